Source: an optimization exercise on an open RTL-to-GDS flow (aim: small area and a short achievable clock period). Production flows keep margins and buffers that such runs may drop. In this exercise RTL edits were held to simulation tests only and were not proved equivalent to the original. Order is by start time. A run may have started before the one above it ended, and the first run may already hold edits. Some runs may be left out. An edit can pass the tests and still lose a function that they never use. Power figures rest on the tool's default switching activity, not on a simulated workload.

--- run.sh ---
#!/bin/bash
# synth_recipe.tcl (not shown) runs the flow's synth.tcl, then flattens the netlist and writes it again
# the make line also repeats each setting of config.mk as NAME=value (left out here)
make -C /OpenROAD-flow-scripts/flow DESIGN_CONFIG=/design/flow/config.mk WORK_HOME=/design/flow/orfs CLKGATE_MAP_FILE= SYNTH_SCRIPT=/design/flow/synth_recipe.tcl finish
--- constraint.sdc ---
create_clock -name core_clock -period 13.0 [get_ports {iClk}]
set_input_delay 2.6000 -clock core_clock [delete_from_list [all_inputs] [get_ports {iClk}]]
set_output_delay 2.6000 -clock core_clock [all_outputs]
set_load 0.01 [all_outputs]
--- config.mk ---
export PLATFORM = sky130hd
export DESIGN_NAME = ALU_Micros1
export DESIGN_NICKNAME = ALU_Micros1
export VERILOG_FILES = /design/flow/design.v
export SDC_FILE = /design/flow/constraint.sdc
export NUM_CORES = 4
export LEC_CHECK = 0
export CAP_MARGIN = 20
export CORE_MARGIN = 2
export CORE_UTILIZATION = 40
export SLEW_MARGIN = 20
--- design.v ---
module ALU_Micros1(
input [7:0] iA,
input [7:0] iB,   
input [4:0] ALU_Sel, 
input iClk,
output [7:0] oRESALU,
output [4:0] oBanderas 
 ); 
   reg [8:0] ALU_Resultadomedio;
	reg [7:0] ALU_D;
	reg [7:0] ALU_Q;
	reg [4:0] Banderas_D;
	reg [4:0] Banderas_Q;
	reg ALU_Carry;
	wire par;
	assign oRESALU = ALU_Q [7:0];
	assign oBanderas = Banderas_Q [4:0];
	assign par = ~^ALU_Q;
 always @(posedge iClk) 
 begin 
     ALU_Q <= ALU_D;
	  Banderas_Q <= Banderas_D;
 end 
    always @(*)
    begin
        ALU_Resultadomedio = 9'b000000000;
        ALU_Carry = 1'b0;
        case(ALU_Sel)
		  5'b00000: begin  
           ALU_Resultadomedio [8:0] = iA * iB;
			  ALU_D [7:0] = ALU_Resultadomedio [7:0];
			  ALU_Carry = ALU_Resultadomedio [8:7];
			        end 
		  5'b00001: begin  
           ALU_Resultadomedio [8:0] = (iB == 8'b00000000) ? 9'b011111111 : iA / iB;
			  ALU_D [7:0] = ALU_Resultadomedio [7:0];
			  ALU_Carry = ALU_Resultadomedio [8:7];
			        end
        5'b00010: begin  
           ALU_Resultadomedio [8:0] = iA + 1'b1;
			  ALU_D [7:0] = ALU_Resultadomedio [7:0];
			  ALU_Carry = ALU_Resultadomedio [8:7];
			        end
        5'b00011: begin  
           ALU_Resultadomedio [8:0] = iA - 1'b1;
			  ALU_D [7:0] = ALU_Resultadomedio [7:0];
			  ALU_Carry = ALU_Resultadomedio [8:7];
			        end
        5'b00100: begin  
           ALU_Resultadomedio [8:0] = iA & iB;
			  ALU_D [7:0] = ALU_Resultadomedio [7:0];
			  ALU_Carry = ALU_Resultadomedio [8:7];
			        end
        5'b00101: begin  
           ALU_Resultadomedio [8:0] = iA | iB;
			  ALU_D [7:0] = ALU_Resultadomedio [7:0];
			  ALU_Carry = ALU_Resultadomedio [8:7];
			        end
        5'b00110: begin  
           ALU_D [7:0]  = ~iA;
			        end
        5'b00111: begin  
           ALU_Resultadomedio [8:0] = iA^iB;
			  ALU_D [7:0] = ALU_Resultadomedio [7:0];
			  ALU_Carry = ALU_Resultadomedio [8:7];
			        end
        5'b01000: begin  
           ALU_D [7:0]  = ~iA;
			         end
        5'b01001: begin  
           ALU_D [6:0] = iA [6:0] <<<iB [6:0];
			  ALU_D [7] = iA[7];
			        end
        5'b01010: begin  
           ALU_D [6:0] = iA [6:0] >>>iB [6:0];
			  ALU_D [7] = iA[7];
			         end
        5'b01011: begin  
           ALU_Resultadomedio [8:0] = iA<<iB;
			  ALU_D [7:0] = ALU_Resultadomedio [7:0];
			  ALU_Carry = ALU_Resultadomedio [8:7];
			         end
        5'b01100: begin  
           ALU_Resultadomedio [8:0] = iA>>iB;
			  ALU_D [7:0] = ALU_Resultadomedio [7:0];
			  ALU_Carry = ALU_Resultadomedio [8:7];
			         end
        5'b01101: begin  
           ALU_Resultadomedio [8:0] = {iA[7:0],iA[7]};
			  ALU_D [7:0] = ALU_Resultadomedio [7:0];
			  ALU_Carry = ALU_Resultadomedio [8:7];
			        end
        5'b01110: begin  
           ALU_Resultadomedio [8:0] = {iA[0],iA[7:1]};
			  ALU_D [7:0] = ALU_Resultadomedio [7:0];
			  ALU_Carry = ALU_Resultadomedio [8:7];
			        end
        5'b01111: begin  
           ALU_Resultadomedio [8:0] = iA+iB;
			  ALU_D [7:0] = ALU_Resultadomedio [7:0];
			  ALU_Carry = ALU_Resultadomedio [8:7];
			        end
        5'b10000: begin  
           ALU_Resultadomedio [8:0] = iA - iB;
			  ALU_D [7:0] = ALU_Resultadomedio [7:0];
			  ALU_Carry = ALU_Resultadomedio [8:7];
			        end
					  default: ALU_D = ALU_Q;
		  endcase
       if(ALU_Q==8'b00000000)  
         begin
			Banderas_D [0] =1'b1;
         end
		  else
			begin
	      Banderas_D [0] =1'b0;	
			end
		 if(ALU_Q [7]==1'b1 && ALU_Q > 8'b01111111 )  
         begin
			Banderas_D [1] =1'b1;
         end
		  else
			begin
	      Banderas_D [1] =1'b0;	
			end
		 if(ALU_Carry==1'b1)  
         begin
			Banderas_D [2] =1'b1;
         end
		  else
			begin
	      Banderas_D [2] =1'b0;	
			end
	    if(ALU_Resultadomedio > 9'b011111111)  
         begin
			Banderas_D [3] =1'b1;
         end
		  else
			begin
	       Banderas_D [3] =1'b0;	
			end
	    if(par==1'b1)  
         begin
			Banderas_D [4] =1'b1;
         end
		  else
			begin
	      Banderas_D [4] =1'b0;	
			end
end
endmodule
==> impl_metrics.ini, run 1 <==
[outcome]
result_of_the_run = complete, no violations

[grt]
grt_pass1_vias = 7042
grt_start_max_net_pins = 28
grt_remaining_overflow = 0
grt_antenna_before_repair = 1
globalRouteTotalUtil_pct = 28.6
wire_length_of_the_first_global_routing_pass_mm = 37.6

[timing]
worst_clock_skew_ns = 0.0110
setup-tns-final_ns = 0
worst-slew-pin-transition_ns = 1.12
final_worst_path_period_share_pct = 96.8
finalMaxSlewViolations = 0
report.final.setup_viol = 0
final_period_minus_worst_setup_slack_ns = 12.58
slew_headroom_pct = 23.4
achievable-frequency_ghz = 0.0795
hold_violations = 0

[power_and_ir_drop]
vdd_drop_max_uv = 51.8
power.switching_w = 0.000267
pwr-share-comb_pct = 79.2
seqPwrFrac_pct = 10.4
power.internal_w = 0.000313
power_density_mw_per_mm2 = 71.8
swShare_pct = 46.0
cellLeakagePower_nw = 3.43
pwr-share-clk_pct = 10.4

[synthesis]
synth_seq_cells = 13
share_of_synthesized_flip_flops_with_an_asynchronous_set_or_reset_pct = 0
synth_ff_type = sky130_fd_sc_hd__edfxtp_1
seq_area_frac_synth_pct = 5.43
synthesis.yosys.warnings = 1
synth-edff-count = 8
area_of_the_mapped_netlist_sq_mm = 0.00627
synth_cells = 846
mappedNetlistNets = 985
postSynthAreaPerCell_sq_um = 7.41
synthDistinctLibCells = 90

[layout]
fillers = 1481
sequential_area_sq_um = 340
multi_input_comb_area_sq_mm = 0.00593
antenna_cells_inserted = 0
drive_above_1_share_pct = 21.6
area_growth_pct = 28.9
final_net_count = 1098
layout.core_utilization_pct = 53.0

[cts]
tritoncts = built
clk_latency_ns = 0.25
ctsHtreeMaxLevel = 1
tritoncts.num_buffers = 3
clk_root_buffer_cell = sky130_fd_sc_hd__clkbuf_16
clockBufferDepth = 2
path_clk_slew_ns = 0.05
clock_sinks = 13
holdBufCountCts = 0

[floorplanning]
area_of_the_core_region_sq_mm = 0.0153
floorplan.initialDensity_pct = 41.1
number_of_top_level_design_ports = 35
fp.dieArea_sq_mm = 0.0167
die_height_um = 129
floorplan.die.width_um = 129
row_count = 45

[worst_setup_path]
required_ns = 12.99
critPathTopFamily = compound AO/OA/AOI/OAI gates
critical-path-slowest-cell = sky130_fd_sc_hd__or4_4
max_stage_delay_ns = 0.55
cp-end-kind = flip-flop
crit_type = input pin to flip-flop
crit_top_cell = sky130_fd_sc_hd__ha_4
arrival_ns = 12.57
worstPathMaxFanout = 6
sort_of_element_at_the_start_of_the_critical_path = input pin
timing.critical_path.buf_inv = 6

[routing]
routed_wirelength_mm = 24.1
dr.first_iter.drc_count = 791
detail_route.drc_violations = 0
ant_nets = 0
vias = 7210
via_per_inst = 6.17
avgRoutedWirePerCell_um = 20.7
drt_pre_antenna_iters = 7

[placement]
gp_congestion = 1.01
place.port_buffers = 34
dp_hpwl_mm = 17.9

[worst_hold_path]
timing.hold.worst.class = flip-flop to flip-flop

[flow_run]
number_of_violations_of_the_max_capacitance_limit = 0
==> through the flow <==
| step | hold WS, ns | total power (W) | cells | setup WS (ns) | cell area, sq um |
|---|---|---|---|---|---|
| 6_report | 0.599 | 0.000580 | 1169 | 0.422 | 8080 |
| 4_1_cts | 0.613 | 0.000549 | 1165 | 0.000179 | 7770 |
| 3_3_place_gp | 0.614 | 0.000471 | 1150 | -0.453 | 7500 |
| 2_1_floorplan | 0.620 | 0.000324 | 846 | 0.0374 | 6320 |
| 5_1_grt | 0.669 | 0.000627 | 1169 | -0.0786 | 8080 |
| 3_5_place_dp | 0.605 | 0.000474 | 1150 | -0.759 | 7500 |
==> worst reg2reg max path: cells and delay by family (launching register included) <==
family     cells  cell delay [ns]
flops          1             0.47
fa+ha+maj      1             0.30
xor+xnor       2             0.27
buf+inv        1             0.07
==> power groups by stage <==
stage / Combinational, W / Clock (W) / Sequential (W)
after floorplan: 0.000258 / 0 / 0.0000652
after detailed placement: 0.000412 / 0 / 0.0000614
after global routing: 0.000504 / 0.0000614 / 0.0000618
after CTS: 0.000428 / 0.0000603 / 0.0000607
final: 0.000459 / 0.0000603 / 0.0000606
after global placement: 0.000409 / 0 / 0.0000613
==> cell type report <==
cell class                 instances  share of cell area (%)
multi-input combinational        726                    73.3
timing repair buffer             152                    15.3
sequential                        13                    4.21
tap                              211                    3.27
inverter                          63                    2.94
clock buffer                       4                   0.975
==> placed cells by master (no fill, tap or decap), types with 12 or more instances in the layout <==
cell and n:
sky130_fd_sc_hd__xnor2_1 23, sky130_fd_sc_hd__clkdlybuf4s50_1 26, sky130_fd_sc_hd__ha_4 13, sky130_fd_sc_hd__nand3_1 22, sky130_fd_sc_hd__nor2_1 91, sky130_fd_sc_hd__a21oi_1 46
sky130_fd_sc_hd__mux2i_1 14, sky130_fd_sc_hd__inv_1 56, sky130_fd_sc_hd__nor3_1 28, sky130_fd_sc_hd__fa_1 20, sky130_fd_sc_hd__a21o_1 13, sky130_fd_sc_hd__buf_4 116
sky130_fd_sc_hd__nand2_1 66, sky130_fd_sc_hd__nand2b_1 12, sky130_fd_sc_hd__o21ai_0 29, sky130_fd_sc_hd__ha_1 82
==> per-layer routing <==
layer,vias to the layer above,GRT usage [%],share of wire (%)
met5,-,0,0
met4,0,12.7,5.3
met3,102,5.28,8.6
met2,353,47.4,46
met1,3385,36.2,41
li1,3370,-,-
==> cells by family (layout without fill, tap and decap cells) <==
logic type                 after synthesis  count (layout)  synth area share (%)
and+or+nand+nor                        307             307                  24.4
other                                    1               1                0.0598
xor gates and xnor gates                35              35                  4.89
buffers and inverters                  107             219                  6.88
adders and majority gates              117             117                  25.7
muxes                                   30              30                  5.53
DFF                                     13              13                  5.43
AOI/OAI and AO/OA                      236             236                  27.1
==> what timing repair did <==
item / 4_1_cts / 5_1_grt
gates resized for setup: 21 / 55
pin swaps: 25 / 36
setup endpoints to repair: 1 / 1
buffers inserted: 11 / 4
==> final timing paths <==
kind	from	to	slack, ns	cells past startpoint
worst max-delay path	iB[7]	ALU_Q[0]	0.42	47
worst min-delay path	ALU_Q[7]	Banderas_Q[1]	0.60	2
worst max register to register	ALU_Q[0]	Banderas_Q[4]	11.77	4
worst min register to register	ALU_Q[7]	Banderas_Q[1]	0.60	2
==> registers in the layout (all words and copies together), names as in the netlist <==
name / count
ALU_Q: 8
Banderas_Q: 5
==> cell usage after synthesis (8+ instances only) <==
cell	instances	area (sq um)
sky130_fd_sc_hd__a211oi_1	14	105
sky130_fd_sc_hd__a21o_1	13	97.6
sky130_fd_sc_hd__a21oi_1	48	240
sky130_fd_sc_hd__clkbuf_1	34	128
sky130_fd_sc_hd__edfxtp_1	8	240
sky130_fd_sc_hd__fa_1	20	400
sky130_fd_sc_hd__ha_1	97	1210
sky130_fd_sc_hd__inv_1	56	210
sky130_fd_sc_hd__mux2_2	13	146
sky130_fd_sc_hd__mux2i_1	14	140
sky130_fd_sc_hd__nand2_1	68	255
sky130_fd_sc_hd__nand2b_1	12	75.1
sky130_fd_sc_hd__nand3_1	22	110
sky130_fd_sc_hd__nand4_1	11	68.8
sky130_fd_sc_hd__nor2_1	92	345
sky130_fd_sc_hd__nor3_1	30	150
sky130_fd_sc_hd__o21a_1	10	75.1
sky130_fd_sc_hd__o21ai_0	34	170
sky130_fd_sc_hd__or3_1	14	87.6
sky130_fd_sc_hd__xnor2_1	24	210
sky130_fd_sc_hd__xor2_1	11	96.3
==> inputs of run 2 (changes only) <==
==> design.v (replaced) <==
module ALU_Micros1(
  input  [7:0] iA,
  input  [7:0] iB,
  input  [4:0] ALU_Sel,
  input        iClk,
  output [7:0] oRESALU,
  output [4:0] oBanderas
);
  reg [7:0] ALU_Q;
  reg [4:0] Banderas_Q;
  assign oRESALU   = ALU_Q;
  assign oBanderas = Banderas_Q;
  wire [4:0] s = ALU_Sel;
  wire o_mul = (s == 5'd0);
  wire o_div = (s == 5'd1);
  wire o_inc = (s == 5'd2);
  wire o_dec = (s == 5'd3);
  wire o_and = (s == 5'd4);
  wire o_or  = (s == 5'd5);
  wire o_not = (s == 5'd6) | (s == 5'd8);
  wire o_xor = (s == 5'd7);
  wire o_asl = (s == 5'd9);
  wire o_asr = (s == 5'd10);
  wire o_lsl = (s == 5'd11);
  wire o_lsr = (s == 5'd12);
  wire o_rol = (s == 5'd13);
  wire o_ror = (s == 5'd14);
  wire o_add = (s == 5'd15);
  wire o_sub = (s == 5'd16);
  wire hold  = (s > 5'd16);
  wire o_ar  = o_inc | o_dec | o_add | o_sub;
  wire pp0_0 = ~(iA[0] & iB[0]);   
  wire pp0_1 = ~(iA[0] & iB[1]);   
  wire pp0_2 = ~(iA[0] & iB[2]);   
  wire pp0_3 = ~(iA[0] & iB[3]);   
  wire pp0_4 = ~(iA[0] & iB[4]);   
  wire pp0_5 = ~(iA[0] & iB[5]);   
  wire pp0_6 = ~(iA[0] & iB[6]);   
  wire pp0_7 = ~(iA[0] & iB[7]);   
  wire pp1_0 = ~(iA[1] & iB[0]);   
  wire pp1_1 = ~(iA[1] & iB[1]);   
  wire pp1_2 = ~(iA[1] & iB[2]);   
  wire pp1_3 = ~(iA[1] & iB[3]);   
  wire pp1_4 = ~(iA[1] & iB[4]);   
  wire pp1_5 = ~(iA[1] & iB[5]);   
  wire pp1_6 = ~(iA[1] & iB[6]);   
  wire pp1_7 = ~(iA[1] & iB[7]);   
  wire pp2_0 = ~(iA[2] & iB[0]);   
  wire pp2_1 = ~(iA[2] & iB[1]);   
  wire pp2_2 = ~(iA[2] & iB[2]);   
  wire pp2_3 = ~(iA[2] & iB[3]);   
  wire pp2_4 = ~(iA[2] & iB[4]);   
  wire pp2_5 = ~(iA[2] & iB[5]);   
  wire pp2_6 = ~(iA[2] & iB[6]);   
  wire pp3_0 = ~(iA[3] & iB[0]);   
  wire pp3_1 = ~(iA[3] & iB[1]);   
  wire pp3_2 = ~(iA[3] & iB[2]);   
  wire pp3_3 = ~(iA[3] & iB[3]);   
  wire pp3_4 = ~(iA[3] & iB[4]);   
  wire pp3_5 = ~(iA[3] & iB[5]);   
  wire pp4_0 = ~(iA[4] & iB[0]);   
  wire pp4_1 = ~(iA[4] & iB[1]);   
  wire pp4_2 = ~(iA[4] & iB[2]);   
  wire pp4_3 = ~(iA[4] & iB[3]);   
  wire pp4_4 = ~(iA[4] & iB[4]);   
  wire pp5_0 = ~(iA[5] & iB[0]);   
  wire pp5_1 = ~(iA[5] & iB[1]);   
  wire pp5_2 = ~(iA[5] & iB[2]);   
  wire pp5_3 = ~(iA[5] & iB[3]);   
  wire pp6_0 = ~(iA[6] & iB[0]);   
  wire pp6_1 = ~(iA[6] & iB[1]);   
  wire pp6_2 = ~(iA[6] & iB[2]);   
  wire pp7_0 = ~(iA[7] & iB[0]);   
  wire pp7_1 = ~(iA[7] & iB[1]);   
  wire m1_s, m1_c;
  xnor2m u_m1x (.a(pp0_6), .b(pp1_5), .y(m1_s));
  or2m u_m1o (.a(pp0_6), .b(pp1_5), .y(m1_c));
  wire m2_s, m2_c;
  fa u_m2 (.a(pp0_7), .b(pp1_6), .c(pp2_5), .s(m2_s), .co(m2_c));
  wire m3_s, m3_c;
  xnor2m u_m3x (.a(pp3_4), .b(pp4_3), .y(m3_s));
  or2m u_m3o (.a(pp3_4), .b(pp4_3), .y(m3_c));
  wire mx4 = pp1_7 ^ pp2_6 ^ pp3_5;
  wire mx5 = ~(pp4_4 ^ pp5_3);
  wire m6_s, m6_c;
  xnor2m u_m6x (.a(pp0_4), .b(pp1_3), .y(m6_s));
  or2m u_m6o (.a(pp0_4), .b(pp1_3), .y(m6_c));
  wire m7_s, m7_c;
  fa u_m7 (.a(pp0_5), .b(pp1_4), .c(pp2_3), .s(m7_s), .co(m7_c));
  wire m8_s, m8_c;
  xnor2m u_m8x (.a(pp3_2), .b(pp4_1), .y(m8_s));
  or2m u_m8o (.a(pp3_2), .b(pp4_1), .y(m8_c));
  wire m9_s, m9_c;
  fa u_m9 (.a(m1_s), .b(pp2_4), .c(pp3_3), .s(m9_s), .co(m9_c));
  wire m10_s, m10_c;
  fa u_m10 (.a(pp4_2), .b(pp5_1), .c(pp6_0), .s(m10_s), .co(m10_c));
  wire m11_s, m11_c;
  fa u_m11 (.a(m2_s), .b(m3_s), .c(pp5_2), .s(m11_s), .co(m11_c));
  wire m12_s, m12_c;
  fa u_m12 (.a(pp6_1), .b(pp7_0), .c(m1_c), .s(m12_s), .co(m12_c));
  wire mx13 = mx4 ^ mx5 ^ pp6_2;
  wire mx14 = pp7_1 ^ m2_c ^ m3_c;
  wire m15_s, m15_c;
  xnor2m u_m15x (.a(pp0_3), .b(pp1_2), .y(m15_s));
  or2m u_m15o (.a(pp0_3), .b(pp1_2), .y(m15_c));
  wire m16_s, m16_c;
  fa u_m16 (.a(m6_s), .b(pp2_2), .c(pp3_1), .s(m16_s), .co(m16_c));
  wire m17_s, m17_c;
  fa u_m17 (.a(m7_s), .b(m8_s), .c(pp5_0), .s(m17_s), .co(m17_c));
  wire m18_s, m18_c;
  fa u_m18 (.a(m9_s), .b(m10_s), .c(m7_c), .s(m18_s), .co(m18_c));
  wire m19_s, m19_c;
  fa u_m19 (.a(m11_s), .b(m12_s), .c(m9_c), .s(m19_s), .co(m19_c));
  wire mx20 = mx13 ^ mx14 ^ m11_c;
  wire m21_s, m21_c;
  xnor2m u_m21x (.a(pp0_2), .b(pp1_1), .y(m21_s));
  or2m u_m21o (.a(pp0_2), .b(pp1_1), .y(m21_c));
  wire m22_s, m22_c;
  fa u_m22 (.a(m15_s), .b(pp2_1), .c(pp3_0), .s(m22_s), .co(m22_c));
  wire m23_s, m23_c;
  fa u_m23 (.a(m16_s), .b(pp4_0), .c(m15_c), .s(m23_s), .co(m23_c));
  wire m24_s, m24_c;
  fa u_m24 (.a(m17_s), .b(m6_c), .c(m16_c), .s(m24_s), .co(m24_c));
  wire m25_s, m25_c;
  fa u_m25 (.a(m18_s), .b(m8_c), .c(m17_c), .s(m25_s), .co(m25_c));
  wire m26_s, m26_c;
  fa u_m26 (.a(m19_s), .b(m10_c), .c(m18_c), .s(m26_s), .co(m26_c));
  wire mx27 = mx20 ^ m12_c ^ m19_c;
  wire [8:0] mul;
  assign mul[0] = ~pp0_0;
  wire m28_s, m28_c;
  xnor2m u_m28x (.a(pp0_1), .b(pp1_0), .y(m28_s));
  or2m u_m28o (.a(pp0_1), .b(pp1_0), .y(m28_c));
  assign mul[1] = ~m28_s;
  wire m29_s, m29_c;
  fa u_m29 (.a(m21_s), .b(pp2_0), .c(m28_c), .s(m29_s), .co(m29_c));
  assign mul[2] = ~m29_s;
  wire m30_s, m30_c;
  fa u_m30 (.a(m22_s), .b(m21_c), .c(m29_c), .s(m30_s), .co(m30_c));
  assign mul[3] = ~m30_s;
  wire m31_s, m31_c;
  fa u_m31 (.a(m23_s), .b(m22_c), .c(m30_c), .s(m31_s), .co(m31_c));
  assign mul[4] = ~m31_s;
  wire m32_s, m32_c;
  fa u_m32 (.a(m24_s), .b(m23_c), .c(m31_c), .s(m32_s), .co(m32_c));
  assign mul[5] = ~m32_s;
  wire m33_s, m33_c;
  fa u_m33 (.a(m25_s), .b(m24_c), .c(m32_c), .s(m33_s), .co(m33_c));
  assign mul[6] = ~m33_s;
  wire m34_s, m34_c;
  fa u_m34 (.a(m26_s), .b(m25_c), .c(m33_c), .s(m34_s), .co(m34_c));
  assign mul[7] = ~m34_s;
  assign mul[8] = ~mx27 ^ ~m26_c ^ ~m34_c;
  wire [7:0] q;
  wire [7:0] nb = ~iB;
  wire hz1 = ~|iB[7:1];
  wire hz2 = ~|iB[7:2];
  wire hz3 = ~|iB[7:3];
  wire hz4 = ~|iB[7:4];
  wire hz5 = ~|iB[7:5];
  wire hz6 = ~|iB[7:6];
  wire hz7 = ~|iB[7:7];
  wire dh7_35_s = iA[7] ^ nb[0];
  wire dh7_35_c = iA[7] & nb[0];
  assign q[7] = hz1 & (iA[7] | nb[0]);
  wire [0:0] r7;
  assign r7[0] = q[7] ? ~dh7_35_s : iA[7];
  wire dh6_36_s = iA[6] ^ nb[0];
  wire dh6_36_c = iA[6] & nb[0];
  wire dh6_37_s = r7[0] ^ nb[1];
  wire dh6_37_c = r7[0] & nb[1];
  wire pg6_38_g = dh6_37_c | (dh6_37_s & (iA[6] | nb[0]));
  assign q[6] = hz2 & pg6_38_g;
  wire [1:0] r6;
  assign r6[0] = q[6] ? ~dh6_36_s : iA[6];
  assign r6[1] = q[6] ? (dh6_37_s ^ (iA[6] | nb[0])) : r7[0];
  wire dh5_39_s = iA[5] ^ nb[0];
  wire dh5_39_c = iA[5] & nb[0];
  wire dh5_40_s = r6[0] ^ nb[1];
  wire dh5_40_c = r6[0] & nb[1];
  wire dh5_41_s = r6[1] ^ nb[2];
  wire dh5_41_c = r6[1] & nb[2];
  wire pg5_42_g = dh5_40_c | (dh5_40_s & (iA[5] | nb[0]));
  wire pg5_43_g = dh5_41_c | (dh5_41_s & pg5_42_g);
  wire pg5_43_p = dh5_41_s & dh5_40_s;
  assign q[5] = hz3 & pg5_43_g;
  wire [2:0] r5;
  assign r5[0] = q[5] ? ~dh5_39_s : iA[5];
  assign r5[1] = q[5] ? (dh5_40_s ^ (iA[5] | nb[0])) : r6[0];
  assign r5[2] = q[5] ? (dh5_41_s ^ pg5_42_g) : r6[1];
  wire dh4_44_s = iA[4] ^ nb[0];
  wire dh4_44_c = iA[4] & nb[0];
  wire dh4_45_s = r5[0] ^ nb[1];
  wire dh4_45_c = r5[0] & nb[1];
  wire dh4_46_s = r5[1] ^ nb[2];
  wire dh4_46_c = r5[1] & nb[2];
  wire dh4_47_s = r5[2] ^ nb[3];
  wire dh4_47_c = r5[2] & nb[3];
  wire pg4_48_g = dh4_45_c | (dh4_45_s & (iA[4] | nb[0]));
  wire pg4_49_g = dh4_47_c | (dh4_47_s & dh4_46_c);
  wire pg4_49_p = dh4_47_s & dh4_46_s;
  wire pg4_50_g = dh4_46_c | (dh4_46_s & pg4_48_g);
  wire pg4_50_p = dh4_46_s & dh4_45_s;
  wire pg4_51_g = pg4_49_g | (pg4_49_p & pg4_48_g);
  wire pg4_51_p = pg4_49_p & dh4_45_s;
  assign q[4] = hz4 & pg4_51_g;
  wire [3:0] r4;
  assign r4[0] = q[4] ? ~dh4_44_s : iA[4];
  assign r4[1] = q[4] ? (dh4_45_s ^ (iA[4] | nb[0])) : r5[0];
  assign r4[2] = q[4] ? (dh4_46_s ^ pg4_48_g) : r5[1];
  assign r4[3] = q[4] ? (dh4_47_s ^ pg4_50_g) : r5[2];
  wire dh3_52_s = iA[3] ^ nb[0];
  wire dh3_52_c = iA[3] & nb[0];
  wire dh3_53_s = r4[0] ^ nb[1];
  wire dh3_53_c = r4[0] & nb[1];
  wire dh3_54_s = r4[1] ^ nb[2];
  wire dh3_54_c = r4[1] & nb[2];
  wire dh3_55_s = r4[2] ^ nb[3];
  wire dh3_55_c = r4[2] & nb[3];
  wire dh3_56_s = r4[3] ^ nb[4];
  wire dh3_56_c = r4[3] & nb[4];
  wire pg3_57_g = dh3_53_c | (dh3_53_s & (iA[3] | nb[0]));
  wire pg3_58_g = dh3_55_c | (dh3_55_s & dh3_54_c);
  wire pg3_58_p = dh3_55_s & dh3_54_s;
  wire pg3_59_g = dh3_54_c | (dh3_54_s & pg3_57_g);
  wire pg3_59_p = dh3_54_s & dh3_53_s;
  wire pg3_60_g = pg3_58_g | (pg3_58_p & pg3_57_g);
  wire pg3_60_p = pg3_58_p & dh3_53_s;
  wire pg3_61_g = dh3_56_c | (dh3_56_s & pg3_60_g);
  wire pg3_61_p = dh3_56_s & pg3_60_p;
  assign q[3] = hz5 & pg3_61_g;
  wire [4:0] r3;
  assign r3[0] = q[3] ? ~dh3_52_s : iA[3];
  assign r3[1] = q[3] ? (dh3_53_s ^ (iA[3] | nb[0])) : r4[0];
  assign r3[2] = q[3] ? (dh3_54_s ^ pg3_57_g) : r4[1];
  assign r3[3] = q[3] ? (dh3_55_s ^ pg3_59_g) : r4[2];
  assign r3[4] = q[3] ? (dh3_56_s ^ pg3_60_g) : r4[3];
  wire dh2_62_s = iA[2] ^ nb[0];
  wire dh2_62_c = iA[2] & nb[0];
  wire dh2_63_s = r3[0] ^ nb[1];
  wire dh2_63_c = r3[0] & nb[1];
  wire dh2_64_s = r3[1] ^ nb[2];
  wire dh2_64_c = r3[1] & nb[2];
  wire dh2_65_s = r3[2] ^ nb[3];
  wire dh2_65_c = r3[2] & nb[3];
  wire dh2_66_s = r3[3] ^ nb[4];
  wire dh2_66_c = r3[3] & nb[4];
  wire dh2_67_s = r3[4] ^ nb[5];
  wire dh2_67_c = r3[4] & nb[5];
  wire pg2_68_g = dh2_63_c | (dh2_63_s & (iA[2] | nb[0]));
  wire pg2_69_g = dh2_65_c | (dh2_65_s & dh2_64_c);
  wire pg2_69_p = dh2_65_s & dh2_64_s;
  wire pg2_70_g = dh2_67_c | (dh2_67_s & dh2_66_c);
  wire pg2_70_p = dh2_67_s & dh2_66_s;
  wire pg2_71_g = dh2_64_c | (dh2_64_s & pg2_68_g);
  wire pg2_71_p = dh2_64_s & dh2_63_s;
  wire pg2_72_g = pg2_69_g | (pg2_69_p & pg2_68_g);
  wire pg2_72_p = pg2_69_p & dh2_63_s;
  wire pg2_73_g = dh2_66_c | (dh2_66_s & pg2_72_g);
  wire pg2_73_p = dh2_66_s & pg2_72_p;
  wire pg2_74_g = pg2_70_g | (pg2_70_p & pg2_72_g);
  wire pg2_74_p = pg2_70_p & pg2_72_p;
  assign q[2] = hz6 & pg2_74_g;
  wire [5:0] r2;
  assign r2[0] = q[2] ? ~dh2_62_s : iA[2];
  assign r2[1] = q[2] ? (dh2_63_s ^ (iA[2] | nb[0])) : r3[0];
  assign r2[2] = q[2] ? (dh2_64_s ^ pg2_68_g) : r3[1];
  assign r2[3] = q[2] ? (dh2_65_s ^ pg2_71_g) : r3[2];
  assign r2[4] = q[2] ? (dh2_66_s ^ pg2_72_g) : r3[3];
  assign r2[5] = q[2] ? (dh2_67_s ^ pg2_73_g) : r3[4];
  wire dh1_75_s = iA[1] ^ nb[0];
  wire dh1_75_c = iA[1] & nb[0];
  wire dh1_76_s = r2[0] ^ nb[1];
  wire dh1_76_c = r2[0] & nb[1];
  wire dh1_77_s = r2[1] ^ nb[2];
  wire dh1_77_c = r2[1] & nb[2];
  wire dh1_78_s = r2[2] ^ nb[3];
  wire dh1_78_c = r2[2] & nb[3];
  wire dh1_79_s = r2[3] ^ nb[4];
  wire dh1_79_c = r2[3] & nb[4];
  wire dh1_80_s = r2[4] ^ nb[5];
  wire dh1_80_c = r2[4] & nb[5];
  wire dh1_81_s = r2[5] ^ nb[6];
  wire dh1_81_c = r2[5] & nb[6];
  wire pg1_82_g = dh1_76_c | (dh1_76_s & (iA[1] | nb[0]));
  wire pg1_83_g = dh1_78_c | (dh1_78_s & dh1_77_c);
  wire pg1_83_p = dh1_78_s & dh1_77_s;
  wire pg1_84_g = dh1_80_c | (dh1_80_s & dh1_79_c);
  wire pg1_84_p = dh1_80_s & dh1_79_s;
  wire pg1_85_g = dh1_77_c | (dh1_77_s & pg1_82_g);
  wire pg1_85_p = dh1_77_s & dh1_76_s;
  wire pg1_86_g = pg1_83_g | (pg1_83_p & pg1_82_g);
  wire pg1_86_p = pg1_83_p & dh1_76_s;
  wire pg1_87_g = dh1_81_c | (dh1_81_s & pg1_84_g);
  wire pg1_87_p = dh1_81_s & pg1_84_p;
  wire pg1_88_g = dh1_79_c | (dh1_79_s & pg1_86_g);
  wire pg1_88_p = dh1_79_s & pg1_86_p;
  wire pg1_89_g = pg1_84_g | (pg1_84_p & pg1_86_g);
  wire pg1_89_p = pg1_84_p & pg1_86_p;
  wire pg1_90_g = pg1_87_g | (pg1_87_p & pg1_86_g);
  wire pg1_90_p = pg1_87_p & pg1_86_p;
  assign q[1] = hz7 & pg1_90_g;
  wire [6:0] r1;
  assign r1[0] = q[1] ? ~dh1_75_s : iA[1];
  assign r1[1] = q[1] ? (dh1_76_s ^ (iA[1] | nb[0])) : r2[0];
  assign r1[2] = q[1] ? (dh1_77_s ^ pg1_82_g) : r2[1];
  assign r1[3] = q[1] ? (dh1_78_s ^ pg1_85_g) : r2[2];
  assign r1[4] = q[1] ? (dh1_79_s ^ pg1_86_g) : r2[3];
  assign r1[5] = q[1] ? (dh1_80_s ^ pg1_88_g) : r2[4];
  assign r1[6] = q[1] ? (dh1_81_s ^ pg1_89_g) : r2[5];
  wire dh0_91_s = iA[0] ^ nb[0];
  wire dh0_91_c = iA[0] & nb[0];
  wire dh0_92_s = r1[0] ^ nb[1];
  wire dh0_92_c = r1[0] & nb[1];
  wire dh0_93_s = r1[1] ^ nb[2];
  wire dh0_93_c = r1[1] & nb[2];
  wire dh0_94_s = r1[2] ^ nb[3];
  wire dh0_94_c = r1[2] & nb[3];
  wire dh0_95_s = r1[3] ^ nb[4];
  wire dh0_95_c = r1[3] & nb[4];
  wire dh0_96_s = r1[4] ^ nb[5];
  wire dh0_96_c = r1[4] & nb[5];
  wire dh0_97_s = r1[5] ^ nb[6];
  wire dh0_97_c = r1[5] & nb[6];
  wire dh0_98_s = r1[6] ^ nb[7];
  wire dh0_98_c = r1[6] & nb[7];
  wire pg0_99_g = dh0_92_c | (dh0_92_s & (iA[0] | nb[0]));
  wire pg0_100_g = dh0_94_c | (dh0_94_s & dh0_93_c);
  wire pg0_100_p = dh0_94_s & dh0_93_s;
  wire pg0_101_g = dh0_96_c | (dh0_96_s & dh0_95_c);
  wire pg0_101_p = dh0_96_s & dh0_95_s;
  wire pg0_102_g = dh0_98_c | (dh0_98_s & dh0_97_c);
  wire pg0_102_p = dh0_98_s & dh0_97_s;
  wire pg0_103_g = dh0_93_c | (dh0_93_s & pg0_99_g);
  wire pg0_103_p = dh0_93_s & dh0_92_s;
  wire pg0_104_g = pg0_100_g | (pg0_100_p & pg0_99_g);
  wire pg0_104_p = pg0_100_p & dh0_92_s;
  wire pg0_105_g = dh0_97_c | (dh0_97_s & pg0_101_g);
  wire pg0_105_p = dh0_97_s & pg0_101_p;
  wire pg0_106_g = pg0_102_g | (pg0_102_p & pg0_101_g);
  wire pg0_106_p = pg0_102_p & pg0_101_p;
  wire pg0_107_g = dh0_95_c | (dh0_95_s & pg0_104_g);
  wire pg0_107_p = dh0_95_s & pg0_104_p;
  wire pg0_108_g = pg0_101_g | (pg0_101_p & pg0_104_g);
  wire pg0_108_p = pg0_101_p & pg0_104_p;
  wire pg0_109_g = pg0_105_g | (pg0_105_p & pg0_104_g);
  wire pg0_109_p = pg0_105_p & pg0_104_p;
  wire pg0_110_g = pg0_106_g | (pg0_106_p & pg0_104_g);
  wire pg0_110_p = pg0_106_p & pg0_104_p;
  assign q[0] = pg0_110_g;
  wire [7:0] ab  = ({8{o_add}} & iB) | ({8{o_sub}} & ~iB) | {8{o_dec}};
  wire       ab8 = o_sub | o_dec;
  wire       cin = o_sub | o_inc;
  wire ad111_s, ad111_c;
  fa u_ad111 (.a(iA[0]), .b(ab[0]), .c(cin), .s(ad111_s), .co(ad111_c));
  wire ad112_s, ad112_c;
  fa u_ad112 (.a(iA[1]), .b(ab[1]), .c(ad111_c), .s(ad112_s), .co(ad112_c));
  wire ad113_s, ad113_c;
  fa u_ad113 (.a(iA[2]), .b(ab[2]), .c(ad112_c), .s(ad113_s), .co(ad113_c));
  wire ad114_s, ad114_c;
  fa u_ad114 (.a(iA[3]), .b(ab[3]), .c(ad113_c), .s(ad114_s), .co(ad114_c));
  wire ad115_s, ad115_c;
  fa u_ad115 (.a(iA[4]), .b(ab[4]), .c(ad114_c), .s(ad115_s), .co(ad115_c));
  wire ad116_s, ad116_c;
  fa u_ad116 (.a(iA[5]), .b(ab[5]), .c(ad115_c), .s(ad116_s), .co(ad116_c));
  wire ad117_s, ad117_c;
  fa u_ad117 (.a(iA[6]), .b(ab[6]), .c(ad116_c), .s(ad117_s), .co(ad117_c));
  wire ad118_s, ad118_c;
  fa u_ad118 (.a(iA[7]), .b(ab[7]), .c(ad117_c), .s(ad118_s), .co(ad118_c));
  wire [8:0] sum = {ab8 ^ ad118_c, ad118_s, ad117_s, ad116_s, ad115_s, ad114_s, ad113_s, ad112_s, ad111_s};
  wire [8:0] shl0 = {1'b0, iA} << iB[3:0];
  wire lbig = o_asl ? (|iB[6:4]) : (|iB[7:4]);
  wire [8:0] shl  = lbig ? 9'h000 : shl0;
  wire [7:0] srin = {iA[7] & ~o_asr, iA[6:0]};
  wire [7:0] shr0 = srin >> iB[2:0];
  wire rbig = o_asr ? (|iB[6:3]) : (|iB[7:3]);
  wire [7:0] shr  = rbig ? 8'h00 : shr0;
  wire [3:0] lt = ({4{o_and}} & 4'b1000) | ({4{o_or}} & 4'b1110) |
                  ({4{o_xor}} & 4'b0110) | ({4{o_not}} & 4'b0011);
  wire [7:0] lu;
  genvar gi;
  generate for (gi = 0; gi < 8; gi = gi + 1) begin : lug
    assign lu[gi] = lt[{iA[gi], iB[gi]}];
  end endgenerate
  wire o_shl = o_asl | o_lsl;
  wire o_shr = o_asr | o_lsr;
  wire [7:0] D = lu
      | ({8{o_mul}} & mul[7:0])
      | ({8{o_div}} & q)
      | ({8{o_ar}}  & sum[7:0])
      | ({o_lsl, {7{o_shl}}} & shl[7:0])
      | ({o_lsr, {7{o_shr}}} & shr)
      | ({8{o_rol}} & {iA[6:0], iA[7]})
      | ({8{o_ror}} & {iA[0], iA[7:1]})
      | {(o_asl | o_asr) & iA[7], 7'd0};
  wire f_v = (o_mul & mul[8]) | (o_ar & sum[8]) | (o_lsl & shl[8]) | (o_rol & iA[7]);
  wire f_c = D[7] & ~(o_not | o_asl | o_asr | hold);
  always @(posedge iClk) begin
    if (!hold) ALU_Q <= D;
    Banderas_Q <= {~^ALU_Q, f_v, f_c, ALU_Q[7], ~|ALU_Q};
  end
endmodule
module fa(input a, input b, input c, output s, output co);
  assign s  = a ^ b ^ c;
  assign co = (a & b) | (a & c) | (b & c);
endmodule
module xnor2m(input a, input b, output y);
  assign y = ~(a ^ b);
endmodule
module or2m(input a, input b, output y);
  assign y = a | b;
endmodule
--- a/config.mk
+++ b/config.mk
@@ -6,6 +6,10 @@
 export NUM_CORES = 4
 export LEC_CHECK = 0
+export ABC_AREA = 1
 export CAP_MARGIN = 20
 export CORE_MARGIN = 2
 export CORE_UTILIZATION = 40
+export SETUP_SLACK_MARGIN = 1.5
 export SLEW_MARGIN = 20
+export SYNTH_HIERARCHICAL = 1
+export SYNTH_MINIMUM_KEEP_SIZE = 0
==> impl_metrics.ini, run 2 <==
[worst_setup_path]
timing.critical_path.buf_inv = 6
arrival_ns = 11.08
reg2reg_depth = 4
worstSetupPathDepth = 55
crit_top_cell = sky130_fd_sc_hd__nand2_2
max_stage_delay_ns = 0.51
cp-end-kind = flip-flop
critical_path.startpoint = iB[4]
rr_endpoint = Banderas_Q[4]
required_ns = 12.98
crit_type = input pin to flip-flop
worstPathMaxFanout = 7
setup.reg_to_reg.worst_slack_ns = 11.89
r2r-start = ALU_Q[7]
crit_path_end = ALU_Q[0]
critical-path-slowest-cell = sky130_fd_sc_hd__fa_1
critPathTopFamily = adder cells
sort_of_element_at_the_start_of_the_critical_path = input pin

[timing]
worst-slew-pin-transition_ns = 0.864
final_worst_path_period_share_pct = 85.4
worst_clock_skew_ns = 0.00243
finalWorstSetupSlack_ns = 1.90
finalMaxSlewViolations = 0
slew_headroom_pct = 42.2
grt_setup_unrepaired = no
achievable-frequency_ghz = 0.0901
report.final.setup_viol = 0
hold_violations = 0
final_period_minus_worst_setup_slack_ns = 11.10
setup-tns-final_ns = 0

[placement]
gp_congestion = 0.998
pre_cts_slack_ns = 0.460
dp_hpwl_mm = 11.1
place.port_buffers = 34

[synthesis]
post_synth_main_area_contributors = sky130_fd_sc_hd__fa_1 (19%), sky130_fd_sc_hd__nand2_1 (14%), sky130_fd_sc_hd__ha_1 (11%)
synth_cells = 654
synth-edff-count = 8
mappedNetlistNets = 757
synthesis.yosys.warnings = 7
share_of_synthesized_flip_flops_with_an_asynchronous_set_or_reset_pct = 0
area_of_the_mapped_netlist_sq_mm = 0.00447
ys_top_cells_by_count = sky130_fd_sc_hd__nand2_1 (171), sky130_fd_sc_hd__inv_1 (85), sky130_fd_sc_hd__o21ai_0 (49), sky130_fd_sc_hd__fa_1 (43), sky130_fd_sc_hd__a21oi_1 (40)
seq_area_frac_synth_pct = 7.62
synth_ff_type = sky130_fd_sc_hd__edfxtp_1
top_cell_type_by_total_area_after_synthesis = sky130_fd_sc_hd__fa_1
synth_top_cell_area_share_pct = 19.3
synth_seq_cells = 13
synthDistinctLibCells = 53
most_frequently_used_cell_type_in_the_post_synthesis_netlist = sky130_fd_sc_hd__nand2_1
postSynthAreaPerCell_sq_um = 6.83

[layout]
final_net_count = 811
commonest_cells_after_routing_fill_and_taps_aside = sky130_fd_sc_hd__nand2_1 (163), sky130_fd_sc_hd__inv_1 (82), sky130_fd_sc_hd__o21ai_0 (43)
reg_top3 = ALU_Q (8), Banderas_Q (5)
drive_above_1_share_pct = 18.4
top_register = ALU_Q
fillers = 1097
final_common_cell = sky130_fd_sc_hd__nand2_1
area_growth_pct = 19.3
largest_register_ffs = 8
antenna_cells_inserted = 0

[routing]
dr.first_iter.drc_count = 408
routed_wirelength_mm = 14.5
drt_pre_antenna_iters = 5
via_per_inst = 5.48
ant_nets = 0
vias = 4643
avgRoutedWirePerCell_um = 17.1
detail_route.drc_violations = 0

[power_and_ir_drop]
power_density_mw_per_mm2 = 63.1
post-layout-total-power_w = 0.000336
cellLeakagePower_nw = 2.59
vdd_drop_max_uv = 56.4

[cts]
tritoncts.num_buffers = 3
tritoncts = built
path_clk_slew_ns = 0.05
clk_root_buffer_cell = sky130_fd_sc_hd__clkbuf_8
clockBufferDepth = 2
ctsHtreeMaxLevel = 1
holdBufCountCts = 0
clk_latency_ns = 0.23
clock_sinks = 13

[grt]
grt_pass1_vias = 4532
globalRouteTotalUtil_pct = 24.8
grt_remaining_overflow = 0
wire_length_of_the_first_global_routing_pass_mm = 23.0
grt_antenna_before_repair = 0
grt_start_max_net_pins = 30

[flow_run]
number_of_violations_of_the_max_capacitance_limit = 0

[floorplanning]
floorplan.initialDensity_pct = 41.0
row_count = 38
fp.dieArea_sq_mm = 0.0120
area_of_the_core_region_sq_mm = 0.0109
number_of_top_level_design_ports = 35
die_height_um = 110
floorplan.die.width_um = 110

[outcome]
result_of_the_run = complete, no violations

[worst_hold_path]
timing.hold.worst.class = flip-flop to flip-flop
## run 2: cell types whose count changed in the layout (fill, tap and decap cells not counted), sizes merged, moves of 23 or more
cell and delta:
buf -84, inv +44, nor2 -53, nor3 -25, ha -59, fa +23, nand2 +117
## run 2: where the power goes
| part | internal [W] | leakage [nW] | switching (W) |
|---|---|---|---|
| registers | 0.0000507 | 0.119 | 0.00000208 |
| logic | 0.000107 | 2.44 | 0.000141 |
| clock network | 0.0000215 | 0.0228 | 0.0000128 |
## run 2: cells by family (layout without fill, tap and decap cells)
group | Yosys count | count (layout) | synth area share, %
fa+ha+maj | 81 | 81 | 29.9
buf+inv | 122 | 174 | 10.8
flops | 13 | 13 | 7.62
simple gates | 285 | 286 | 29.4
xor+xnor | 21 | 21 | 4.71
compound gates | 132 | 132 | 17.5
## run 2: layout make-up
| cell class | count | area (sq um) | area share, % |
|---|---|---|---|
| Timing Repair Buffer | 68 | 593 | 11.1 |
| Sequential cell | 13 | 340 | 6.39 |
| Inverter | 102 | 388 | 7.28 |
| Tap cell | 140 | 175 | 3.29 |
| Multi-Input combinational cell | 520 | 3790 | 71.1 |
| Clock buffer | 4 | 45.0 | 0.845 |
## run 2: through the flow
stage	hold slack (ns)	cells	cell area, sq um	util (%)
after CTS	0.390	840	5190	47.7
final	0.386	847	5330	48.9
after global routing	0.395	847	5330	48.9
after detailed placement	0.378	822	4990	45.8
after floorplan	0.435	654	4470	-
after global placement	0.381	822	4990	45.8
## run 2: timing repair
item / CTS / global route
gates resized for setup: 24 / 33
endpoints found under the setup margin: 1 / 1
pin swaps: 9 / 22
cloned: 1 / 0
setup buffers: 13 / 7
## run 2: worst min-delay path by stage
stage                   from            end  slack [ns]  cells past startpoint
floorplan           ALU_Q[7]  Banderas_Q[1]        0.44                      0
global placement    ALU_Q[7]  Banderas_Q[1]        0.38                      0
detailed placement  ALU_Q[7]  Banderas_Q[1]        0.38                      0
CTS                 ALU_Q[7]  Banderas_Q[1]        0.39                      0
global route        ALU_Q[7]  Banderas_Q[1]        0.39                      0
finish              ALU_Q[7]  Banderas_Q[1]        0.39                      0
## run 2: per-module statistics from Yosys (local to each module, per instance)
module	cells inside	flops+latches	copies in the design	area, sq um
ALU_Micros1	569	13	1	3670
fa	1	0	29	20.0
xnor2m	5	0	7	18.8
or2m	3	0	7	11.3
## run 2: metal layers
layer	vias to the layer above	share of wire (%)	global-route usage [%]
li1	2229	-	-
met1	2180	43	32.4
met2	204	48	43.2
met3	30	6.5	2.19
met4	0	3.2	8.05
met5	-	0	0
==> inputs of run 3 (changes only) <==
==> design.v (replaced) <==
module ALU_Micros1(
  input  [7:0] iA,
  input  [7:0] iB,
  input  [4:0] ALU_Sel,
  input        iClk,
  output [7:0] oRESALU,
  output [4:0] oBanderas
);
  reg [7:0] ALU_Q;
  reg [4:0] Banderas_Q;
  assign oRESALU   = ALU_Q;
  assign oBanderas = Banderas_Q;
  wire [4:0] s = ALU_Sel;
  wire o_mul = (s == 5'd0);
  wire o_div = (s == 5'd1);
  wire o_inc = (s == 5'd2);
  wire o_dec = (s == 5'd3);
  wire o_and = (s == 5'd4);
  wire o_or  = (s == 5'd5);
  wire o_not = (s == 5'd6) | (s == 5'd8);
  wire o_xor = (s == 5'd7);
  wire o_asl = (s == 5'd9);
  wire o_asr = (s == 5'd10);
  wire o_lsl = (s == 5'd11);
  wire o_lsr = (s == 5'd12);
  wire o_rol = (s == 5'd13);
  wire o_ror = (s == 5'd14);
  wire o_add = (s == 5'd15);
  wire o_sub = (s == 5'd16);
  wire hold  = (s > 5'd16);
  wire o_ar  = o_inc | o_dec | o_add | o_sub;
  wire pp0_0 = ~(iA[0] & iB[0]);   
  wire pp0_1 = ~(iA[0] & iB[1]);   
  wire pp0_2 = ~(iA[0] & iB[2]);   
  wire pp0_3 = ~(iA[0] & iB[3]);   
  wire pp0_4 = ~(iA[0] & iB[4]);   
  wire pp0_5 = ~(iA[0] & iB[5]);   
  wire pp0_6 = ~(iA[0] & iB[6]);   
  wire pp0_7 = ~(iA[0] & iB[7]);   
  wire pp1_0 = ~(iA[1] & iB[0]);   
  wire pp1_1 = ~(iA[1] & iB[1]);   
  wire pp1_2 = ~(iA[1] & iB[2]);   
  wire pp1_3 = ~(iA[1] & iB[3]);   
  wire pp1_4 = ~(iA[1] & iB[4]);   
  wire pp1_5 = ~(iA[1] & iB[5]);   
  wire pp1_6 = ~(iA[1] & iB[6]);   
  wire pp1_7 = ~(iA[1] & iB[7]);   
  wire pp2_0 = ~(iA[2] & iB[0]);   
  wire pp2_1 = ~(iA[2] & iB[1]);   
  wire pp2_2 = ~(iA[2] & iB[2]);   
  wire pp2_3 = ~(iA[2] & iB[3]);   
  wire pp2_4 = ~(iA[2] & iB[4]);   
  wire pp2_5 = ~(iA[2] & iB[5]);   
  wire pp2_6 = ~(iA[2] & iB[6]);   
  wire pp3_0 = ~(iA[3] & iB[0]);   
  wire pp3_1 = ~(iA[3] & iB[1]);   
  wire pp3_2 = ~(iA[3] & iB[2]);   
  wire pp3_3 = ~(iA[3] & iB[3]);   
  wire pp3_4 = ~(iA[3] & iB[4]);   
  wire pp3_5 = ~(iA[3] & iB[5]);   
  wire pp4_0 = ~(iA[4] & iB[0]);   
  wire pp4_1 = ~(iA[4] & iB[1]);   
  wire pp4_2 = ~(iA[4] & iB[2]);   
  wire pp4_3 = ~(iA[4] & iB[3]);   
  wire pp4_4 = ~(iA[4] & iB[4]);   
  wire pp5_0 = ~(iA[5] & iB[0]);   
  wire pp5_1 = ~(iA[5] & iB[1]);   
  wire pp5_2 = ~(iA[5] & iB[2]);   
  wire pp5_3 = ~(iA[5] & iB[3]);   
  wire pp6_0 = ~(iA[6] & iB[0]);   
  wire pp6_1 = ~(iA[6] & iB[1]);   
  wire pp6_2 = ~(iA[6] & iB[2]);   
  wire pp7_0 = ~(iA[7] & iB[0]);   
  wire pp7_1 = ~(iA[7] & iB[1]);   
  wire m1_s, m1_c;
  xnor2m u_m1x (.a(pp0_6), .b(pp1_5), .y(m1_s));
  or2m u_m1o (.a(pp0_6), .b(pp1_5), .y(m1_c));
  wire m2_s, m2_c;
  fa u_m2 (.a(pp0_7), .b(pp1_6), .c(pp2_5), .s(m2_s), .co(m2_c));
  wire m3_s, m3_c;
  xnor2m u_m3x (.a(pp3_4), .b(pp4_3), .y(m3_s));
  or2m u_m3o (.a(pp3_4), .b(pp4_3), .y(m3_c));
  wire mx4 = pp1_7 ^ pp2_6 ^ pp3_5;
  wire mx5 = ~(pp4_4 ^ pp5_3);
  wire m6_s, m6_c;
  xnor2m u_m6x (.a(pp0_4), .b(pp1_3), .y(m6_s));
  or2m u_m6o (.a(pp0_4), .b(pp1_3), .y(m6_c));
  wire m7_s, m7_c;
  fa u_m7 (.a(pp0_5), .b(pp1_4), .c(pp2_3), .s(m7_s), .co(m7_c));
  wire m8_s, m8_c;
  xnor2m u_m8x (.a(pp3_2), .b(pp4_1), .y(m8_s));
  or2m u_m8o (.a(pp3_2), .b(pp4_1), .y(m8_c));
  wire m9_s, m9_c;
  fa u_m9 (.a(m1_s), .b(pp2_4), .c(pp3_3), .s(m9_s), .co(m9_c));
  wire m10_s, m10_c;
  fa u_m10 (.a(pp4_2), .b(pp5_1), .c(pp6_0), .s(m10_s), .co(m10_c));
  wire m11_s, m11_c;
  fa u_m11 (.a(m2_s), .b(m3_s), .c(pp5_2), .s(m11_s), .co(m11_c));
  wire m12_s, m12_c;
  fa u_m12 (.a(pp6_1), .b(pp7_0), .c(m1_c), .s(m12_s), .co(m12_c));
  wire mx13 = mx4 ^ mx5 ^ pp6_2;
  wire mx14 = pp7_1 ^ m2_c ^ m3_c;
  wire m15_s, m15_c;
  xnor2m u_m15x (.a(pp0_3), .b(pp1_2), .y(m15_s));
  or2m u_m15o (.a(pp0_3), .b(pp1_2), .y(m15_c));
  wire m16_s, m16_c;
  fa u_m16 (.a(m6_s), .b(pp2_2), .c(pp3_1), .s(m16_s), .co(m16_c));
  wire m17_s, m17_c;
  fa u_m17 (.a(m7_s), .b(m8_s), .c(pp5_0), .s(m17_s), .co(m17_c));
  wire m18_s, m18_c;
  fa u_m18 (.a(m9_s), .b(m10_s), .c(m7_c), .s(m18_s), .co(m18_c));
  wire m19_s, m19_c;
  fa u_m19 (.a(m11_s), .b(m12_s), .c(m9_c), .s(m19_s), .co(m19_c));
  wire mx20 = mx13 ^ mx14 ^ m11_c;
  wire m21_s, m21_c;
  xnor2m u_m21x (.a(pp0_2), .b(pp1_1), .y(m21_s));
  or2m u_m21o (.a(pp0_2), .b(pp1_1), .y(m21_c));
  wire m22_s, m22_c;
  fa u_m22 (.a(m15_s), .b(pp2_1), .c(pp3_0), .s(m22_s), .co(m22_c));
  wire m23_s, m23_c;
  fa u_m23 (.a(m16_s), .b(pp4_0), .c(m15_c), .s(m23_s), .co(m23_c));
  wire m24_s, m24_c;
  fa u_m24 (.a(m17_s), .b(m6_c), .c(m16_c), .s(m24_s), .co(m24_c));
  wire m25_s, m25_c;
  fa u_m25 (.a(m18_s), .b(m8_c), .c(m17_c), .s(m25_s), .co(m25_c));
  wire m26_s, m26_c;
  fa u_m26 (.a(m19_s), .b(m10_c), .c(m18_c), .s(m26_s), .co(m26_c));
  wire mx27 = mx20 ^ m12_c ^ m19_c;
  wire [8:0] mul;
  assign mul[0] = ~pp0_0;
  wire m28_s, m28_c;
  xnor2m u_m28x (.a(pp0_1), .b(pp1_0), .y(m28_s));
  or2m u_m28o (.a(pp0_1), .b(pp1_0), .y(m28_c));
  assign mul[1] = ~m28_s;
  wire m29_s, m29_c;
  fa u_m29 (.a(m21_s), .b(pp2_0), .c(m28_c), .s(m29_s), .co(m29_c));
  assign mul[2] = ~m29_s;
  wire m30_s, m30_c;
  fa u_m30 (.a(m22_s), .b(m21_c), .c(m29_c), .s(m30_s), .co(m30_c));
  assign mul[3] = ~m30_s;
  wire m31_s, m31_c;
  fa u_m31 (.a(m23_s), .b(m22_c), .c(m30_c), .s(m31_s), .co(m31_c));
  assign mul[4] = ~m31_s;
  wire m32_s, m32_c;
  fa u_m32 (.a(m24_s), .b(m23_c), .c(m31_c), .s(m32_s), .co(m32_c));
  assign mul[5] = ~m32_s;
  wire m33_s, m33_c;
  fa u_m33 (.a(m25_s), .b(m24_c), .c(m32_c), .s(m33_s), .co(m33_c));
  assign mul[6] = ~m33_s;
  wire m34_s, m34_c;
  fa u_m34 (.a(m26_s), .b(m25_c), .c(m33_c), .s(m34_s), .co(m34_c));
  assign mul[7] = ~m34_s;
  assign mul[8] = ~mx27 ^ ~m26_c ^ ~m34_c;
  wire [7:0] q;
  wire [9:0] m1 = {2'b00, iB};
  wire [9:0] m2 = {1'b0, iB, 1'b0};
  wire [9:0] m3 = m1 + m2;
  wire [9:0] n1 = ~m1;
  wire [9:0] n3 = ~m3;
  wire s6m1p35_p = iA[6] ^ n1[0];
  wire s6m1p35_g = iA[6] & n1[0];
  wire s6m1p36_p = iA[7] ^ n1[1];
  wire s6m1p36_g = iA[7] & n1[1];
  wire s6m1c37_g = s6m1p36_g | (s6m1p36_p & (iA[6] | n1[0]));
  wire s6m1c37_p = s6m1p36_p & s6m1p35_p;
  wire ge6_1 = (~|m1[9:2]) & s6m1c37_g;
  wire s6m2p38_p = iA[7] ^ n1[0];
  wire s6m2p38_g = iA[7] & n1[0];
  wire ge6_2 = (~|m1[9:1]) & (iA[7] | n1[0]);
  wire s6m3p39_p = iA[6] ^ n3[0];
  wire s6m3p39_g = iA[6] & n3[0];
  wire s6m3p40_p = iA[7] ^ n3[1];
  wire s6m3p40_g = iA[7] & n3[1];
  wire s6m3c41_g = s6m3p40_g | (s6m3p40_p & (iA[6] | n3[0]));
  wire s6m3c41_p = s6m3p40_p & s6m3p39_p;
  wire ge6_3 = (~|m3[9:2]) & s6m3c41_g;
  assign q[7] = ge6_2;
  assign q[6] = ge6_3 | (ge6_1 & ~ge6_2);
  wire [1:0] r6;
  assign r6[0] = ge6_3 ? ~s6m3p39_p : ge6_2 ? iA[6] : ge6_1 ? ~s6m1p35_p : iA[6];
  assign r6[1] = ge6_3 ? (s6m3p40_p ^ (iA[6] | n3[0])) : ge6_2 ? ~s6m2p38_p : ge6_1 ? (s6m1p36_p ^ (iA[6] | n1[0])) : iA[7];
  wire s4m1p42_p = iA[4] ^ n1[0];
  wire s4m1p42_g = iA[4] & n1[0];
  wire s4m1p43_p = iA[5] ^ n1[1];
  wire s4m1p43_g = iA[5] & n1[1];
  wire s4m1p44_p = r6[0] ^ n1[2];
  wire s4m1p44_g = r6[0] & n1[2];
  wire s4m1p45_p = r6[1] ^ n1[3];
  wire s4m1p45_g = r6[1] & n1[3];
  wire s4m1c46_g = s4m1p43_g | (s4m1p43_p & (iA[4] | n1[0]));
  wire s4m1c46_p = s4m1p43_p & s4m1p42_p;
  wire s4m1c47_g = s4m1p45_g | (s4m1p45_p & s4m1p44_g);
  wire s4m1c47_p = s4m1p45_p & s4m1p44_p;
  wire s4m1c48_g = s4m1p44_g | (s4m1p44_p & s4m1c46_g);
  wire s4m1c48_p = s4m1p44_p & s4m1c46_p;
  wire s4m1c49_g = s4m1c47_g | (s4m1c47_p & s4m1c46_g);
  wire s4m1c49_p = s4m1c47_p & s4m1c46_p;
  wire ge4_1 = (~|m1[9:4]) & s4m1c49_g;
  wire s4m2p50_p = iA[5] ^ n1[0];
  wire s4m2p50_g = iA[5] & n1[0];
  wire s4m2p51_p = r6[0] ^ n1[1];
  wire s4m2p51_g = r6[0] & n1[1];
  wire s4m2p52_p = r6[1] ^ n1[2];
  wire s4m2p52_g = r6[1] & n1[2];
  wire s4m2c53_g = s4m2p51_g | (s4m2p51_p & (iA[5] | n1[0]));
  wire s4m2c53_p = s4m2p51_p & s4m2p50_p;
  wire s4m2c54_g = s4m2p52_g | (s4m2p52_p & s4m2c53_g);
  wire s4m2c54_p = s4m2p52_p & s4m2c53_p;
  wire ge4_2 = (~|m1[9:3]) & s4m2c54_g;
  wire s4m3p55_p = iA[4] ^ n3[0];
  wire s4m3p55_g = iA[4] & n3[0];
  wire s4m3p56_p = iA[5] ^ n3[1];
  wire s4m3p56_g = iA[5] & n3[1];
  wire s4m3p57_p = r6[0] ^ n3[2];
  wire s4m3p57_g = r6[0] & n3[2];
  wire s4m3p58_p = r6[1] ^ n3[3];
  wire s4m3p58_g = r6[1] & n3[3];
  wire s4m3c59_g = s4m3p56_g | (s4m3p56_p & (iA[4] | n3[0]));
  wire s4m3c59_p = s4m3p56_p & s4m3p55_p;
  wire s4m3c60_g = s4m3p58_g | (s4m3p58_p & s4m3p57_g);
  wire s4m3c60_p = s4m3p58_p & s4m3p57_p;
  wire s4m3c61_g = s4m3p57_g | (s4m3p57_p & s4m3c59_g);
  wire s4m3c61_p = s4m3p57_p & s4m3c59_p;
  wire s4m3c62_g = s4m3c60_g | (s4m3c60_p & s4m3c59_g);
  wire s4m3c62_p = s4m3c60_p & s4m3c59_p;
  wire ge4_3 = (~|m3[9:4]) & s4m3c62_g;
  assign q[5] = ge4_2;
  assign q[4] = ge4_3 | (ge4_1 & ~ge4_2);
  wire [3:0] r4;
  assign r4[0] = ge4_3 ? ~s4m3p55_p : ge4_2 ? iA[4] : ge4_1 ? ~s4m1p42_p : iA[4];
  assign r4[1] = ge4_3 ? (s4m3p56_p ^ (iA[4] | n3[0])) : ge4_2 ? ~s4m2p50_p : ge4_1 ? (s4m1p43_p ^ (iA[4] | n1[0])) : iA[5];
  assign r4[2] = ge4_3 ? (s4m3p57_p ^ s4m3c59_g) : ge4_2 ? (s4m2p51_p ^ (iA[5] | n1[0])) : ge4_1 ? (s4m1p44_p ^ s4m1c46_g) : r6[0];
  assign r4[3] = ge4_3 ? (s4m3p58_p ^ s4m3c61_g) : ge4_2 ? (s4m2p52_p ^ s4m2c53_g) : ge4_1 ? (s4m1p45_p ^ s4m1c48_g) : r6[1];
  wire s2m1p63_p = iA[2] ^ n1[0];
  wire s2m1p63_g = iA[2] & n1[0];
  wire s2m1p64_p = iA[3] ^ n1[1];
  wire s2m1p64_g = iA[3] & n1[1];
  wire s2m1p65_p = r4[0] ^ n1[2];
  wire s2m1p65_g = r4[0] & n1[2];
  wire s2m1p66_p = r4[1] ^ n1[3];
  wire s2m1p66_g = r4[1] & n1[3];
  wire s2m1p67_p = r4[2] ^ n1[4];
  wire s2m1p67_g = r4[2] & n1[4];
  wire s2m1p68_p = r4[3] ^ n1[5];
  wire s2m1p68_g = r4[3] & n1[5];
  wire s2m1c69_g = s2m1p64_g | (s2m1p64_p & (iA[2] | n1[0]));
  wire s2m1c69_p = s2m1p64_p & s2m1p63_p;
  wire s2m1c70_g = s2m1p66_g | (s2m1p66_p & s2m1p65_g);
  wire s2m1c70_p = s2m1p66_p & s2m1p65_p;
  wire s2m1c71_g = s2m1p68_g | (s2m1p68_p & s2m1p67_g);
  wire s2m1c71_p = s2m1p68_p & s2m1p67_p;
  wire s2m1c72_g = s2m1p65_g | (s2m1p65_p & s2m1c69_g);
  wire s2m1c72_p = s2m1p65_p & s2m1c69_p;
  wire s2m1c73_g = s2m1c70_g | (s2m1c70_p & s2m1c69_g);
  wire s2m1c73_p = s2m1c70_p & s2m1c69_p;
  wire s2m1c74_g = s2m1p67_g | (s2m1p67_p & s2m1c73_g);
  wire s2m1c74_p = s2m1p67_p & s2m1c73_p;
  wire s2m1c75_g = s2m1c71_g | (s2m1c71_p & s2m1c73_g);
  wire s2m1c75_p = s2m1c71_p & s2m1c73_p;
  wire ge2_1 = (~|m1[9:6]) & s2m1c75_g;
  wire s2m2p76_p = iA[3] ^ n1[0];
  wire s2m2p76_g = iA[3] & n1[0];
  wire s2m2p77_p = r4[0] ^ n1[1];
  wire s2m2p77_g = r4[0] & n1[1];
  wire s2m2p78_p = r4[1] ^ n1[2];
  wire s2m2p78_g = r4[1] & n1[2];
  wire s2m2p79_p = r4[2] ^ n1[3];
  wire s2m2p79_g = r4[2] & n1[3];
  wire s2m2p80_p = r4[3] ^ n1[4];
  wire s2m2p80_g = r4[3] & n1[4];
  wire s2m2c81_g = s2m2p77_g | (s2m2p77_p & (iA[3] | n1[0]));
  wire s2m2c81_p = s2m2p77_p & s2m2p76_p;
  wire s2m2c82_g = s2m2p79_g | (s2m2p79_p & s2m2p78_g);
  wire s2m2c82_p = s2m2p79_p & s2m2p78_p;
  wire s2m2c83_g = s2m2p78_g | (s2m2p78_p & s2m2c81_g);
  wire s2m2c83_p = s2m2p78_p & s2m2c81_p;
  wire s2m2c84_g = s2m2c82_g | (s2m2c82_p & s2m2c81_g);
  wire s2m2c84_p = s2m2c82_p & s2m2c81_p;
  wire s2m2c85_g = s2m2p80_g | (s2m2p80_p & s2m2c84_g);
  wire s2m2c85_p = s2m2p80_p & s2m2c84_p;
  wire ge2_2 = (~|m1[9:5]) & s2m2c85_g;
  wire s2m3p86_p = iA[2] ^ n3[0];
  wire s2m3p86_g = iA[2] & n3[0];
  wire s2m3p87_p = iA[3] ^ n3[1];
  wire s2m3p87_g = iA[3] & n3[1];
  wire s2m3p88_p = r4[0] ^ n3[2];
  wire s2m3p88_g = r4[0] & n3[2];
  wire s2m3p89_p = r4[1] ^ n3[3];
  wire s2m3p89_g = r4[1] & n3[3];
  wire s2m3p90_p = r4[2] ^ n3[4];
  wire s2m3p90_g = r4[2] & n3[4];
  wire s2m3p91_p = r4[3] ^ n3[5];
  wire s2m3p91_g = r4[3] & n3[5];
  wire s2m3c92_g = s2m3p87_g | (s2m3p87_p & (iA[2] | n3[0]));
  wire s2m3c92_p = s2m3p87_p & s2m3p86_p;
  wire s2m3c93_g = s2m3p89_g | (s2m3p89_p & s2m3p88_g);
  wire s2m3c93_p = s2m3p89_p & s2m3p88_p;
  wire s2m3c94_g = s2m3p91_g | (s2m3p91_p & s2m3p90_g);
  wire s2m3c94_p = s2m3p91_p & s2m3p90_p;
  wire s2m3c95_g = s2m3p88_g | (s2m3p88_p & s2m3c92_g);
  wire s2m3c95_p = s2m3p88_p & s2m3c92_p;
  wire s2m3c96_g = s2m3c93_g | (s2m3c93_p & s2m3c92_g);
  wire s2m3c96_p = s2m3c93_p & s2m3c92_p;
  wire s2m3c97_g = s2m3p90_g | (s2m3p90_p & s2m3c96_g);
  wire s2m3c97_p = s2m3p90_p & s2m3c96_p;
  wire s2m3c98_g = s2m3c94_g | (s2m3c94_p & s2m3c96_g);
  wire s2m3c98_p = s2m3c94_p & s2m3c96_p;
  wire ge2_3 = (~|m3[9:6]) & s2m3c98_g;
  assign q[3] = ge2_2;
  assign q[2] = ge2_3 | (ge2_1 & ~ge2_2);
  wire [5:0] r2;
  assign r2[0] = ge2_3 ? ~s2m3p86_p : ge2_2 ? iA[2] : ge2_1 ? ~s2m1p63_p : iA[2];
  assign r2[1] = ge2_3 ? (s2m3p87_p ^ (iA[2] | n3[0])) : ge2_2 ? ~s2m2p76_p : ge2_1 ? (s2m1p64_p ^ (iA[2] | n1[0])) : iA[3];
  assign r2[2] = ge2_3 ? (s2m3p88_p ^ s2m3c92_g) : ge2_2 ? (s2m2p77_p ^ (iA[3] | n1[0])) : ge2_1 ? (s2m1p65_p ^ s2m1c69_g) : r4[0];
  assign r2[3] = ge2_3 ? (s2m3p89_p ^ s2m3c95_g) : ge2_2 ? (s2m2p78_p ^ s2m2c81_g) : ge2_1 ? (s2m1p66_p ^ s2m1c72_g) : r4[1];
  assign r2[4] = ge2_3 ? (s2m3p90_p ^ s2m3c96_g) : ge2_2 ? (s2m2p79_p ^ s2m2c83_g) : ge2_1 ? (s2m1p67_p ^ s2m1c73_g) : r4[2];
  assign r2[5] = ge2_3 ? (s2m3p91_p ^ s2m3c97_g) : ge2_2 ? (s2m2p80_p ^ s2m2c84_g) : ge2_1 ? (s2m1p68_p ^ s2m1c74_g) : r4[3];
  wire s0m1p99_p = iA[0] ^ n1[0];
  wire s0m1p99_g = iA[0] & n1[0];
  wire s0m1p100_p = iA[1] ^ n1[1];
  wire s0m1p100_g = iA[1] & n1[1];
  wire s0m1p101_p = r2[0] ^ n1[2];
  wire s0m1p101_g = r2[0] & n1[2];
  wire s0m1p102_p = r2[1] ^ n1[3];
  wire s0m1p102_g = r2[1] & n1[3];
  wire s0m1p103_p = r2[2] ^ n1[4];
  wire s0m1p103_g = r2[2] & n1[4];
  wire s0m1p104_p = r2[3] ^ n1[5];
  wire s0m1p104_g = r2[3] & n1[5];
  wire s0m1p105_p = r2[4] ^ n1[6];
  wire s0m1p105_g = r2[4] & n1[6];
  wire s0m1p106_p = r2[5] ^ n1[7];
  wire s0m1p106_g = r2[5] & n1[7];
  wire s0m1c107_g = s0m1p100_g | (s0m1p100_p & (iA[0] | n1[0]));
  wire s0m1c107_p = s0m1p100_p & s0m1p99_p;
  wire s0m1c108_g = s0m1p102_g | (s0m1p102_p & s0m1p101_g);
  wire s0m1c108_p = s0m1p102_p & s0m1p101_p;
  wire s0m1c109_g = s0m1p104_g | (s0m1p104_p & s0m1p103_g);
  wire s0m1c109_p = s0m1p104_p & s0m1p103_p;
  wire s0m1c110_g = s0m1p106_g | (s0m1p106_p & s0m1p105_g);
  wire s0m1c110_p = s0m1p106_p & s0m1p105_p;
  wire s0m1c111_g = s0m1p101_g | (s0m1p101_p & s0m1c107_g);
  wire s0m1c111_p = s0m1p101_p & s0m1c107_p;
  wire s0m1c112_g = s0m1c108_g | (s0m1c108_p & s0m1c107_g);
  wire s0m1c112_p = s0m1c108_p & s0m1c107_p;
  wire s0m1c113_g = s0m1p105_g | (s0m1p105_p & s0m1c109_g);
  wire s0m1c113_p = s0m1p105_p & s0m1c109_p;
  wire s0m1c114_g = s0m1c110_g | (s0m1c110_p & s0m1c109_g);
  wire s0m1c114_p = s0m1c110_p & s0m1c109_p;
  wire s0m1c115_g = s0m1p103_g | (s0m1p103_p & s0m1c112_g);
  wire s0m1c115_p = s0m1p103_p & s0m1c112_p;
  wire s0m1c116_g = s0m1c109_g | (s0m1c109_p & s0m1c112_g);
  wire s0m1c116_p = s0m1c109_p & s0m1c112_p;
  wire s0m1c117_g = s0m1c113_g | (s0m1c113_p & s0m1c112_g);
  wire s0m1c117_p = s0m1c113_p & s0m1c112_p;
  wire s0m1c118_g = s0m1c114_g | (s0m1c114_p & s0m1c112_g);
  wire s0m1c118_p = s0m1c114_p & s0m1c112_p;
  wire ge0_1 = (~|m1[9:8]) & s0m1c118_g;
  wire s0m2p119_p = iA[1] ^ n1[0];
  wire s0m2p119_g = iA[1] & n1[0];
  wire s0m2p120_p = r2[0] ^ n1[1];
  wire s0m2p120_g = r2[0] & n1[1];
  wire s0m2p121_p = r2[1] ^ n1[2];
  wire s0m2p121_g = r2[1] & n1[2];
  wire s0m2p122_p = r2[2] ^ n1[3];
  wire s0m2p122_g = r2[2] & n1[3];
  wire s0m2p123_p = r2[3] ^ n1[4];
  wire s0m2p123_g = r2[3] & n1[4];
  wire s0m2p124_p = r2[4] ^ n1[5];
  wire s0m2p124_g = r2[4] & n1[5];
  wire s0m2p125_p = r2[5] ^ n1[6];
  wire s0m2p125_g = r2[5] & n1[6];
  wire s0m2c126_g = s0m2p120_g | (s0m2p120_p & (iA[1] | n1[0]));
  wire s0m2c126_p = s0m2p120_p & s0m2p119_p;
  wire s0m2c127_g = s0m2p122_g | (s0m2p122_p & s0m2p121_g);
  wire s0m2c127_p = s0m2p122_p & s0m2p121_p;
  wire s0m2c128_g = s0m2p124_g | (s0m2p124_p & s0m2p123_g);
  wire s0m2c128_p = s0m2p124_p & s0m2p123_p;
  wire s0m2c129_g = s0m2p121_g | (s0m2p121_p & s0m2c126_g);
  wire s0m2c129_p = s0m2p121_p & s0m2c126_p;
  wire s0m2c130_g = s0m2c127_g | (s0m2c127_p & s0m2c126_g);
  wire s0m2c130_p = s0m2c127_p & s0m2c126_p;
  wire s0m2c131_g = s0m2p125_g | (s0m2p125_p & s0m2c128_g);
  wire s0m2c131_p = s0m2p125_p & s0m2c128_p;
  wire s0m2c132_g = s0m2p123_g | (s0m2p123_p & s0m2c130_g);
  wire s0m2c132_p = s0m2p123_p & s0m2c130_p;
  wire s0m2c133_g = s0m2c128_g | (s0m2c128_p & s0m2c130_g);
  wire s0m2c133_p = s0m2c128_p & s0m2c130_p;
  wire s0m2c134_g = s0m2c131_g | (s0m2c131_p & s0m2c130_g);
  wire s0m2c134_p = s0m2c131_p & s0m2c130_p;
  wire ge0_2 = (~|m1[9:7]) & s0m2c134_g;
  wire s0m3p135_p = iA[0] ^ n3[0];
  wire s0m3p135_g = iA[0] & n3[0];
  wire s0m3p136_p = iA[1] ^ n3[1];
  wire s0m3p136_g = iA[1] & n3[1];
  wire s0m3p137_p = r2[0] ^ n3[2];
  wire s0m3p137_g = r2[0] & n3[2];
  wire s0m3p138_p = r2[1] ^ n3[3];
  wire s0m3p138_g = r2[1] & n3[3];
  wire s0m3p139_p = r2[2] ^ n3[4];
  wire s0m3p139_g = r2[2] & n3[4];
  wire s0m3p140_p = r2[3] ^ n3[5];
  wire s0m3p140_g = r2[3] & n3[5];
  wire s0m3p141_p = r2[4] ^ n3[6];
  wire s0m3p141_g = r2[4] & n3[6];
  wire s0m3p142_p = r2[5] ^ n3[7];
  wire s0m3p142_g = r2[5] & n3[7];
  wire s0m3c143_g = s0m3p136_g | (s0m3p136_p & (iA[0] | n3[0]));
  wire s0m3c143_p = s0m3p136_p & s0m3p135_p;
  wire s0m3c144_g = s0m3p138_g | (s0m3p138_p & s0m3p137_g);
  wire s0m3c144_p = s0m3p138_p & s0m3p137_p;
  wire s0m3c145_g = s0m3p140_g | (s0m3p140_p & s0m3p139_g);
  wire s0m3c145_p = s0m3p140_p & s0m3p139_p;
  wire s0m3c146_g = s0m3p142_g | (s0m3p142_p & s0m3p141_g);
  wire s0m3c146_p = s0m3p142_p & s0m3p141_p;
  wire s0m3c147_g = s0m3p137_g | (s0m3p137_p & s0m3c143_g);
  wire s0m3c147_p = s0m3p137_p & s0m3c143_p;
  wire s0m3c148_g = s0m3c144_g | (s0m3c144_p & s0m3c143_g);
  wire s0m3c148_p = s0m3c144_p & s0m3c143_p;
  wire s0m3c149_g = s0m3p141_g | (s0m3p141_p & s0m3c145_g);
  wire s0m3c149_p = s0m3p141_p & s0m3c145_p;
  wire s0m3c150_g = s0m3c146_g | (s0m3c146_p & s0m3c145_g);
  wire s0m3c150_p = s0m3c146_p & s0m3c145_p;
  wire s0m3c151_g = s0m3p139_g | (s0m3p139_p & s0m3c148_g);
  wire s0m3c151_p = s0m3p139_p & s0m3c148_p;
  wire s0m3c152_g = s0m3c145_g | (s0m3c145_p & s0m3c148_g);
  wire s0m3c152_p = s0m3c145_p & s0m3c148_p;
  wire s0m3c153_g = s0m3c149_g | (s0m3c149_p & s0m3c148_g);
  wire s0m3c153_p = s0m3c149_p & s0m3c148_p;
  wire s0m3c154_g = s0m3c150_g | (s0m3c150_p & s0m3c148_g);
  wire s0m3c154_p = s0m3c150_p & s0m3c148_p;
  wire ge0_3 = (~|m3[9:8]) & s0m3c154_g;
  assign q[1] = ge0_2;
  assign q[0] = ge0_3 | (ge0_1 & ~ge0_2);
  wire [7:0] ab  = ({8{o_add}} & iB) | ({8{o_sub}} & ~iB) | {8{o_dec}};
  wire       ab8 = o_sub | o_dec;
  wire       cin = o_sub | o_inc;
  wire ad155_s, ad155_c;
  fa u_ad155 (.a(iA[0]), .b(ab[0]), .c(cin), .s(ad155_s), .co(ad155_c));
  wire ad156_s, ad156_c;
  fa u_ad156 (.a(iA[1]), .b(ab[1]), .c(ad155_c), .s(ad156_s), .co(ad156_c));
  wire ad157_s, ad157_c;
  fa u_ad157 (.a(iA[2]), .b(ab[2]), .c(ad156_c), .s(ad157_s), .co(ad157_c));
  wire ad158_s, ad158_c;
  fa u_ad158 (.a(iA[3]), .b(ab[3]), .c(ad157_c), .s(ad158_s), .co(ad158_c));
  wire ad159_s, ad159_c;
  fa u_ad159 (.a(iA[4]), .b(ab[4]), .c(ad158_c), .s(ad159_s), .co(ad159_c));
  wire ad160_s, ad160_c;
  fa u_ad160 (.a(iA[5]), .b(ab[5]), .c(ad159_c), .s(ad160_s), .co(ad160_c));
  wire ad161_s, ad161_c;
  fa u_ad161 (.a(iA[6]), .b(ab[6]), .c(ad160_c), .s(ad161_s), .co(ad161_c));
  wire ad162_s, ad162_c;
  fa u_ad162 (.a(iA[7]), .b(ab[7]), .c(ad161_c), .s(ad162_s), .co(ad162_c));
  wire [8:0] sum = {ab8 ^ ad162_c, ad162_s, ad161_s, ad160_s, ad159_s, ad158_s, ad157_s, ad156_s, ad155_s};
  wire [8:0] shl0 = {1'b0, iA} << iB[3:0];
  wire lbig = o_asl ? (|iB[6:4]) : (|iB[7:4]);
  wire [8:0] shl  = lbig ? 9'h000 : shl0;
  wire [7:0] srin = {iA[7] & ~o_asr, iA[6:0]};
  wire [7:0] shr0 = srin >> iB[2:0];
  wire rbig = o_asr ? (|iB[6:3]) : (|iB[7:3]);
  wire [7:0] shr  = rbig ? 8'h00 : shr0;
  wire [3:0] lt = ({4{o_and}} & 4'b1000) | ({4{o_or}} & 4'b1110) |
                  ({4{o_xor}} & 4'b0110) | ({4{o_not}} & 4'b0011);
  wire [7:0] lu;
  genvar gi;
  generate for (gi = 0; gi < 8; gi = gi + 1) begin : lug
    assign lu[gi] = lt[{iA[gi], iB[gi]}];
  end endgenerate
  wire o_shl = o_asl | o_lsl;
  wire o_shr = o_asr | o_lsr;
  wire [7:0] D = lu
      | ({8{o_mul}} & mul[7:0])
      | ({8{o_div}} & q)
      | ({8{o_ar}}  & sum[7:0])
      | ({o_lsl, {7{o_shl}}} & shl[7:0])
      | ({o_lsr, {7{o_shr}}} & shr)
      | ({8{o_rol}} & {iA[6:0], iA[7]})
      | ({8{o_ror}} & {iA[0], iA[7:1]})
      | {(o_asl | o_asr) & iA[7], 7'd0};
  wire f_v = (o_mul & mul[8]) | (o_ar & sum[8]) | (o_lsl & shl[8]) | (o_rol & iA[7]);
  wire f_c = D[7] & ~(o_not | o_asl | o_asr | hold);
  always @(posedge iClk) begin
    if (!hold) ALU_Q <= D;
    Banderas_Q <= {~^ALU_Q, f_v, f_c, ALU_Q[7], ~|ALU_Q};
  end
endmodule
module fa(input a, input b, input c, output s, output co);
  assign s  = a ^ b ^ c;
  assign co = (a & b) | (a & c) | (b & c);
endmodule
module xnor2m(input a, input b, output y);
  assign y = ~(a ^ b);
endmodule
module or2m(input a, input b, output y);
  assign y = a | b;
endmodule
--- a/config.mk
+++ b/config.mk
@@ -10,5 +10,5 @@
 export CORE_MARGIN = 2
 export CORE_UTILIZATION = 40
-export SETUP_SLACK_MARGIN = 1.5
+export SETUP_SLACK_MARGIN = 4
 export SLEW_MARGIN = 20
 export SYNTH_HIERARCHICAL = 1
==> impl_metrics.ini, run 3 <==
[outcome]
result_of_the_run = complete, no violations

[layout]
drive_above_1_share_pct = 18.0
final_common_cell = sky130_fd_sc_hd__nand2_1
area_growth_pct = 27.8
reg_top3 = ALU_Q (8), Banderas_Q (5)
fin_cells = 1013
top_register = ALU_Q
commonest_cells_after_routing_fill_and_taps_aside = sky130_fd_sc_hd__nand2_1 (185), sky130_fd_sc_hd__inv_1 (114), sky130_fd_sc_hd__ha_1 (59)
final_net_count = 980
antenna_cells_inserted = 0
largest_register_ffs = 8
layout.core_utilization_pct = 52.1

[synthesis]
post_synth_main_area_contributors = sky130_fd_sc_hd__fa_1 (18%), sky130_fd_sc_hd__ha_1 (17%), sky130_fd_sc_hd__nand2_1 (15%)
ys_top_cells_by_count = sky130_fd_sc_hd__nand2_1 (199), sky130_fd_sc_hd__inv_1 (124), sky130_fd_sc_hd__ha_1 (69), sky130_fd_sc_hd__o21ai_0 (55), sky130_fd_sc_hd__nor2_1 (49)
synthDistinctLibCells = 50
synth_cells = 760
most_frequently_used_cell_type_in_the_post_synthesis_netlist = sky130_fd_sc_hd__nand2_1
synth_fa_ha_area_share_pct = 35.2
share_of_synthesized_flip_flops_with_an_asynchronous_set_or_reset_pct = 0
area_of_the_mapped_netlist_sq_mm = 0.00513
seq_area_frac_synth_pct = 6.64
post_synth_xor_area_fraction_pct = 4.59
synth_top_cell_area_share_pct = 18.4
area_fraction_in_and_or_nand_and_nor_cells_after_synthesis_pct = 25.8
synth_seq_cells = 13
synth_ff_type = sky130_fd_sc_hd__edfxtp_1
multiplexer_share_of_the_synthesized_area_pct = 0.195
mappedNetlistNets = 898
postSynthAreaPerCell_sq_um = 6.74
synth-edff-count = 8
synth_top_family_by_area = adder cells
synthesis.yosys.warnings = 7
post_synthesis_compound_gate_area_fraction_pct = 16.9
top_cell_type_by_total_area_after_synthesis = sky130_fd_sc_hd__fa_1

[worst_setup_path]
critical-path-slowest-cell = sky130_fd_sc_hd__fa_2
crit_top_cell = sky130_fd_sc_hd__nand2_2
arrival_ns = 8.81
worstPathMaxFanout = 5
sort_of_element_at_the_start_of_the_critical_path = input pin
required_ns = 12.99
crit_type = input pin to flip-flop
cp-end-kind = flip-flop
max_stage_delay_ns = 0.42

[timing]
achievable-frequency_ghz = 0.113
slew_headroom_pct = 49.4
setup-tns-final_ns = 0
grt_setup_unrepaired = yes
finalMaxSlewViolations = 0
worst_clock_skew_ns = 0.00615
final_period_minus_worst_setup_slack_ns = 8.82
worst-slew-pin-transition_ns = 0.757
report.final.setup_viol = 0
final_worst_path_period_share_pct = 67.9
hold_violations = 0

[placement]
dp_hpwl_mm = 13.7
place.detailed.instances = 959
place.port_buffers = 34
gp_congestion = 1.00

[cts]
clockBufferDepth = 2
clock_sinks = 13
holdBufCountCts = 0
path_clk_slew_ns = 0.05
tritoncts.num_buffers = 3
clk_latency_ns = 0.24
ctsHtreeMaxLevel = 1
tritoncts = built
clk_root_buffer_cell = sky130_fd_sc_hd__clkbuf_16

[floorplanning]
area_of_the_core_region_sq_mm = 0.0126
row_count = 41
floorplan.initialDensity_pct = 40.8
die_height_um = 117
floorplan.die.width_um = 117
number_of_top_level_design_ports = 35
fp.dieArea_sq_mm = 0.0137

[routing]
via_per_inst = 5.43
vias = 5497
dr.first_iter.drc_count = 482
routed_wirelength_mm = 18.0
drt_pre_antenna_iters = 6
ant_nets = 0
detail_route.drc_violations = 0
avgRoutedWirePerCell_um = 17.8

[grt]
grt_start_max_net_pins = 30
grt_pass1_vias = 5062
globalRouteTotalUtil_pct = 25.8
grt_antenna_before_repair = 0
grt_remaining_overflow = 0
wire_length_of_the_first_global_routing_pass_mm = 27.0

[power_and_ir_drop]
cellLeakagePower_nw = 3.19
power_density_mw_per_mm2 = 67.0
vdd_drop_max_uv = 39.1

[worst_hold_path]
timing.hold.worst.class = flip-flop to flip-flop

[flow_run]
number_of_violations_of_the_max_capacitance_limit = 0
run 3: cell count changes after synthesis, moves of 6 or more:
cell                      change
sky130_fd_sc_hd__inv_1       +39
sky130_fd_sc_hd__o21ai_0      +6
sky130_fd_sc_hd__nor2_1      +18
sky130_fd_sc_hd__nand2_1     +28
sky130_fd_sc_hd__xnor2_1      +6
sky130_fd_sc_hd__ha_1        +31
sky130_fd_sc_hd__inv_2       -11
run 3: worst paths after layout:
check | from | to | slack, ns | depth (start not counted)
setup / recovery | iB[2] | ALU_Q[0] | 4.18 | 41
hold / removal | ALU_Q[7] | Banderas_Q[1] | 0.42 | 0
setup reg to reg | ALU_Q[0] | Banderas_Q[4] | 11.84 | 4
hold reg to reg | ALU_Q[7] | Banderas_Q[1] | 0.42 | 0
run 3: power breakdown:
group | internal [W] | total, W | switching (W)
clock network | 0.0000414 | 0.0000587 | 0.0000173
registers | 0.0000512 | 0.0000539 | 0.00000276
logic | 0.000142 | 0.000327 | 0.000185
run 3: metrics by stage:
step	setup WS [ns]	power, W	hold WS (ns)	cell area (sq um)
2_1_floorplan	4.01	0.000246	0.435	5130
3_3_place_gp	2.34	0.000332	0.420	5680
3_5_place_dp	2.12	0.000337	0.432	5680
4_1_cts	4.00	0.000409	0.443	6020
5_1_grt	3.90	0.000478	0.442	6550
6_report	4.18	0.000439	0.423	6550
run 3: critical path, delay by kind of cell:
family	cells	cell delay (ns)
adders and majority gates	6	2.15
and+or+nand+nor	20	2.10
AOI/OAI and AO/OA	8	1.00
buffers and inverters	6	0.73
xor gates and xnor gates	1	0.18
run 3: layout make-up:
| type | count | area [sq um] |
|---|---|---|
| clock buffer | 4 | 78.8 |
| fill | 1192 | 6010 |
| timing repair buffer | 93 | 867 |
| sequential | 13 | 340 |
| inverter | 128 | 509 |
| multi-input combinational | 603 | 4540 |
| tap | 172 | 215 |
run 3: kinds of logic (layout without fill, tap and decap cells):
family,count (synthesis),in the layout
adder cells (fa/ha/maj),116,116
AO/OA/AOI/OAI,146,146
XOR/XNOR,26,26
multiplexers,1,1
buffers and inverters,144,225
AND/OR/NAND/NOR,314,314
flip-flops,13,13
run 3: timing repair:
action	4_1_cts	5_1_grt
resized for setup	47	99
setup buffers	9	39
cloned	2	0
endpoints found under the hold margin	0	0
pin swaps	4	38
endpoints found under the setup margin	4	2
run 3: layer usage:
metal / vias to the layer above / global-route usage, % / share of wire, %
li1: 2647 / - / -
met1: 2558 / 36.1 / 42
met2: 238 / 42.6 / 46
met3: 54 / 1.44 / 7.6
met4: 0 / 8.55 / 4.1
met5: - / 0 / 0
run 3: Yosys stat by module, one instance, submodules excluded:
module | flip-flops and latches | times used
ALU_Micros1 | 13 | 1
fa | 0 | 29
xnor2m | 0 | 7
or2m | 0 | 7
==> inputs of run 4 (changes only) <==
==> flow/run.sh (new file) <==
#!/bin/bash
set -euo pipefail
W=$PWD
rm -rf "$W/scripts_fa"
cp -r "$FLOW_HOME/scripts" "$W/scripts_fa"
sed -i 's/^  extract_fa {\*}\[dont_use_extract_fa_args\]$/  extract_fa {*}[dont_use_extract_fa_args] fa/' "$W/scripts_fa/synth.tcl"
grep -q 'extract_fa {\*}\[dont_use_extract_fa_args\] fa$' "$W/scripts_fa/synth.tcl"
export BUFFER_PORTS_ARGS="-buffer_cell sky130_fd_sc_hd__buf_2"
bash standard.sh SCRIPTS_DIR="$W/scripts_fa" SETUP_SLACK_MARGIN=6.5 finish > "$W/flow.log" 2>&1
==> standard.sh (new file) <==
#!/bin/bash
# synth_recipe.tcl (not shown) runs the flow's synth.tcl, then flattens the netlist and writes it again
# the make line also repeats each setting of config.mk as NAME=value (left out here)
make -C /OpenROAD-flow-scripts/flow DESIGN_CONFIG=/design/flow/config.mk WORK_HOME=/design/flow/orfs CLKGATE_MAP_FILE= SYNTH_SCRIPT=/design/flow/synth_recipe.tcl "${@:-finish}"
--- a/config.mk
+++ b/config.mk
@@ -9,6 +9,5 @@
 export CAP_MARGIN = 20
 export CORE_MARGIN = 2
-export CORE_UTILIZATION = 40
-export SETUP_SLACK_MARGIN = 4
+export CORE_UTILIZATION = 65
 export SLEW_MARGIN = 20
 export SYNTH_HIERARCHICAL = 1
removed: run.sh
==> impl_metrics.ini, run 4 <==
[timing]
report.final.setup_viol = 0
setup-tns-final_ns = 0
final_period_minus_worst_setup_slack_ns = 6.44
slew_headroom_pct = 30.6
grt_setup_unrepaired = yes
achievable-frequency_ghz = 0.155
worst_clock_skew_ns = 0.00803
final_worst_path_period_share_pct = 49.6
worst-slew-pin-transition_ns = 1.01
finalMaxSlewViolations = 0
hold_violations = 0

[floorplanning]
floorplan.initialDensity_pct = 67.5
fp.dieArea_sq_mm = 0.00828
number_of_top_level_design_ports = 35
die_height_um = 91.0
floorplan.die.width_um = 91.0
row_count = 31
area_of_the_core_region_sq_mm = 0.00729

[synthesis]
synthesis.yosys.warnings = 7
synth_seq_cells = 13
top_cell_type_by_total_area_after_synthesis = sky130_fd_sc_hd__nand2_1
mappedNetlistNets = 901
postSynthAreaPerCell_sq_um = 5.79
share_of_synthesized_flip_flops_with_an_asynchronous_set_or_reset_pct = 0
synth_ff_type = sky130_fd_sc_hd__edfxtp_1
post_synth_main_area_contributors = sky130_fd_sc_hd__nand2_1 (21%), sky130_fd_sc_hd__fa_1 (12%), sky130_fd_sc_hd__inv_1 (7.9%)
synth_cells = 850
synth-edff-count = 8
most_frequently_used_cell_type_in_the_post_synthesis_netlist = sky130_fd_sc_hd__nand2_1
seq_area_frac_synth_pct = 6.92
synthDistinctLibCells = 57
synth_top_cell_area_share_pct = 21.4
area_of_the_mapped_netlist_sq_mm = 0.00492
ys_top_cells_by_count = sky130_fd_sc_hd__nand2_1 (280), sky130_fd_sc_hd__inv_1 (104), sky130_fd_sc_hd__nor2_1 (77), sky130_fd_sc_hd__nand3_1 (61), sky130_fd_sc_hd__o21ai_0 (37)

[routing]
avgRoutedWirePerCell_um = 19.1
drt_pre_antenna_iters = 8
dr.first_iter.drc_count = 1104
ant_nets = 0
via_per_inst = 6.45
vias = 6335
routed_wirelength_mm = 18.7
detail_route.drc_violations = 0

[placement]
place.port_buffers = 34
dp_hpwl_mm = 14.0
gp_congestion = 1.09

[worst_setup_path]
required_ns = 13.01
critical_path.startpoint = iB[2]
critical-path-slowest-cell = sky130_fd_sc_hd__o22ai_1
critPathTopFamily = simple AND/OR/NAND/NOR gates
arrival_ns = 6.45
crit_top_cell = sky130_fd_sc_hd__nand2_1
crit_type = input pin to flip-flop
cp-end-kind = flip-flop
timing.critical_path.buf_inv = 4
worstPathMaxFanout = 30
r2r-start = ALU_Q[5]
sort_of_element_at_the_start_of_the_critical_path = input pin
max_stage_delay_ns = 0.31

[cts]
clk_root_buffer_cell = sky130_fd_sc_hd__clkbuf_8
path_clk_slew_ns = 0.06
clk_latency_ns = 0.25
ctsHtreeMaxLevel = 1
clockBufferDepth = 2
clock_sinks = 13
tritoncts = built
tritoncts.num_buffers = 3

[power_and_ir_drop]
cellLeakagePower_nw = 2.88
vdd_drop_max_uv = 44.8
power_density_mw_per_mm2 = 64.9

[layout]
antenna_cells_inserted = 0
commonest_cells_after_routing_fill_and_taps_aside = sky130_fd_sc_hd__nand2_1 (267), sky130_fd_sc_hd__inv_1 (97), sky130_fd_sc_hd__nor2_1 (67)
largest_register_ffs = 8
area_growth_pct = 15.5
layout.core_utilization_pct = 77.9
reg_top3 = ALU_Q (8), Banderas_Q (5)
final_net_count = 935
final_common_cell = sky130_fd_sc_hd__nand2_1
top_register = ALU_Q
drive_above_1_share_pct = 21.2

[worst_hold_path]
hold_path_startpoint = ALU_Q[7]
timing.hold.worst.class = flip-flop to flip-flop

[outcome]
result_of_the_run = complete, no violations

[grt]
grt_antenna_before_repair = 0
wire_length_of_the_first_global_routing_pass_mm = 29.0
grt_remaining_overflow = 0
grt_start_max_net_pins = 31
grt_pass1_vias = 5898
globalRouteTotalUtil_pct = 43.3

[flow_run]
number_of_violations_of_the_max_capacitance_limit = 0
## run 4: cell count changes after synthesis, moves of 8 or more
cell,previous run,this run
sky130_fd_sc_hd__nand2_1,199,280
sky130_fd_sc_hd__ha_1,69,0
sky130_fd_sc_hd__nor2_1,49,77
sky130_fd_sc_hd__nand3_1,34,61
sky130_fd_sc_hd__nand2_2,5,28
sky130_fd_sc_hd__inv_1,124,104
sky130_fd_sc_hd__a21oi_1,42,24
sky130_fd_sc_hd__fa_1,47,29
sky130_fd_sc_hd__o21ai_0,55,37
sky130_fd_sc_hd__nand3_2,2,15
sky130_fd_sc_hd__inv_2,2,11
sky130_fd_sc_hd__o22ai_1,5,13
## run 4: modules after synthesis (local to each module, per instance)
module / copies in the design / cells / flip-flops and latches
fa: 29 / 1 / 0
ALU_Micros1: 1 / 765 / 13
xnor2m: 7 / 5 / 0
or2m: 7 / 3 / 0
## run 4: cell type report
type | count | area (sq um)
sequential | 13 | 340
tap | 99 | 124
clock buffer | 4 | 45.0
inverter | 120 | 500
multi-input combinational | 690 | 4170
fill | 543 | 1610
timing repair buffer | 56 | 503
## run 4: routing by layer
layer  routed length [um]  up-vias  track usage [%]
met1                 6560     2778             53.5
li1                     -     2818                -
met4                 1170        0             21.0
met3                 2780      151             10.2
met2                 8210      588             70.8
met5                    0        -                0
## run 4: what timing repair did
action,4_1_cts,5_1_grt
buffers inserted,3,18
setup endpoints to repair,6,6
hold buffers,0,0
cloned,0,1
pin swaps,2,16
resized for setup,16,95
## run 4: worst register-to-register path: cells and delay by family, from the launching register on
kind | cells | cell delay [ns]
and+or+nand+nor | 2 | 0.41
DFF | 1 | 0.40
xor gates and xnor gates | 2 | 0.22
## run 4: power by group
part | internal [W] | switching [W]
clock | 0.0000217 | 0.0000163
sequential | 0.0000511 | 0.00000339
combinational | 0.0000991 | 0.000177
## run 4: worst paths after layout
| check | end | slack (ns) | cells past startpoint |
|---|---|---|---|
| setup / recovery | ALU_Q[0] | 6.56 | 32 |
| hold / removal | Banderas_Q[1] | 0.48 | 0 |
| setup reg to reg | Banderas_Q[4] | 11.86 | 4 |
| hold reg to reg | Banderas_Q[1] | 0.48 | 0 |
## run 4: through the flow
step                      hold WS (ns)  setup slack (ns)  instance area [sq um]  total power (W)  std cells
after floorplan                  0.456              6.42                   4970         0.000239        850
after global placement           0.469              5.65                   5110         0.000295        956
after detailed placement         0.480              5.67                   5110         0.000301        956
after CTS                        0.492              6.50                   5230         0.000341        963
after global routing             0.487              6.30                   5680         0.000394        982
final                            0.478              6.56                   5680         0.000369        982
## run 4: kinds of logic (layout without fill, tap and decap cells)
kind of cell	Yosys count	in the layout	synth area share, %
AOI/OAI and AO/OA	136	136	17.8
xor gates and xnor gates	29	29	5.47
adders and majority gates	29	29	11.8
buffers and inverters	147	180	12.2
DFF	13	13	6.92
and+or+nand+nor	496	496	45.9
==> inputs of run 5 (changes only) <==
==> design.v (replaced) <==
module ALU_Micros1(
  input  [7:0] iA,
  input  [7:0] iB,
  input  [4:0] ALU_Sel,
  input        iClk,
  output [7:0] oRESALU,
  output [4:0] oBanderas
);
  reg [7:0] ALU_Q;
  reg [4:0] Banderas_Q;
  assign oRESALU   = ALU_Q;
  assign oBanderas = Banderas_Q;
  wire [4:0] s = ALU_Sel;
  wire o_mul = (s == 5'd0);
  wire o_div = (s == 5'd1);
  wire o_inc = (s == 5'd2);
  wire o_dec = (s == 5'd3);
  wire o_and = (s == 5'd4);
  wire o_or  = (s == 5'd5);
  wire o_not = (s == 5'd6) | (s == 5'd8);
  wire o_xor = (s == 5'd7);
  wire o_asl = (s == 5'd9);
  wire o_asr = (s == 5'd10);
  wire o_lsl = (s == 5'd11);
  wire o_lsr = (s == 5'd12);
  wire o_rol = (s == 5'd13);
  wire o_ror = (s == 5'd14);
  wire o_add = (s == 5'd15);
  wire o_sub = (s == 5'd16);
  wire hold  = (s > 5'd16);
  wire o_ar  = o_inc | o_dec | o_add | o_sub;
  wire o_au  = o_ar | o_and | o_or | o_xor | o_not;
  wire o_left  = o_asl | o_lsl | o_rol;
  wire o_right = o_asr | o_lsr | o_ror;
  wire o_sh    = o_left | o_right;
  wire [7:0] am = {iA[7] & ~o_asr, iA[6:0]};
  wire [7:0] ma = o_right ? {am[0], am[1], am[2], am[3], am[4], am[5], am[6], am[7]} : iA;
  wire       rot  = o_rol | o_ror;
  wire       asx  = o_asl | o_asr;
  wire       inr  = asx ? ~|iB[6:3] : ~|iB[7:3];    
  wire [7:0] oneh = 8'd1 << iB[2:0];
  wire [8:0] shb  = rot ? 9'd2 : {o_lsl & (iB == 8'd8), {8{inr}} & oneh};
  wire [8:0] mb   = o_sh ? shb : {1'b0, iB};
  wire pp0_0 = ~(ma[0] & mb[0]);
  wire pp0_1 = ~(ma[0] & mb[1]);
  wire pp0_2 = ~(ma[0] & mb[2]);
  wire pp0_3 = ~(ma[0] & mb[3]);
  wire pp0_4 = ~(ma[0] & mb[4]);
  wire pp0_5 = ~(ma[0] & mb[5]);
  wire pp0_6 = ~(ma[0] & mb[6]);
  wire pp0_7 = ~(ma[0] & mb[7]);
  wire pp0_8 = ~(ma[0] & mb[8]);
  wire pp1_0 = ~(ma[1] & mb[0]);
  wire pp1_1 = ~(ma[1] & mb[1]);
  wire pp1_2 = ~(ma[1] & mb[2]);
  wire pp1_3 = ~(ma[1] & mb[3]);
  wire pp1_4 = ~(ma[1] & mb[4]);
  wire pp1_5 = ~(ma[1] & mb[5]);
  wire pp1_6 = ~(ma[1] & mb[6]);
  wire pp1_7 = ~(ma[1] & mb[7]);
  wire pp2_0 = ~(ma[2] & mb[0]);
  wire pp2_1 = ~(ma[2] & mb[1]);
  wire pp2_2 = ~(ma[2] & mb[2]);
  wire pp2_3 = ~(ma[2] & mb[3]);
  wire pp2_4 = ~(ma[2] & mb[4]);
  wire pp2_5 = ~(ma[2] & mb[5]);
  wire pp2_6 = ~(ma[2] & mb[6]);
  wire pp3_0 = ~(ma[3] & mb[0]);
  wire pp3_1 = ~(ma[3] & mb[1]);
  wire pp3_2 = ~(ma[3] & mb[2]);
  wire pp3_3 = ~(ma[3] & mb[3]);
  wire pp3_4 = ~(ma[3] & mb[4]);
  wire pp3_5 = ~(ma[3] & mb[5]);
  wire pp4_0 = ~(ma[4] & mb[0]);
  wire pp4_1 = ~(ma[4] & mb[1]);
  wire pp4_2 = ~(ma[4] & mb[2]);
  wire pp4_3 = ~(ma[4] & mb[3]);
  wire pp4_4 = ~(ma[4] & mb[4]);
  wire pp5_0 = ~(ma[5] & mb[0]);
  wire pp5_1 = ~(ma[5] & mb[1]);
  wire pp5_2 = ~(ma[5] & mb[2]);
  wire pp5_3 = ~(ma[5] & mb[3]);
  wire pp6_0 = ~(ma[6] & mb[0]);
  wire pp6_1 = ~(ma[6] & mb[1]);
  wire pp6_2 = ~(ma[6] & mb[2]);
  wire pp7_0 = ~(ma[7] & mb[0]);
  wire pp7_1 = ~(ma[7] & mb[1]);
  wire m1_s = ~(pp0_6 ^ pp1_5);
  wire m1_c = pp0_6 | pp1_5;
  wire m2_s, m2_c;
  fa u_m2 (.a(pp0_7), .b(pp1_6), .c(pp2_5), .s(m2_s), .co(m2_c));
  wire m3_s = ~(pp3_4 ^ pp4_3);
  wire m3_c = pp3_4 | pp4_3;
  wire mx4 = pp0_8 ^ pp1_7 ^ pp2_6;
  wire mx5 = pp3_5 ^ pp4_4 ^ pp5_3;
  wire m6_s = ~(pp0_4 ^ pp1_3);
  wire m6_c = pp0_4 | pp1_3;
  wire m7_s, m7_c;
  fa u_m7 (.a(pp0_5), .b(pp1_4), .c(pp2_3), .s(m7_s), .co(m7_c));
  wire m8_s = ~(pp3_2 ^ pp4_1);
  wire m8_c = pp3_2 | pp4_1;
  wire m9_s, m9_c;
  fa u_m9 (.a(m1_s), .b(pp2_4), .c(pp3_3), .s(m9_s), .co(m9_c));
  wire m10_s, m10_c;
  fa u_m10 (.a(pp4_2), .b(pp5_1), .c(pp6_0), .s(m10_s), .co(m10_c));
  wire m11_s, m11_c;
  fa u_m11 (.a(m2_s), .b(m3_s), .c(pp5_2), .s(m11_s), .co(m11_c));
  wire m12_s, m12_c;
  fa u_m12 (.a(pp6_1), .b(pp7_0), .c(m1_c), .s(m12_s), .co(m12_c));
  wire mx13 = mx4 ^ mx5 ^ pp6_2;
  wire mx14 = pp7_1 ^ m2_c ^ m3_c;
  wire m15_s = ~(pp0_3 ^ pp1_2);
  wire m15_c = pp0_3 | pp1_2;
  wire m16_s, m16_c;
  fa u_m16 (.a(m6_s), .b(pp2_2), .c(pp3_1), .s(m16_s), .co(m16_c));
  wire m17_s, m17_c;
  fa u_m17 (.a(m7_s), .b(m8_s), .c(pp5_0), .s(m17_s), .co(m17_c));
  wire m18_s, m18_c;
  fa u_m18 (.a(m9_s), .b(m10_s), .c(m7_c), .s(m18_s), .co(m18_c));
  wire m19_s, m19_c;
  fa u_m19 (.a(m11_s), .b(m12_s), .c(m9_c), .s(m19_s), .co(m19_c));
  wire mx20 = mx13 ^ mx14 ^ m11_c;
  wire m21_s = ~(pp0_2 ^ pp1_1);
  wire m21_c = pp0_2 | pp1_1;
  wire m22_s, m22_c;
  fa u_m22 (.a(m15_s), .b(pp2_1), .c(pp3_0), .s(m22_s), .co(m22_c));
  wire m23_s, m23_c;
  fa u_m23 (.a(m16_s), .b(pp4_0), .c(m15_c), .s(m23_s), .co(m23_c));
  wire m24_s, m24_c;
  fa u_m24 (.a(m17_s), .b(m6_c), .c(m16_c), .s(m24_s), .co(m24_c));
  wire m25_s, m25_c;
  fa u_m25 (.a(m18_s), .b(m8_c), .c(m17_c), .s(m25_s), .co(m25_c));
  wire m26_s, m26_c;
  fa u_m26 (.a(m19_s), .b(m10_c), .c(m18_c), .s(m26_s), .co(m26_c));
  wire mx27 = mx20 ^ m12_c ^ m19_c;
  wire [8:0] P;
  wire [8:0] mfx = {~mx27, ~m26_s, ~m25_s, ~m24_s, ~m23_s, ~m22_s, ~m21_s, ~pp0_1, ~pp0_0};
  wire [8:0] mfy = {~m26_c, ~m25_c, ~m24_c, ~m23_c, ~m22_c, ~m21_c, ~pp2_0, ~pp1_0, 1'b0};
  wire [8:0] mfp = mfx ^ mfy;
  wire [8:0] mfg = mfx & mfy;
  wire mfc28_g = mfg[1] | (mfp[1] & mfg[0]);
  wire mfc28_p = mfp[1] & mfp[0];
  wire mfc29_g = mfg[3] | (mfp[3] & mfg[2]);
  wire mfc29_p = mfp[3] & mfp[2];
  wire mfc30_g = mfg[5] | (mfp[5] & mfg[4]);
  wire mfc30_p = mfp[5] & mfp[4];
  wire mfc31_g = mfg[7] | (mfp[7] & mfg[6]);
  wire mfc31_p = mfp[7] & mfp[6];
  wire mfc32_g = mfc29_g | (mfc29_p & mfc28_g);
  wire mfc32_p = mfc29_p & mfc28_p;
  wire mfc33_g = mfc31_g | (mfc31_p & mfc30_g);
  wire mfc33_p = mfc31_p & mfc30_p;
  wire mfc34_g = mfc33_g | (mfc33_p & mfc32_g);
  wire mfc34_p = mfc33_p & mfc32_p;
  wire mfc35_g = mfc30_g | (mfc30_p & mfc32_g);
  wire mfc35_p = mfc30_p & mfc32_p;
  wire mfc36_g = mfg[2] | (mfp[2] & mfc28_g);
  wire mfc36_p = mfp[2] & mfc28_p;
  wire mfc37_g = mfg[4] | (mfp[4] & mfc32_g);
  wire mfc37_p = mfp[4] & mfc32_p;
  wire mfc38_g = mfg[6] | (mfp[6] & mfc35_g);
  wire mfc38_p = mfp[6] & mfc35_p;
  wire mfc39_g = mfg[8] | (mfp[8] & mfc34_g);
  wire mfc39_p = mfp[8] & mfc34_p;
  assign P = mfp ^ {mfc34_g, mfc38_g, mfc35_g, mfc37_g, mfc32_g, mfc36_g, mfc28_g, mfg[0], 1'b0};
  wire [7:0] q;
  wire [9:0] m1 = {2'b00, iB};
  wire [9:0] m3 = {2'b00, iB} + {1'b0, iB, 1'b0};
  wire [9:0] n1 = ~m1;
  wire [9:0] n3 = ~m3;
  wire s6m1p40_p = iA[6] ^ n1[0];
  wire s6m1p40_g = iA[6] & n1[0];
  wire s6m1p41_p = iA[7] ^ n1[1];
  wire s6m1p41_g = iA[7] & n1[1];
  wire s6m1c42_g = s6m1p41_g | (s6m1p41_p & (s6m1p40_g | (s6m1p40_p & 1'b1)));
  wire s6m1c42_p = s6m1p41_p & s6m1p40_p;
  wire ge6_1 = (~|m1[9:2]) & s6m1c42_g;
  wire s6m2p43_p = iA[7] ^ n1[0];
  wire s6m2p43_g = iA[7] & n1[0];
  wire ge6_2 = (~|m1[9:1]) & (s6m2p43_g | (s6m2p43_p & 1'b1));
  wire s6m3p44_p = iA[6] ^ n3[0];
  wire s6m3p44_g = iA[6] & n3[0];
  wire s6m3p45_p = iA[7] ^ n3[1];
  wire s6m3p45_g = iA[7] & n3[1];
  wire s6m3c46_g = s6m3p45_g | (s6m3p45_p & (s6m3p44_g | (s6m3p44_p & 1'b1)));
  wire s6m3c46_p = s6m3p45_p & s6m3p44_p;
  wire ge6_3 = (~|m3[9:2]) & s6m3c46_g;
  assign q[7] = ge6_2;
  assign q[6] = ge6_3 | (ge6_1 & ~ge6_2);
  wire [1:0] r6;
  assign r6[0] = ge6_3 ? ~s6m3p44_p : ge6_2 ? iA[6] : ge6_1 ? ~s6m1p40_p : iA[6];
  assign r6[1] = ge6_3 ? (s6m3p45_p ^ (s6m3p44_g | (s6m3p44_p & 1'b1))) : ge6_2 ? ~s6m2p43_p : ge6_1 ? (s6m1p41_p ^ (s6m1p40_g | (s6m1p40_p & 1'b1))) : iA[7];
  wire s4m1p47_p = iA[4] ^ n1[0];
  wire s4m1p47_g = iA[4] & n1[0];
  wire s4m1p48_p = iA[5] ^ n1[1];
  wire s4m1p48_g = iA[5] & n1[1];
  wire s4m1p49_p = r6[0] ^ n1[2];
  wire s4m1p49_g = r6[0] & n1[2];
  wire s4m1p50_p = r6[1] ^ n1[3];
  wire s4m1p50_g = r6[1] & n1[3];
  wire s4m1c51_g = s4m1p48_g | (s4m1p48_p & (s4m1p47_g | (s4m1p47_p & 1'b1)));
  wire s4m1c51_p = s4m1p48_p & s4m1p47_p;
  wire s4m1c52_g = s4m1p50_g | (s4m1p50_p & s4m1p49_g);
  wire s4m1c52_p = s4m1p50_p & s4m1p49_p;
  wire s4m1c53_g = s4m1p49_g | (s4m1p49_p & s4m1c51_g);
  wire s4m1c53_p = s4m1p49_p & s4m1c51_p;
  wire s4m1c54_g = s4m1c52_g | (s4m1c52_p & s4m1c51_g);
  wire s4m1c54_p = s4m1c52_p & s4m1c51_p;
  wire ge4_1 = (~|m1[9:4]) & s4m1c54_g;
  wire s4m2p55_p = iA[5] ^ n1[0];
  wire s4m2p55_g = iA[5] & n1[0];
  wire s4m2p56_p = r6[0] ^ n1[1];
  wire s4m2p56_g = r6[0] & n1[1];
  wire s4m2p57_p = r6[1] ^ n1[2];
  wire s4m2p57_g = r6[1] & n1[2];
  wire s4m2c58_g = s4m2p56_g | (s4m2p56_p & (s4m2p55_g | (s4m2p55_p & 1'b1)));
  wire s4m2c58_p = s4m2p56_p & s4m2p55_p;
  wire s4m2c59_g = s4m2p57_g | (s4m2p57_p & s4m2c58_g);
  wire s4m2c59_p = s4m2p57_p & s4m2c58_p;
  wire ge4_2 = (~|m1[9:3]) & s4m2c59_g;
  wire s4m3p60_p = iA[4] ^ n3[0];
  wire s4m3p60_g = iA[4] & n3[0];
  wire s4m3p61_p = iA[5] ^ n3[1];
  wire s4m3p61_g = iA[5] & n3[1];
  wire s4m3p62_p = r6[0] ^ n3[2];
  wire s4m3p62_g = r6[0] & n3[2];
  wire s4m3p63_p = r6[1] ^ n3[3];
  wire s4m3p63_g = r6[1] & n3[3];
  wire s4m3c64_g = s4m3p61_g | (s4m3p61_p & (s4m3p60_g | (s4m3p60_p & 1'b1)));
  wire s4m3c64_p = s4m3p61_p & s4m3p60_p;
  wire s4m3c65_g = s4m3p63_g | (s4m3p63_p & s4m3p62_g);
  wire s4m3c65_p = s4m3p63_p & s4m3p62_p;
  wire s4m3c66_g = s4m3p62_g | (s4m3p62_p & s4m3c64_g);
  wire s4m3c66_p = s4m3p62_p & s4m3c64_p;
  wire s4m3c67_g = s4m3c65_g | (s4m3c65_p & s4m3c64_g);
  wire s4m3c67_p = s4m3c65_p & s4m3c64_p;
  wire ge4_3 = (~|m3[9:4]) & s4m3c67_g;
  assign q[5] = ge4_2;
  assign q[4] = ge4_3 | (ge4_1 & ~ge4_2);
  wire [3:0] r4;
  assign r4[0] = ge4_3 ? ~s4m3p60_p : ge4_2 ? iA[4] : ge4_1 ? ~s4m1p47_p : iA[4];
  assign r4[1] = ge4_3 ? (s4m3p61_p ^ (s4m3p60_g | (s4m3p60_p & 1'b1))) : ge4_2 ? ~s4m2p55_p : ge4_1 ? (s4m1p48_p ^ (s4m1p47_g | (s4m1p47_p & 1'b1))) : iA[5];
  assign r4[2] = ge4_3 ? (s4m3p62_p ^ s4m3c64_g) : ge4_2 ? (s4m2p56_p ^ (s4m2p55_g | (s4m2p55_p & 1'b1))) : ge4_1 ? (s4m1p49_p ^ s4m1c51_g) : r6[0];
  assign r4[3] = ge4_3 ? (s4m3p63_p ^ s4m3c66_g) : ge4_2 ? (s4m2p57_p ^ s4m2c58_g) : ge4_1 ? (s4m1p50_p ^ s4m1c53_g) : r6[1];
  wire s2m1p68_p = iA[2] ^ n1[0];
  wire s2m1p68_g = iA[2] & n1[0];
  wire s2m1p69_p = iA[3] ^ n1[1];
  wire s2m1p69_g = iA[3] & n1[1];
  wire s2m1p70_p = r4[0] ^ n1[2];
  wire s2m1p70_g = r4[0] & n1[2];
  wire s2m1p71_p = r4[1] ^ n1[3];
  wire s2m1p71_g = r4[1] & n1[3];
  wire s2m1p72_p = r4[2] ^ n1[4];
  wire s2m1p72_g = r4[2] & n1[4];
  wire s2m1p73_p = r4[3] ^ n1[5];
  wire s2m1p73_g = r4[3] & n1[5];
  wire s2m1c74_g = s2m1p69_g | (s2m1p69_p & (s2m1p68_g | (s2m1p68_p & 1'b1)));
  wire s2m1c74_p = s2m1p69_p & s2m1p68_p;
  wire s2m1c75_g = s2m1p71_g | (s2m1p71_p & s2m1p70_g);
  wire s2m1c75_p = s2m1p71_p & s2m1p70_p;
  wire s2m1c76_g = s2m1p73_g | (s2m1p73_p & s2m1p72_g);
  wire s2m1c76_p = s2m1p73_p & s2m1p72_p;
  wire s2m1c77_g = s2m1p70_g | (s2m1p70_p & s2m1c74_g);
  wire s2m1c77_p = s2m1p70_p & s2m1c74_p;
  wire s2m1c78_g = s2m1c75_g | (s2m1c75_p & s2m1c74_g);
  wire s2m1c78_p = s2m1c75_p & s2m1c74_p;
  wire s2m1c79_g = s2m1p72_g | (s2m1p72_p & s2m1c78_g);
  wire s2m1c79_p = s2m1p72_p & s2m1c78_p;
  wire s2m1c80_g = s2m1c76_g | (s2m1c76_p & s2m1c78_g);
  wire s2m1c80_p = s2m1c76_p & s2m1c78_p;
  wire ge2_1 = (~|m1[9:6]) & s2m1c80_g;
  wire s2m2p81_p = iA[3] ^ n1[0];
  wire s2m2p81_g = iA[3] & n1[0];
  wire s2m2p82_p = r4[0] ^ n1[1];
  wire s2m2p82_g = r4[0] & n1[1];
  wire s2m2p83_p = r4[1] ^ n1[2];
  wire s2m2p83_g = r4[1] & n1[2];
  wire s2m2p84_p = r4[2] ^ n1[3];
  wire s2m2p84_g = r4[2] & n1[3];
  wire s2m2p85_p = r4[3] ^ n1[4];
  wire s2m2p85_g = r4[3] & n1[4];
  wire s2m2c86_g = s2m2p82_g | (s2m2p82_p & (s2m2p81_g | (s2m2p81_p & 1'b1)));
  wire s2m2c86_p = s2m2p82_p & s2m2p81_p;
  wire s2m2c87_g = s2m2p84_g | (s2m2p84_p & s2m2p83_g);
  wire s2m2c87_p = s2m2p84_p & s2m2p83_p;
  wire s2m2c88_g = s2m2p83_g | (s2m2p83_p & s2m2c86_g);
  wire s2m2c88_p = s2m2p83_p & s2m2c86_p;
  wire s2m2c89_g = s2m2c87_g | (s2m2c87_p & s2m2c86_g);
  wire s2m2c89_p = s2m2c87_p & s2m2c86_p;
  wire s2m2c90_g = s2m2p85_g | (s2m2p85_p & s2m2c89_g);
  wire s2m2c90_p = s2m2p85_p & s2m2c89_p;
  wire ge2_2 = (~|m1[9:5]) & s2m2c90_g;
  wire s2m3p91_p = iA[2] ^ n3[0];
  wire s2m3p91_g = iA[2] & n3[0];
  wire s2m3p92_p = iA[3] ^ n3[1];
  wire s2m3p92_g = iA[3] & n3[1];
  wire s2m3p93_p = r4[0] ^ n3[2];
  wire s2m3p93_g = r4[0] & n3[2];
  wire s2m3p94_p = r4[1] ^ n3[3];
  wire s2m3p94_g = r4[1] & n3[3];
  wire s2m3p95_p = r4[2] ^ n3[4];
  wire s2m3p95_g = r4[2] & n3[4];
  wire s2m3p96_p = r4[3] ^ n3[5];
  wire s2m3p96_g = r4[3] & n3[5];
  wire s2m3c97_g = s2m3p92_g | (s2m3p92_p & (s2m3p91_g | (s2m3p91_p & 1'b1)));
  wire s2m3c97_p = s2m3p92_p & s2m3p91_p;
  wire s2m3c98_g = s2m3p94_g | (s2m3p94_p & s2m3p93_g);
  wire s2m3c98_p = s2m3p94_p & s2m3p93_p;
  wire s2m3c99_g = s2m3p96_g | (s2m3p96_p & s2m3p95_g);
  wire s2m3c99_p = s2m3p96_p & s2m3p95_p;
  wire s2m3c100_g = s2m3p93_g | (s2m3p93_p & s2m3c97_g);
  wire s2m3c100_p = s2m3p93_p & s2m3c97_p;
  wire s2m3c101_g = s2m3c98_g | (s2m3c98_p & s2m3c97_g);
  wire s2m3c101_p = s2m3c98_p & s2m3c97_p;
  wire s2m3c102_g = s2m3p95_g | (s2m3p95_p & s2m3c101_g);
  wire s2m3c102_p = s2m3p95_p & s2m3c101_p;
  wire s2m3c103_g = s2m3c99_g | (s2m3c99_p & s2m3c101_g);
  wire s2m3c103_p = s2m3c99_p & s2m3c101_p;
  wire ge2_3 = (~|m3[9:6]) & s2m3c103_g;
  assign q[3] = ge2_2;
  assign q[2] = ge2_3 | (ge2_1 & ~ge2_2);
  wire [5:0] r2;
  assign r2[0] = ge2_3 ? ~s2m3p91_p : ge2_2 ? iA[2] : ge2_1 ? ~s2m1p68_p : iA[2];
  assign r2[1] = ge2_3 ? (s2m3p92_p ^ (s2m3p91_g | (s2m3p91_p & 1'b1))) : ge2_2 ? ~s2m2p81_p : ge2_1 ? (s2m1p69_p ^ (s2m1p68_g | (s2m1p68_p & 1'b1))) : iA[3];
  assign r2[2] = ge2_3 ? (s2m3p93_p ^ s2m3c97_g) : ge2_2 ? (s2m2p82_p ^ (s2m2p81_g | (s2m2p81_p & 1'b1))) : ge2_1 ? (s2m1p70_p ^ s2m1c74_g) : r4[0];
  assign r2[3] = ge2_3 ? (s2m3p94_p ^ s2m3c100_g) : ge2_2 ? (s2m2p83_p ^ s2m2c86_g) : ge2_1 ? (s2m1p71_p ^ s2m1c77_g) : r4[1];
  assign r2[4] = ge2_3 ? (s2m3p95_p ^ s2m3c101_g) : ge2_2 ? (s2m2p84_p ^ s2m2c88_g) : ge2_1 ? (s2m1p72_p ^ s2m1c78_g) : r4[2];
  assign r2[5] = ge2_3 ? (s2m3p96_p ^ s2m3c102_g) : ge2_2 ? (s2m2p85_p ^ s2m2c89_g) : ge2_1 ? (s2m1p73_p ^ s2m1c79_g) : r4[3];
  wire s0m1p104_p = iA[0] ^ n1[0];
  wire s0m1p104_g = iA[0] & n1[0];
  wire s0m1p105_p = iA[1] ^ n1[1];
  wire s0m1p105_g = iA[1] & n1[1];
  wire s0m1p106_p = r2[0] ^ n1[2];
  wire s0m1p106_g = r2[0] & n1[2];
  wire s0m1p107_p = r2[1] ^ n1[3];
  wire s0m1p107_g = r2[1] & n1[3];
  wire s0m1p108_p = r2[2] ^ n1[4];
  wire s0m1p108_g = r2[2] & n1[4];
  wire s0m1p109_p = r2[3] ^ n1[5];
  wire s0m1p109_g = r2[3] & n1[5];
  wire s0m1p110_p = r2[4] ^ n1[6];
  wire s0m1p110_g = r2[4] & n1[6];
  wire s0m1p111_p = r2[5] ^ n1[7];
  wire s0m1p111_g = r2[5] & n1[7];
  wire s0m1c112_g = s0m1p105_g | (s0m1p105_p & (s0m1p104_g | (s0m1p104_p & 1'b1)));
  wire s0m1c112_p = s0m1p105_p & s0m1p104_p;
  wire s0m1c113_g = s0m1p107_g | (s0m1p107_p & s0m1p106_g);
  wire s0m1c113_p = s0m1p107_p & s0m1p106_p;
  wire s0m1c114_g = s0m1p109_g | (s0m1p109_p & s0m1p108_g);
  wire s0m1c114_p = s0m1p109_p & s0m1p108_p;
  wire s0m1c115_g = s0m1p111_g | (s0m1p111_p & s0m1p110_g);
  wire s0m1c115_p = s0m1p111_p & s0m1p110_p;
  wire s0m1c116_g = s0m1p106_g | (s0m1p106_p & s0m1c112_g);
  wire s0m1c116_p = s0m1p106_p & s0m1c112_p;
  wire s0m1c117_g = s0m1c113_g | (s0m1c113_p & s0m1c112_g);
  wire s0m1c117_p = s0m1c113_p & s0m1c112_p;
  wire s0m1c118_g = s0m1p110_g | (s0m1p110_p & s0m1c114_g);
  wire s0m1c118_p = s0m1p110_p & s0m1c114_p;
  wire s0m1c119_g = s0m1c115_g | (s0m1c115_p & s0m1c114_g);
  wire s0m1c119_p = s0m1c115_p & s0m1c114_p;
  wire s0m1c120_g = s0m1p108_g | (s0m1p108_p & s0m1c117_g);
  wire s0m1c120_p = s0m1p108_p & s0m1c117_p;
  wire s0m1c121_g = s0m1c114_g | (s0m1c114_p & s0m1c117_g);
  wire s0m1c121_p = s0m1c114_p & s0m1c117_p;
  wire s0m1c122_g = s0m1c118_g | (s0m1c118_p & s0m1c117_g);
  wire s0m1c122_p = s0m1c118_p & s0m1c117_p;
  wire s0m1c123_g = s0m1c119_g | (s0m1c119_p & s0m1c117_g);
  wire s0m1c123_p = s0m1c119_p & s0m1c117_p;
  wire ge0_1 = (~|m1[9:8]) & s0m1c123_g;
  wire s0m2p124_p = iA[1] ^ n1[0];
  wire s0m2p124_g = iA[1] & n1[0];
  wire s0m2p125_p = r2[0] ^ n1[1];
  wire s0m2p125_g = r2[0] & n1[1];
  wire s0m2p126_p = r2[1] ^ n1[2];
  wire s0m2p126_g = r2[1] & n1[2];
  wire s0m2p127_p = r2[2] ^ n1[3];
  wire s0m2p127_g = r2[2] & n1[3];
  wire s0m2p128_p = r2[3] ^ n1[4];
  wire s0m2p128_g = r2[3] & n1[4];
  wire s0m2p129_p = r2[4] ^ n1[5];
  wire s0m2p129_g = r2[4] & n1[5];
  wire s0m2p130_p = r2[5] ^ n1[6];
  wire s0m2p130_g = r2[5] & n1[6];
  wire s0m2c131_g = s0m2p125_g | (s0m2p125_p & (s0m2p124_g | (s0m2p124_p & 1'b1)));
  wire s0m2c131_p = s0m2p125_p & s0m2p124_p;
  wire s0m2c132_g = s0m2p127_g | (s0m2p127_p & s0m2p126_g);
  wire s0m2c132_p = s0m2p127_p & s0m2p126_p;
  wire s0m2c133_g = s0m2p129_g | (s0m2p129_p & s0m2p128_g);
  wire s0m2c133_p = s0m2p129_p & s0m2p128_p;
  wire s0m2c134_g = s0m2p126_g | (s0m2p126_p & s0m2c131_g);
  wire s0m2c134_p = s0m2p126_p & s0m2c131_p;
  wire s0m2c135_g = s0m2c132_g | (s0m2c132_p & s0m2c131_g);
  wire s0m2c135_p = s0m2c132_p & s0m2c131_p;
  wire s0m2c136_g = s0m2p130_g | (s0m2p130_p & s0m2c133_g);
  wire s0m2c136_p = s0m2p130_p & s0m2c133_p;
  wire s0m2c137_g = s0m2p128_g | (s0m2p128_p & s0m2c135_g);
  wire s0m2c137_p = s0m2p128_p & s0m2c135_p;
  wire s0m2c138_g = s0m2c133_g | (s0m2c133_p & s0m2c135_g);
  wire s0m2c138_p = s0m2c133_p & s0m2c135_p;
  wire s0m2c139_g = s0m2c136_g | (s0m2c136_p & s0m2c135_g);
  wire s0m2c139_p = s0m2c136_p & s0m2c135_p;
  wire ge0_2 = (~|m1[9:7]) & s0m2c139_g;
  wire s0m3p140_p = iA[0] ^ n3[0];
  wire s0m3p140_g = iA[0] & n3[0];
  wire s0m3p141_p = iA[1] ^ n3[1];
  wire s0m3p141_g = iA[1] & n3[1];
  wire s0m3p142_p = r2[0] ^ n3[2];
  wire s0m3p142_g = r2[0] & n3[2];
  wire s0m3p143_p = r2[1] ^ n3[3];
  wire s0m3p143_g = r2[1] & n3[3];
  wire s0m3p144_p = r2[2] ^ n3[4];
  wire s0m3p144_g = r2[2] & n3[4];
  wire s0m3p145_p = r2[3] ^ n3[5];
  wire s0m3p145_g = r2[3] & n3[5];
  wire s0m3p146_p = r2[4] ^ n3[6];
  wire s0m3p146_g = r2[4] & n3[6];
  wire s0m3p147_p = r2[5] ^ n3[7];
  wire s0m3p147_g = r2[5] & n3[7];
  wire s0m3c148_g = s0m3p141_g | (s0m3p141_p & (s0m3p140_g | (s0m3p140_p & 1'b1)));
  wire s0m3c148_p = s0m3p141_p & s0m3p140_p;
  wire s0m3c149_g = s0m3p143_g | (s0m3p143_p & s0m3p142_g);
  wire s0m3c149_p = s0m3p143_p & s0m3p142_p;
  wire s0m3c150_g = s0m3p145_g | (s0m3p145_p & s0m3p144_g);
  wire s0m3c150_p = s0m3p145_p & s0m3p144_p;
  wire s0m3c151_g = s0m3p147_g | (s0m3p147_p & s0m3p146_g);
  wire s0m3c151_p = s0m3p147_p & s0m3p146_p;
  wire s0m3c152_g = s0m3p142_g | (s0m3p142_p & s0m3c148_g);
  wire s0m3c152_p = s0m3p142_p & s0m3c148_p;
  wire s0m3c153_g = s0m3c149_g | (s0m3c149_p & s0m3c148_g);
  wire s0m3c153_p = s0m3c149_p & s0m3c148_p;
  wire s0m3c154_g = s0m3p146_g | (s0m3p146_p & s0m3c150_g);
  wire s0m3c154_p = s0m3p146_p & s0m3c150_p;
  wire s0m3c155_g = s0m3c151_g | (s0m3c151_p & s0m3c150_g);
  wire s0m3c155_p = s0m3c151_p & s0m3c150_p;
  wire s0m3c156_g = s0m3p144_g | (s0m3p144_p & s0m3c153_g);
  wire s0m3c156_p = s0m3p144_p & s0m3c153_p;
  wire s0m3c157_g = s0m3c150_g | (s0m3c150_p & s0m3c153_g);
  wire s0m3c157_p = s0m3c150_p & s0m3c153_p;
  wire s0m3c158_g = s0m3c154_g | (s0m3c154_p & s0m3c153_g);
  wire s0m3c158_p = s0m3c154_p & s0m3c153_p;
  wire s0m3c159_g = s0m3c155_g | (s0m3c155_p & s0m3c153_g);
  wire s0m3c159_p = s0m3c155_p & s0m3c153_p;
  wire ge0_3 = (~|m3[9:8]) & s0m3c159_g;
  assign q[1] = ge0_2;
  assign q[0] = ge0_3 | (ge0_1 & ~ge0_2);
  wire [7:0] ab  = ({8{o_add | o_and | o_or | o_xor}} & iB) | ({8{o_sub}} & ~iB) | {8{o_dec | o_not}};
  wire       ab8 = o_sub | o_dec;
  wire       cin = o_sub | o_inc;
  wire [7:0] ap  = iA ^ ab;
  wire [7:0] ag  = iA & ab;
  wire adc160_g = ag[1] | (ap[1] & (ag[0] | (ap[0] & cin)));
  wire adc160_p = ap[1] & ap[0];
  wire adc161_g = ag[3] | (ap[3] & ag[2]);
  wire adc161_p = ap[3] & ap[2];
  wire adc162_g = ag[5] | (ap[5] & ag[4]);
  wire adc162_p = ap[5] & ap[4];
  wire adc163_g = ag[7] | (ap[7] & ag[6]);
  wire adc163_p = ap[7] & ap[6];
  wire adc164_g = adc161_g | (adc161_p & adc160_g);
  wire adc164_p = adc161_p & adc160_p;
  wire adc165_g = adc163_g | (adc163_p & adc162_g);
  wire adc165_p = adc163_p & adc162_p;
  wire adc166_g = adc165_g | (adc165_p & adc164_g);
  wire adc166_p = adc165_p & adc164_p;
  wire adc167_g = adc162_g | (adc162_p & adc164_g);
  wire adc167_p = adc162_p & adc164_p;
  wire adc168_g = ag[2] | (ap[2] & adc160_g);
  wire adc168_p = ap[2] & adc160_p;
  wire adc169_g = ag[4] | (ap[4] & adc164_g);
  wire adc169_p = ap[4] & adc164_p;
  wire adc170_g = ag[6] | (ap[6] & adc167_g);
  wire adc170_p = ap[6] & adc167_p;
  wire [8:0] ac = {adc166_g, adc170_g, adc167_g, adc169_g, adc164_g, adc168_g, adc160_g, (ag[0] | (ap[0] & cin)), cin};
  wire pe = ~o_and;
  wire ge = o_and | o_or;
  wire [7:0] au = (({8{pe}} & ap) | ({8{ge}} & ag)) ^ ({8{o_ar}} & ac[7:0]);
  wire sum8 = ab8 ^ ac[8];
  wire [7:0] Prev = {P[0], P[1], P[2], P[3], P[4], P[5], P[6], P[7]};
  wire o_pl = o_mul | o_lsl | o_rol;
  wire [7:0] D = ({8{o_au}} & au)
      | ({o_pl, {7{o_pl | o_asl}}} & P[7:0])
      | ({o_lsr | o_ror, {7{o_right}}} & Prev)
      | ({8{o_div}} & q)
      | {(asx & iA[7]) | (o_ror & iA[0]), 6'd0, o_rol & iA[7]};
  wire f_v = (o_pl & P[8]) | (o_ar & sum8);
  wire f_c = D[7] & ~(o_not | asx | hold);
  always @(posedge iClk) begin
    if (!hold) ALU_Q <= D;
    Banderas_Q <= {~^ALU_Q, f_v, f_c, ALU_Q[7], ~|ALU_Q};
  end
endmodule
module fa(input a, input b, input c, output s, output co);
  assign s  = a ^ b ^ c;
  assign co = (a & b) | (a & c) | (b & c);
endmodule
--- a/flow/run.sh
+++ b/flow/run.sh
@@ -1,3 +1,8 @@
 #!/bin/bash
+# The standard layout (standard.sh) with these changes:
+#  - synthesis maps full adders (Yosys extract_fa) only inside the design's `fa` module,
+#    instead of wherever a 3-input XOR/majority pair appears (in the divider that put slow
+#    adder cells on the critical path); everything else is left to ABC as usual;
+#  - the port buffers that placement inserts are sky130_fd_sc_hd__buf_2;
 set -euo pipefail
 W=$PWD
@@ -7,3 +12,3 @@
 grep -q 'extract_fa {\*}\[dont_use_extract_fa_args\] fa$' "$W/scripts_fa/synth.tcl"
 export BUFFER_PORTS_ARGS="-buffer_cell sky130_fd_sc_hd__buf_2"
-bash standard.sh SCRIPTS_DIR="$W/scripts_fa" SETUP_SLACK_MARGIN=6.5 finish > "$W/flow.log" 2>&1
+bash standard.sh SCRIPTS_DIR="$W/scripts_fa" SETUP_SLACK_MARGIN=6 finish > "$W/flow.log" 2>&1
==> impl_metrics.ini, run 5 <==
[outcome]
result_of_the_run = complete, no violations

[layout]
sequential_area_sq_um = 340
commonest_cells_after_routing_fill_and_taps_aside = sky130_fd_sc_hd__nand2_1 (287), sky130_fd_sc_hd__nor2_1 (97), sky130_fd_sc_hd__inv_1 (96)
antenna_cells_inserted = 0
multi_input_comb_area_sq_mm = 0.00387
fillers = 641
top_register = ALU_Q
final_net_count = 913
reg_top3 = ALU_Q (8), Banderas_Q (5)
post-route-cell-area_sq_mm = 0.00509
final_common_cell = sky130_fd_sc_hd__nand2_1
area_growth_pct = 8.75
drive_above_1_share_pct = 17.4
largest_register_ffs = 8

[power_and_ir_drop]
cellLeakagePower_nw = 2.56
vdd_drop_max_uv = 83.9
power_density_mw_per_mm2 = 86.2

[routing]
drt_pre_antenna_iters = 7
detail_route.drc_violations = 0
via_per_inst = 5.98
vias = 5802
routed_wirelength_mm = 15.0
avgRoutedWirePerCell_um = 15.4
ant_nets = 0
dr.first_iter.drc_count = 776

[worst_setup_path]
cp-end-kind = flip-flop
crit_type = input pin to flip-flop
required_ns = 13.00
sort_of_element_at_the_start_of_the_critical_path = input pin
setup.reg_to_reg.worst_slack_ns = 11.86
worstPathMaxFanout = 14
arrival_ns = 6.90

[synthesis]
postSynthAreaPerCell_sq_um = 5.57
synth_seq_cells = 13
synth_top_cell_area_share_pct = 23.2
seq_area_frac_synth_pct = 7.28
synth-edff-count = 8
synth_cells = 840
most_frequently_used_cell_type_in_the_post_synthesis_netlist = sky130_fd_sc_hd__nand2_1
synth_ff_type = sky130_fd_sc_hd__edfxtp_1
mappedNetlistNets = 877
area_of_the_mapped_netlist_sq_mm = 0.00468
post_synth_main_area_contributors = sky130_fd_sc_hd__nand2_1 (23%), sky130_fd_sc_hd__nor2_1 (7.9%), sky130_fd_sc_hd__inv_1 (7.7%)
share_of_synthesized_flip_flops_with_an_asynchronous_set_or_reset_pct = 0
ys_top_cells_by_count = sky130_fd_sc_hd__nand2_1 (289), sky130_fd_sc_hd__nor2_1 (99), sky130_fd_sc_hd__inv_1 (96), sky130_fd_sc_hd__nand3_1 (60), sky130_fd_sc_hd__o21ai_0 (36)
top_cell_type_by_total_area_after_synthesis = sky130_fd_sc_hd__nand2_1
synthDistinctLibCells = 52
synthesis.yosys.warnings = 7

[floorplanning]
fp.dieArea_sq_mm = 0.00789
number_of_top_level_design_ports = 35
row_count = 30
area_of_the_core_region_sq_mm = 0.00687
floorplan.die.width_um = 88.8
die_height_um = 88.8
floorplan.initialDensity_pct = 68.1

[cts]
clock_sinks = 13
tritoncts = built
clockBufferDepth = 2
clk_latency_ns = 0.24
path_clk_slew_ns = 0.06
tritoncts.num_buffers = 3
clk_root_buffer_cell = sky130_fd_sc_hd__clkbuf_8
ctsHtreeMaxLevel = 1
holdBufCountCts = 0

[timing]
final_period_minus_worst_setup_slack_ns = 6.90
hold_violations = 0
final_worst_path_period_share_pct = 53.1
worst-slew-pin-transition_ns = 0.782
grt_setup_unrepaired = no
report.final.setup_viol = 0
slew_headroom_pct = 47.5
worst_clock_skew_ns = 0.00289
achievable-frequency_ghz = 0.145
setup-tns-final_ns = 0
finalMaxSlewViolations = 0

[grt]
grt_start_max_net_pins = 19
wire_length_of_the_first_global_routing_pass_mm = 23.3
grt_antenna_before_repair = 0
globalRouteTotalUtil_pct = 37.5
grt_remaining_overflow = 0
grt_pass1_vias = 4910

[placement]
gp_congestion = 1.00
place.port_buffers = 34
detailed_place.area_sq_mm = 0.00489
dp_hpwl_mm = 11.9

[worst_hold_path]
timing.hold.worst.class = flip-flop to flip-flop

[flow_run]
number_of_violations_of_the_max_capacitance_limit = 0
run 5: power by group:
group | total [W] | switching, W | internal (W)
clock network | 0.0000362 | 0.0000145 | 0.0000216
registers | 0.0000593 | 0.00000443 | 0.0000549
logic | 0.000343 | 0.000217 | 0.000126
run 5: cell families after synthesis:
family / count (synthesis) / synth area share, %
adders and majority gates: 16 / 6.63
and+or+nand+nor: 534 / 52.4
AOI/OAI and AO/OA: 106 / 14.2
DFF: 13 / 7.28
xor gates and xnor gates: 41 / 8.16
buffers and inverters: 130 / 11.3
run 5: final timing paths:
| check | start | endpoint | cells after the start |
|---|---|---|---|
| hold reg to reg | ALU_Q[7] | Banderas_Q[1] | 0 |
| setup reg to reg | ALU_Q[5] | Banderas_Q[4] | 4 |
| hold / removal | ALU_Q[7] | Banderas_Q[1] | 0 |
| setup / recovery | ALU_Sel[1] | ALU_Q[0] | 25 |
run 5: critical path: stages:
cell and delay (ns):
sky130_fd_sc_hd__buf_2 0.14, sky130_fd_sc_hd__inv_2 0.08, sky130_fd_sc_hd__nor2_2 0.06, sky130_fd_sc_hd__nand2_2 0.10, sky130_fd_sc_hd__nor2_4 0.05, sky130_fd_sc_hd__nor2_4 0.22
sky130_fd_sc_hd__inv_6 0.11, sky130_fd_sc_hd__nor3_4 0.27, sky130_fd_sc_hd__clkinv_2 0.18, sky130_fd_sc_hd__o21ai_1 0.36, sky130_fd_sc_hd__inv_1 0.16, sky130_fd_sc_hd__nand2_1 0.12
sky130_fd_sc_hd__fa_1 0.46, sky130_fd_sc_hd__fa_1 0.54, sky130_fd_sc_hd__fa_1 0.52, sky130_fd_sc_hd__nor2_1 0.10, sky130_fd_sc_hd__inv_1 0.07, sky130_fd_sc_hd__a21boi_2 0.17
sky130_fd_sc_hd__nand2_1 0.11, sky130_fd_sc_hd__a21oi_2 0.16, sky130_fd_sc_hd__nor2_1 0.09, sky130_fd_sc_hd__nand2_1 0.06, sky130_fd_sc_hd__nand4_1 0.07, sky130_fd_sc_hd__inv_1 0.06
sky130_fd_sc_hd__nand2_1 0.05
run 5: area by class of cell:
| cell class | count | area share (%) |
|---|---|---|
| sequential | 13 | 6.69 |
| tap | 96 | 2.36 |
| timing repair buffer | 43 | 4.92 |
| inverter | 117 | 9.03 |
| timing repair inverter | 1 | 0.0984 |
| clock buffer | 4 | 0.886 |
| multi-input combinational | 697 | 76.0 |
run 5: stage by stage:
step,util (%),cells,setup slack [ns],hold slack [ns],power [W]
4_1_cts,72.0,963,6.02,0.433,0.000415
5_1_grt,74.0,971,5.94,0.454,0.000476
3_3_place_gp,71.2,958,5.81,0.407,0.000365
2_1_floorplan,-,840,6.16,0.456,0.000307
6_report,74.0,971,6.10,0.434,0.000438
3_5_place_dp,71.2,958,5.56,0.421,0.000378
run 5: modules after synthesis, one instance, submodules excluded:
module	times used	cells inside	area, sq um	flip-flops and latches
ALU_Micros1	1	825	4380	13
fa	15	1	20.0	0
run 5: timing repair:
item | in CTS | in global routing
endpoints found under the setup margin | 4 | 6
pin swaps | 1 | 8
resized for setup | 5 | 23
buffers inserted | 1 | 7
gates cloned | 0 | 1
run 5: routing by layer:
| layer | global-route usage [%] | wire length (um) | vias to the layer above |
|---|---|---|---|
| li1 | - | - | 2764 |
| met1 | 54.1 | 6040 | 2553 |
| met2 | 57.3 | 6380 | 408 |
| met3 | 6.90 | 1960 | 77 |
| met4 | 10.2 | 571 | 0 |
| met5 | 0 | 0 | - |
==> inputs of run 6 (changes only) <==
--- a/design.v
+++ b/design.v
@@ -12,34 +12,45 @@
   assign oBanderas = Banderas_Q;
   wire [4:0] s = ALU_Sel;
-  wire o_mul = (s == 5'd0);
-  wire o_div = (s == 5'd1);
-  wire o_inc = (s == 5'd2);
-  wire o_dec = (s == 5'd3);
-  wire o_and = (s == 5'd4);
-  wire o_or  = (s == 5'd5);
-  wire o_not = (s == 5'd6) | (s == 5'd8);
-  wire o_xor = (s == 5'd7);
-  wire o_asl = (s == 5'd9);
-  wire o_asr = (s == 5'd10);
-  wire o_lsl = (s == 5'd11);
-  wire o_lsr = (s == 5'd12);
-  wire o_rol = (s == 5'd13);
-  wire o_ror = (s == 5'd14);
-  wire o_add = (s == 5'd15);
-  wire o_sub = (s == 5'd16);
-  wire hold  = (s > 5'd16);
+  wire [3:0] c = ALU_Sel[3:0];
+  wire hold  = s[4] & (c != 4'd0);
+  wire o_mul = ~s[4] & (c == 4'd0);
+  wire o_div = (c == 4'd1);
+  wire o_inc = (c == 4'd2);
+  wire o_dec = (c == 4'd3);
+  wire o_and = (c == 4'd4);
+  wire o_or  = (c == 4'd5);
+  wire o_not = (c == 4'd6) | (c == 4'd8);
+  wire o_xor = (c == 4'd7);
+  wire o_asl = (c == 4'd9);
+  wire o_asr = (c == 4'd10);
+  wire o_lsl = (c == 4'd11);
+  wire o_lsr = (c == 4'd12);
+  wire o_rol = (c == 4'd13);
+  wire o_ror = (c == 4'd14);
+  wire o_add = (c == 4'd15);
+  wire o_sub = s[4];
   wire o_ar  = o_inc | o_dec | o_add | o_sub;
   wire o_au  = o_ar | o_and | o_or | o_xor | o_not;
   wire o_left  = o_asl | o_lsl | o_rol;
   wire o_right = o_asr | o_lsr | o_ror;
-  wire o_sh    = o_left | o_right;
-  wire [7:0] am = {iA[7] & ~o_asr, iA[6:0]};
-  wire [7:0] ma = o_right ? {am[0], am[1], am[2], am[3], am[4], am[5], am[6], am[7]} : iA;
-  wire       rot  = o_rol | o_ror;
-  wire       asx  = o_asl | o_asr;
-  wire       inr  = asx ? ~|iB[6:3] : ~|iB[7:3];    
+  wire asx = o_asl | o_asr;
+  wire m_sh  = c[3];                         
+  wire m_rev = c[3] & ~c[0];                 
+  wire m_rot = c[2] & (c[1] ^ c[0]);         
+  wire m_asx = ~c[2] & (c[1] ^ c[0]);        
+  wire m_l8  = ~c[2] & c[1] & c[0];          
+  wire a_b   = c[2] & (c[0] | ~c[1]);        
+  wire a_nb  = s[4];                         
+  wire a_one = (c[3] & ~c[0]) | (~c[2] & c[1] & c[0]) | (c[2] & c[1] & ~c[0]);   
+  wire a_cin = s[4] | ~(c[0] | c[3]);        
+  wire a_ce  = s[4] | ~(c[3] | c[2]) | (c[3] & c[1] & c[0]);   
+  wire a_pe  = ~(c[2] & ~c[1] & ~c[0]);      
+  wire a_ge  = c[2] & ~c[1];                 
+  wire [7:0] am = {iA[7] & ~(m_asx & m_rev), iA[6:0]};
+  wire [7:0] ma = m_rev ? {am[0], am[1], am[2], am[3], am[4], am[5], am[6], am[7]} : iA;
+  wire       inr  = m_asx ? ~|iB[6:3] : ~|iB[7:3];    
   wire [7:0] oneh = 8'd1 << iB[2:0];
-  wire [8:0] shb  = rot ? 9'd2 : {o_lsl & (iB == 8'd8), {8{inr}} & oneh};
-  wire [8:0] mb   = o_sh ? shb : {1'b0, iB};
+  wire [8:0] shb  = m_rot ? 9'd2 : {m_l8 & (iB == 8'd8), {8{inr}} & oneh};
+  wire [8:0] mb   = m_sh ? shb : {1'b0, iB};
   wire pp0_0 = ~(ma[0] & mb[0]);
   wire pp0_1 = ~(ma[0] & mb[1]);
@@ -175,8 +186,8 @@
   wire s6m1c42_g = s6m1p41_g | (s6m1p41_p & (s6m1p40_g | (s6m1p40_p & 1'b1)));
   wire s6m1c42_p = s6m1p41_p & s6m1p40_p;
-  wire ge6_1 = (~|m1[9:2]) & s6m1c42_g;
+  wire ge6_1 = (~|iB[7:2]) & s6m1c42_g;
   wire s6m2p43_p = iA[7] ^ n1[0];
   wire s6m2p43_g = iA[7] & n1[0];
-  wire ge6_2 = (~|m1[9:1]) & (s6m2p43_g | (s6m2p43_p & 1'b1));
+  wire ge6_2 = (~|iB[7:1]) & (s6m2p43_g | (s6m2p43_p & 1'b1));
   wire s6m3p44_p = iA[6] ^ n3[0];
   wire s6m3p44_g = iA[6] & n3[0];
@@ -185,5 +196,5 @@
   wire s6m3c46_g = s6m3p45_g | (s6m3p45_p & (s6m3p44_g | (s6m3p44_p & 1'b1)));
   wire s6m3c46_p = s6m3p45_p & s6m3p44_p;
-  wire ge6_3 = (~|m3[9:2]) & s6m3c46_g;
+  wire ge6_3 = ((iB <= 8'd1)) & s6m3c46_g;
   assign q[7] = ge6_2;
   assign q[6] = ge6_3 | (ge6_1 & ~ge6_2);
@@ -207,5 +218,5 @@
   wire s4m1c54_g = s4m1c52_g | (s4m1c52_p & s4m1c51_g);
   wire s4m1c54_p = s4m1c52_p & s4m1c51_p;
-  wire ge4_1 = (~|m1[9:4]) & s4m1c54_g;
+  wire ge4_1 = (~|iB[7:4]) & s4m1c54_g;
   wire s4m2p55_p = iA[5] ^ n1[0];
   wire s4m2p55_g = iA[5] & n1[0];
@@ -218,5 +229,5 @@
   wire s4m2c59_g = s4m2p57_g | (s4m2p57_p & s4m2c58_g);
   wire s4m2c59_p = s4m2p57_p & s4m2c58_p;
-  wire ge4_2 = (~|m1[9:3]) & s4m2c59_g;
+  wire ge4_2 = (~|iB[7:3]) & s4m2c59_g;
   wire s4m3p60_p = iA[4] ^ n3[0];
   wire s4m3p60_g = iA[4] & n3[0];
@@ -235,5 +246,5 @@
   wire s4m3c67_g = s4m3c65_g | (s4m3c65_p & s4m3c64_g);
   wire s4m3c67_p = s4m3c65_p & s4m3c64_p;
-  wire ge4_3 = (~|m3[9:4]) & s4m3c67_g;
+  wire ge4_3 = ((iB <= 8'd5)) & s4m3c67_g;
   assign q[5] = ge4_2;
   assign q[4] = ge4_3 | (ge4_1 & ~ge4_2);
@@ -269,5 +280,5 @@
   wire s2m1c80_g = s2m1c76_g | (s2m1c76_p & s2m1c78_g);
   wire s2m1c80_p = s2m1c76_p & s2m1c78_p;
-  wire ge2_1 = (~|m1[9:6]) & s2m1c80_g;
+  wire ge2_1 = (~|iB[7:6]) & s2m1c80_g;
   wire s2m2p81_p = iA[3] ^ n1[0];
   wire s2m2p81_g = iA[3] & n1[0];
@@ -290,5 +301,5 @@
   wire s2m2c90_g = s2m2p85_g | (s2m2p85_p & s2m2c89_g);
   wire s2m2c90_p = s2m2p85_p & s2m2c89_p;
-  wire ge2_2 = (~|m1[9:5]) & s2m2c90_g;
+  wire ge2_2 = (~|iB[7:5]) & s2m2c90_g;
   wire s2m3p91_p = iA[2] ^ n3[0];
   wire s2m3p91_g = iA[2] & n3[0];
@@ -317,5 +328,5 @@
   wire s2m3c103_g = s2m3c99_g | (s2m3c99_p & s2m3c101_g);
   wire s2m3c103_p = s2m3c99_p & s2m3c101_p;
-  wire ge2_3 = (~|m3[9:6]) & s2m3c103_g;
+  wire ge2_3 = ((iB <= 8'd21)) & s2m3c103_g;
   assign q[3] = ge2_2;
   assign q[2] = ge2_3 | (ge2_1 & ~ge2_2);
@@ -367,5 +378,5 @@
   wire s0m1c123_g = s0m1c119_g | (s0m1c119_p & s0m1c117_g);
   wire s0m1c123_p = s0m1c119_p & s0m1c117_p;
-  wire ge0_1 = (~|m1[9:8]) & s0m1c123_g;
+  wire ge0_1 = (1'b1) & s0m1c123_g;
   wire s0m2p124_p = iA[1] ^ n1[0];
   wire s0m2p124_g = iA[1] & n1[0];
@@ -400,5 +411,5 @@
   wire s0m2c139_g = s0m2c136_g | (s0m2c136_p & s0m2c135_g);
   wire s0m2c139_p = s0m2c136_p & s0m2c135_p;
-  wire ge0_2 = (~|m1[9:7]) & s0m2c139_g;
+  wire ge0_2 = (~|iB[7:7]) & s0m2c139_g;
   wire s0m3p140_p = iA[0] ^ n3[0];
   wire s0m3p140_g = iA[0] & n3[0];
@@ -441,10 +452,10 @@
   wire s0m3c159_g = s0m3c155_g | (s0m3c155_p & s0m3c153_g);
   wire s0m3c159_p = s0m3c155_p & s0m3c153_p;
-  wire ge0_3 = (~|m3[9:8]) & s0m3c159_g;
+  wire ge0_3 = ((iB <= 8'd85)) & s0m3c159_g;
   assign q[1] = ge0_2;
   assign q[0] = ge0_3 | (ge0_1 & ~ge0_2);
-  wire [7:0] ab  = ({8{o_add | o_and | o_or | o_xor}} & iB) | ({8{o_sub}} & ~iB) | {8{o_dec | o_not}};
+  wire [7:0] ab  = ({8{a_b}} & iB) | ({8{a_nb}} & ~iB) | {8{a_one}};
   wire       ab8 = o_sub | o_dec;
-  wire       cin = o_sub | o_inc;
+  wire       cin = a_cin;
   wire [7:0] ap  = iA ^ ab;
   wire [7:0] ag  = iA & ab;
@@ -472,7 +483,5 @@
   wire adc170_p = ap[6] & adc167_p;
   wire [8:0] ac = {adc166_g, adc170_g, adc167_g, adc169_g, adc164_g, adc168_g, adc160_g, (ag[0] | (ap[0] & cin)), cin};
-  wire pe = ~o_and;
-  wire ge = o_and | o_or;
-  wire [7:0] au = (({8{pe}} & ap) | ({8{ge}} & ag)) ^ ({8{o_ar}} & ac[7:0]);
+  wire [7:0] au = (({8{a_pe}} & ap) | ({8{a_ge}} & ag)) ^ ({8{a_ce}} & ac[7:0]);
   wire sum8 = ab8 ^ ac[8];
   wire [7:0] Prev = {P[0], P[1], P[2], P[3], P[4], P[5], P[6], P[7]};
@@ -483,5 +492,5 @@
       | ({8{o_div}} & q)
       | {(asx & iA[7]) | (o_ror & iA[0]), 6'd0, o_rol & iA[7]};
-  wire f_v = (o_pl & P[8]) | (o_ar & sum8);
+  wire f_v = ((o_pl & P[8]) | (o_ar & sum8)) & ~hold;
   wire f_c = D[7] & ~(o_not | asx | hold);
   always @(posedge iClk) begin
==> impl_metrics.ini, run 6 <==
[grt]
globalRouteTotalUtil_pct = 37.0
wire_length_of_the_first_global_routing_pass_mm = 22.8
grt_start_max_net_pins = 19
grt_antenna_before_repair = 0
grt_pass1_vias = 4888
grt_remaining_overflow = 0

[timing]
final_period_minus_worst_setup_slack_ns = 6.79
finalMaxSlewViolations = 0
setup-tns-final_ns = 0
hold_violations = 0
worst_clock_skew_ns = 0.000748
slew_headroom_pct = 32.6
grt_setup_unrepaired = no
finalWorstSetupSlack_ns = 6.21
final_worst_path_period_share_pct = 52.2
achievable-frequency_ghz = 0.147
worst-slew-pin-transition_ns = 1.00
worst_hold_slack_ns = 0.472
report.final.setup_viol = 0

[cts]
ctsHtreeMaxLevel = 1
clk_root_buffer_cell = sky130_fd_sc_hd__clkbuf_8
clk_latency_ns = 0.24
tritoncts.num_buffers = 3
cts_post_setup_buffers_inserted = 0
clockBufferDepth = 2
holdBufCountCts = 0
clock_sinks = 13
tritoncts = built
path_clk_slew_ns = 0.05

[routing]
detail_route.drc_violations = 0
via_per_inst = 6.07
vias = 5625
drt_pre_antenna_iters = 10
dr.first_iter.drc_count = 585
routed_wirelength_mm = 14.0
avgRoutedWirePerCell_um = 15.2
ant_nets = 0

[layout]
commonest_cells_after_routing_fill_and_taps_aside = sky130_fd_sc_hd__nand2_1 (253), sky130_fd_sc_hd__nor2_1 (104), sky130_fd_sc_hd__inv_1 (96)
final_common_cell = sky130_fd_sc_hd__nand2_1
reg_top3 = ALU_Q (8), Banderas_Q (5)
drive_above_1_share_pct = 12.9
fillers = 650
top_register = ALU_Q
largest_register_ffs = 8
final_net_count = 884
antenna_cells_inserted = 0
area_growth_pct = 6.27

[power_and_ir_drop]
power_density_mw_per_mm2 = 74.2
cellLeakagePower_nw = 2.35
vdd_drop_max_uv = 49.3

[placement]
gp_congestion = 0.984
place.port_buffers = 34
pre_cts_slack_ns = 5.68
dp_hpwl_mm = 11.3

[synthesis]
most_frequently_used_cell_type_in_the_post_synthesis_netlist = sky130_fd_sc_hd__nand2_1
seq_area_frac_synth_pct = 7.51
synthDistinctLibCells = 53
synth-edff-count = 8
mappedNetlistNets = 863
post_synth_main_area_contributors = sky130_fd_sc_hd__nand2_1 (21%), sky130_fd_sc_hd__nor2_1 (8.9%), sky130_fd_sc_hd__inv_1 (7.9%)
top_cell_type_by_total_area_after_synthesis = sky130_fd_sc_hd__nand2_1
synthesis.yosys.warnings = 7
share_of_synthesized_flip_flops_with_an_asynchronous_set_or_reset_pct = 0
synth_cells = 826
area_of_the_mapped_netlist_sq_mm = 0.00453
synth_seq_cells = 13
ys_top_cells_by_count = sky130_fd_sc_hd__nand2_1 (253), sky130_fd_sc_hd__nor2_1 (107), sky130_fd_sc_hd__inv_1 (96), sky130_fd_sc_hd__nand3_1 (66), sky130_fd_sc_hd__o21ai_0 (34)
synth_top_cell_area_share_pct = 20.9
synth_ff_type = sky130_fd_sc_hd__edfxtp_1
postSynthAreaPerCell_sq_um = 5.49

[floorplanning]
row_count = 30
floorplan.initialDensity_pct = 67.1
number_of_top_level_design_ports = 35
floorplan.die.width_um = 87.5
die_height_um = 87.5
area_of_the_core_region_sq_mm = 0.00676
fp.dieArea_sq_mm = 0.00766

[worst_setup_path]
timing.critical_path.buf_inv = 3
critPathTopFamily = adder cells
cp_cell_sequence = buf_2 -> clkinv_4 -> nand2_2 -> nor2_1 -> o21ai_1 -> inv_1 -> nand3_1 -> o21ai_2 -> nand2_1 -> fa_1 -> fa_1 -> fa_1 -> fa_1 -> xnor2_2 -> xnor2_1 -> xor2_1 -> a21oi_1 -> o21ai_0 -> a21boi_1
cp-end-kind = flip-flop
required_ns = 13.15
crit_type = input pin to flip-flop
max_stage_delay_ns = 0.53
arrival_ns = 6.94
crit_top_cell = sky130_fd_sc_hd__fa_1
critical-path-slowest-cell = sky130_fd_sc_hd__fa_1
sort_of_element_at_the_start_of_the_critical_path = input pin
worstPathMaxFanout = 18

[outcome]
result_of_the_run = complete, no violations

[flow_run]
number_of_violations_of_the_max_capacitance_limit = 0

[worst_hold_path]
timing.hold.worst.class = flip-flop to flip-flop
run 6: changes by cell type in the layout (fill, tap and decap cells not counted), moves of 7 or more:
cell,previous run,this run
sky130_fd_sc_hd__nand2_1,287,253
sky130_fd_sc_hd__a21oi_1,18,32
sky130_fd_sc_hd__nand3_2,16,5
sky130_fd_sc_hd__o22ai_1,13,4
sky130_fd_sc_hd__a211oi_1,0,8
sky130_fd_sc_hd__buf_4,8,0
sky130_fd_sc_hd__nand3_1,59,66
sky130_fd_sc_hd__nor2_1,97,104
sky130_fd_sc_hd__nor3_1,4,11
run 6: worst register-to-register path: stages, from the launching register on:
cell,delay (ns)
sky130_fd_sc_hd__edfxtp_1,0.40
sky130_fd_sc_hd__or2_2,0.32
sky130_fd_sc_hd__nand2_1,0.08
sky130_fd_sc_hd__xnor2_1,0.15
sky130_fd_sc_hd__xnor2_1,0.15
run 6: worst paths after layout:
kind | from | endpoint | slack [ns] | cells after the start
hold reg to reg | ALU_Q[7] | Banderas_Q[1] | 0.47 | 0
setup reg to reg | ALU_Q[3] | Banderas_Q[4] | 11.82 | 4
hold / removal | ALU_Q[7] | Banderas_Q[1] | 0.47 | 0
setup / recovery | iB[3] | Banderas_Q[3] | 6.21 | 19
run 6: Yosys stat by module (local to each module, per instance):
module	cells	flops+latches	cell area (sq um)
ALU_Micros1	811	13	4230
fa	1	0	20.0
run 6: cells by family (layout without fill, tap and decap cells):
family / count (synthesis) / in the layout / share of synthesized area (%)
AND/OR/NAND/NOR: 493 / 493 / 47.7
XOR/XNOR: 41 / 41 / 7.92
adder cells (fa/ha/maj): 16 / 16 / 6.85
AO/OA/AOI/OAI: 131 / 131 / 18.3
flip-flops: 13 / 13 / 7.51
buffers and inverters: 132 / 152 / 11.7
run 6: report_power, final:
part | total (W) | switching [W] | leakage (nW) | internal, W
clock network | 0.0000358 | 0.0000142 | 0.0228 | 0.0000216
logic | 0.000262 | 0.000170 | 2.20 | 0.0000923
registers | 0.0000599 | 0.00000473 | 0.120 | 0.0000551
run 6: per-stage QoR:
step,cells,total power (W),utilization (%),cell area (sq um)
2_1_floorplan,826,0.000257,-,4530
3_3_place_gp,922,0.000305,69.7,4710
3_5_place_dp,922,0.000314,69.7,4710
4_1_cts,926,0.000351,70.4,4750
5_1_grt,926,0.000392,71.3,4820
6_report,926,0.000358,71.3,4820
run 6: area by class of cell:
type	count	area (sq um)	area share (%)
Clock buffer	4	45.0	0.935
Inverter	114	438	9.09
Multi-Input combinational cell	681	3720	77.3
Sequential cell	13	340	7.06
Tap cell	80	100	2.08
Timing Repair Buffer	34	170	3.53
run 6: what timing repair did:
item	4_1_cts	5_1_grt
gates resized for setup	1	17
endpoints found under the setup margin	2	6
cloned	0	0
pin swaps	0	3
run 6: routing by layer:
metal / GRT usage [%] / wire, um / vias to the layer above
li1: - / - / 2717
met1: 51.2 / 5830 / 2516
met2: 55.4 / 5860 / 341
met3: 11.2 / 1860 / 51
met4: 11.5 / 481 / 0
met5: 0 / 0 / -
==> inputs of run 7 (changes only) <==
--- a/design.v
+++ b/design.v
@@ -39,5 +39,4 @@
   wire m_rot = c[2] & (c[1] ^ c[0]);         
   wire m_asx = ~c[2] & (c[1] ^ c[0]);        
-  wire m_l8  = ~c[2] & c[1] & c[0];          
   wire a_b   = c[2] & (c[0] | ~c[1]);        
   wire a_nb  = s[4];                         
@@ -49,8 +48,8 @@
   wire [7:0] am = {iA[7] & ~(m_asx & m_rev), iA[6:0]};
   wire [7:0] ma = m_rev ? {am[0], am[1], am[2], am[3], am[4], am[5], am[6], am[7]} : iA;
-  wire       inr  = m_asx ? ~|iB[6:3] : ~|iB[7:3];    
   wire [7:0] oneh = 8'd1 << iB[2:0];
-  wire [8:0] shb  = m_rot ? 9'd2 : {m_l8 & (iB == 8'd8), {8{inr}} & oneh};
-  wire [8:0] mb   = m_sh ? shb : {1'b0, iB};
+  wire [7:0] shb  = m_rot ? 8'd2 : oneh;
+  wire [8:0] mb   = m_sh ? {1'b0, shb} : {1'b0, iB};
+  wire       sbig = asx ? |iB[6:3] : |iB[7:3];
   wire pp0_0 = ~(ma[0] & mb[0]);
   wire pp0_1 = ~(ma[0] & mb[1]);
@@ -486,11 +485,13 @@
   wire sum8 = ab8 ^ ac[8];
   wire [7:0] Prev = {P[0], P[1], P[2], P[3], P[4], P[5], P[6], P[7]};
-  wire o_pl = o_mul | o_lsl | o_rol;
+  wire o_pl = o_mul | ((o_lsl & ~sbig) | o_rol);
+  wire o_pa = o_pl | (o_asl & ~sbig);
+  wire o_pr = (o_lsr | o_asr) & ~sbig | o_ror;
   wire [7:0] D = ({8{o_au}} & au)
-      | ({o_pl, {7{o_pl | o_asl}}} & P[7:0])
-      | ({o_lsr | o_ror, {7{o_right}}} & Prev)
+      | ({o_pl, {7{o_pa}}} & P[7:0])
+      | ({(o_lsr & ~sbig) | o_ror, {7{o_pr}}} & Prev)
       | ({8{o_div}} & q)
       | {(asx & iA[7]) | (o_ror & iA[0]), 6'd0, o_rol & iA[7]};
-  wire f_v = ((o_pl & P[8]) | (o_ar & sum8)) & ~hold;
+  wire f_v = ((o_pl & P[8]) | (o_ar & sum8) | (o_lsl & (iB == 8'd8) & iA[0])) & ~hold;
   wire f_c = D[7] & ~(o_not | asx | hold);
   always @(posedge iClk) begin
==> impl_metrics.ini, run 7 <==
[outcome]
result_of_the_run = complete, no violations

[worst_setup_path]
worstPathMaxFanout = 15
crit_top_cell = sky130_fd_sc_hd__fa_1
r2r-start = ALU_Q[5]
required_ns = 13.12
crit_type = input pin to flip-flop
arrival_ns = 6.85
critical-path-slowest-cell = sky130_fd_sc_hd__fa_1
reg2reg_depth = 4
cp-end-kind = flip-flop
cp_cell_sequence = buf_4 -> clkinvlp_4 -> nor2_4 -> inv_1 -> o21ai_4 -> nand2_1 -> fa_1 -> fa_1 -> fa_1 -> fa_1 -> xnor2_1 -> xnor2_1 -> xor2_1 -> xor2_1 -> a21oi_1 -> o21ai_1 -> a31oi_1
sort_of_element_at_the_start_of_the_critical_path = input pin
max_stage_delay_ns = 0.54
setup.reg_to_reg.worst_slack_ns = 11.81
rr_endpoint = Banderas_Q[4]

[power_and_ir_drop]
power_density_mw_per_mm2 = 75.1
vdd_drop_max_uv = 59.9
seqPwrFrac_pct = 15.9
power.internal_w = 0.000173
power.switching_w = 0.000194
pwr-share-comb_pct = 74.4
cellLeakagePower_nw = 2.43
pwr-share-clk_pct = 9.7
swShare_pct = 52.8

[placement]
detailed_place.area_sq_mm = 0.00477
dp_hpwl_mm = 11.7
place.port_buffers = 34
gp_congestion = 0.992
pre_cts_slack_ns = 5.47

[synthesis]
synth_seq_cells = 13
synth_top_cell_area_share_pct = 21.9
synth-edff-count = 8
most_frequently_used_cell_type_in_the_post_synthesis_netlist = sky130_fd_sc_hd__nand2_1
seq_area_frac_synth_pct = 7.46
post_synth_main_area_contributors = sky130_fd_sc_hd__nand2_1 (22%), sky130_fd_sc_hd__nand3_1 (8.2%), sky130_fd_sc_hd__inv_1 (8.1%)
top_cell_type_by_total_area_after_synthesis = sky130_fd_sc_hd__nand2_1
synthesis.yosys.warnings = 7
synth_ff_type = sky130_fd_sc_hd__edfxtp_1
synthDistinctLibCells = 54
area_of_the_mapped_netlist_sq_mm = 0.00456
synth_cells = 828
share_of_synthesized_flip_flops_with_an_asynchronous_set_or_reset_pct = 0
postSynthAreaPerCell_sq_um = 5.51
mappedNetlistNets = 865
ys_top_cells_by_count = sky130_fd_sc_hd__nand2_1 (266), sky130_fd_sc_hd__inv_1 (99), sky130_fd_sc_hd__nor2_1 (96), sky130_fd_sc_hd__nand3_1 (75), sky130_fd_sc_hd__o21ai_0 (33)

[worst_hold_path]
hold-path-endpoint = Banderas_Q[1]
timing.hold.worst.class = flip-flop to flip-flop
min_path_cells = 0
hold_path_startpoint = ALU_Q[7]

[layout]
sequential_area_sq_um = 340
final_common_cell = sky130_fd_sc_hd__nand2_1
largest_register_ffs = 8
fillers = 657
reg_top3 = ALU_Q (8), Banderas_Q (5)
post-route-cell-area_sq_mm = 0.00490
drive_above_1_share_pct = 13.9
multi_input_comb_area_sq_mm = 0.00372
final_net_count = 892
layout.core_utilization_pct = 72.1
commonest_cells_after_routing_fill_and_taps_aside = sky130_fd_sc_hd__nand2_1 (266), sky130_fd_sc_hd__inv_1 (97), sky130_fd_sc_hd__nor2_1 (93)
antenna_cells_inserted = 0
top_register = ALU_Q
area_growth_pct = 7.26

[grt]
grt_start_max_net_pins = 20
grt_pass1_vias = 4932
grt_antenna_before_repair = 0
wire_length_of_the_first_global_routing_pass_mm = 22.5
globalRouteTotalUtil_pct = 36.6
grt_remaining_overflow = 0

[floorplanning]
die_height_um = 87.8
number_of_top_level_design_ports = 35
floorplan.die.width_um = 87.8
row_count = 30
floorplan.initialDensity_pct = 67.2
fp.dieArea_sq_mm = 0.00771
area_of_the_core_region_sq_mm = 0.00679

[cts]
holdBufCountCts = 0
tritoncts = built
clk_latency_ns = 0.24
ctsHtreeMaxLevel = 1
tritoncts.num_buffers = 3
clockBufferDepth = 2
path_clk_slew_ns = 0.05
clk_root_buffer_cell = sky130_fd_sc_hd__clkbuf_8
clock_sinks = 13

[timing]
hold_violations = 0
finalMaxSlewViolations = 0
final_period_minus_worst_setup_slack_ns = 6.73
slew_headroom_pct = 29.5
worst_clock_skew_ns = 0.000572
setup-tns-final_ns = 0
finalWorstSetupSlack_ns = 6.27
grt_setup_unrepaired = no
achievable-frequency_ghz = 0.149
final_worst_path_period_share_pct = 51.7
report.final.setup_viol = 0
worst-slew-pin-transition_ns = 1.05

[routing]
vias = 5650
dr.first_iter.drc_count = 654
avgRoutedWirePerCell_um = 15.3
ant_nets = 0
drt_pre_antenna_iters = 8
detail_route.drc_violations = 0
routed_wirelength_mm = 14.5
via_per_inst = 5.95

[flow_run]
number_of_violations_of_the_max_capacitance_limit = 0
-- run 7: cell types whose count changed after synthesis, sizes merged, moves of 3 or more --
cell | before | now
nor2 | 112 | 104
nand2 | 274 | 292
o211ai | 3 | 7
nand3 | 72 | 80
a21oi | 36 | 27
o22ai | 9 | 2
a22o | 5 | 2
nor3 | 11 | 6
inv | 109 | 118
clkinv | 5 | 2
buf | 12 | 9
-- run 7: power by group through the flow --
stage | registers, W | logic [W] | clock network, W
floorplan | 0.0000628 | 0.000200 | 0
finish | 0.0000585 | 0.000274 | 0.0000355
CTS | 0.0000583 | 0.000266 | 0.0000354
detailed placement | 0.0000591 | 0.000264 | 0
global placement | 0.0000585 | 0.000255 | 0
global route | 0.0000594 | 0.000303 | 0.0000377
-- run 7: per-module statistics from Yosys (local to each module, per instance) --
module | cells inside | flip-flops and latches
ALU_Micros1 | 813 | 13
fa | 1 | 0
-- run 7: timing repair --
| action | CTS | global route |
|---|---|---|
| endpoints found under the setup margin | 4 | 3 |
| resized for setup | 2 | 13 |
| gates cloned | 0 | 0 |
| pin swaps | 0 | 1 |
| setup buffers | 0 | 3 |
-- run 7: worst max path at each step --
stage,startpoint,endpoint,slack [ns],cells past startpoint
after global placement,ALU_Sel[3],Banderas_Q[3],5.70,17
after detailed placement,ALU_Sel[3],Banderas_Q[3],5.47,17
final,ALU_Sel[3],Banderas_Q[3],6.27,17
after floorplan,ALU_Sel[3],Banderas_Q[3],6.59,16
after CTS,ALU_Sel[3],Banderas_Q[3],6.06,20
after global routing,ALU_Sel[3],Banderas_Q[3],6.01,20
-- run 7: cell families (layout without fill, tap and decap cells) --
kind of cell | after synthesis | count (layout) | synth area share [%]
AND/OR/NAND/NOR | 504 | 504 | 49.0
buffers and inverters | 135 | 161 | 11.8
XOR/XNOR | 40 | 40 | 7.68
adder cells (fa/ha/maj) | 17 | 17 | 7.02
AO/OA/AOI/OAI | 119 | 119 | 17.0
flip-flops | 13 | 13 | 7.46
-- run 7: worst max-delay path, delay by kind of cell --
kind | cells | cell delay (ns)
AO/OA/AOI/OAI | 4 | 0.54
XOR/XNOR | 4 | 0.74
adder cells (fa/ha/maj) | 4 | 2.02
buffers and inverters | 3 | 0.58
AND/OR/NAND/NOR | 2 | 0.36
-- run 7: layout make-up --
| type | instances | share of cell area [%] |
|---|---|---|
| well taps | 96 | 2.45 |
| clock buffers | 4 | 0.920 |
| inverters | 120 | 9.43 |
| repair buffers | 37 | 4.24 |
| flip-flops and latches | 13 | 6.95 |
| multi-input cells | 680 | 76.0 |
-- run 7: metal layers --
metal / track usage (%) / part of all wire, % / routed length, um / vias up
met5: 0 / 0 / 0 / -
met4: 11.5 / 3.4 / 494 / 0
met3: 9.99 / 13 / 1950 / 63
met2: 56.7 / 43 / 6290 / 365
met1: 49.5 / 40 / 5770 / 2502
li1: - / - / - / 2720
-- run 7: metrics by stage --
step                total power, W  instances  hold WS (ns)
global placement          0.000313        943         0.428
CTS                       0.000359        947         0.456
detailed placement        0.000323        943         0.441
finish                    0.000368        950         0.459
global route              0.000400        950         0.462
floorplan                 0.000263        828         0.456
==> inputs of run 8 (changes only) <==
--- a/design.v
+++ b/design.v
@@ -111,37 +111,37 @@
   wire m8_c = pp3_2 | pp4_1;
   wire m9_s, m9_c;
-  fa u_m9 (.a(m1_s), .b(pp2_4), .c(pp3_3), .s(m9_s), .co(m9_c));
+  fa u_m9 (.a(pp2_4), .b(pp3_3), .c(pp4_2), .s(m9_s), .co(m9_c));
   wire m10_s, m10_c;
-  fa u_m10 (.a(pp4_2), .b(pp5_1), .c(pp6_0), .s(m10_s), .co(m10_c));
+  fa u_m10 (.a(pp5_1), .b(pp6_0), .c(m1_s), .s(m10_s), .co(m10_c));
   wire m11_s, m11_c;
-  fa u_m11 (.a(m2_s), .b(m3_s), .c(pp5_2), .s(m11_s), .co(m11_c));
+  fa u_m11 (.a(pp5_2), .b(pp6_1), .c(pp7_0), .s(m11_s), .co(m11_c));
   wire m12_s, m12_c;
-  fa u_m12 (.a(pp6_1), .b(pp7_0), .c(m1_c), .s(m12_s), .co(m12_c));
-  wire mx13 = mx4 ^ mx5 ^ pp6_2;
-  wire mx14 = pp7_1 ^ m2_c ^ m3_c;
+  fa u_m12 (.a(m1_c), .b(m3_s), .c(m2_s), .s(m12_s), .co(m12_c));
+  wire mx13 = pp6_2 ^ pp7_1 ^ m3_c;
+  wire mx14 = mx4 ^ mx5 ^ m2_c;
   wire m15_s = ~(pp0_3 ^ pp1_2);
   wire m15_c = pp0_3 | pp1_2;
   wire m16_s, m16_c;
-  fa u_m16 (.a(m6_s), .b(pp2_2), .c(pp3_1), .s(m16_s), .co(m16_c));
+  fa u_m16 (.a(pp2_2), .b(pp3_1), .c(pp4_0), .s(m16_s), .co(m16_c));
   wire m17_s, m17_c;
-  fa u_m17 (.a(m7_s), .b(m8_s), .c(pp5_0), .s(m17_s), .co(m17_c));
+  fa u_m17 (.a(pp5_0), .b(m6_c), .c(m8_s), .s(m17_s), .co(m17_c));
   wire m18_s, m18_c;
-  fa u_m18 (.a(m9_s), .b(m10_s), .c(m7_c), .s(m18_s), .co(m18_c));
+  fa u_m18 (.a(m8_c), .b(m7_c), .c(m9_s), .s(m18_s), .co(m18_c));
   wire m19_s, m19_c;
-  fa u_m19 (.a(m11_s), .b(m12_s), .c(m9_c), .s(m19_s), .co(m19_c));
-  wire mx20 = mx13 ^ mx14 ^ m11_c;
+  fa u_m19 (.a(m9_c), .b(m11_s), .c(m10_c), .s(m19_s), .co(m19_c));
+  wire mx20 = m11_c ^ mx13 ^ mx14;
   wire m21_s = ~(pp0_2 ^ pp1_1);
   wire m21_c = pp0_2 | pp1_1;
   wire m22_s, m22_c;
-  fa u_m22 (.a(m15_s), .b(pp2_1), .c(pp3_0), .s(m22_s), .co(m22_c));
+  fa u_m22 (.a(pp2_1), .b(pp3_0), .c(m15_s), .s(m22_s), .co(m22_c));
   wire m23_s, m23_c;
-  fa u_m23 (.a(m16_s), .b(pp4_0), .c(m15_c), .s(m23_s), .co(m23_c));
+  fa u_m23 (.a(m15_c), .b(m6_s), .c(m16_s), .s(m23_s), .co(m23_c));
   wire m24_s, m24_c;
-  fa u_m24 (.a(m17_s), .b(m6_c), .c(m16_c), .s(m24_s), .co(m24_c));
+  fa u_m24 (.a(m16_c), .b(m7_s), .c(m17_s), .s(m24_s), .co(m24_c));
   wire m25_s, m25_c;
-  fa u_m25 (.a(m18_s), .b(m8_c), .c(m17_c), .s(m25_s), .co(m25_c));
+  fa u_m25 (.a(m17_c), .b(m10_s), .c(m18_s), .s(m25_s), .co(m25_c));
   wire m26_s, m26_c;
-  fa u_m26 (.a(m19_s), .b(m10_c), .c(m18_c), .s(m26_s), .co(m26_c));
-  wire mx27 = mx20 ^ m12_c ^ m19_c;
+  fa u_m26 (.a(m18_c), .b(m12_s), .c(m19_s), .s(m26_s), .co(m26_c));
+  wire mx27 = m12_c ^ m19_c ^ mx20;
   wire [8:0] P;
   wire [8:0] mfx = {~mx27, ~m26_s, ~m25_s, ~m24_s, ~m23_s, ~m22_s, ~m21_s, ~pp0_1, ~pp0_0};
--- a/flow/run.sh
+++ b/flow/run.sh
@@ -12,3 +12,3 @@
 grep -q 'extract_fa {\*}\[dont_use_extract_fa_args\] fa$' "$W/scripts_fa/synth.tcl"
 export BUFFER_PORTS_ARGS="-buffer_cell sky130_fd_sc_hd__buf_2"
-bash standard.sh SCRIPTS_DIR="$W/scripts_fa" SETUP_SLACK_MARGIN=6 finish > "$W/flow.log" 2>&1
+bash standard.sh SCRIPTS_DIR="$W/scripts_fa" SETUP_SLACK_MARGIN=6.5 finish > "$W/flow.log" 2>&1
==> impl_metrics.ini, run 8 <==
[timing]
final_worst_path_period_share_pct = 48.7
worst_clock_skew_ns = 0.000777
grt_setup_unrepaired = no
final_period_minus_worst_setup_slack_ns = 6.33
finalMaxSlewViolations = 0
worst-slew-pin-transition_ns = 0.602
hold_violations = 0
achievable-frequency_ghz = 0.158
report.final.setup_viol = 0
setup-tns-final_ns = 0
slew_headroom_pct = 59.6

[layout]
area_growth_pct = 11.2
final_net_count = 905
layout.core_utilization_pct = 75.1
largest_register_ffs = 8
reg_top3 = ALU_Q (8), Banderas_Q (5)
top_register = ALU_Q
drive_above_1_share_pct = 18.1
commonest_cells_after_routing_fill_and_taps_aside = sky130_fd_sc_hd__nand2_1 (264), sky130_fd_sc_hd__inv_1 (92), sky130_fd_sc_hd__nor2_1 (90)
antenna_cells_inserted = 0
final_common_cell = sky130_fd_sc_hd__nand2_1

[synthesis]
synth_top_cell_area_share_pct = 22.0
synth_seq_cells = 13
ys_top_cells_by_count = sky130_fd_sc_hd__nand2_1 (269), sky130_fd_sc_hd__nor2_1 (97), sky130_fd_sc_hd__inv_1 (94), sky130_fd_sc_hd__nand3_1 (76), sky130_fd_sc_hd__o21ai_0 (32)
share_of_synthesized_flip_flops_with_an_asynchronous_set_or_reset_pct = 0
area_of_the_mapped_netlist_sq_mm = 0.00459
synthDistinctLibCells = 55
postSynthAreaPerCell_sq_um = 5.51
top_cell_type_by_total_area_after_synthesis = sky130_fd_sc_hd__nand2_1
seq_area_frac_synth_pct = 7.42
post_synth_main_area_contributors = sky130_fd_sc_hd__nand2_1 (22%), sky130_fd_sc_hd__nand3_1 (8.3%), sky130_fd_sc_hd__nor2_1 (7.9%)
mappedNetlistNets = 870
synth_cells = 833
synth_ff_type = sky130_fd_sc_hd__edfxtp_1
synth-edff-count = 8
synthesis.yosys.warnings = 7
most_frequently_used_cell_type_in_the_post_synthesis_netlist = sky130_fd_sc_hd__nand2_1

[cts]
holdBufCountCts = 0
clock_sinks = 13
tritoncts.num_buffers = 3
path_clk_slew_ns = 0.06
clk_root_buffer_cell = sky130_fd_sc_hd__clkbuf_8
tritoncts = built
clockBufferDepth = 2
ctsHtreeMaxLevel = 1
clk_latency_ns = 0.25

[worst_setup_path]
sort_of_element_at_the_start_of_the_critical_path = input pin
crit_type = input pin to flip-flop
required_ns = 13.01
arrival_ns = 6.34
critical-path-slowest-cell = sky130_fd_sc_hd__nor2_1
crit_top_cell = sky130_fd_sc_hd__nand2_1
max_stage_delay_ns = 0.43
setup.reg_to_reg.worst_slack_ns = 11.81
worstPathMaxFanout = 7
cp-end-kind = flip-flop

[routing]
dr.first_iter.drc_count = 623
ant_nets = 0
via_per_inst = 6.03
drt_pre_antenna_iters = 6
avgRoutedWirePerCell_um = 15.5
detail_route.drc_violations = 0
vias = 5807
routed_wirelength_mm = 14.9

[power_and_ir_drop]
cellLeakagePower_nw = 2.52
vdd_drop_max_uv = 51.0
power_density_mw_per_mm2 = 74.9

[grt]
wire_length_of_the_first_global_routing_pass_mm = 23.4
grt_antenna_before_repair = 0
grt_pass1_vias = 4942
grt_remaining_overflow = 0
globalRouteTotalUtil_pct = 37.9
grt_start_max_net_pins = 19

[placement]
place.port_buffers = 34
gp_congestion = 0.988
dp_hpwl_mm = 11.7

[floorplanning]
number_of_top_level_design_ports = 35
die_height_um = 88.0
area_of_the_core_region_sq_mm = 0.00679
floorplan.die.width_um = 88.0
fp.dieArea_sq_mm = 0.00774
row_count = 30
floorplan.initialDensity_pct = 67.5

[worst_hold_path]
timing.hold.worst.class = flip-flop to flip-flop

[flow_run]
number_of_violations_of_the_max_capacitance_limit = 0

[outcome]
result_of_the_run = complete, no violations
-- run 8: cell types whose count changed after synthesis, moves of 2 or more --
cell and delta:
sky130_fd_sc_hd__inv_1 -5, sky130_fd_sc_hd__a21oi_1 -4, sky130_fd_sc_hd__a21oi_2 +3, sky130_fd_sc_hd__nand2_1 +3, sky130_fd_sc_hd__clkinv_1 -2, sky130_fd_sc_hd__buf_2 +2, sky130_fd_sc_hd__inv_2 +6, sky130_fd_sc_hd__nand2_2 +4
sky130_fd_sc_hd__o21ai_1 +3, sky130_fd_sc_hd__o21ai_2 -2, sky130_fd_sc_hd__nand2_4 -2
-- run 8: stage by stage --
| stage | total power, W | setup WS [ns] | cells | instance area [sq um] | hold slack [ns] |
|---|---|---|---|---|---|
| 2_1_floorplan | 0.000260 | 6.78 | 833 | 4590 | 0.456 |
| 3_3_place_gp | 0.000310 | 6.16 | 946 | 4790 | 0.396 |
| 3_5_place_dp | 0.000320 | 5.92 | 946 | 4790 | 0.425 |
| 4_1_cts | 0.000359 | 6.52 | 953 | 4870 | 0.437 |
| 5_1_grt | 0.000413 | 6.42 | 963 | 5100 | 0.452 |
| 6_report | 0.000382 | 6.67 | 963 | 5100 | 0.429 |
-- run 8: critical path, delay by kind of cell --
family          cells  cell delay, ns
compound gates      1            0.23
buf+inv             4            0.45
simple gates       26            3.04
-- run 8: cell families (layout without fill, tap and decap cells) --
kind of cell,count (synthesis),in the layout,share of synthesized area [%]
AOI/OAI and AO/OA,117,117,16.7
xor gates and xnor gates,39,39,7.61
adders and majority gates,17,17,6.98
buffers and inverters,137,171,12.0
DFF,13,13,7.42
and+or+nand+nor,510,510,49.3
-- run 8: per-module statistics from Yosys (local to each module, per instance) --
module / flops+latches / area, sq um
ALU_Micros1: 13 / 4290
fa: 0 / 20.0
-- run 8: timing repair --
| action | CTS | global route |
|---|---|---|
| setup buffers | 3 | 10 |
| resized for setup | 6 | 47 |
| pin swaps | 1 | 9 |
| endpoints found under the setup margin | 5 | 6 |
-- run 8: path summary, 6_finish.rpt --
| kind | from | end | cells past startpoint |
|---|---|---|---|
| max | iB[7] | ALU_Q[0] | 31 |
| min | ALU_Q[7] | Banderas_Q[1] | 0 |
| max reg2reg | ALU_Q[5] | Banderas_Q[4] | 4 |
| min reg2reg | ALU_Q[7] | Banderas_Q[1] | 0 |
-- run 8: metal layers --
layer	vias to the layer above	wire length [um]	GRT usage [%]
li1	2736	-	-
met1	2623	5980	53.9
met2	388	6680	59.5
met3	60	1750	6.22
met4	0	495	9.93
met5	-	0	0
-- run 8: report_power, final --
part	total [W]	switching [W]	internal, W
Clock	0.0000375	0.0000158	0.0000217
Combinational	0.000287	0.000182	0.000105
Sequential	0.0000579	0.00000389	0.0000540
Total	0.000382	0.000201	0.000181
-- run 8: cell type report --
type	instances	area (sq um)
flip-flops and latches	13	340
multi-input cells	683	3840
inverters	120	463
fillers	558	1690
well taps	96	120
clock buffers	4	45.0
repair buffers	47	295
==> inputs of run 9 (changes only) <==
--- a/design.v
+++ b/design.v
@@ -198,7 +198,11 @@
   assign q[7] = ge6_2;
   assign q[6] = ge6_3 | (ge6_1 & ~ge6_2);
+  wire sl6_3 = ge6_3;
+  wire sl6_2 = ge6_2 & ~ge6_3;
+  wire sl6_1 = ge6_1 & ~ge6_2;
+  wire sl6_0 = ~ge6_1;
   wire [1:0] r6;
-  assign r6[0] = ge6_3 ? ~s6m3p44_p : ge6_2 ? iA[6] : ge6_1 ? ~s6m1p40_p : iA[6];
-  assign r6[1] = ge6_3 ? (s6m3p45_p ^ (s6m3p44_g | (s6m3p44_p & 1'b1))) : ge6_2 ? ~s6m2p43_p : ge6_1 ? (s6m1p41_p ^ (s6m1p40_g | (s6m1p40_p & 1'b1))) : iA[7];
+  assign r6[0] = (sl6_3 & ~s6m3p44_p) | (sl6_2 & iA[6]) | (sl6_1 & ~s6m1p40_p) | (sl6_0 & iA[6]);
+  assign r6[1] = (sl6_3 & (s6m3p45_p ^ (s6m3p44_g | (s6m3p44_p & 1'b1)))) | (sl6_2 & ~s6m2p43_p) | (sl6_1 & (s6m1p41_p ^ (s6m1p40_g | (s6m1p40_p & 1'b1)))) | (sl6_0 & iA[7]);
   wire s4m1p47_p = iA[4] ^ n1[0];
   wire s4m1p47_g = iA[4] & n1[0];
@@ -248,9 +252,13 @@
   assign q[5] = ge4_2;
   assign q[4] = ge4_3 | (ge4_1 & ~ge4_2);
+  wire sl4_3 = ge4_3;
+  wire sl4_2 = ge4_2 & ~ge4_3;
+  wire sl4_1 = ge4_1 & ~ge4_2;
+  wire sl4_0 = ~ge4_1;
   wire [3:0] r4;
-  assign r4[0] = ge4_3 ? ~s4m3p60_p : ge4_2 ? iA[4] : ge4_1 ? ~s4m1p47_p : iA[4];
-  assign r4[1] = ge4_3 ? (s4m3p61_p ^ (s4m3p60_g | (s4m3p60_p & 1'b1))) : ge4_2 ? ~s4m2p55_p : ge4_1 ? (s4m1p48_p ^ (s4m1p47_g | (s4m1p47_p & 1'b1))) : iA[5];
-  assign r4[2] = ge4_3 ? (s4m3p62_p ^ s4m3c64_g) : ge4_2 ? (s4m2p56_p ^ (s4m2p55_g | (s4m2p55_p & 1'b1))) : ge4_1 ? (s4m1p49_p ^ s4m1c51_g) : r6[0];
-  assign r4[3] = ge4_3 ? (s4m3p63_p ^ s4m3c66_g) : ge4_2 ? (s4m2p57_p ^ s4m2c58_g) : ge4_1 ? (s4m1p50_p ^ s4m1c53_g) : r6[1];
+  assign r4[0] = (sl4_3 & ~s4m3p60_p) | (sl4_2 & iA[4]) | (sl4_1 & ~s4m1p47_p) | (sl4_0 & iA[4]);
+  assign r4[1] = (sl4_3 & (s4m3p61_p ^ (s4m3p60_g | (s4m3p60_p & 1'b1)))) | (sl4_2 & ~s4m2p55_p) | (sl4_1 & (s4m1p48_p ^ (s4m1p47_g | (s4m1p47_p & 1'b1)))) | (sl4_0 & iA[5]);
+  assign r4[2] = (sl4_3 & (s4m3p62_p ^ s4m3c64_g)) | (sl4_2 & (s4m2p56_p ^ (s4m2p55_g | (s4m2p55_p & 1'b1)))) | (sl4_1 & (s4m1p49_p ^ s4m1c51_g)) | (sl4_0 & r6[0]);
+  assign r4[3] = (sl4_3 & (s4m3p63_p ^ s4m3c66_g)) | (sl4_2 & (s4m2p57_p ^ s4m2c58_g)) | (sl4_1 & (s4m1p50_p ^ s4m1c53_g)) | (sl4_0 & r6[1]);
   wire s2m1p68_p = iA[2] ^ n1[0];
   wire s2m1p68_g = iA[2] & n1[0];
@@ -330,11 +338,15 @@
   assign q[3] = ge2_2;
   assign q[2] = ge2_3 | (ge2_1 & ~ge2_2);
+  wire sl2_3 = ge2_3;
+  wire sl2_2 = ge2_2 & ~ge2_3;
+  wire sl2_1 = ge2_1 & ~ge2_2;
+  wire sl2_0 = ~ge2_1;
   wire [5:0] r2;
-  assign r2[0] = ge2_3 ? ~s2m3p91_p : ge2_2 ? iA[2] : ge2_1 ? ~s2m1p68_p : iA[2];
-  assign r2[1] = ge2_3 ? (s2m3p92_p ^ (s2m3p91_g | (s2m3p91_p & 1'b1))) : ge2_2 ? ~s2m2p81_p : ge2_1 ? (s2m1p69_p ^ (s2m1p68_g | (s2m1p68_p & 1'b1))) : iA[3];
-  assign r2[2] = ge2_3 ? (s2m3p93_p ^ s2m3c97_g) : ge2_2 ? (s2m2p82_p ^ (s2m2p81_g | (s2m2p81_p & 1'b1))) : ge2_1 ? (s2m1p70_p ^ s2m1c74_g) : r4[0];
-  assign r2[3] = ge2_3 ? (s2m3p94_p ^ s2m3c100_g) : ge2_2 ? (s2m2p83_p ^ s2m2c86_g) : ge2_1 ? (s2m1p71_p ^ s2m1c77_g) : r4[1];
-  assign r2[4] = ge2_3 ? (s2m3p95_p ^ s2m3c101_g) : ge2_2 ? (s2m2p84_p ^ s2m2c88_g) : ge2_1 ? (s2m1p72_p ^ s2m1c78_g) : r4[2];
-  assign r2[5] = ge2_3 ? (s2m3p96_p ^ s2m3c102_g) : ge2_2 ? (s2m2p85_p ^ s2m2c89_g) : ge2_1 ? (s2m1p73_p ^ s2m1c79_g) : r4[3];
+  assign r2[0] = (sl2_3 & ~s2m3p91_p) | (sl2_2 & iA[2]) | (sl2_1 & ~s2m1p68_p) | (sl2_0 & iA[2]);
+  assign r2[1] = (sl2_3 & (s2m3p92_p ^ (s2m3p91_g | (s2m3p91_p & 1'b1)))) | (sl2_2 & ~s2m2p81_p) | (sl2_1 & (s2m1p69_p ^ (s2m1p68_g | (s2m1p68_p & 1'b1)))) | (sl2_0 & iA[3]);
+  assign r2[2] = (sl2_3 & (s2m3p93_p ^ s2m3c97_g)) | (sl2_2 & (s2m2p82_p ^ (s2m2p81_g | (s2m2p81_p & 1'b1)))) | (sl2_1 & (s2m1p70_p ^ s2m1c74_g)) | (sl2_0 & r4[0]);
+  assign r2[3] = (sl2_3 & (s2m3p94_p ^ s2m3c100_g)) | (sl2_2 & (s2m2p83_p ^ s2m2c86_g)) | (sl2_1 & (s2m1p71_p ^ s2m1c77_g)) | (sl2_0 & r4[1]);
+  assign r2[4] = (sl2_3 & (s2m3p95_p ^ s2m3c101_g)) | (sl2_2 & (s2m2p84_p ^ s2m2c88_g)) | (sl2_1 & (s2m1p72_p ^ s2m1c78_g)) | (sl2_0 & r4[2]);
+  assign r2[5] = (sl2_3 & (s2m3p96_p ^ s2m3c102_g)) | (sl2_2 & (s2m2p85_p ^ s2m2c89_g)) | (sl2_1 & (s2m1p73_p ^ s2m1c79_g)) | (sl2_0 & r4[3]);
   wire s0m1p104_p = iA[0] ^ n1[0];
   wire s0m1p104_g = iA[0] & n1[0];
--- a/flow/run.sh
+++ b/flow/run.sh
@@ -12,3 +12,3 @@
 grep -q 'extract_fa {\*}\[dont_use_extract_fa_args\] fa$' "$W/scripts_fa/synth.tcl"
 export BUFFER_PORTS_ARGS="-buffer_cell sky130_fd_sc_hd__buf_2"
-bash standard.sh SCRIPTS_DIR="$W/scripts_fa" SETUP_SLACK_MARGIN=6.5 finish > "$W/flow.log" 2>&1
+bash standard.sh SCRIPTS_DIR="$W/scripts_fa" SETUP_SLACK_MARGIN=6 finish > "$W/flow.log" 2>&1
==> impl_metrics.ini, run 9 <==
[synthesis]
synth_top_cell_area_share_pct = 22.7
share_of_synthesized_flip_flops_with_an_asynchronous_set_or_reset_pct = 0
synth_cells = 813
area_of_the_mapped_netlist_sq_mm = 0.00444
postSynthAreaPerCell_sq_um = 5.46
most_frequently_used_cell_type_in_the_post_synthesis_netlist = sky130_fd_sc_hd__nand2_1
synth_seq_cells = 13
post_synth_xor_area_fraction_pct = 7.50
synth-edff-count = 8
synth_ff_type = sky130_fd_sc_hd__edfxtp_1
synth_top_family_by_area = simple AND/OR/NAND/NOR gates
post_synthesis_compound_gate_area_fraction_pct = 16.2
synthesis.yosys.warnings = 7
synth_fa_ha_area_share_pct = 7.22
ys_top_cells_by_count = sky130_fd_sc_hd__nand2_1 (268), sky130_fd_sc_hd__inv_1 (110), sky130_fd_sc_hd__nor2_1 (79), sky130_fd_sc_hd__nand3_1 (63), sky130_fd_sc_hd__o21ai_0 (35)
synthDistinctLibCells = 48
post_synth_main_area_contributors = sky130_fd_sc_hd__nand2_1 (23%), sky130_fd_sc_hd__inv_1 (9.3%), sky130_fd_sc_hd__nand3_1 (7.1%)
mappedNetlistNets = 850
area_fraction_in_and_or_nand_and_nor_cells_after_synthesis_pct = 49.5
seq_area_frac_synth_pct = 7.67
multiplexer_share_of_the_synthesized_area_pct = 0
top_cell_type_by_total_area_after_synthesis = sky130_fd_sc_hd__nand2_1

[cts]
ctsHtreeMaxLevel = 1
tritoncts.num_buffers = 3
tritoncts = built
clock_sinks = 13
holdBufCountCts = 0
clk_root_buffer_cell = sky130_fd_sc_hd__clkbuf_8
ctsResizeCount = 0
clk_latency_ns = 0.26
clockBufferDepth = 2
path_clk_slew_ns = 0.06
cts_post_setup_buffers_inserted = 0

[worst_setup_path]
worstPathMaxFanout = 15
cp-end-kind = flip-flop
arrival_ns = 6.54
crit_type = input pin to flip-flop
sort_of_element_at_the_start_of_the_critical_path = input pin
required_ns = 13.02

[layout]
final_common_cell = sky130_fd_sc_hd__nand2_1
final_net_count = 875
largest_register_ffs = 8
antenna_cells_inserted = 0
top_register = ALU_Q
reg_top3 = ALU_Q (8), Banderas_Q (5)
post-route-cell-area_sq_mm = 0.00470
drive_above_1_share_pct = 10.2
area_growth_pct = 5.89
commonest_cells_after_routing_fill_and_taps_aside = sky130_fd_sc_hd__nand2_1 (268), sky130_fd_sc_hd__inv_1 (110), sky130_fd_sc_hd__nor2_1 (79)

[outcome]
result_of_the_run = complete, no violations

[timing]
setup-tns-final_ns = 0
slew_headroom_pct = 26.4
achievable-frequency_ghz = 0.153
report.final.setup_viol = 0
grt_setup_unrepaired = no
finalMaxSlewViolations = 0
worst_clock_skew_ns = 0.00661
worst-slew-pin-transition_ns = 1.10
final_period_minus_worst_setup_slack_ns = 6.52
final_worst_path_period_share_pct = 50.2
hold_violations = 0
finalWorstSetupSlack_ns = 6.48
worst_hold_slack_ns = 0.426

[floorplanning]
number_of_top_level_design_ports = 35
floorplan.initialDensity_pct = 66.4
floorplan.die.width_um = 86.6
fp.dieArea_sq_mm = 0.00750
die_height_um = 86.6
row_count = 30
area_of_the_core_region_sq_mm = 0.00668

[grt]
wire_length_of_the_first_global_routing_pass_mm = 23.2
grt_antenna_before_repair = 0
grt_remaining_overflow = 0
grt_start_max_net_pins = 19
globalRouteTotalUtil_pct = 39.2
grt_pass1_vias = 4819

[routing]
detail_route.drc_violations = 0
dr.first_iter.drc_count = 736
drt_pre_antenna_iters = 8
vias = 5695
routed_wirelength_mm = 14.9
avgRoutedWirePerCell_um = 16.2
ant_nets = 0
via_per_inst = 6.21

[worst_hold_path]
timing.hold.worst.class = flip-flop to flip-flop

[placement]
place.port_buffers = 34
gp_congestion = 1.10
dp_hpwl_mm = 12.1
pre_cts_slack_ns = 6.10
detailed_place.area_sq_mm = 0.00465

[flow_run]
number_of_violations_of_the_max_capacitance_limit = 0

[power_and_ir_drop]
post-layout-total-power_w = 0.000352
power_density_mw_per_mm2 = 74.9
cellLeakagePower_nw = 2.37
vdd_drop_max_uv = 70.9
## run 9: cell count changes after synthesis, sizes merged, moves of 2 or more
cell | before | now
o211ai | 7 | 5
a21oi | 26 | 23
nand3 | 81 | 73
o2111ai | 5 | 8
o21ai | 47 | 49
nand4 | 7 | 32
buf | 11 | 7
nor2 | 104 | 86
clkinv | 1 | 5
nand2 | 297 | 280
## run 9: per-layer routing
| metal | GRT usage (%) | routed length [um] |
|---|---|---|
| met5 | 0 | 0 |
| met2 | 59.4 | 6320 |
| met4 | 11.8 | 518 |
| met1 | 56.6 | 6030 |
| met3 | 7.24 | 2010 |
## run 9: per-stage QoR
stage                     utilization [%]  cells
after detailed placement             69.6    913
after global placement               69.6    913
after CTS                            70.2    917
after floorplan                         -    813
final                                70.3    917
after global routing                 70.3    917
## run 9: report_power, final
part | internal, W | switching [W]
Clock | 0.0000213 | 0.0000169
Combinational | 0.0000899 | 0.000166
Sequential | 0.0000541 | 0.00000422
## run 9: critical path: stages
cell and delay [ns]:
sky130_fd_sc_hd__buf_2 0.25, sky130_fd_sc_hd__inv_1 0.19, sky130_fd_sc_hd__nor2_4 0.30, sky130_fd_sc_hd__inv_1 0.14, sky130_fd_sc_hd__o21ai_1 0.47, sky130_fd_sc_hd__inv_1 0.12, sky130_fd_sc_hd__nor2_1 0.23, sky130_fd_sc_hd__nand3_1 0.16
sky130_fd_sc_hd__nand2_1 0.12, sky130_fd_sc_hd__fa_1 0.45, sky130_fd_sc_hd__xnor2_1 0.27, sky130_fd_sc_hd__nand2_1 0.08, sky130_fd_sc_hd__o21ai_1 0.13, sky130_fd_sc_hd__nand3_1 0.13, sky130_fd_sc_hd__a31oi_1 0.24, sky130_fd_sc_hd__nand2_1 0.12
sky130_fd_sc_hd__nand2_1 0.09, sky130_fd_sc_hd__xnor2_1 0.10, sky130_fd_sc_hd__nand2_1 0.08, sky130_fd_sc_hd__o2111ai_1 0.13, sky130_fd_sc_hd__inv_1 0.09, sky130_fd_sc_hd__nand2_1 0.05
## run 9: worst paths after layout
path	from	to	slack (ns)	cells after the start
worst max-delay path	ALU_Sel[3]	ALU_Q[0]	6.48	22
worst min register to register	ALU_Q[7]	Banderas_Q[1]	0.43	0
worst min-delay path	ALU_Q[7]	Banderas_Q[1]	0.43	0
worst max register to register	ALU_Q[4]	Banderas_Q[4]	11.85	4
## run 9: cells by family (layout without fill, tap and decap cells)
logic type	Yosys count	count (layout)
compound gates	116	116
xor+xnor	38	38
fa+ha+maj	17	17
buf+inv	138	162
flops	13	13
simple gates	491	491
## run 9: modules after synthesis, one instance, submodules excluded
module | cell area [sq um] | cells | flip-flops and latches
ALU_Micros1 | 4140 | 798 | 13
fa | 20.0 | 1 | 0
## run 9: area by class of cell
cell class	instances	area (sq um)
multi-input cells	662	3570
fillers	610	1980
inverters	124	467
flip-flops and latches	13	340
repair buffers	34	170
well taps	80	100
clock buffers	3	41.3
clock inverters	1	5.00
==> inputs of run 10 (changes only) <==
--- a/config.mk
+++ b/config.mk
@@ -9,5 +9,5 @@
 export CAP_MARGIN = 20
 export CORE_MARGIN = 2
-export CORE_UTILIZATION = 65
+export CORE_UTILIZATION = 70
 export SLEW_MARGIN = 20
 export SYNTH_HIERARCHICAL = 1
==> impl_metrics.ini, run 10 <==
[grt]
grt_start_max_net_pins = 19
wire_length_of_the_first_global_routing_pass_mm = 23.9
grt_remaining_overflow = 0
grt_antenna_before_repair = 0
grt_pass1_vias = 5004
globalRouteTotalUtil_pct = 41.9

[routing]
ant_nets = 0
drt_pre_antenna_iters = 7
routed_wirelength_mm = 14.9
vias = 5720
dr.first_iter.drc_count = 922
detail_route.drc_violations = 0
avgRoutedWirePerCell_um = 16.3
via_per_inst = 6.26

[timing]
worst_hold_slack_ns = 0.419
setup-tns-final_ns = 0
slew_headroom_pct = 32.3
final_worst_path_period_share_pct = 51.6
worst_clock_skew_ns = 0.00410
finalWorstSetupSlack_ns = 6.29
achievable-frequency_ghz = 0.149
worst-slew-pin-transition_ns = 1.01
report.final.setup_viol = 0
final_period_minus_worst_setup_slack_ns = 6.71
hold_violations = 0
finalMaxSlewViolations = 0
grt_setup_unrepaired = no

[floorplanning]
fp.dieArea_sq_mm = 0.00699
die_height_um = 83.6
area_of_the_core_region_sq_mm = 0.00624
floorplan.die.width_um = 83.6
row_count = 29
floorplan.initialDensity_pct = 71.1
number_of_top_level_design_ports = 35

[power_and_ir_drop]
pwr-share-clk_pct = 10.4
power.internal_w = 0.000166
power_density_mw_per_mm2 = 75.1
cellLeakagePower_nw = 2.37
pwr-share-comb_pct = 73.2
swShare_pct = 52.9
seqPwrFrac_pct = 16.5
power.switching_w = 0.000186
post-layout-total-power_w = 0.000352
vdd_drop_max_uv = 91.2

[synthesis]
postSynthAreaPerCell_sq_um = 5.46
synth-edff-count = 8
mappedNetlistNets = 850
synthesis.yosys.warnings = 7
area_of_the_mapped_netlist_sq_mm = 0.00444
ys_top_cells_by_count = sky130_fd_sc_hd__nand2_1 (268), sky130_fd_sc_hd__inv_1 (110), sky130_fd_sc_hd__nor2_1 (79), sky130_fd_sc_hd__nand3_1 (63), sky130_fd_sc_hd__o21ai_0 (35)
share_of_synthesized_flip_flops_with_an_asynchronous_set_or_reset_pct = 0
synth_top_cell_area_share_pct = 22.7
synth_cells = 813
synthDistinctLibCells = 48
most_frequently_used_cell_type_in_the_post_synthesis_netlist = sky130_fd_sc_hd__nand2_1
seq_area_frac_synth_pct = 7.67
synth_seq_cells = 13
post_synth_main_area_contributors = sky130_fd_sc_hd__nand2_1 (23%), sky130_fd_sc_hd__inv_1 (9.3%), sky130_fd_sc_hd__nand3_1 (7.1%)
synth_ff_type = sky130_fd_sc_hd__edfxtp_1
top_cell_type_by_total_area_after_synthesis = sky130_fd_sc_hd__nand2_1

[outcome]
result_of_the_run = complete, no violations

[layout]
reg_top3 = ALU_Q (8), Banderas_Q (5)
largest_register_ffs = 8
commonest_cells_after_routing_fill_and_taps_aside = sky130_fd_sc_hd__nand2_1 (268), sky130_fd_sc_hd__inv_1 (110), sky130_fd_sc_hd__nor2_1 (79)
area_growth_pct = 5.78
final_common_cell = sky130_fd_sc_hd__nand2_1
antenna_cells_inserted = 0
top_register = ALU_Q
final_net_count = 875
fin_cells = 914
drive_above_1_share_pct = 10.0

[cts]
clock_sinks = 13
tritoncts.num_buffers = 3
cts_post_setup_buffers_inserted = 0
clk_root_buffer_cell = sky130_fd_sc_hd__clkbuf_8
path_clk_slew_ns = 0.06
tritoncts = built
ctsHtreeMaxLevel = 1
clk_latency_ns = 0.24
clockBufferDepth = 2

[worst_hold_path]
hold_path_startpoint = ALU_Q[7]
hold-path-endpoint = Banderas_Q[1]
min_path_cells = 0
timing.hold.worst.class = flip-flop to flip-flop

[worst_setup_path]
worstPathMaxFanout = 16
rr_endpoint = Banderas_Q[4]
setup.reg_to_reg.worst_slack_ns = 11.85
critical-path-slowest-cell = sky130_fd_sc_hd__o21ai_1
r2r-start = ALU_Q[5]
max_stage_delay_ns = 0.50
cp-end-kind = flip-flop
crit_top_cell = sky130_fd_sc_hd__nand2_1
sort_of_element_at_the_start_of_the_critical_path = input pin
arrival_ns = 6.72
required_ns = 13.00
crit_type = input pin to flip-flop
reg2reg_depth = 4

[placement]
place.detailed.instances = 910
pre_cts_slack_ns = 6.14
gp_congestion = 1.09
dp_hpwl_mm = 12.1
place.port_buffers = 34

[flow_run]
number_of_violations_of_the_max_capacitance_limit = 0
[run 10: cell counts after synthesis]
Identical to the previous run, type by type.
[run 10: worst max path at each step]
stage	cells after the start	end	slack [ns]	from
2_1_floorplan	17	Banderas_Q[3]	7.10	ALU_Sel[3]
3_5_place_dp	20	ALU_Q[0]	6.14	ALU_Sel[3]
3_3_place_gp	17	ALU_Q[0]	6.22	ALU_Sel[3]
6_report	31	ALU_Q[0]	6.29	iB[2]
5_1_grt	20	ALU_Q[0]	6.02	ALU_Sel[3]
4_1_cts	20	Banderas_Q[2]	6.38	ALU_Sel[3]
[run 10: metal layers]
layer / vias up / global-route usage [%] / routed length, um
met5: - / 0 / 0
met4: 0 / 14.2 / 573
met3: 78 / 8.31 / 2100
met2: 435 / 64.4 / 6340
met1: 2501 / 58.7 / 5890
li1: 2706 / - / -
[run 10: cell type report]
class                      count  area [sq um]
clock buffer                   4          45.0
sequential                    13           340
fill                         562          1550
multi-input combinational    662          3570
timing repair buffer          34           170
inverter                     124           467
tap                           77          96.3
[run 10: per-stage QoR]
stage	utilization, %	area (sq um)
after global placement	74.4	4640
after global routing	75.2	4690
after CTS	75.1	4690
after detailed placement	74.4	4640
final	75.2	4690
after floorplan	-	4440
[run 10: power by group through the flow]
stage | clock [W] | sequential (W) | combinational (W)
2_1_floorplan | 0 | 0.0000628 | 0.000183
3_3_place_gp | 0 | 0.0000584 | 0.000241
3_5_place_dp | 0 | 0.0000587 | 0.000248
4_1_cts | 0.0000364 | 0.0000580 | 0.000250
5_1_grt | 0.0000377 | 0.0000590 | 0.000284
6_report | 0.0000365 | 0.0000580 | 0.000258
[run 10: kinds of logic (layout without fill, tap and decap cells)]
kind of cell    count (synthesis)  after routing  share of synthesized area [%]
simple gates                  491            491                           49.5
compound gates                116            116                           16.2
buf+inv                       138            162                           11.9
fa+ha+maj                      17             17                           7.22
xor+xnor                       38             38                           7.50
flops                          13             13                           7.67
[run 10: per-module statistics from Yosys, one instance, submodules excluded]
module | cell area [sq um] | flops+latches | times used
ALU_Micros1 | 4140 | 13 | 1
fa | 20.0 | 0 | 15
[run 10: worst max-delay path: cells and delay by family]
family,cells,cell delay [ns]
compound gates,3,0.77
xor+xnor,1,0.22
buf+inv,4,0.82
simple gates,23,2.31
[run 10: timing repair]
action | 4_1_cts | 5_1_grt
resized for setup | 0 | 1
hold buffers | 0 | 0
endpoints found under the setup margin | 0 | 4

## re-timing with driven ports
In the flow no input, the clock included, has a driving cell. The finished layouts below were timed again as built, in two steps.
Step 1 (the two cells are an assumption about what drives the block):
set clk [get_ports {iClk}]
set_driving_cell -lib_cell sky130_fd_sc_hd__clkbuf_16 $clk
set_driving_cell -lib_cell sky130_fd_sc_hd__buf_2 [delete_from_list [all_inputs] $clk]
Step 2 times the ports against the registers' clock, not the clock port: input delays grow and output delays shrink by t, the midpoint of the rising clock arrivals with the driver on.
Three values: ideal, step 1, step 2; two values: the first two.
| run | t, ns | setup slack, ns | worst register clock-pin slew, ns |
|---|---|---|---|
| run 1 | 0.276 | 0.422 / 0.422 / 0.145 | 0.05 / 0.05 |
| run 2 | 0.257 | 1.896 / 1.896 / 1.640 | 0.05 / 0.05 |
| run 3 | 0.271 | 4.178 / 4.168 / 3.897 | 0.05 / 0.05 |
| run 4 | 0.271 | 6.556 / 6.493 / 6.222 | 0.06 / 0.06 |
| run 5 | 0.262 | 6.096 / 6.086 / 5.825 | 0.06 / 0.06 |
| run 6 | 0.262 | 6.213 / 6.209 / 5.948 | 0.05 / 0.05 |
| run 7 | 0.260 | 6.273 / 6.272 / 6.012 | 0.05 / 0.05 |
| run 8 | 0.269 | 6.669 / 6.647 / 6.378 | 0.06 / 0.06 |
| run 9 | 0.276 | 6.479 / 6.476 / 6.200 | 0.06 / 0.06 |
| run 10 | 0.266 | 6.286 / 6.290 / 6.024 | 0.06 / 0.06 |
After both steps setup and hold are still met in every run listed. The setup slack of run 4, which loses most, moves by -0.063 ns with the drivers and by -0.334 ns with both steps.
